This is an optimization exercise on Yosys and OpenROAD, whose aim is small area and a short achievable clock period, not a production implementation. Function was checked by simulation only, so behaviour that the tests miss may differ from the original. Order is by start time. A run may have started before the one above it ended, and the first run may already hold edits. Not every run is shown, and edits may drop behaviour that the tests do not exercise. Power and IR drop assume default switching activity.

$ cat config.mk
export PLATFORM = sky130hd
export DESIGN_NAME = systolic_array_with_skew
export DESIGN_NICKNAME = systolic_array_with_skew
export VERILOG_FILES = /design/flow/design.v
export SDC_FILE = /design/flow/constraint.sdc
export NUM_CORES = 4
export LEC_CHECK = 0
export CAP_MARGIN = 20
export CORE_MARGIN = 2
export CORE_UTILIZATION = 40
export SLEW_MARGIN = 20
$ cat constraint.sdc
create_clock -name core_clock -period 10.0 [get_ports {clk}]
set_input_delay 2.0000 -clock core_clock [delete_from_list [all_inputs] [get_ports {clk}]]
set_output_delay 2.0000 -clock core_clock [all_outputs]
set_load 0.01 [all_outputs]
$ cat design.v
module multiplier
#(
  parameter A_WIDTH = 16,
  parameter B_WIDTH = 16,
  parameter P_WIDTH = 32
)(
  input signed [A_WIDTH-1:0] a,
  input signed [B_WIDTH-1:0] b,
  output signed [P_WIDTH-1:0] p
);
  assign p = a * b;
endmodule
module adder
#(
  parameter A_WIDTH = 32,
  parameter B_WIDTH = 32,
  parameter S_WIDTH = 32
)(
  input signed [A_WIDTH-1:0] a,
  input signed [B_WIDTH-1:0] b,
  output signed [S_WIDTH-1:0] s
);
  assign s = a + b;
endmodule
module mac
#(
  parameter IFMAP_WIDTH = 16,
  parameter WEIGHT_WIDTH = 16,
  parameter OFMAP_WIDTH = 32
)(
  input clk,
  input rst_n,
  input en,
  input weight_wen,
  input signed [IFMAP_WIDTH - 1 : 0] ifmap_in,
  input signed [WEIGHT_WIDTH - 1 : 0] weight_in,
  input signed [OFMAP_WIDTH - 1 : 0] ofmap_in,
  output signed [IFMAP_WIDTH - 1 : 0] ifmap_out,
  output signed [OFMAP_WIDTH - 1 : 0] ofmap_out
);
  reg signed [WEIGHT_WIDTH - 1 : 0] weight_r;
  reg signed [IFMAP_WIDTH - 1 : 0] ifmap_r;
  reg signed [OFMAP_WIDTH - 1 : 0] ofmap_r;
  wire signed [OFMAP_WIDTH-1:0] prd;
  wire signed [OFMAP_WIDTH-1:0] accum;
  multiplier #(IFMAP_WIDTH, WEIGHT_WIDTH, OFMAP_WIDTH) mul
  (
    .a (ifmap_in),
    .b (weight_r),
    .p (prd)
  );
  adder #(OFMAP_WIDTH, OFMAP_WIDTH, OFMAP_WIDTH) add
  (
    .a (prd),
    .b (ofmap_in),
    .s (accum)
  );
  assign ifmap_out = ifmap_r;
  assign ofmap_out = ofmap_r;
  always_ff @(posedge clk) begin
    if (!rst_n) begin
      weight_r <= 0;
      ifmap_r <= 0;
      ofmap_r <= 0;
    end else begin
      if (en) begin
        ifmap_r <= ifmap_in;
        ofmap_r <= accum;
      end
      if (weight_wen) begin
        weight_r <= weight_in;
      end
    end
  end   
endmodule
module en_reg #(parameter DATA_WIDTH = 1) (
  input clk,
  input rst_n,
  input en,
  input [DATA_WIDTH - 1 : 0] din,
  output [DATA_WIDTH - 1 : 0] dout
);
  reg [DATA_WIDTH - 1 : 0] r;
  always @ (posedge clk) begin
    if (rst_n) begin
      if (en) begin
        r <= din;
      end
    end else begin
      r <= 0;
    end
  end
  assign dout = r;
endmodule
module skew_registers
#(
  parameter DATA_WIDTH = 16,
  parameter N = 4
)(
  input clk,
  input rst_n,
  input en,
  input [N * DATA_WIDTH - 1 : 0] din,
  output [N * DATA_WIDTH - 1 : 0] dout
);
  genvar y, x;
  generate
    for (y = 0; y < N; y = y + 1) begin: row
      wire [DATA_WIDTH - 1 : 0] d_w [y : 0];
      assign d_w[0] = din[y * DATA_WIDTH +: DATA_WIDTH];
      for (x = 0; x < y; x = x + 1) begin: col
        en_reg #(.DATA_WIDTH(DATA_WIDTH)) skew_r (
          .clk(clk),
          .rst_n(rst_n),
          .en(en),
          .din(d_w[x]),
          .dout(d_w[x + 1])
        );
      end
      assign dout[y * DATA_WIDTH +: DATA_WIDTH] = d_w[y];
    end
  endgenerate
endmodule
module systolic_array
#( 
  parameter IFMAP_WIDTH = 16,
  parameter WEIGHT_WIDTH = 16,
  parameter OFMAP_WIDTH = 32,
  parameter ARRAY_HEIGHT = 4,
  parameter ARRAY_WIDTH = 4
)(
  input clk,
  input rst_n,
  input en,
  input weight_en,
  input [ARRAY_HEIGHT - 1 : 0] weight_wen,
  input [ARRAY_HEIGHT * IFMAP_WIDTH - 1 : 0] ifmap_in,
  input [ARRAY_WIDTH * WEIGHT_WIDTH - 1 : 0] weight_in,
  input [ARRAY_WIDTH * OFMAP_WIDTH - 1 : 0] ofmap_in,
  output [ARRAY_WIDTH * OFMAP_WIDTH - 1 : 0] ofmap_out
);
  wire [ARRAY_WIDTH * WEIGHT_WIDTH - 1 : 0] weight_in_skewed;
  skew_registers
  #(
    .DATA_WIDTH(WEIGHT_WIDTH),
    .N(ARRAY_WIDTH)
  ) weight_in_skew_registers_inst (
    .clk(clk),
    .rst_n(rst_n),
    .en(weight_en),
    .din(weight_in),
    .dout(weight_in_skewed)
  );
  genvar x, y; 
  generate
    for (x = 0; x < ARRAY_WIDTH; x = x + 1) begin: row_reg
      wire [ARRAY_HEIGHT - 1 : 0] wen_col;
      for (y = 0; y < ARRAY_HEIGHT; y = y + 1) begin: col_reg
        if (x == 0) begin
          assign wen_col[y] = weight_wen[y];
        end else begin
          en_reg #(.DATA_WIDTH(1)) skew_r (
            .clk(clk),
            .rst_n(rst_n),
            .en(weight_en),
            .din(row_reg[x - 1].wen_col[y]),
            .dout(wen_col[y])
          );
        end
      end
    end
  endgenerate
  generate
    for (x = 0; x < ARRAY_WIDTH; x = x + 1) begin : arr_row
      wire [ARRAY_HEIGHT * IFMAP_WIDTH - 1 : 0] ifmap_o;
      wire [(ARRAY_HEIGHT + 1) * OFMAP_WIDTH - 1 : 0] ofmap_c;
      assign ofmap_c[0 +: OFMAP_WIDTH] = ofmap_in[x * OFMAP_WIDTH +: OFMAP_WIDTH];
      for (y = 0; y < ARRAY_HEIGHT; y = y + 1) begin : arr_col
        wire [IFMAP_WIDTH-1:0] ifmap_i;
        if (x == 0) begin
          assign ifmap_i = ifmap_in[y * IFMAP_WIDTH +: IFMAP_WIDTH];
        end else begin
          assign ifmap_i = arr_row[x-1].ifmap_o[y * IFMAP_WIDTH +: IFMAP_WIDTH];
        end
        mac #(IFMAP_WIDTH, WEIGHT_WIDTH, OFMAP_WIDTH) pe 
        (
          .clk (clk),
          .rst_n (rst_n),
          .en (en),
          .weight_wen (row_reg[x].wen_col[y]),
          .ifmap_in (ifmap_i),
          .weight_in (weight_in_skewed[x * WEIGHT_WIDTH +: WEIGHT_WIDTH]),
          .ofmap_in (ofmap_c[y * OFMAP_WIDTH +: OFMAP_WIDTH]),
          .ifmap_out (ifmap_o[y * IFMAP_WIDTH +: IFMAP_WIDTH]),
          .ofmap_out (ofmap_c[(y + 1) * OFMAP_WIDTH +: OFMAP_WIDTH])
        );
      end
      assign ofmap_out[x * OFMAP_WIDTH +: OFMAP_WIDTH] = ofmap_c[ARRAY_HEIGHT * OFMAP_WIDTH +: OFMAP_WIDTH];
    end
  endgenerate
endmodule
module systolic_array_with_skew
#( 
  parameter IFMAP_WIDTH = 16,
  parameter WEIGHT_WIDTH = 16,
  parameter OFMAP_WIDTH = 32,
  parameter ARRAY_HEIGHT = 4,
  parameter ARRAY_WIDTH = 4
)(
  input clk,
  input rst_n,
  input en,
  input weight_en,
  input [ARRAY_HEIGHT - 1 : 0] weight_wen,
  input [ARRAY_HEIGHT * IFMAP_WIDTH - 1 : 0] ifmap_in,
  input [ARRAY_WIDTH * WEIGHT_WIDTH - 1 : 0] weight_in,
  input [ARRAY_WIDTH * OFMAP_WIDTH - 1 : 0] ofmap_in,
  output [ARRAY_WIDTH * OFMAP_WIDTH - 1 : 0] ofmap_out
);
  wire [ARRAY_HEIGHT * IFMAP_WIDTH - 1 : 0] ifmap;
  wire [ARRAY_WIDTH * OFMAP_WIDTH - 1 : 0] ofmap;
  wire [ARRAY_WIDTH * OFMAP_WIDTH - 1 : 0] ofmap_reversed;
  wire [ARRAY_WIDTH * OFMAP_WIDTH - 1 : 0] ofmap_out_reversed;
  skew_registers
  #(
    .DATA_WIDTH(IFMAP_WIDTH),
    .N(ARRAY_HEIGHT)
  ) ifmap_skew_registers (
    .clk(clk),
    .rst_n(rst_n),
    .en(en),
    .din(ifmap_in),
    .dout(ifmap)
  );
  systolic_array
  #( 
    .IFMAP_WIDTH(IFMAP_WIDTH),
    .WEIGHT_WIDTH(WEIGHT_WIDTH),
    .OFMAP_WIDTH(OFMAP_WIDTH),
    .ARRAY_HEIGHT(ARRAY_HEIGHT),
    .ARRAY_WIDTH(ARRAY_WIDTH)
  ) systolic_array_inst (
    .clk(clk),
    .rst_n(rst_n),
    .en(en),
    .weight_en(weight_en),
    .weight_wen(weight_wen),
    .ifmap_in(ifmap),
    .weight_in(weight_in),
    .ofmap_in(ofmap_in),
    .ofmap_out(ofmap)
  );
  skew_registers
  #(
    .DATA_WIDTH(OFMAP_WIDTH),
    .N(ARRAY_WIDTH)
  ) ofmap_skew_registers (
    .clk(clk),
    .rst_n(rst_n),
    .en(en),
    .din(ofmap_reversed),
    .dout(ofmap_out_reversed)
  );
  genvar x;
  generate
    for (x = 0; x < ARRAY_WIDTH; x++) begin: reverse 
      assign ofmap_reversed[x * OFMAP_WIDTH +: OFMAP_WIDTH] = ofmap[(ARRAY_WIDTH - 1 - x) * OFMAP_WIDTH +: OFMAP_WIDTH];
      assign ofmap_out[x * OFMAP_WIDTH +: OFMAP_WIDTH] = ofmap_out_reversed[(ARRAY_WIDTH - 1 - x) * OFMAP_WIDTH +: OFMAP_WIDTH];
    end
  endgenerate
endmodule
$ cat run.sh
#!/bin/bash
# synth_recipe.tcl (not shown) runs the flow's synth.tcl, then flattens the netlist and writes it again
# the make line also repeats each setting of config.mk as NAME=value (left out here)
make -C /OpenROAD-flow-scripts/flow DESIGN_CONFIG=/design/flow/config.mk WORK_HOME=/design/flow/orfs CLKGATE_MAP_FILE= SYNTH_SCRIPT=/design/flow/synth_recipe.tcl finish
==> results of run 1 <==
## state kept, by name, indices dropped and copies added, names as in the netlist, named ones only
name and flops:
systolic_array_inst.arr_row.arr_col.pe.ofmap_r 512, systolic_array_inst.arr_row.arr_col.pe.ifmap_r 192, ifmap_skew_registers.row.col.skew_r.r 96, systolic_array_inst.row.col.genblk1.skew_r.r 12, ofmap_skew_registers.row.col.skew_r.r 192, systolic_array_inst.arr_row.arr_col.pe.weight_r 256
## per-stage QoR
stage / setup WS [ns] / hold WS [ns]
2_1_floorplan: 2.22 / 0.425
3_3_place_gp: 0.626 / 0.441
3_5_place_dp: 0.838 / 0.445
4_1_cts: 1.88 / 0.458
5_1_grt: 1.49 / 0.479
6_report: 1.83 / 0.451
## placed cells by master (no fill, tap or decap), drive strengths merged, types with 69 or more instances in the layout
cell type / instances
nor3: 89
nand2: 2187
nand2b: 124
fa: 4672
nor2: 1554
o21a: 78
and2: 1956
buf: 163
mux2i: 1104
inv: 5404
a21o: 201
o21ai: 322
nor2b: 69
a21oi: 380
a211oi: 83
clkbuf: 242
clkdlybuf4s50: 386
xnor2: 430
dfxtp: 1356
xor2: 164
ha: 1568
nand3: 74
## worst reg2reg max path, delay by kind of cell (launching register included)
kind | cells | cell delay, ns
muxes | 1 | 0.14
DFF | 1 | 0.89
buffers and inverters | 3 | 0.14
xor gates and xnor gates | 1 | 0.46
and+or+nand+nor | 2 | 0.33
adders and majority gates | 7 | 3.41
AOI/OAI and AO/OA | 7 | 2.02
## worst paths after layout
path	from	to	depth (start not counted)
min	register	register	2
max reg2reg	ifmap_skew_registers.row[3].col[2].skew_r.r[9]	register	21
min reg2reg	register	register	2
max	ifmap_in[15]	register	23
## cell type report
| cell class | instances | area share, % |
|---|---|---|
| multi-input combinational | 15535 | 71.1 |
| sequential | 1356 | 11.5 |
| inverter | 5388 | 8.59 |
| tap | 7234 | 3.84 |
| timing repair buffer | 550 | 2.22 |
| clock buffer | 241 | 2.17 |
| clock inverter | 95 | 0.511 |
| antenna | 14 | 0.0149 |
## where the power goes
group / internal, W / total [W] / switching, W / leakage, nW
Sequential: 0.00570 / 0.00620 / 0.000500 / 11.0
Clock: 0.00412 / 0.00701 / 0.00289 / 3.08
Combinational: 0.00289 / 0.00681 / 0.00391 / 108
## synth_stat cells, types with 196 or more instances
master    count
xnor2_1     430
and2_1     1956
o21ai_0     289
nand2_1    2186
a21oi_1     380
clkbuf_1    868
a21o_1      196
nor2_1     1554
ha_1       1568
fa_1       4672
dfxtp_1    1356
mux2i_1    1104
inv_1      5387
## cells by family (layout without fill, tap and decap cells)
group           Yosys count  after routing  share of synthesized area, %
other cells               0             14                             0
buf+inv                6329           6274                          10.9
simple gates           6218           6218                          13.4
compound gates         1376           1376                          4.02
xor+xnor                594            594                          2.38
mux                    1107           1107                          5.07
fa+ha+maj              6240           6240                          51.7
flops                  1356           1356                          12.4
## routing by layer
layer	wire, µm	vias to the layer above	global-route usage [%]
li1	-	68472	-
met1	277000	76484	31.5
met2	258000	3636	34.1
met3	36200	590	3.32
met4	12400	16	4.35
met5	107	-	0
==> qor.txt, run 1 <==
Worst Setup Path Type - in -> reg
first-pass GRT wire length - 937 mm
share of layout cells above drive strength 1 - 2.24%
max-cap violations - 0
First DRT Iteration DRCs - 8966
Core Region - 545000 µm²
total CTS buffers - 182
Max VDD drop - 0.140 mV
multi-input logic area - 168000 µm²
pin count of the biggest net entering global routing - 169
Die Area - 553000 µm²
port bufs - 391
Final Skew - 0.0771 ns
Worst EP arrival - 8.95 ns
Synth cell types - 90
Skew-Pair Late Insertion Delay - 0.95 ns
LEAKAGE - 122 nW
RSZ-0062 raised after global routing - false
# DRC - 0
postcts setup bufs - 0
Warnings, synthesis - 6
Critical Path Max Stage Delay - 0.75 ns
CP startpoint kind - input port
routed via count - 149k
H-Tree Depth - 4
CTS tree - built
fin area - 236000 µm²
Final HPWL DP - 476 mm
Avg Inst Size Synth - 9.42 µm²
Die Y - 743 µm
Inst Count DP - 30.1k
Top Family by Delay on Critical Path - adder cells
Filler Cell Count - 53.1k
total power - 0.0200 W
FF+latch count, synth - 1356
Bufs on Longest Clock Path - 4
Tmin final - 8.17 ns
Starting Density - 40.2%
total grt overflow - 0
cell mode on critical path - fa_1
WP buf/inv - 6
GP Congestion - 0.886
FF+latch area - 27100 µm²
area of the mapped netlist - 219000 µm²
most area-hungry cell type in the Yosys netlist - fa_1
flop-to-flop setup slack - 2.51 ns
Post-synth ARST share - 0%
vias in the first global route - 160k
Rows - 271
final period utilization - 81.7%
routed vias/inst - 4.91
setup tns final - 0 ns
outcome - no timing/DRC/antenna violations
fmax - 122 MHz
Mapped Cells - 23.2k
IO Pins - 392
GRT Total Usage - 21.6%
Max-slew headroom - 26.1%
fin cells - 30.4k
Worst Tran Pin Value - 1.11 ns
Slowest cell on crit path - clkdlybuf4s50_1
drt pass-1 iters - 6
top post-synthesis cells by area - fa_1, dfxtp_1, inv_1
placed cell area - 229000 µm²
Synth top area share - 42.8%
Nets - 29.5k
Num Clock Sinks - 1356
Layout area overhead - 7.77%
CP Capture Type - register
worst-path cell chain - clkdlybuf4s50_1 -> nand2_1 -> inv_1 -> fa_1 -> inv_1 -> fa_1 -> inv_1 -> fa_1 -> fa_1 -> fa_1 -> inv_1 -> fa_1 -> inv_1 -> ha_1 -> a21o_1 -> a21oi_1 -> and3b_1 -> a21o_1 -> a21oi_1 -> a21oi_1 -> a21oi_1 -> mux2i_1 -> a211oi_1
Slew Limit Fails - 0
Post-CTS Hold Fix Bufs - 0
Post-synth EDFFs - 0
CP required - 10.78 ns
Root Driver - clkbuf_16
Finished Core Util - 43.3%
die width - 743 µm
WL/cell - 19.2 µm
Resized Gates After CTS - 0
# setup viols final - 0
register area share after synthesis - 12.4%
Hold Crit Class - reg -> reg
initial antenna violation count - 42
WL final - 584 mm
clock slew at reported path FFs - 0.06 ns
ANT nets after route - 0
Main synth FF type - dfxtp_1
crit path max fanout - 17
final hold violations - 0
pwr dens - 85.0 nW/µm²
==> run 2: too many edits to list; what changed since run 1 <==
design.v: 271 -> 1937 lines; modules unchanged: 0
  mac_cs: new, 483 lines, not shown
  mac_port: new, 450 lines, not shown
  mac_dbl: new, 890 lines, shown in part
  dffre: new, 14 lines
  systolic_array_with_skew: edited, 70 -> 100 lines
  removed: multiplier, adder, mac, en_reg, skew_registers, systolic_array
==> module mac_dbl as of run 2, first 37 of 890 lines <==
module mac_dbl (
  input [15:0] a,
  input [15:0] w,
  input [15:0] a2,
  input [15:0] w2,
  input [31:0] c,
  output [31:0] s,
  output [31:0] co
);
  wire p_one0 = w[0] ^ 1'b0;
  wire p_two0 = (w[1] & ~w[0] & ~1'b0) | (~w[1] & w[0] & 1'b0);
  wire p_e0_0 = (p_one0 & a[0]) ^ w[1];
  wire p_e0_1 = ((p_one0 & a[1]) | (p_two0 & a[0])) ^ w[1];
  wire p_e0_2 = ((p_one0 & a[2]) | (p_two0 & a[1])) ^ w[1];
  wire p_e0_3 = ((p_one0 & a[3]) | (p_two0 & a[2])) ^ w[1];
  wire p_e0_4 = ((p_one0 & a[4]) | (p_two0 & a[3])) ^ w[1];
  wire p_e0_5 = ((p_one0 & a[5]) | (p_two0 & a[4])) ^ w[1];
  wire p_e0_6 = ((p_one0 & a[6]) | (p_two0 & a[5])) ^ w[1];
  wire p_e0_7 = ((p_one0 & a[7]) | (p_two0 & a[6])) ^ w[1];
  wire p_e0_8 = ((p_one0 & a[8]) | (p_two0 & a[7])) ^ w[1];
  wire p_e0_9 = ((p_one0 & a[9]) | (p_two0 & a[8])) ^ w[1];
  wire p_e0_10 = ((p_one0 & a[10]) | (p_two0 & a[9])) ^ w[1];
  wire p_e0_11 = ((p_one0 & a[11]) | (p_two0 & a[10])) ^ w[1];
  wire p_e0_12 = ((p_one0 & a[12]) | (p_two0 & a[11])) ^ w[1];
  wire p_e0_13 = ((p_one0 & a[13]) | (p_two0 & a[12])) ^ w[1];
  wire p_e0_14 = ((p_one0 & a[14]) | (p_two0 & a[13])) ^ w[1];
  wire p_e0_15 = ((p_one0 & a[15]) | (p_two0 & a[14])) ^ w[1];
  wire p_e0_16 = ~(((p_one0 & a[15]) | (p_two0 & a[15])) ^ w[1]);
  wire p_one1 = w[2] ^ w[1];
  wire p_two1 = (w[3] & ~w[2] & ~w[1]) | (~w[3] & w[2] & w[1]);
  wire p_e1_0 = (p_one1 & a[0]) ^ w[3];
  wire p_e1_1 = ((p_one1 & a[1]) | (p_two1 & a[0])) ^ w[3];
  wire p_e1_2 = ((p_one1 & a[2]) | (p_two1 & a[1])) ^ w[3];
  wire p_e1_3 = ((p_one1 & a[3]) | (p_two1 & a[2])) ^ w[3];
  wire p_e1_4 = ((p_one1 & a[4]) | (p_two1 & a[3])) ^ w[3];
  wire p_e1_5 = ((p_one1 & a[5]) | (p_two1 & a[4])) ^ w[3];
  wire p_e1_6 = ((p_one1 & a[6]) | (p_two1 & a[5])) ^ w[3];
==> module dffre as of run 2 <==
module dffre #(parameter N = 1) (
  input clk,
  input rst_n,
  input en,
  input [N-1:0] d,
  output [N-1:0] q
);
  reg [N-1:0] r;
  always @(posedge clk) begin
    if (!rst_n) r <= {N{1'b0}};
    else if (en) r <= d;
  end
  assign q = r;
endmodule
==> module systolic_array_with_skew as of run 2 <==
module systolic_array_with_skew
#(
  parameter IFMAP_WIDTH = 16,
  parameter WEIGHT_WIDTH = 16,
  parameter OFMAP_WIDTH = 32,
  parameter ARRAY_HEIGHT = 4,
  parameter ARRAY_WIDTH = 4
)(
  input clk,
  input rst_n,
  input en,
  input weight_en,
  input [3:0] weight_wen,
  input [63:0] ifmap_in,
  input [63:0] weight_in,
  input [127:0] ofmap_in,
  output [127:0] ofmap_out
);
  genvar x, y, j;
  wire [15:0] pix [0:3];
  assign pix[0] = ifmap_in[15:0];
  generate
    for (y = 1; y < 4; y = y + 1) begin : isk
      wire [15:0] st [0:y];
      assign st[0] = ifmap_in[y*16 +: 16];
      for (j = 0; j < y; j = j + 1) begin : s
        dffre #(16) r (.clk(clk), .rst_n(rst_n), .en(en), .d(st[j]), .q(st[j+1]));
      end
      assign pix[y] = st[y];
    end
  endgenerate
  wire [15:0] wsk [0:3];
  assign wsk[0] = weight_in[15:0];
  generate
    for (x = 1; x < 4; x = x + 1) begin : wskw
      wire [15:0] st [0:x];
      assign st[0] = weight_in[x*16 +: 16];
      for (j = 0; j < x; j = j + 1) begin : s
        dffre #(16) r (.clk(clk), .rst_n(rst_n), .en(weight_en), .d(st[j]), .q(st[j+1]));
      end
      assign wsk[x] = st[x];
    end
  endgenerate
  wire [3:0] wen [0:3];
  assign wen[0] = weight_wen;
  generate
    for (x = 1; x < 4; x = x + 1) begin : wenr
      dffre #(4) r (.clk(clk), .rst_n(rst_n), .en(weight_en), .d(wen[x-1]), .q(wen[x]));
    end
  endgenerate
  wire [15:0] wr [0:3][0:3];
  wire [15:0] ir [0:3][0:3];
  generate
    for (x = 0; x < 4; x = x + 1) begin : col
      for (y = 0; y < 4; y = y + 1) begin : row
        dffre #(16) wreg (.clk(clk), .rst_n(rst_n), .en(wen[x][y]), .d(wsk[x]), .q(wr[x][y]));
        if (x < 3) begin : ip
          dffre #(16) ireg (.clk(clk), .rst_n(rst_n), .en(en),
                            .d(x == 0 ? pix[y] : ir[x == 0 ? 0 : x-1][y]), .q(ir[x][y]));
        end
      end
    end
  endgenerate
  wire [15:0] w00s;
  wire [31:0] c00;
  dffre #(16) w00snap (.clk(clk), .rst_n(rst_n), .en(en), .d(wr[0][0]), .q(w00s));
  dffre #(32) c00reg (.clk(clk), .rst_n(rst_n), .en(en), .d(ofmap_in[31:0]), .q(c00));
  wire [31:0] ps [0:3][0:3];
  wire [31:0] pc [0:3][0:3];
  generate
    for (x = 0; x < 4; x = x + 1) begin : mc
      for (y = 0; y < 4; y = y + 1) begin : mr
        if (!(x == 0 && y == 0)) begin : m
          wire [31:0] ns, nc;
          if (x == 0 && y == 1) begin : d
            mac_dbl u (.a(pix[1]), .w(wr[0][1]), .a2(ir[0][0]), .w2(w00s), .c(c00), .s(ns), .co(nc));
          end else if (y == 0) begin : p
            mac_port u (.a(ir[x == 0 ? 0 : x-1][0]), .w(wr[x][0]), .c(ofmap_in[x*32 +: 32]), .s(ns), .co(nc));
          end else begin : c
            mac_cs u (.a(x == 0 ? pix[y] : ir[x == 0 ? 0 : x-1][y]), .w(wr[x][y]),
                      .cs(ps[x][y == 0 ? 0 : y-1]), .cc(pc[x][y == 0 ? 0 : y-1]), .s(ns), .co(nc));
          end
          dffre #(32) sreg (.clk(clk), .rst_n(rst_n), .en(en), .d(ns), .q(ps[x][y]));
          dffre #(32) creg (.clk(clk), .rst_n(rst_n), .en(en), .d(nc), .q(pc[x][y]));
        end
      end
    end
  endgenerate
  generate
    for (x = 0; x < 3; x = x + 1) begin : dsk
      wire [31:0] st [0:3-x];
      assign st[0] = ps[x][3] + pc[x][3];
      for (j = 0; j < 3 - x; j = j + 1) begin : s
        dffre #(32) r (.clk(clk), .rst_n(rst_n), .en(en), .d(st[j]), .q(st[j+1]));
      end
      assign ofmap_out[x*32 +: 32] = st[3-x];
    end
  endgenerate
  assign ofmap_out[127:96] = ps[3][3] + pc[3][3];
endmodule
==> run 2 against run 1 <==
Against the previous run:
- sequential cell count is 466 higher
- non-clock buffer count is 394 higher
- combinational power is 54% higher
- area after synthesis is 9.6% lower
- die area is 9.5% lower
- worst setup slack better by 1.6 ns
- sequential power is about 40% higher
- total power is 41% higher
- fmax is 24% higher
- register-to-register slack better by 1.6 ns
- largest power group is now combinational cells
==> qor.txt, run 2 <==
pre-CTS setup slack - 4.15 ns (+3.32 ns)
Nets - 27.6k (-6.5%)
synth cell count leaders - nand2_1, nor2_1, inv_1, fa_1, clkbuf_1
RSZ-0062 raised after global routing - false
drt pass-1 iters - 9 (+3)
most area-hungry cell type in the Yosys netlist - fa_1
share of layout cells above drive strength 1 - 4.71% (+2.5 points)
Warnings, synthesis - 4 (-2)
Final WS setup - 3.39 ns (+1.56 ns)
Reg power frac - 30.7% (-0.3 points)
Synth top area share - 21.9% (-21 points)
setup tns final - 0 ns (unchanged)
GP Congestion - 0.932 (+5.3%)
Max VDD drop - 0.174 mV (+25%)
fmax - 151 MHz (+24%)
vias in the first global route - 162k (+0.87%)
Num Clock Sinks - 1822 (+34%)
Slew Limit Fails - 0 (unchanged)
Die Y - 707 µm (-4.9%)
# DRC - 0 (unchanged)
Main synth FF type - dfxtp_1
Final HPWL DP - 483 mm (+1.5%)
Worst EP arrival - 4.61 ns (-4.34 ns)
port bufs - 391 (unchanged)
WP buf/inv - 2 (-4)
pin count of the biggest net entering global routing - 223 (+32%)
final hold violations - 0 (unchanged)
commonest cells after routing, fill and taps aside - nand2_1, nor2_1, inv_1
top post-synthesis cells by area - fa_1, dfxtp_1, mux2i_1
clock power share - 32.1% (-2.9 points)
Starting Density - 40.1% (-0.040 points)
total CTS buffers - 230 (+26%)
routed vias/inst - 5.56 (+13%)
die width - 707 µm (-4.9%)
worst-path cell chain - ha_1 -> inv_1 -> fa_1 -> nor2b_1 -> o21ai_1 -> a211oi_2 -> o211ai_2 -> a2111oi_2 -> nor3_1 -> o21ai_0 -> o21ai_0 -> xnor2_1 -> clkdlybuf4s50_1
Mapped Cells - 26.2k (+13%)
biggest regs - mc.mr.m.sreg.r x480, mc.mr.m.creg.r x450, col.row.wreg.r x256
Top Family by Delay on Critical Path - compound AO/OA/AOI/OAI gates
Max-slew headroom - 24.9% (-1.2 points)
Finished Core Util - 43.1% (-0.14 points)
sw frac - 37.4% (+0.94 points)
IO Pins - 392 (unchanged)
fin area - 213000 µm² (-9.8%)
Root Driver - clkbuf_16
most common cell after layout, fill and taps aside - nand2_1
Filler Cell Count - 49.1k (-7.4%)
CP Capture Type - output port
Comb pwr share - 37.3% (+3.3 points)
H-Tree Depth - 4 (unchanged)
Core Region - 493000 µm² (-9.5%)
WL final - 659 mm (+13%)
final period utilization - 66.1% (-16 points)
Post-synth EDFFs - 0 (unchanged)
clock slew at reported path FFs - 0.06 ns (about the same)
max reg flops - 480 (-6.3%)
placed cell area - 204000 µm² (-11%)
Worst Setup Path Type - reg -> out
Slowest cell on crit path - a2111oi_2
LEAKAGE - 82.1 nW (-33%)
Hold Crit Class - reg -> reg
routed via count - 175k (+17%)
Tmin final - 6.61 ns (-1.56 ns)
Most flops, register - mc.mr.m.sreg.r
crit path max fanout - 3 (-14)
max-cap violations - 0 (unchanged)
Die Area - 500000 µm² (-9.5%)
register area share after synthesis - 18.4% (+6.0 points)
initial antenna violation count - 28 (-33%)
Final Skew - 0.0628 ns (-0.0143 ns)
Synth cell types - 87 (-3.3%)
Int Pwr - 0.0177 W (+39%)
Resized Gates After CTS - 0 (unchanged)
Post-CTS Hold Fix Bufs - 0 (unchanged)
outcome - no timing/DRC/antenna violations
Avg Inst Size Synth - 7.54 µm² (-20%)
GRT Total Usage - 25.5% (+3.9 points)
cell mode on critical path - o21ai_0
# setup viols final - 0 (unchanged)
CP required - 8.00 ns (-2.78 ns)
area of the mapped netlist - 198000 µm² (-9.6%)
total grt overflow - 0 (unchanged)
CP startpoint kind - register
FF+latch count, synth - 1822 (+34%)
count leader, synth - nand2_1
Bufs on Longest Clock Path - 4 (unchanged)
Post-synth ARST share - 0% (unchanged)
First DRT Iteration DRCs - 17.9k (+100%)
Rows - 258 (-4.8%)
WL/cell - 20.9 µm (+9.1%)
Critical Path Max Stage Delay - 0.71 ns (-0.04 ns)
Layout area overhead - 7.52%
first-pass GRT wire length - 1010 mm (+7.4%)
Skew-Pair Late Insertion Delay - 1.01 ns (+0.06 ns)
Worst Tran Pin Value - 1.12 ns (+0.0120 ns)
pwr dens - 133 nW/µm² (+56%)
CTS tree - built
postcts setup bufs - 0 (unchanged)
sw power - 0.0106 W (+45%)
ANT nets after route - 0 (unchanged)
## run 2: cell count changes after synthesis, sizes merged, moves of 1534 or more
cell,previous run,this run
inv,5387,2527
fa,4672,2164
nor2,1554,3356
and2,1956,174
nand2,2187,3964
a21oi,380,2089
o21ai,322,1856
## run 2: metrics by stage
| step | power (W) | hold WS [ns] | instances |
|---|---|---|---|
| 6_report | 0.0283 | 0.452 | 31470 |
| 2_1_floorplan | 0.0154 | 0.425 | 26212 |
| 4_1_cts | 0.0285 | 0.452 | 31463 |
| 5_1_grt | 0.0301 | 0.471 | 31464 |
| 3_3_place_gp | 0.0191 | 0.437 | 31042 |
| 3_5_place_dp | 0.0193 | 0.443 | 31043 |
## run 2: metal layers
metal	wire [µm]	part of all wire, %	vias to the layer above	GRT usage (%)
li1	-	-	82926	-
met1	285000	43	84533	35.0
met2	303000	46	6534	41.3
met3	43400	6.6	947	2.88
met4	27700	4.2	4	9.43
met5	27	0.0041	-	0
## run 2: cell type report
cell class              instances  area, µm²  share of cell area [%]
clock buffers                 291       6360                    2.99
diodes                          7       17.5                 0.00824
multi-input cells           19245     142000                    66.8
flip-flops and latches       1822      36600                    17.2
well taps                    6500       8130                    3.82
inverters                    2532       9510                    4.47
repair buffers                944       8270                    3.89
clock inverters               129       1790                   0.841
## run 2: worst min-delay path, delay by kind of cell, from the launching register on
family           cells  cell delay (ns)
AO/OA/AOI/OAI        1             0.05
flip-flops           1             0.31
AND/OR/NAND/NOR      1             0.05
## run 2: final timing paths
check	depth (start not counted)	end	slack [ns]	from
max	13	ofmap_out[120]	3.39	mc[3].mr[3].m.sreg.r[0]
min reg2reg	2	dsk[2].s[0].r.r[30]	0.45	dsk[2].s[0].r.r[30]
max reg2reg	14	mc[0].mr[1].m.sreg.r[14]	4.11	col[0].row[1].wreg.r[9]
min	2	dsk[2].s[0].r.r[30]	0.45	dsk[2].s[0].r.r[30]
## run 2: cells by family after synthesis
group / share of synthesized area [%]
and+or+nand+nor: 15.8
AOI/OAI and AO/OA: 18.4
buffers and inverters: 9.77
adders and majority gates: 26.2
DFF: 18.4
muxes: 8.72
xor gates and xnor gates: 2.67
## run 2: power groups by stage
stage,Clock (W),Combinational [W],Sequential [W]
4_1_cts,0.00929,0.0105,0.00865
3_5_place_dp,0,0.0105,0.00881
6_report,0.00907,0.0105,0.00866
2_1_floorplan,0,0.00695,0.00847
3_3_place_gp,0,0.0103,0.00879
5_1_grt,0.00955,0.0118,0.00874
==> run 3: too many edits to list; what changed since run 2 <==
design.v: 1937 -> 2931 lines; modules unchanged: 1
  mac_port: edited, 450 -> 434 lines, not shown
  mac_port0: new, 434 lines, not shown
  mac_prod: new, 369 lines, not shown
  mac_cs0: new, 465 lines, not shown
  mac_cs1: new, 463 lines, not shown
  mac_cs2: new, 467 lines, shown in part
  add4: new, 129 lines
  fa: new, 4 lines
  ha: new, 4 lines
  benc: new, 13 lines
  systolic_array_with_skew: edited, 100 -> 135 lines
  removed: mac_cs, mac_dbl
==> module mac_cs2 as of run 3, first 37 of 467 lines <==
module mac_cs2 (
  input [15:0] a,
  input [23:0] w,
  input [31:0] cs,
  input [31:0] cc,
  output [31:0] s,
  output [31:0] co
);
  wire p_e0_0 = (w[0] & a[0]) ^ w[16];
  wire p_e0_1 = ((w[0] & a[1]) | (w[8] & a[0])) ^ w[16];
  wire p_e0_2 = ((w[0] & a[2]) | (w[8] & a[1])) ^ w[16];
  wire p_e0_3 = ((w[0] & a[3]) | (w[8] & a[2])) ^ w[16];
  wire p_e0_4 = ((w[0] & a[4]) | (w[8] & a[3])) ^ w[16];
  wire p_e0_5 = ((w[0] & a[5]) | (w[8] & a[4])) ^ w[16];
  wire p_e0_6 = ((w[0] & a[6]) | (w[8] & a[5])) ^ w[16];
  wire p_e0_7 = ((w[0] & a[7]) | (w[8] & a[6])) ^ w[16];
  wire p_e0_8 = ((w[0] & a[8]) | (w[8] & a[7])) ^ w[16];
  wire p_e0_9 = ((w[0] & a[9]) | (w[8] & a[8])) ^ w[16];
  wire p_e0_10 = ((w[0] & a[10]) | (w[8] & a[9])) ^ w[16];
  wire p_e0_11 = ((w[0] & a[11]) | (w[8] & a[10])) ^ w[16];
  wire p_e0_12 = ((w[0] & a[12]) | (w[8] & a[11])) ^ w[16];
  wire p_e0_13 = ((w[0] & a[13]) | (w[8] & a[12])) ^ w[16];
  wire p_e0_14 = ((w[0] & a[14]) | (w[8] & a[13])) ^ w[16];
  wire p_e0_15 = ((w[0] & a[15]) | (w[8] & a[14])) ^ w[16];
  wire p_e0_16 = ~(((w[0] & a[15]) | (w[8] & a[15])) ^ w[16]);
  wire p_e1_0 = (w[1] & a[0]) ^ w[17];
  wire p_e1_1 = ((w[1] & a[1]) | (w[9] & a[0])) ^ w[17];
  wire p_e1_2 = ((w[1] & a[2]) | (w[9] & a[1])) ^ w[17];
  wire p_e1_3 = ((w[1] & a[3]) | (w[9] & a[2])) ^ w[17];
  wire p_e1_4 = ((w[1] & a[4]) | (w[9] & a[3])) ^ w[17];
  wire p_e1_5 = ((w[1] & a[5]) | (w[9] & a[4])) ^ w[17];
  wire p_e1_6 = ((w[1] & a[6]) | (w[9] & a[5])) ^ w[17];
  wire p_e1_7 = ((w[1] & a[7]) | (w[9] & a[6])) ^ w[17];
  wire p_e1_8 = ((w[1] & a[8]) | (w[9] & a[7])) ^ w[17];
  wire p_e1_9 = ((w[1] & a[9]) | (w[9] & a[8])) ^ w[17];
  wire p_e1_10 = ((w[1] & a[10]) | (w[9] & a[9])) ^ w[17];
  wire p_e1_11 = ((w[1] & a[11]) | (w[9] & a[10])) ^ w[17];
==> module add4 as of run 3 <==
module add4 (
  input [31:0] xs,
  input [31:0] xc,
  input [31:0] ys,
  input [31:0] yc,
  output [31:0] s,
  output [31:0] co
);
  wire t1, t2;
  fa t1_fa (.a(xs[0]), .b(xc[0]), .c(ys[0]), .s(t1), .co(t2));
  wire t3, t4;
  fa t3_fa (.a(xs[1]), .b(xc[1]), .c(ys[1]), .s(t3), .co(t4));
  wire t5, t6;
  fa t5_fa (.a(xs[2]), .b(xc[2]), .c(ys[2]), .s(t5), .co(t6));
  wire t7, t8;
  fa t7_fa (.a(xs[3]), .b(xc[3]), .c(ys[3]), .s(t7), .co(t8));
  wire t9, t10;
  fa t9_fa (.a(xs[4]), .b(xc[4]), .c(ys[4]), .s(t9), .co(t10));
  wire t11, t12;
  fa t11_fa (.a(xs[5]), .b(xc[5]), .c(ys[5]), .s(t11), .co(t12));
  wire t13, t14;
  fa t13_fa (.a(yc[5]), .b(t10), .c(t11), .s(t13), .co(t14));
  wire t15, t16;
  fa t15_fa (.a(xs[6]), .b(xc[6]), .c(ys[6]), .s(t15), .co(t16));
  wire t17, t18;
  fa t17_fa (.a(yc[6]), .b(t12), .c(t15), .s(t17), .co(t18));
  wire t19, t20;
  fa t19_fa (.a(xs[7]), .b(xc[7]), .c(ys[7]), .s(t19), .co(t20));
  wire t21, t22;
  fa t21_fa (.a(yc[7]), .b(t16), .c(t19), .s(t21), .co(t22));
  wire t23, t24;
  fa t23_fa (.a(xs[8]), .b(xc[8]), .c(ys[8]), .s(t23), .co(t24));
  wire t25, t26;
  ha t25_ha (.a(t20), .b(t23), .s(t25), .co(t26));
  wire t27, t28;
  fa t27_fa (.a(xs[9]), .b(xc[9]), .c(ys[9]), .s(t27), .co(t28));
  wire t29, t30;
  fa t29_fa (.a(yc[9]), .b(t24), .c(t27), .s(t29), .co(t30));
  wire t31, t32;
  fa t31_fa (.a(xs[10]), .b(xc[10]), .c(ys[10]), .s(t31), .co(t32));
  wire t33, t34;
  fa t33_fa (.a(yc[10]), .b(t28), .c(t31), .s(t33), .co(t34));
  wire t35, t36;
  fa t35_fa (.a(xs[11]), .b(xc[11]), .c(ys[11]), .s(t35), .co(t36));
  wire t37, t38;
  fa t37_fa (.a(yc[11]), .b(t32), .c(t35), .s(t37), .co(t38));
  wire t39, t40;
  fa t39_fa (.a(xs[12]), .b(xc[12]), .c(ys[12]), .s(t39), .co(t40));
  wire t41, t42;
  fa t41_fa (.a(yc[12]), .b(t36), .c(t39), .s(t41), .co(t42));
  wire t43, t44;
  fa t43_fa (.a(xs[13]), .b(xc[13]), .c(ys[13]), .s(t43), .co(t44));
  wire t45, t46;
  fa t45_fa (.a(yc[13]), .b(t40), .c(t43), .s(t45), .co(t46));
  wire t47, t48;
  fa t47_fa (.a(xs[14]), .b(xc[14]), .c(ys[14]), .s(t47), .co(t48));
  wire t49, t50;
  fa t49_fa (.a(yc[14]), .b(t44), .c(t47), .s(t49), .co(t50));
  wire t51, t52;
  fa t51_fa (.a(xs[15]), .b(xc[15]), .c(ys[15]), .s(t51), .co(t52));
  wire t53, t54;
  fa t53_fa (.a(yc[15]), .b(t48), .c(t51), .s(t53), .co(t54));
  wire t55, t56;
  fa t55_fa (.a(xs[16]), .b(xc[16]), .c(ys[16]), .s(t55), .co(t56));
  wire t57, t58;
  fa t57_fa (.a(yc[16]), .b(t52), .c(t55), .s(t57), .co(t58));
  wire t59, t60;
  fa t59_fa (.a(xs[17]), .b(xc[17]), .c(ys[17]), .s(t59), .co(t60));
  wire t61, t62;
  fa t61_fa (.a(yc[17]), .b(t56), .c(t59), .s(t61), .co(t62));
  wire t63, t64;
  fa t63_fa (.a(xs[18]), .b(xc[18]), .c(ys[18]), .s(t63), .co(t64));
  wire t65, t66;
  fa t65_fa (.a(yc[18]), .b(t60), .c(t63), .s(t65), .co(t66));
  wire t67, t68;
  fa t67_fa (.a(xs[19]), .b(xc[19]), .c(ys[19]), .s(t67), .co(t68));
  wire t69, t70;
  fa t69_fa (.a(yc[19]), .b(t64), .c(t67), .s(t69), .co(t70));
  wire t71, t72;
  fa t71_fa (.a(xs[20]), .b(xc[20]), .c(ys[20]), .s(t71), .co(t72));
  wire t73, t74;
  fa t73_fa (.a(yc[20]), .b(t68), .c(t71), .s(t73), .co(t74));
  wire t75, t76;
  fa t75_fa (.a(xs[21]), .b(xc[21]), .c(ys[21]), .s(t75), .co(t76));
  wire t77, t78;
  fa t77_fa (.a(yc[21]), .b(t72), .c(t75), .s(t77), .co(t78));
  wire t79, t80;
  fa t79_fa (.a(xs[22]), .b(xc[22]), .c(ys[22]), .s(t79), .co(t80));
  wire t81, t82;
  fa t81_fa (.a(yc[22]), .b(t76), .c(t79), .s(t81), .co(t82));
  wire t83, t84;
  fa t83_fa (.a(xs[23]), .b(xc[23]), .c(ys[23]), .s(t83), .co(t84));
  wire t85, t86;
  fa t85_fa (.a(yc[23]), .b(t80), .c(t83), .s(t85), .co(t86));
  wire t87, t88;
  fa t87_fa (.a(xs[24]), .b(xc[24]), .c(ys[24]), .s(t87), .co(t88));
  wire t89, t90;
  fa t89_fa (.a(yc[24]), .b(t84), .c(t87), .s(t89), .co(t90));
  wire t91, t92;
  fa t91_fa (.a(xs[25]), .b(xc[25]), .c(ys[25]), .s(t91), .co(t92));
  wire t93, t94;
  fa t93_fa (.a(yc[25]), .b(t88), .c(t91), .s(t93), .co(t94));
  wire t95, t96;
  fa t95_fa (.a(xs[26]), .b(xc[26]), .c(ys[26]), .s(t95), .co(t96));
  wire t97, t98;
  fa t97_fa (.a(yc[26]), .b(t92), .c(t95), .s(t97), .co(t98));
  wire t99, t100;
  fa t99_fa (.a(xs[27]), .b(xc[27]), .c(ys[27]), .s(t99), .co(t100));
  wire t101, t102;
  fa t101_fa (.a(yc[27]), .b(t96), .c(t99), .s(t101), .co(t102));
  wire t103, t104;
  fa t103_fa (.a(xs[28]), .b(xc[28]), .c(ys[28]), .s(t103), .co(t104));
  wire t105, t106;
  fa t105_fa (.a(yc[28]), .b(t100), .c(t103), .s(t105), .co(t106));
  wire t107, t108;
  fa t107_fa (.a(xs[29]), .b(xc[29]), .c(ys[29]), .s(t107), .co(t108));
  wire t109, t110;
  fa t109_fa (.a(yc[29]), .b(t104), .c(t107), .s(t109), .co(t110));
  wire t111, t112;
  fa t111_fa (.a(xs[30]), .b(xc[30]), .c(ys[30]), .s(t111), .co(t112));
  wire t113, t114;
  fa t113_fa (.a(yc[30]), .b(t108), .c(t111), .s(t113), .co(t114));
  wire t115, t116;
  fa t115_fa (.a(xs[31]), .b(xc[31]), .c(ys[31]), .s(t115), .co(t116));
  wire t117, t118;
  fa t117_fa (.a(yc[31]), .b(t112), .c(t115), .s(t117), .co(t118));
  assign s = {t114, t110, t106, t102, t98, t94, t90, t86, t82, t78, t74, t70, t66, t62, t58, t54, t50, t46, t42, t38, t34, t30, t26, t22, t18, t14, t13, t8, t6, t4, t2, t1};
  assign co = {t117, t113, t109, t105, t101, t97, t93, t89, t85, t81, t77, t73, t69, t65, t61, t57, t53, t49, t45, t41, t37, t33, t29, t25, t21, t17, 1'b0, t9, t7, t5, t3, 1'b0};
endmodule
==> module fa as of run 3 <==
module fa (input a, input b, input c, output s, output co);
  assign s = a ^ b ^ c;
  assign co = (a & b) | (a & c) | (b & c);
endmodule
==> module ha as of run 3 <==
module ha (input a, input b, output s, output co);
  assign s = a ^ b;
  assign co = a & b;
endmodule
==> module benc as of run 3 <==
module benc (input [15:0] b, output [23:0] e);
  genvar i;
  generate
    for (i = 0; i < 8; i = i + 1) begin : d
      wire b2 = b[2*i+1];
      wire b1 = b[2*i];
      wire b0 = (i == 0) ? 1'b0 : b[(i == 0 ? 0 : 2*i-1)];
      assign e[i] = b1 ^ b0;
      assign e[8+i] = (b2 & ~b1 & ~b0) | (~b2 & b1 & b0);
      assign e[16+i] = b2 & ~(b1 & b0);
    end
  endgenerate
endmodule
==> module systolic_array_with_skew as of run 3 <==
module systolic_array_with_skew
#(
  parameter IFMAP_WIDTH = 16,
  parameter WEIGHT_WIDTH = 16,
  parameter OFMAP_WIDTH = 32,
  parameter ARRAY_HEIGHT = 4,
  parameter ARRAY_WIDTH = 4
)(
  input clk,
  input rst_n,
  input en,
  input weight_en,
  input [3:0] weight_wen,
  input [63:0] ifmap_in,
  input [63:0] weight_in,
  input [127:0] ofmap_in,
  output [127:0] ofmap_out
);
  genvar x, y, j;
  wire [15:0] pix [0:3];
  assign pix[0] = ifmap_in[15:0];
  generate
    for (y = 1; y < 4; y = y + 1) begin : isk
      wire [15:0] st [0:y];
      assign st[0] = ifmap_in[y*16 +: 16];
      for (j = 0; j < y; j = j + 1) begin : s
        dffre #(16) r (.clk(clk), .rst_n(rst_n), .en(en), .d(st[j]), .q(st[j+1]));
      end
      assign pix[y] = st[y];
    end
  endgenerate
  wire [23:0] wenc [0:3];
  generate
    for (x = 0; x < 4; x = x + 1) begin : wskw
      wire [15:0] st [0:x];
      assign st[0] = weight_in[x*16 +: 16];
      for (j = 0; j < x; j = j + 1) begin : s
        dffre #(16) r (.clk(clk), .rst_n(rst_n), .en(weight_en), .d(st[j]), .q(st[j+1]));
      end
      benc e (.b(st[x]), .e(wenc[x]));
    end
  endgenerate
  wire [3:0] wen [0:3];
  assign wen[0] = weight_wen;
  generate
    for (x = 1; x < 4; x = x + 1) begin : wenr
      dffre #(4) r (.clk(clk), .rst_n(rst_n), .en(weight_en), .d(wen[x-1]), .q(wen[x]));
    end
  endgenerate
  wire [23:0] wr [0:3][0:3];
  wire [15:0] ir [0:3][0:3];
  generate
    for (x = 0; x < 4; x = x + 1) begin : col
      for (y = 0; y < 4; y = y + 1) begin : row
        dffre #(24) wreg (.clk(clk), .rst_n(rst_n), .en(wen[x][y]), .d(wenc[x]), .q(wr[x][y]));
        if (x < 3) begin : ip
          dffre #(16) ireg (.clk(clk), .rst_n(rst_n), .en(en),
                            .d(x == 0 ? pix[y] : ir[x == 0 ? 0 : x-1][y]), .q(ir[x][y]));
        end
      end
    end
  endgenerate
  wire [31:0] ps [0:3][0:3];
  wire [31:0] pc [0:3][0:3];
  generate
    for (x = 0; x < 4; x = x + 1) begin : mc
      for (y = 0; y < 4; y = y + 1) begin : mr
        if (!(x == 3 && y == 3)) begin : m
          wire [31:0] ns, nc;
          if (x == 0 && y == 0) begin : p0
            mac_port0 u (.a(pix[0]), .w(wr[0][0]), .c(ofmap_in[31:0]), .s(ns), .co(nc));
          end else if (y == 0) begin : p
            mac_port u (.a(ir[x == 0 ? 0 : x-1][0]), .w(wr[x][0]), .c(ofmap_in[x*32 +: 32]), .s(ns), .co(nc));
          end else if (x == 0 && y == 1) begin : c01
            mac_cs0 u (.a(x == 0 ? pix[y] : ir[x == 0 ? 0 : x-1][y]), .w(wr[x][y]),
                      .cs(ps[x][y == 0 ? 0 : y-1]), .cc(pc[x][y == 0 ? 0 : y-1]), .s(ns), .co(nc));
          end else if (x == 0 && y == 2) begin : c02
            mac_cs1 u (.a(x == 0 ? pix[y] : ir[x == 0 ? 0 : x-1][y]), .w(wr[x][y]),
                      .cs(ps[x][y == 0 ? 0 : y-1]), .cc(pc[x][y == 0 ? 0 : y-1]), .s(ns), .co(nc));
          end else if (x == 0 && y == 3) begin : c03
            mac_cs2 u (.a(x == 0 ? pix[y] : ir[x == 0 ? 0 : x-1][y]), .w(wr[x][y]),
                      .cs(ps[x][y == 0 ? 0 : y-1]), .cc(pc[x][y == 0 ? 0 : y-1]), .s(ns), .co(nc));
          end else if (x == 1 && y == 1) begin : c11
            mac_cs0 u (.a(x == 0 ? pix[y] : ir[x == 0 ? 0 : x-1][y]), .w(wr[x][y]),
                      .cs(ps[x][y == 0 ? 0 : y-1]), .cc(pc[x][y == 0 ? 0 : y-1]), .s(ns), .co(nc));
          end else if (x == 1 && y == 2) begin : c12
            mac_cs1 u (.a(x == 0 ? pix[y] : ir[x == 0 ? 0 : x-1][y]), .w(wr[x][y]),
                      .cs(ps[x][y == 0 ? 0 : y-1]), .cc(pc[x][y == 0 ? 0 : y-1]), .s(ns), .co(nc));
          end else if (x == 1 && y == 3) begin : c13
            mac_cs2 u (.a(x == 0 ? pix[y] : ir[x == 0 ? 0 : x-1][y]), .w(wr[x][y]),
                      .cs(ps[x][y == 0 ? 0 : y-1]), .cc(pc[x][y == 0 ? 0 : y-1]), .s(ns), .co(nc));
          end else if (x == 2 && y == 1) begin : c21
            mac_cs0 u (.a(x == 0 ? pix[y] : ir[x == 0 ? 0 : x-1][y]), .w(wr[x][y]),
                      .cs(ps[x][y == 0 ? 0 : y-1]), .cc(pc[x][y == 0 ? 0 : y-1]), .s(ns), .co(nc));
          end else if (x == 2 && y == 2) begin : c22
            mac_cs1 u (.a(x == 0 ? pix[y] : ir[x == 0 ? 0 : x-1][y]), .w(wr[x][y]),
                      .cs(ps[x][y == 0 ? 0 : y-1]), .cc(pc[x][y == 0 ? 0 : y-1]), .s(ns), .co(nc));
          end else if (x == 2 && y == 3) begin : c23
            mac_cs2 u (.a(x == 0 ? pix[y] : ir[x == 0 ? 0 : x-1][y]), .w(wr[x][y]),
                      .cs(ps[x][y == 0 ? 0 : y-1]), .cc(pc[x][y == 0 ? 0 : y-1]), .s(ns), .co(nc));
          end else if (x == 3 && y == 1) begin : c31
            mac_cs0 u (.a(x == 0 ? pix[y] : ir[x == 0 ? 0 : x-1][y]), .w(wr[x][y]),
                      .cs(ps[x][y == 0 ? 0 : y-1]), .cc(pc[x][y == 0 ? 0 : y-1]), .s(ns), .co(nc));
          end else if (x == 3 && y == 2) begin : c32
            mac_cs1 u (.a(x == 0 ? pix[y] : ir[x == 0 ? 0 : x-1][y]), .w(wr[x][y]),
                      .cs(ps[x][y == 0 ? 0 : y-1]), .cc(pc[x][y == 0 ? 0 : y-1]), .s(ns), .co(nc));
          end else begin : none
          end
          dffre #(32) sreg (.clk(clk), .rst_n(rst_n), .en(en), .d(ns), .q(ps[x][y]));
          dffre #(32) creg (.clk(clk), .rst_n(rst_n), .en(en), .d(nc), .q(pc[x][y]));
        end
      end
    end
  endgenerate
  wire [23:0] w33n = wen[3][3] ? wenc[3] : wr[3][3];
  wire [31:0] m1s, m1c, m2s, m2c, xs, xc, ys, yc;
  mac_prod m1 (.a(ir[1][3]), .w(w33n), .s(m1s), .co(m1c));
  mac_prod m2 (.a(ir[2][3]), .w(wenc[3]), .s(m2s), .co(m2c));
  dffre #(64) xreg (.clk(clk), .rst_n(rst_n), .en(en | wen[3][3]),
                    .d(en ? {m1s, m1c} : {m2s, m2c}), .q({xs, xc}));
  add4 a33 (.xs(xs), .xc(xc), .ys(ps[3][2]), .yc(pc[3][2]), .s(ys), .co(yc));
  wire [31:0] o33;
  dffre #(32) o33reg (.clk(clk), .rst_n(rst_n), .en(en), .d(ys + yc), .q(o33));
  assign ofmap_out[127:96] = o33;
  generate
    for (x = 0; x < 3; x = x + 1) begin : dsk
      wire [31:0] st [0:3-x];
      assign st[0] = ps[x][3] + pc[x][3];
      for (j = 0; j < 3 - x; j = j + 1) begin : s
        dffre #(32) r (.clk(clk), .rst_n(rst_n), .en(en), .d(st[j]), .q(st[j+1]));
      end
      assign ofmap_out[x*32 +: 32] = st[3-x];
    end
  endgenerate
endmodule
removed: run.sh
==> flow/run.sh (new file) <==
#!/bin/bash
set -euo pipefail
WORK=$(pwd)
SETUP_MARGIN=6.0
FLOWDIR=$WORK/flow

# synthesis script: synth_recipe.tcl with the adder mapping in front of the
# first synth call
{
  echo 'proc synth {args} {'
  echo '  if {![info exists ::adders_mapped]} {'
  echo '    set ::adders_mapped 1'
  echo "    yosys techmap -map $FLOWDIR/fa_map.v"
  echo '  }'
  echo '  yosys synth -nofsm -noshare {*}$args'
  echo '}'
  tail -n +2 "$WORK/synth_recipe.tcl"
} > "$WORK/own_synth.tcl"
grep -q '^proc synth {args} { yosys synth -nofsm -noshare {\*}\$args }$' "$WORK/synth_recipe.tcl"

sed "s#SYNTH_SCRIPT=[^ ]*#SYNTH_SCRIPT=$WORK/own_synth.tcl SETUP_SLACK_MARGIN=$SETUP_MARGIN#" "$WORK/standard.sh" > "$WORK/own_standard.sh"
grep -q "SYNTH_SCRIPT=$WORK/own_synth.tcl" "$WORK/own_standard.sh"

bash "$WORK/own_standard.sh" "$@" > "$WORK/orfs_make.log" 2>&1
==> flow/fa_map.v (new file) <==
// Maps the design's full and half adder modules straight onto the
// library's adder cells, so the compressor trees keep their structure.
(* techmap_celltype = "fa" *)
module _map_fa (input a, input b, input c, output s, output co);
  sky130_fd_sc_hd__fa_1 _TECHMAP_REPLACE_ (.A(a), .B(b), .CIN(c), .SUM(s), .COUT(co));
endmodule

(* techmap_celltype = "ha" *)
module _map_ha (input a, input b, output s, output co);
  sky130_fd_sc_hd__ha_1 _TECHMAP_REPLACE_ (.A(a), .B(b), .SUM(s), .COUT(co));
endmodule
==> standard.sh (new file) <==
#!/bin/bash
# synth_recipe.tcl (not shown) runs the flow's synth.tcl, then flattens the netlist and writes it again
# the make line also repeats each setting of config.mk as NAME=value (left out here)
make -C /OpenROAD-flow-scripts/flow DESIGN_CONFIG=/design/flow/config.mk WORK_HOME=/design/flow/orfs CLKGATE_MAP_FILE= SYNTH_SCRIPT=/design/flow/synth_recipe.tcl "${@:-finish}"
--- a/config.mk
+++ b/config.mk
@@ -7,2 +7,3 @@
 export LEC_CHECK = 0
+export ABC_AREA = 1
 export CAP_MARGIN = 20
==> run 3 against run 2 <==
Against the previous run:
- first-iteration DRC count is 19% lower
- worst hold slack improved by 0.0020 ns
- critical endpoint is now mc[0].mr[0].m.creg.r[16]
- sequential power up 18%
==> qor.txt, run 3 <==
Die Y - 645 µm (-8.9%)
LEAKAGE - 86.5 nW (+5.3%)
Core Region - 409000 µm² (-17%)
Synth cell types - 41 (-53%)
Post-Synth Adder-Cell Area - 31.2% (+5.0 points)
max reg flops - 480 (unchanged)
commonest cells after routing, fill and taps aside - xor2_1, nor2_1, fa_1
Warnings, synthesis - 6 (+2)
pwr dens - 262 nW/µm² (+97%)
die width - 645 µm (-8.9%)
final hold violations - 0 (unchanged)
H-Tree Depth - 4 (unchanged)
Post-synth EDFFs - 0 (unchanged)
clock slew at reported path FFs - 0.07 ns (about the same)
Final HPWL DP - 412 mm (-15%)
CP required - 10.83 ns (+2.83 ns)
ANT nets after route - 0 (unchanged)
hold wc startpoint - dsk[0].s[0].r.r[29]
Slew Limit Fails - 0 (unchanged)
Main synth FF type - dfxtp_1
share of layout cells above drive strength 1 - 10.6% (+5.9 points)
top post-synthesis cells by area - fa_1, dfxtp_1, xor2_1
routed via count - 136k (-22%)
mux contribution to synthesized area - 0% (-8.7 points)
routed vias/inst - 5.64 (+1.5%)
port bufs - 391 (unchanged)
Mapped Cells - 18.6k (-29%)
total grt overflow - 0 (unchanged)
CP Capture Type - register
Die Area - 415000 µm² (-17%)
Post-CTS Hold Fix Bufs - 0 (unchanged)
Tmin final - 4.08 ns (-2.53 ns)
Num Clock Sinks - 1915 (+5.1%)
Avg Inst Size Synth - 8.82 µm² (+17%)
crit path max fanout - 7 (+4)
Post-Synth XOR/XNOR Area - 12.6% (+10 points)
Synth Area in Simple Gates - 8.23% (-7.5 points)
RR Startpoint - wskw[3].s[2].r.r[7]
total CTS buffers - 226 (-1.7%)
placed cell area - 172000 µm² (-16%)
Layout area overhead - 13.9%
reg2reg path depth - 17 (+3)
fin area - 187000 µm² (-12%)
Final Skew - 0.104 ns (+0.0416 ns)
GRT Total Usage - 27.0% (+1.5 points)
FF+latch count, synth - 1915 (+5.1%)
GP Congestion - 0.943 (+1.1%)
most area-hungry cell type in the Yosys netlist - fa_1
Bufs on Longest Clock Path - 4 (unchanged)
Starting Density - 40.1% (about the same)
synth cell count leaders - fa_1, xor2_1, nor2_1, o22ai_1, o21ai_0
CP startpoint kind - input port
# setup viols final - 0 (unchanged)
Post-synth ARST share - 0% (unchanged)
register area share after synthesis - 23.4% (+4.9 points)
cell mode on critical path - fa_2
# DRC - 0 (unchanged)
Min-Delay Path Depth - 2 (unchanged)
outcome - no timing/DRC/antenna violations
WL final - 579 mm (-12%)
max-cap violations - 0 (unchanged)
main combinational cell family by area after synthesis - adder cells
first-pass GRT wire length - 866 mm (-14%)
drt pass-1 iters - 8 (-1)
Critical Path Max Stage Delay - 0.51 ns (-0.20 ns)
Skew-Pair Late Insertion Delay - 1.00 ns (about the same)
Most flops, register - mc.mr.m.sreg.r
Max VDD drop - 0.177 mV (+1.6%)
Reg-to-Reg End - xreg.r[45]
initial antenna violation count - 36 (+29%)
RSZ-0062 raised after global routing - true
Rows - 235 (-8.9%)
Max-slew headroom - 21.7% (-3.2 points)
Worst Setup Path Type - in -> reg
First DRT Iteration DRCs - 14.5k (-19%)
Worst Hold End - dsk[0].s[1].r.r[29]
Synth Area in Compound Gates - 17.1% (-1.3 points)
Nets - 21.5k (-22%)
Worst EP arrival - 4.91 ns (+0.30 ns)
pin count of the biggest net entering global routing - 228 (+2.2%)
biggest regs - mc.mr.m.sreg.r x480, col.row.wreg.r x384, mc.mr.m.creg.r x375
setup tns final - 0 ns (unchanged)
CTS tree - built
Root Driver - clkbuf_16
fmax - 245 MHz (+62%)
worst-path cell chain - buf_8 -> clkinv_8 -> o22ai_4 -> xor2_1 -> fa_2 -> fa_2 -> fa_2 -> fa_1 -> fa_2 -> o21ai_2 -> a21oi_1
Slowest cell on crit path - fa_1
flop-to-flop setup slack - 5.93 ns (+1.82 ns)
vias in the first global route - 134k (-17%)
IO Pins - 392 (unchanged)
Worst Tran Pin Value - 1.17 ns (+0.0555 ns)
most common cell after layout, fill and taps aside - xor2_1
Synth top area share - 27.8% (+5.9 points)
Hold Crit Class - reg -> reg
area of the mapped netlist - 164000 µm² (-17%)
final period utilization - 40.8% (-25 points)
count leader, synth - fa_1
WL/cell - 24.0 µm (+15%)
run 3: worst max-delay path by stage:
stage	end	cells past startpoint	slack [ns]	startpoint
finish	mc[0].mr[0].m.creg.r[16]	11	5.92	ifmap_in[13]
global route	xreg.r[45]	17	5.77	wskw[3].s[2].r.r[7]
CTS	mc[0].mr[0].m.sreg.r[19]	11	5.86	ifmap_in[0]
detailed placement	mc[0].mr[0].m.sreg.r[19]	11	3.87	ifmap_in[15]
global placement	mc[0].mr[0].m.sreg.r[19]	11	3.92	ifmap_in[15]
floorplan	mc[0].mr[0].m.creg.r[16]	11	5.11	ifmap_in[13]
run 3: kinds of logic (layout without fill, tap and decap cells):
kind of cell               Yosys count  after routing
and+or+nand+nor                   3441           3441
DFF                               1915           1915
xor gates and xnor gates          2368           2368
buffers and inverters             3118           3184
adders and majority gates         2725           2725
other                                1             19
AOI/OAI and AO/OA                 5044           5046
run 3: area by class of cell:
class	instances	area (µm²)
repair buffers	1110	10500
fillers	39400	222000
diodes	11	27.5
well taps	5451	6820
clock inverters	98	1290
clock buffers	317	6460
inverters	1655	7360
repair inverters	4	36.3
flip-flops and latches	1915	38500
multi-input cells	13588	116000
run 3: through the flow:
step,hold WS [ns],power (W),cells,util (%),worst slack [ns]
4_1_cts,0.452,0.0484,23846,44.7,5.86
5_1_grt,0.478,0.0532,24142,45.7,5.77
6_report,0.454,0.0490,24149,45.7,5.92
3_3_place_gp,0.447,0.0388,23235,42.1,3.92
2_1_floorplan,0.434,0.0294,18619,-,5.11
3_5_place_dp,0.447,0.0391,23235,42.1,3.87
run 3: layer usage:
layer	vias up	track usage (%)	share of wire [%]	wire length, µm
li1	61044	-	-	-
met1	67263	37.5	43	247000
met2	6764	41.0	43	252000
met3	1231	5.91	9.6	55400
met4	16	10.5	4.3	25100
met5	-	0	0.023	136
run 3: what timing repair did:
| item | in CTS | in global routing |
|---|---|---|
| cloned | 16 | 1 |
| setup buffers | 180 | 291 |
| pin swaps | 86 | 132 |
| gates resized for setup | 560 | 402 |
| setup endpoints to repair | 257 | 253 |
run 3: where the power goes:
part / internal [W] / total, W / leakage, nW / switching (W)
registers: 0.00914 / 0.0102 / 15.9 / 0.00110
clock network: 0.00510 / 0.00879 / 3.77 / 0.00368
logic: 0.0127 / 0.0300 / 66.8 / 0.0173
run 3: critical path, delay by kind of cell:
family,cells,cell delay [ns]
AO/OA/AOI/OAI,3,0.31
XOR/XNOR,1,0.21
adder cells (fa/ha/maj),5,2.21
buffers and inverters,2,0.17
==> run 4: too many edits to list; what changed since run 3 <==
design.v: 2931 -> 2499 lines; modules unchanged: 2
  mac_port: edited, 434 -> 423 lines, not shown
  mac_port0: edited, 434 -> 423 lines, not shown
  mac_prod: edited, 369 -> 368 lines, not shown
  mac_cs0: edited, 465 -> 496 lines, shown in part
  mac_cs1: edited, 463 -> 464 lines, not shown
  add4: edited, 129 -> 135 lines
  benc: edited, 13 -> 13 lines
  dffre: edited, 14 -> 14 lines
  systolic_array_with_skew: edited, 135 -> 155 lines
  removed: mac_cs2
==> module mac_cs0 as of run 4, first 37 of 496 lines <==
module mac_cs0 (
  input [15:0] a,
  input [23:0] w,
  input [31:0] cs,
  input [31:0] cc,
  input ns,
  output [31:0] s,
  output [31:0] co
);
  wire p_e0_0 = (~w[0] & ~a[0]) ^ w[16];
  wire p_e0_1 = ((~w[0] & ~a[1]) | (~w[8] & ~a[0])) ^ w[16];
  wire p_e0_2 = ((~w[0] & ~a[2]) | (~w[8] & ~a[1])) ^ w[16];
  wire p_e0_3 = ((~w[0] & ~a[3]) | (~w[8] & ~a[2])) ^ w[16];
  wire p_e0_4 = ((~w[0] & ~a[4]) | (~w[8] & ~a[3])) ^ w[16];
  wire p_e0_5 = ((~w[0] & ~a[5]) | (~w[8] & ~a[4])) ^ w[16];
  wire p_e0_6 = ((~w[0] & ~a[6]) | (~w[8] & ~a[5])) ^ w[16];
  wire p_e0_7 = ((~w[0] & ~a[7]) | (~w[8] & ~a[6])) ^ w[16];
  wire p_e0_8 = ((~w[0] & ~a[8]) | (~w[8] & ~a[7])) ^ w[16];
  wire p_e0_9 = ((~w[0] & ~a[9]) | (~w[8] & ~a[8])) ^ w[16];
  wire p_e0_10 = ((~w[0] & ~a[10]) | (~w[8] & ~a[9])) ^ w[16];
  wire p_e0_11 = ((~w[0] & ~a[11]) | (~w[8] & ~a[10])) ^ w[16];
  wire p_e0_12 = ((~w[0] & ~a[12]) | (~w[8] & ~a[11])) ^ w[16];
  wire p_e0_13 = ((~w[0] & ~a[13]) | (~w[8] & ~a[12])) ^ w[16];
  wire p_e0_14 = ((~w[0] & ~a[14]) | (~w[8] & ~a[13])) ^ w[16];
  wire p_e0_15 = ((~w[0] & ~a[15]) | (~w[8] & ~a[14])) ^ w[16];
  wire p_e0_16 = ((~w[0] & ~a[15]) | (~w[8] & ~a[15])) ^ w[16];
  wire p_e0_16n = ~p_e0_16;
  wire p_e1_0 = (~w[1] & ~a[0]) ^ w[17];
  wire p_e1_1 = ((~w[1] & ~a[1]) | (~w[9] & ~a[0])) ^ w[17];
  wire p_e1_2 = ((~w[1] & ~a[2]) | (~w[9] & ~a[1])) ^ w[17];
  wire p_e1_3 = ((~w[1] & ~a[3]) | (~w[9] & ~a[2])) ^ w[17];
  wire p_e1_4 = ((~w[1] & ~a[4]) | (~w[9] & ~a[3])) ^ w[17];
  wire p_e1_5 = ((~w[1] & ~a[5]) | (~w[9] & ~a[4])) ^ w[17];
  wire p_e1_6 = ((~w[1] & ~a[6]) | (~w[9] & ~a[5])) ^ w[17];
  wire p_e1_7 = ((~w[1] & ~a[7]) | (~w[9] & ~a[6])) ^ w[17];
  wire p_e1_8 = ((~w[1] & ~a[8]) | (~w[9] & ~a[7])) ^ w[17];
  wire p_e1_9 = ((~w[1] & ~a[9]) | (~w[9] & ~a[8])) ^ w[17];
==> module add4 as of run 4 <==
module add4 (
  input [31:0] xs,
  input [31:0] xc,
  input [31:0] ys,
  input [31:0] yc,
  output [31:0] s,
  output [31:0] co
);
  wire t1, t2;
  fa t1_fa (.a(xs[0]), .b(xc[0]), .c(ys[0]), .s(t1), .co(t2));
  wire t3, t4;
  fa t3_fa (.a(xs[1]), .b(xc[1]), .c(ys[1]), .s(t3), .co(t4));
  wire t5, t6;
  fa t5_fa (.a(xs[2]), .b(xc[2]), .c(ys[2]), .s(t5), .co(t6));
  wire t7, t8;
  fa t7_fa (.a(yc[2]), .b(t4), .c(t5), .s(t7), .co(t8));
  wire t9, t10;
  fa t9_fa (.a(xs[3]), .b(xc[3]), .c(ys[3]), .s(t9), .co(t10));
  wire t11, t12;
  fa t11_fa (.a(yc[3]), .b(t6), .c(t9), .s(t11), .co(t12));
  wire t13, t14;
  fa t13_fa (.a(xs[4]), .b(xc[4]), .c(ys[4]), .s(t13), .co(t14));
  wire t15, t16;
  fa t15_fa (.a(yc[4]), .b(t10), .c(t13), .s(t15), .co(t16));
  wire t17, t18;
  fa t17_fa (.a(xs[5]), .b(xc[5]), .c(ys[5]), .s(t17), .co(t18));
  wire t19, t20;
  fa t19_fa (.a(yc[5]), .b(t14), .c(t17), .s(t19), .co(t20));
  wire t21, t22;
  fa t21_fa (.a(xs[6]), .b(xc[6]), .c(ys[6]), .s(t21), .co(t22));
  wire t23, t24;
  fa t23_fa (.a(yc[6]), .b(t18), .c(t21), .s(t23), .co(t24));
  wire t25, t26;
  fa t25_fa (.a(xs[7]), .b(xc[7]), .c(ys[7]), .s(t25), .co(t26));
  wire t27, t28;
  fa t27_fa (.a(yc[7]), .b(t22), .c(t25), .s(t27), .co(t28));
  wire t29, t30;
  fa t29_fa (.a(xs[8]), .b(xc[8]), .c(ys[8]), .s(t29), .co(t30));
  wire t31, t32;
  fa t31_fa (.a(yc[8]), .b(t26), .c(t29), .s(t31), .co(t32));
  wire t33, t34;
  fa t33_fa (.a(xs[9]), .b(xc[9]), .c(ys[9]), .s(t33), .co(t34));
  wire t35, t36;
  fa t35_fa (.a(yc[9]), .b(t30), .c(t33), .s(t35), .co(t36));
  wire t37, t38;
  fa t37_fa (.a(xs[10]), .b(xc[10]), .c(ys[10]), .s(t37), .co(t38));
  wire t39, t40;
  fa t39_fa (.a(yc[10]), .b(t34), .c(t37), .s(t39), .co(t40));
  wire t41, t42;
  fa t41_fa (.a(xs[11]), .b(xc[11]), .c(ys[11]), .s(t41), .co(t42));
  wire t43, t44;
  fa t43_fa (.a(yc[11]), .b(t38), .c(t41), .s(t43), .co(t44));
  wire t45, t46;
  fa t45_fa (.a(xs[12]), .b(xc[12]), .c(ys[12]), .s(t45), .co(t46));
  wire t47, t48;
  fa t47_fa (.a(yc[12]), .b(t42), .c(t45), .s(t47), .co(t48));
  wire t49, t50;
  fa t49_fa (.a(xs[13]), .b(xc[13]), .c(ys[13]), .s(t49), .co(t50));
  wire t51, t52;
  fa t51_fa (.a(yc[13]), .b(t46), .c(t49), .s(t51), .co(t52));
  wire t53, t54;
  fa t53_fa (.a(xs[14]), .b(xc[14]), .c(ys[14]), .s(t53), .co(t54));
  wire t55, t56;
  fa t55_fa (.a(yc[14]), .b(t50), .c(t53), .s(t55), .co(t56));
  wire t57, t58;
  fa t57_fa (.a(xs[15]), .b(xc[15]), .c(ys[15]), .s(t57), .co(t58));
  wire t59, t60;
  fa t59_fa (.a(yc[15]), .b(t54), .c(t57), .s(t59), .co(t60));
  wire t61, t62;
  fa t61_fa (.a(xs[16]), .b(xc[16]), .c(ys[16]), .s(t61), .co(t62));
  wire t63, t64;
  fa t63_fa (.a(yc[16]), .b(t58), .c(t61), .s(t63), .co(t64));
  wire t65, t66;
  fa t65_fa (.a(xs[17]), .b(xc[17]), .c(ys[17]), .s(t65), .co(t66));
  wire t67, t68;
  fa t67_fa (.a(yc[17]), .b(t62), .c(t65), .s(t67), .co(t68));
  wire t69, t70;
  fa t69_fa (.a(xs[18]), .b(xc[18]), .c(ys[18]), .s(t69), .co(t70));
  wire t71, t72;
  fa t71_fa (.a(yc[18]), .b(t66), .c(t69), .s(t71), .co(t72));
  wire t73, t74;
  fa t73_fa (.a(xs[19]), .b(xc[19]), .c(ys[19]), .s(t73), .co(t74));
  wire t75, t76;
  fa t75_fa (.a(yc[19]), .b(t70), .c(t73), .s(t75), .co(t76));
  wire t77, t78;
  fa t77_fa (.a(xs[20]), .b(xc[20]), .c(ys[20]), .s(t77), .co(t78));
  wire t79, t80;
  fa t79_fa (.a(yc[20]), .b(t74), .c(t77), .s(t79), .co(t80));
  wire t81, t82;
  fa t81_fa (.a(xs[21]), .b(xc[21]), .c(ys[21]), .s(t81), .co(t82));
  wire t83, t84;
  fa t83_fa (.a(yc[21]), .b(t78), .c(t81), .s(t83), .co(t84));
  wire t85, t86;
  fa t85_fa (.a(xs[22]), .b(xc[22]), .c(ys[22]), .s(t85), .co(t86));
  wire t87, t88;
  fa t87_fa (.a(yc[22]), .b(t82), .c(t85), .s(t87), .co(t88));
  wire t89, t90;
  fa t89_fa (.a(xs[23]), .b(xc[23]), .c(ys[23]), .s(t89), .co(t90));
  wire t91, t92;
  fa t91_fa (.a(yc[23]), .b(t86), .c(t89), .s(t91), .co(t92));
  wire t93, t94;
  fa t93_fa (.a(xs[24]), .b(xc[24]), .c(ys[24]), .s(t93), .co(t94));
  wire t95, t96;
  fa t95_fa (.a(yc[24]), .b(t90), .c(t93), .s(t95), .co(t96));
  wire t97, t98;
  fa t97_fa (.a(xs[25]), .b(xc[25]), .c(ys[25]), .s(t97), .co(t98));
  wire t99, t100;
  fa t99_fa (.a(yc[25]), .b(t94), .c(t97), .s(t99), .co(t100));
  wire t101, t102;
  fa t101_fa (.a(xs[26]), .b(xc[26]), .c(ys[26]), .s(t101), .co(t102));
  wire t103, t104;
  fa t103_fa (.a(yc[26]), .b(t98), .c(t101), .s(t103), .co(t104));
  wire t105, t106;
  fa t105_fa (.a(xs[27]), .b(xc[27]), .c(ys[27]), .s(t105), .co(t106));
  wire t107, t108;
  fa t107_fa (.a(yc[27]), .b(t102), .c(t105), .s(t107), .co(t108));
  wire t109, t110;
  fa t109_fa (.a(xs[28]), .b(xc[28]), .c(ys[28]), .s(t109), .co(t110));
  wire t111, t112;
  fa t111_fa (.a(yc[28]), .b(t106), .c(t109), .s(t111), .co(t112));
  wire t113, t114;
  fa t113_fa (.a(xs[29]), .b(xc[29]), .c(ys[29]), .s(t113), .co(t114));
  wire t115, t116;
  fa t115_fa (.a(yc[29]), .b(t110), .c(t113), .s(t115), .co(t116));
  wire t117, t118;
  fa t117_fa (.a(xs[30]), .b(xc[30]), .c(ys[30]), .s(t117), .co(t118));
  wire t119, t120;
  fa t119_fa (.a(yc[30]), .b(t114), .c(t117), .s(t119), .co(t120));
  wire t121, t122;
  fa t121_fa (.a(xs[31]), .b(xc[31]), .c(ys[31]), .s(t121), .co(t122));
  wire t123, t124;
  fa t123_fa (.a(yc[31]), .b(t118), .c(t121), .s(t123), .co(t124));
  assign s = {t120, t116, t112, t108, t104, t100, t96, t92, t88, t84, t80, t76, t72, t68, t64, t60, t56, t52, t48, t44, t40, t36, t32, t28, t24, t20, t16, t12, t8, t7, t2, t1};
  assign co = {t123, t119, t115, t111, t107, t103, t99, t95, t91, t87, t83, t79, t75, t71, t67, t63, t59, t55, t51, t47, t43, t39, t35, t31, t27, t23, t19, t15, t11, 1'b0, t3, 1'b0};
endmodule
==> module benc as of run 4 <==
module benc #(parameter INV = 1) (input [15:0] b, output [23:0] e);
  genvar i;
  generate
    for (i = 0; i < 8; i = i + 1) begin : d
      wire b2 = b[2*i+1];
      wire b1 = b[2*i];
      wire b0 = (i == 0) ? 1'b0 : b[(i == 0 ? 0 : 2*i-1)];
      assign e[i] = INV[0] ^ b1 ^ b0;
      assign e[8+i] = INV[0] ^ ((b2 & ~b1 & ~b0) | (~b2 & b1 & b0));
      assign e[16+i] = b2 & ~(b1 & b0);
    end
  endgenerate
endmodule
==> module dffre as of run 4 <==
module dffre #(parameter N = 1, parameter [N-1:0] INIT = {N{1'b0}}) (
  input clk,
  input rst_n,
  input en,
  input [N-1:0] d,
  output [N-1:0] q
);
  reg [N-1:0] r;
  always @(posedge clk) begin
    if (!rst_n) r <= INIT;
    else if (en) r <= d;
  end
  assign q = r;
endmodule
==> module systolic_array_with_skew as of run 4 <==
module systolic_array_with_skew
#(
  parameter IFMAP_WIDTH = 16,
  parameter WEIGHT_WIDTH = 16,
  parameter OFMAP_WIDTH = 32,
  parameter ARRAY_HEIGHT = 4,
  parameter ARRAY_WIDTH = 4
)(
  input clk,
  input rst_n,
  input en,
  input weight_en,
  input [3:0] weight_wen,
  input [63:0] ifmap_in,
  input [63:0] weight_in,
  input [127:0] ofmap_in,
  output [127:0] ofmap_out
);
  genvar x, y, j;
  wire [15:0] pix [0:3];
  assign pix[0] = ~ifmap_in[15:0];      
  generate
    for (y = 1; y < 4; y = y + 1) begin : isk
      wire [15:0] st [0:y];
      assign st[0] = ~ifmap_in[y*16 +: 16];
      for (j = 0; j < y; j = j + 1) begin : s
        dffre #(16, 16'hffff) r (.clk(clk), .rst_n(rst_n), .en(en), .d(st[j]), .q(st[j+1]));
      end
      assign pix[y] = st[y];
    end
  endgenerate
  wire [23:0] wenc [0:3];
  generate
    for (x = 0; x < 4; x = x + 1) begin : wskw
      wire [15:0] st [0:x];
      assign st[0] = weight_in[x*16 +: 16];
      for (j = 0; j < x; j = j + 1) begin : s
        if (x < 3 || j < x - 1) begin : raw
          dffre #(16) r (.clk(clk), .rst_n(rst_n), .en(weight_en), .d(st[j]), .q(st[j+1]));
        end
      end
      if (x < 3) begin : e
        benc e (.b(st[x]), .e(wenc[x]));
      end else begin : e3
        wire [23:0] enc;
        benc e (.b(st[x-1]), .e(enc));
        dffre #(24, 24'h00ffff) r (.clk(clk), .rst_n(rst_n), .en(weight_en), .d(enc), .q(wenc[x]));
      end
    end
  endgenerate
  wire [3:0] wen [0:3];
  assign wen[0] = weight_wen;
  generate
    for (x = 1; x < 4; x = x + 1) begin : wenr
      dffre #(4) r (.clk(clk), .rst_n(rst_n), .en(weight_en), .d(wen[x-1]), .q(wen[x]));
    end
  endgenerate
  wire [23:0] wr [0:3][0:3];
  wire [15:0] ir [0:3][0:3];
  generate
    for (x = 0; x < 4; x = x + 1) begin : col
      for (y = 0; y < 4; y = y + 1) begin : row
        if (x == 0 && y == 0) begin : w00
          wire [23:0] enct;
          benc #(0) e (.b(weight_in[15:0]), .e(enct));
          dffre #(24) wreg (.clk(clk), .rst_n(rst_n), .en(wen[x][y]), .d(enct), .q(wr[x][y]));
        end else begin : wn
          dffre #(24, 24'h00ffff) wreg (.clk(clk), .rst_n(rst_n), .en(wen[x][y]), .d(wenc[x]), .q(wr[x][y]));
        end
        if (x < 3) begin : ip
          dffre #(16, 16'hffff) ireg (.clk(clk), .rst_n(rst_n), .en(en),
                            .d(x == 0 ? pix[y] : ir[x == 0 ? 0 : x-1][y]), .q(ir[x][y]));
        end
      end
    end
  endgenerate
  wire negs [0:3];
  generate
    for (x = 0; x < 4; x = x + 1) begin : ngs
      dffre #(1) r (.clk(clk), .rst_n(rst_n), .en(en), .d(wr[x][0][23]), .q(negs[x]));
    end
  endgenerate
  wire [31:0] ps [0:3][0:3];
  wire [31:0] pc [0:3][0:3];
  generate
    for (x = 0; x < 4; x = x + 1) begin : mc
      for (y = 0; y < 4; y = y + 1) begin : mr
        if (!(x == 3 && y == 3)) begin : m
          wire [31:0] ns, nc;
          if (x == 0 && y == 0) begin : p0
            mac_port0 u (.a(ifmap_in[15:0]), .w(wr[0][0]), .c(ofmap_in[31:0]), .s(ns), .co(nc));
          end else if (y == 0) begin : p
            mac_port u (.a(ir[x == 0 ? 0 : x-1][0]), .w(wr[x][0]), .c(ofmap_in[x*32 +: 32]), .s(ns), .co(nc));
          end else if (x == 0 && y == 1) begin : c01
            mac_cs0 u (.a(x == 0 ? pix[y] : ir[x == 0 ? 0 : x-1][y]), .w(wr[x][y]),
                      .cs(ps[x][y == 0 ? 0 : y-1]), .cc(pc[x][y == 0 ? 0 : y-1]), .ns(negs[x]), .s(ns), .co(nc));
          end else if (x == 0 && y == 2) begin : c02
            mac_cs1 u (.a(x == 0 ? pix[y] : ir[x == 0 ? 0 : x-1][y]), .w(wr[x][y]),
                      .cs(ps[x][y == 0 ? 0 : y-1]), .cc(pc[x][y == 0 ? 0 : y-1]), .s(ns), .co(nc));
          end else if (x == 0 && y == 3) begin : c03
            mac_cs1 u (.a(x == 0 ? pix[y] : ir[x == 0 ? 0 : x-1][y]), .w(wr[x][y]),
                      .cs(ps[x][y == 0 ? 0 : y-1]), .cc(pc[x][y == 0 ? 0 : y-1]), .s(ns), .co(nc));
          end else if (x == 1 && y == 1) begin : c11
            mac_cs0 u (.a(x == 0 ? pix[y] : ir[x == 0 ? 0 : x-1][y]), .w(wr[x][y]),
                      .cs(ps[x][y == 0 ? 0 : y-1]), .cc(pc[x][y == 0 ? 0 : y-1]), .ns(negs[x]), .s(ns), .co(nc));
          end else if (x == 1 && y == 2) begin : c12
            mac_cs1 u (.a(x == 0 ? pix[y] : ir[x == 0 ? 0 : x-1][y]), .w(wr[x][y]),
                      .cs(ps[x][y == 0 ? 0 : y-1]), .cc(pc[x][y == 0 ? 0 : y-1]), .s(ns), .co(nc));
          end else if (x == 1 && y == 3) begin : c13
            mac_cs1 u (.a(x == 0 ? pix[y] : ir[x == 0 ? 0 : x-1][y]), .w(wr[x][y]),
                      .cs(ps[x][y == 0 ? 0 : y-1]), .cc(pc[x][y == 0 ? 0 : y-1]), .s(ns), .co(nc));
          end else if (x == 2 && y == 1) begin : c21
            mac_cs0 u (.a(x == 0 ? pix[y] : ir[x == 0 ? 0 : x-1][y]), .w(wr[x][y]),
                      .cs(ps[x][y == 0 ? 0 : y-1]), .cc(pc[x][y == 0 ? 0 : y-1]), .ns(negs[x]), .s(ns), .co(nc));
          end else if (x == 2 && y == 2) begin : c22
            mac_cs1 u (.a(x == 0 ? pix[y] : ir[x == 0 ? 0 : x-1][y]), .w(wr[x][y]),
                      .cs(ps[x][y == 0 ? 0 : y-1]), .cc(pc[x][y == 0 ? 0 : y-1]), .s(ns), .co(nc));
          end else if (x == 2 && y == 3) begin : c23
            mac_cs1 u (.a(x == 0 ? pix[y] : ir[x == 0 ? 0 : x-1][y]), .w(wr[x][y]),
                      .cs(ps[x][y == 0 ? 0 : y-1]), .cc(pc[x][y == 0 ? 0 : y-1]), .s(ns), .co(nc));
          end else if (x == 3 && y == 1) begin : c31
            mac_cs0 u (.a(x == 0 ? pix[y] : ir[x == 0 ? 0 : x-1][y]), .w(wr[x][y]),
                      .cs(ps[x][y == 0 ? 0 : y-1]), .cc(pc[x][y == 0 ? 0 : y-1]), .ns(negs[x]), .s(ns), .co(nc));
          end else if (x == 3 && y == 2) begin : c32
            mac_cs1 u (.a(x == 0 ? pix[y] : ir[x == 0 ? 0 : x-1][y]), .w(wr[x][y]),
                      .cs(ps[x][y == 0 ? 0 : y-1]), .cc(pc[x][y == 0 ? 0 : y-1]), .s(ns), .co(nc));
          end else begin : none
          end
          dffre #(32) sreg (.clk(clk), .rst_n(rst_n), .en(en), .d(ns), .q(ps[x][y]));
          dffre #(32) creg (.clk(clk), .rst_n(rst_n), .en(en), .d(nc), .q(pc[x][y]));
        end
      end
    end
  endgenerate
  wire [23:0] w33n = wen[3][3] ? wenc[3] : wr[3][3];
  wire [31:0] m1s, m1c, m2s, m2c, xs, xc, ys, yc;
  mac_prod m1 (.a(ir[1][3]), .w(w33n), .s(m1s), .co(m1c));
  mac_prod m2 (.a(ir[2][3]), .w(wenc[3]), .s(m2s), .co(m2c));
  dffre #(64) xreg (.clk(clk), .rst_n(rst_n), .en(en | wen[3][3]),
                    .d(en ? {m1s, m1c} : {m2s, m2c}), .q({xs, xc}));
  add4 a33 (.xs(xs), .xc(xc), .ys(ps[3][2]), .yc(pc[3][2]), .s(ys), .co(yc));
  wire [31:0] o33;
  dffre #(32) o33reg (.clk(clk), .rst_n(rst_n), .en(en), .d(ys + yc), .q(o33));
  assign ofmap_out[127:96] = o33;
  generate
    for (x = 0; x < 3; x = x + 1) begin : dsk
      wire [31:0] st [0:3-x];
      assign st[0] = ps[x][3] + pc[x][3];
      for (j = 0; j < 3 - x; j = j + 1) begin : s
        dffre #(32) r (.clk(clk), .rst_n(rst_n), .en(en), .d(st[j]), .q(st[j+1]));
      end
      assign ofmap_out[x*32 +: 32] = st[3-x];
    end
  endgenerate
endmodule
--- a/flow/run.sh
+++ b/flow/run.sh
@@ -3,3 +3,5 @@
 WORK=$(pwd)
-SETUP_MARGIN=6.0
+SETUP_MARGIN=6.3
+# extra ORFS settings: no dummy clock-tree loads, small port buffers
+EXTRA="'CTS_ARGS=-sink_clustering_enable -repair_clock_nets -dont_use_dummy_load' BUFFER_PORTS_ARGS='-buffer_cell sky130_fd_sc_hd__buf_2'"
 FLOWDIR=$WORK/flow
@@ -20,3 +22,3 @@
 
-sed "s#SYNTH_SCRIPT=[^ ]*#SYNTH_SCRIPT=$WORK/own_synth.tcl SETUP_SLACK_MARGIN=$SETUP_MARGIN#" "$WORK/standard.sh" > "$WORK/own_standard.sh"
+sed "s#SYNTH_SCRIPT=[^ ]*#SYNTH_SCRIPT=$WORK/own_synth.tcl SETUP_SLACK_MARGIN=$SETUP_MARGIN $EXTRA#" "$WORK/standard.sh" > "$WORK/own_standard.sh"
 grep -q "SYNTH_SCRIPT=$WORK/own_synth.tcl" "$WORK/own_standard.sh"
==> run 4 against run 3 <==
Against the previous run:
- still clean
- final area fell by 0.61%
- non-clock buffer count decreased by 115
- sequential cell count is 93 higher
- critical path depth increased by 1
- worst hold slack worse by 0.024 ns
- critical endpoint unchanged
- highest routed layer unchanged
==> qor.txt, run 4 <==
Avg Inst Size Synth - 8.71 µm² (-1.2%)
outcome - no timing/DRC/antenna violations
Worst EP arrival - 4.81 ns (-0.10 ns)
Tmin final - 4.02 ns (-0.0612 ns)
Max VDD drop - 0.190 mV (+7.6%)
pwr dens - 245 nW/µm² (-6.4%)
H-Tree Depth - 4 (unchanged)
count leader, synth - nor2_1
Root Driver - clkbuf_16
fmax - 249 MHz (+1.5%)
placed cell area - 174000 µm² (+1.1%)
ANT nets after route - 0 (unchanged)
mux contribution to synthesized area - 0% (unchanged)
Layout area overhead - 9.61%
max reg flops - 480 (unchanged)
setup tns final - 0 ns (unchanged)
synth cell count leaders - nor2_1, fa_1, xor2_1, o22ai_1, dfxtp_1
top post-synthesis cells by area - fa_1, dfxtp_1, xor2_1
# setup viols final - 0 (unchanged)
Synth Area in Simple Gates - 11.0% (+2.8 points)
GRT Total Usage - 27.0% (-0.049 points)
Core Region - 423000 µm² (+3.4%)
vias in the first global route - 137k (+2.5%)
Skew-Pair Late Insertion Delay - 0.98 ns (-0.02 ns)
Post-CTS Hold Fix Bufs - 0 (unchanged)
fin area - 186000 µm² (-0.61%)
most area-hungry cell type in the Yosys netlist - fa_1
routed vias/inst - 5.70 (+0.92%)
Die Area - 429000 µm² (+3.3%)
final period utilization - 40.2% (-0.61 points)
# DRC - 0 (unchanged)
final hold violations - 0 (unchanged)
initial antenna violation count - 35 (-2.8%)
Rows - 239 (+1.7%)
max-cap violations - 0 (unchanged)
GP Congestion - 0.912 (-3.3%)
Synth cell types - 47 (+15%)
Nets - 21.7k (+1.2%)
Synth Area in Compound Gates - 15.2% (-1.9 points)
IO Pins - 392 (unchanged)
Max-slew headroom - 20.1% (-1.7 points)
commonest cells after routing, fill and taps aside - nor2_1, xor2_1, fa_1
Worst Setup Path Type - in -> reg
Post-Synth XOR/XNOR Area - 12.2% (-0.42 points)
CP required - 10.79 ns (-0.04 ns)
Worst Tran Pin Value - 1.19 ns (+0.0126 ns)
Warnings, synthesis - 9 (+3)
share of layout cells above drive strength 1 - 12.1% (+1.5 points)
total power - 0.0456 W (-7.0%)
Finished Core Util - 43.9% (-1.8 points)
Post-synth EDFFs - 0 (unchanged)
Final HPWL DP - 420 mm (+1.9%)
clock slew at reported path FFs - 0.06 ns (about the same)
CP Capture Type - register
Main synth FF type - dfxtp_1
First DRT Iteration DRCs - 14.6k (+0.13%)
Synth top area share - 27.3% (-0.43 points)
routed via count - 139k (+1.9%)
CP startpoint kind - input port
first-pass GRT wire length - 888 mm (+2.5%)
pin count of the biggest net entering global routing - 235 (+3.1%)
biggest regs - mc.mr.m.sreg.r x480, mc.mr.m.creg.r x450, col.row.wn.wreg.r x360
main combinational cell family by area after synthesis - adder cells
WL final - 598 mm (+3.2%)
Final Skew - 0.127 ns (+0.0225 ns)
total grt overflow - 0 (unchanged)
Starting Density - 40.1% (-0.042 points)
CTS tree - built
Num Clock Sinks - 2008 (+4.9%)
Bufs on Longest Clock Path - 4 (unchanged)
Filler Cell Count - 41.4k (+5.1%)
Slew Limit Fails - 0 (unchanged)
FF+latch count, synth - 2008 (+4.9%)
register area share after synthesis - 23.7% (+0.36 points)
Mapped Cells - 19.5k (+4.5%)
RSZ-0062 raised after global routing - true
crit path max fanout - 5 (-2)
Post-synth ARST share - 0% (unchanged)
Final WS setup - 5.98 ns (+0.0612 ns)
drt pass-1 iters - 7 (-1)
area of the mapped netlist - 169000 µm² (+3.3%)
pre-CTS setup slack - 4.73 ns (+0.863 ns)
WL/cell - 24.5 µm (+2.2%)
Hold Crit Class - reg -> reg
die width - 655 µm (+1.6%)
most common cell after layout, fill and taps aside - nor2_1
total CTS buffers - 237 (+4.9%)
Die Y - 655 µm (+1.6%)
Post-Synth Adder-Cell Area - 30.6% (-0.57 points)
Most flops, register - mc.mr.m.sreg.r
LEAKAGE - 88.4 nW (+2.2%)
port bufs - 391 (unchanged)
## run 4: changes by cell type after synthesis, sizes merged, moves of 177 or more
| cell | previous run | this run |
|---|---|---|
| nand2 | 1044 | 1790 |
| nor2 | 2100 | 2326 |
| nand3 | 222 | 547 |
| clkinv | 178 | 1 |
| inv | 1477 | 1080 |
| clkbuf | 961 | 1293 |
| o21ai | 1975 | 1591 |
| buf | 502 | 681 |
## run 4: final timing paths
kind,endpoint,depth (start not counted),from,slack (ns)
setup / recovery,mc[0].mr[0].m.creg.r[16],12,ifmap_in[13],5.98
hold / removal,dsk[0].s[1].r.r[7],2,dsk[0].s[0].r.r[7],0.43
setup reg to reg,mc[0].mr[0].m.creg.r[21],9,col[0].row[0].w00.wreg.r[11],6.19
hold reg to reg,dsk[0].s[1].r.r[7],2,dsk[0].s[0].r.r[7],0.43
## run 4: routing by layer
layer | up-vias | part of all wire (%) | GRT usage [%] | wire length (µm)
li1 | 62058 | - | - | -
met1 | 68525 | 42 | 37.1 | 249000
met2 | 7009 | 44 | 40.9 | 261000
met3 | 1354 | 8.9 | 4.87 | 53100
met4 | 14 | 5.7 | 13.1 | 34300
met5 | - | 0.019 | 0 | 112
## run 4: critical path, stage by stage
cell,delay (ns)
buf_8,0.08
clkinvlp_4,0.12
buf_6,0.17
buf_6,0.12
o22ai_4,0.14
xor2_1,0.21
fa_2,0.48
fa_2,0.36
fa_2,0.54
fa_2,0.42
nor2_1,0.11
nor2_1,0.05
## run 4: layout make-up
| cell class | instances | area, µm² | area share (%) |
|---|---|---|---|
| antenna | 13 | 32.5 | 0.0175 |
| tap | 5663 | 7090 | 3.81 |
| clock buffer | 237 | 5930 | 3.19 |
| inverter | 1081 | 4270 | 2.30 |
| multi-input combinational | 14396 | 120000 | 64.4 |
| timing repair buffer | 995 | 7860 | 4.23 |
| sequential | 2008 | 40900 | 22.0 |
## run 4: cell families (layout without fill, tap and decap cells)
logic type | after synthesis | count (layout)
xor+xnor | 2364 | 2364
fa+ha+maj | 2759 | 2759
buf+inv | 3055 | 2313
simple gates | 4720 | 4725
other cells | 1 | 15
flops | 2008 | 2008
compound gates | 4546 | 4546
## run 4: repair_timing
item / CTS / global route
pin swaps: 105 / 172
buffers inserted: 104 / 173
setup endpoints to repair: 347 / 437
cloned: 2 / 11
gates resized for setup: 503 / 576
## run 4: metrics by stage
stage | hold slack [ns] | instances
floorplan | 0.429 | 19454
global placement | 0.439 | 23852
detailed placement | 0.443 | 23852
CTS | 0.430 | 24195
global route | 0.443 | 24388
finish | 0.430 | 24393
## run 4: power breakdown
group | leakage [nW] | switching [W] | internal, W
logic | 68.9 | 0.0154 | 0.0115
clock network | 2.92 | 0.00338 | 0.00410
registers | 16.6 | 0.00169 | 0.00952
--- run 5: outline of the changes from run 4 ---
design.v: 2499 -> 3437 lines; modules unchanged: 7
  mac_port0: edited, 423 -> 235 lines, not shown
  mac_cs0: edited, 496 -> 656 lines, shown in part
  mac_cs1: edited, 464 -> 464 lines
  mac_cs2: new, 496 lines, not shown
  mac_cs3: new, 464 lines, not shown
  systolic_array_with_skew: edited, 155 -> 161 lines
==> module mac_cs0, changes in run 5, first 33 of 791 lines <==
@@ -5,3 +5,5 @@
   input [31:0] cc,
-  input ns,
+  input [15:0] a2,
+  input [23:0] w2,
+  input [7:0] ns,
   output [31:0] s,
@@ -146,351 +148,509 @@
   wire p_e7_16 = ~(((~w[7] & ~a[15]) | (~w[15] & ~a[15])) ^ w[23]);
+  wire q_e5_0 = (w2[5] & ~a2[0]) ^ w2[21];
+  wire q_e5_1 = ((w2[5] & ~a2[1]) | (w2[13] & ~a2[0])) ^ w2[21];
+  wire q_e5_2 = ((w2[5] & ~a2[2]) | (w2[13] & ~a2[1])) ^ w2[21];
+  wire q_e5_3 = ((w2[5] & ~a2[3]) | (w2[13] & ~a2[2])) ^ w2[21];
+  wire q_e5_4 = ((w2[5] & ~a2[4]) | (w2[13] & ~a2[3])) ^ w2[21];
+  wire q_e5_5 = ((w2[5] & ~a2[5]) | (w2[13] & ~a2[4])) ^ w2[21];
+  wire q_e5_6 = ((w2[5] & ~a2[6]) | (w2[13] & ~a2[5])) ^ w2[21];
+  wire q_e5_7 = ((w2[5] & ~a2[7]) | (w2[13] & ~a2[6])) ^ w2[21];
+  wire q_e5_8 = ((w2[5] & ~a2[8]) | (w2[13] & ~a2[7])) ^ w2[21];
+  wire q_e5_9 = ((w2[5] & ~a2[9]) | (w2[13] & ~a2[8])) ^ w2[21];
+  wire q_e5_10 = ((w2[5] & ~a2[10]) | (w2[13] & ~a2[9])) ^ w2[21];
+  wire q_e5_11 = ((w2[5] & ~a2[11]) | (w2[13] & ~a2[10])) ^ w2[21];
+  wire q_e5_12 = ((w2[5] & ~a2[12]) | (w2[13] & ~a2[11])) ^ w2[21];
+  wire q_e5_13 = ((w2[5] & ~a2[13]) | (w2[13] & ~a2[12])) ^ w2[21];
+  wire q_e5_14 = ((w2[5] & ~a2[14]) | (w2[13] & ~a2[13])) ^ w2[21];
+  wire q_e5_15 = ((w2[5] & ~a2[15]) | (w2[13] & ~a2[14])) ^ w2[21];
+  wire q_e5_16 = ~(((w2[5] & ~a2[15]) | (w2[13] & ~a2[15])) ^ w2[21]);
+  wire q_e6_0 = (w2[6] & ~a2[0]) ^ w2[22];
+  wire q_e6_1 = ((w2[6] & ~a2[1]) | (w2[14] & ~a2[0])) ^ w2[22];
+  wire q_e6_2 = ((w2[6] & ~a2[2]) | (w2[14] & ~a2[1])) ^ w2[22];
+  wire q_e6_3 = ((w2[6] & ~a2[3]) | (w2[14] & ~a2[2])) ^ w2[22];
+  wire q_e6_4 = ((w2[6] & ~a2[4]) | (w2[14] & ~a2[3])) ^ w2[22];
+  wire q_e6_5 = ((w2[6] & ~a2[5]) | (w2[14] & ~a2[4])) ^ w2[22];
+  wire q_e6_6 = ((w2[6] & ~a2[6]) | (w2[14] & ~a2[5])) ^ w2[22];
==> module mac_cs1, changes in run 5 <==
@@ -148,3 +148,3 @@
   wire t3, t4;
-  fa t3_fa (.a(cs[1]), .b(p_e0_1), .c(t2), .s(t3), .co(t4));
+  fa t3_fa (.a(cs[1]), .b(cc[1]), .c(p_e0_1), .s(t3), .co(t4));
   wire t5, t6;
@@ -461,4 +461,4 @@
   ha t315_ha (.a(t313), .b(t310), .s(t315), .co(t316));
-  assign s = {t312, t308, t302, t296, t288, t280, t270, t260, t248, t236, t222, t208, t192, t176, t160, t144, t128, t112, t98, t84, t72, t60, t50, t40, t37, t24, t18, t15, t8, t4, t3, t1};
-  assign co = {t315, t311, t307, t301, t295, t287, t279, t269, t259, t247, t235, t221, t207, t191, t175, t159, t143, t127, t111, t97, t83, t71, t59, t49, t39, t31, t23, t17, t11, t7, 1'b0, 1'b0};
+  assign s = {t312, t308, t302, t296, t288, t280, t270, t260, t248, t236, t222, t208, t192, t176, t160, t144, t128, t112, t98, t84, t72, t60, t50, t40, t37, t24, t18, t15, t8, t4, t2, t1};
+  assign co = {t315, t311, t307, t301, t295, t287, t279, t269, t259, t247, t235, t221, t207, t191, t175, t159, t143, t127, t111, t97, t83, t71, t59, t49, t39, t31, t23, t17, t11, t7, t3, 1'b0};
 endmodule
==> module systolic_array_with_skew, changes in run 5 <==
@@ -78,3 +78,3 @@
   generate
-    for (x = 0; x < 4; x = x + 1) begin : ngs
+    for (x = 1; x < 4; x = x + 1) begin : ngs
       dffre #(1) r (.clk(clk), .rst_n(rst_n), .en(en), .d(wr[x][0][23]), .q(negs[x]));
@@ -82,2 +82,8 @@
   endgenerate
+  wire [8:0] w00q;
+  wire [7:0] n00d;
+  dffre #(9) w00snap (.clk(clk), .rst_n(rst_n), .en(en),
+                      .d({wr[0][0][23:21], wr[0][0][15:13], wr[0][0][7:5]}), .q(w00q));
+  dffre #(8) n00snap (.clk(clk), .rst_n(rst_n), .en(en), .d(wr[0][0][23:16]), .q(n00d));
+  wire [23:0] w00d = {w00q[8:6], 5'd0, w00q[5:3], 5'd0, w00q[2:0], 5'd0};
   wire [31:0] ps [0:3][0:3];
@@ -95,3 +101,3 @@
             mac_cs0 u (.a(x == 0 ? pix[y] : ir[x == 0 ? 0 : x-1][y]), .w(wr[x][y]),
-                      .cs(ps[x][y == 0 ? 0 : y-1]), .cc(pc[x][y == 0 ? 0 : y-1]), .ns(negs[x]), .s(ns), .co(nc));
+                      .cs(ps[x][y == 0 ? 0 : y-1]), .cc(pc[x][y == 0 ? 0 : y-1]), .a2(ir[0][0]), .w2(w00d), .ns(n00d), .s(ns), .co(nc));
           end else if (x == 0 && y == 2) begin : c02
@@ -103,24 +109,24 @@
           end else if (x == 1 && y == 1) begin : c11
-            mac_cs0 u (.a(x == 0 ? pix[y] : ir[x == 0 ? 0 : x-1][y]), .w(wr[x][y]),
+            mac_cs2 u (.a(x == 0 ? pix[y] : ir[x == 0 ? 0 : x-1][y]), .w(wr[x][y]),
                       .cs(ps[x][y == 0 ? 0 : y-1]), .cc(pc[x][y == 0 ? 0 : y-1]), .ns(negs[x]), .s(ns), .co(nc));
           end else if (x == 1 && y == 2) begin : c12
-            mac_cs1 u (.a(x == 0 ? pix[y] : ir[x == 0 ? 0 : x-1][y]), .w(wr[x][y]),
+            mac_cs3 u (.a(x == 0 ? pix[y] : ir[x == 0 ? 0 : x-1][y]), .w(wr[x][y]),
                       .cs(ps[x][y == 0 ? 0 : y-1]), .cc(pc[x][y == 0 ? 0 : y-1]), .s(ns), .co(nc));
           end else if (x == 1 && y == 3) begin : c13
-            mac_cs1 u (.a(x == 0 ? pix[y] : ir[x == 0 ? 0 : x-1][y]), .w(wr[x][y]),
+            mac_cs3 u (.a(x == 0 ? pix[y] : ir[x == 0 ? 0 : x-1][y]), .w(wr[x][y]),
                       .cs(ps[x][y == 0 ? 0 : y-1]), .cc(pc[x][y == 0 ? 0 : y-1]), .s(ns), .co(nc));
           end else if (x == 2 && y == 1) begin : c21
-            mac_cs0 u (.a(x == 0 ? pix[y] : ir[x == 0 ? 0 : x-1][y]), .w(wr[x][y]),
+            mac_cs2 u (.a(x == 0 ? pix[y] : ir[x == 0 ? 0 : x-1][y]), .w(wr[x][y]),
                       .cs(ps[x][y == 0 ? 0 : y-1]), .cc(pc[x][y == 0 ? 0 : y-1]), .ns(negs[x]), .s(ns), .co(nc));
           end else if (x == 2 && y == 2) begin : c22
-            mac_cs1 u (.a(x == 0 ? pix[y] : ir[x == 0 ? 0 : x-1][y]), .w(wr[x][y]),
+            mac_cs3 u (.a(x == 0 ? pix[y] : ir[x == 0 ? 0 : x-1][y]), .w(wr[x][y]),
                       .cs(ps[x][y == 0 ? 0 : y-1]), .cc(pc[x][y == 0 ? 0 : y-1]), .s(ns), .co(nc));
           end else if (x == 2 && y == 3) begin : c23
-            mac_cs1 u (.a(x == 0 ? pix[y] : ir[x == 0 ? 0 : x-1][y]), .w(wr[x][y]),
+            mac_cs3 u (.a(x == 0 ? pix[y] : ir[x == 0 ? 0 : x-1][y]), .w(wr[x][y]),
                       .cs(ps[x][y == 0 ? 0 : y-1]), .cc(pc[x][y == 0 ? 0 : y-1]), .s(ns), .co(nc));
           end else if (x == 3 && y == 1) begin : c31
-            mac_cs0 u (.a(x == 0 ? pix[y] : ir[x == 0 ? 0 : x-1][y]), .w(wr[x][y]),
+            mac_cs2 u (.a(x == 0 ? pix[y] : ir[x == 0 ? 0 : x-1][y]), .w(wr[x][y]),
                       .cs(ps[x][y == 0 ? 0 : y-1]), .cc(pc[x][y == 0 ? 0 : y-1]), .ns(negs[x]), .s(ns), .co(nc));
           end else if (x == 3 && y == 2) begin : c32
-            mac_cs1 u (.a(x == 0 ? pix[y] : ir[x == 0 ? 0 : x-1][y]), .w(wr[x][y]),
+            mac_cs3 u (.a(x == 0 ? pix[y] : ir[x == 0 ? 0 : x-1][y]), .w(wr[x][y]),
                       .cs(ps[x][y == 0 ? 0 : y-1]), .cc(pc[x][y == 0 ? 0 : y-1]), .s(ns), .co(nc));
@@ -128,3 +134,3 @@
           end
-          dffre #(32) sreg (.clk(clk), .rst_n(rst_n), .en(en), .d(ns), .q(ps[x][y]));
+          dffre #(32, (x == 0 && y == 0) ? 32'h01550000 : 32'h0) sreg (.clk(clk), .rst_n(rst_n), .en(en), .d(ns), .q(ps[x][y]));
           dffre #(32) creg (.clk(clk), .rst_n(rst_n), .en(en), .d(nc), .q(pc[x][y]));
==> run 5 against run 4 <==
Against the previous run:
- synthesized cell count about the same
- highest routed layer unchanged
- non-clock buffer count down 13
- clock power barely moved
- worst hold slack gained 0.017 ns
==> qor.txt, run 5 <==
total CTS buffers - 236 (-0.42%)
max-cap violations - 0 (unchanged)
Final Skew - 0.128 ns (+0.000816 ns)
Avg Inst Size Synth - 8.71 µm² (about the same)
Slowest cell on crit path - fa_2
pwr dens - 250 nW/µm² (+1.8%)
most area-hungry cell type in the Yosys netlist - fa_1
Synth top area share - 27.3% (-0.076 points)
Post-synth EDFFs - 0 (unchanged)
worst-path cell chain - clkinvlp_4 -> buf_12 -> buf_6 -> buf_6 -> o22ai_4 -> xor2_2 -> fa_2 -> fa_2 -> fa_2 -> fa_2 -> fa_2 -> nor2_1 -> nor2_1
ANT nets after route - 0 (unchanged)
Main synth FF type - dfxtp_1
clock slew at reported path FFs - 0.06 ns (about the same)
fmax - 260 MHz (+4.4%)
Critical Path Max Stage Delay - 0.59 ns (+0.05 ns)
Filler Cell Count - 41.5k (+0.33%)
FF+latch count, synth - 2018 (+0.50%)
Slew Limit Fails - 0 (unchanged)
Worst Tran Pin Value - 1.14 ns (-0.0496 ns)
RSZ-0062 raised after global routing - true
# setup viols final - 0 (unchanged)
fin cells - 24.4k (+0.078%)
# DRC - 0 (unchanged)
area of the mapped netlist - 170000 µm² (about the same)
Rows - 239 (unchanged)
CP Capture Type - register
final hold violations - 0 (unchanged)
FF+latch area - 41200 µm² (+0.74%)
Final HPWL DP - 415 mm (-1.2%)
Inst Count DP - 23.9k (+0.0084%)
port bufs - 391 (unchanged)
Mapped Cells - 19.5k (+0.072%)
Worst Setup Path Type - reg -> reg
Layout area overhead - 9.38%
Post-synth ARST share - 0% (unchanged)
commonest cells after routing, fill and taps aside - nor2_1, xor2_1, fa_1
Nets - 21.7k (+0.0046%)
max reg flops - 480 (unchanged)
Most flops, register - mc.mr.m.sreg.r
Max VDD drop - 0.215 mV (+13%)
GRT Total Usage - 26.4% (-0.61 points)
Root Driver - clkbuf_16
LEAKAGE - 88.5 nW (+0.11%)
H-Tree Depth - 4 (unchanged)
CP required - 10.92 ns (+0.13 ns)
Bufs on Longest Clock Path - 4 (unchanged)
Core Region - 423000 µm² (unchanged)
register area share after synthesis - 23.8% (+0.11 points)
initial antenna violation count - 32 (-8.6%)
Die Y - 655 µm (about the same)
vias in the first global route - 135k (-2.0%)
First DRT Iteration DRCs - 15.4k (+5.7%)
first-pass GRT wire length - 874 mm (-1.6%)
count leader, synth - fa_1
WL/cell - 24.1 µm (-1.7%)
share of layout cells above drive strength 1 - 11.4% (-0.74 points)
IO Pins - 392 (unchanged)
routed vias/inst - 5.69 (about the same)
Starting Density - 40.1% (about the same)
Worst EP arrival - 4.77 ns (-0.04 ns)
Synth cell types - 42 (-11%)
top post-synthesis cells by area - fa_1, dfxtp_1, xor2_1
CP startpoint kind - register
Tmin final - 3.85 ns (-0.170 ns)
routed via count - 139k (+0.044%)
Warnings, synthesis - 13 (+4)
Num Clock Sinks - 2018 (+0.50%)
outcome - no timing/DRC/antenna violations
Hold Crit Class - reg -> reg
most common cell after layout, fill and taps aside - nor2_1
biggest regs - mc.mr.m.sreg.r x480, mc.mr.m.creg.r x447, col.row.wn.wreg.r x360
synth cell count leaders - fa_1, nor2_1, xor2_1, o22ai_1, dfxtp_1
setup tns final - 0 ns (unchanged)
pin count of the biggest net entering global routing - 218 (-7.2%)
GP Congestion - 0.928 (+1.8%)
Post-CTS Hold Fix Bufs - 0 (unchanged)
total grt overflow - 0 (unchanged)
die width - 655 µm (about the same)
WL final - 588 mm (-1.6%)
CTS tree - built
cell mode on critical path - fa_2
multi-input logic area - 119000 µm² (-0.73%)
Max-slew headroom - 24.2% (+4.1 points)
crit path max fanout - 4 (-1)
final period utilization - 38.5% (-1.7 points)
drt pass-1 iters - 9 (+2)
Skew-Pair Late Insertion Delay - 0.98 ns (about the same)
Die Area - 429000 µm² (about the same)
run 5: cell types whose count changed after synthesis, sizes merged, moves of 10 or more:
cell    before   now
clkbuf    1293  1304
dfxtp     2008  2018
a21oi      859   889
nand2     1790  1806
clkinv       1    16
buf        681   659
nor2      2326  2272
run 5: metal layers:
layer  vias up  wire, µm  global-route usage, %
met4        12     25000                   9.86
met5         -        82                      0
met2      7176    249000                   38.6
met3      1304     61500                   6.53
met1     68319    252000                   37.4
li1      62210         -                      -
run 5: kinds of logic (layout without fill, tap and decap cells):
group                    after synthesis  in the layout  synth area share (%)
buffers and inverters               3063           2318                  7.37
XOR/XNOR                            2367           2367                  12.2
AND/OR/NAND/NOR                     4690           4696                  10.9
adder cells (fa/ha/maj)             2748           2748                  30.5
other                                  1             22               0.00221
AO/OA/AOI/OAI                       4580           4580                  15.2
flip-flops                          2018           2018                  23.8
run 5: cell type report:
type / instances / share of cell area (%)
antenna: 20 / 0.0270
clock buffer: 236 / 3.19
inverter: 1100 / 2.42
multi-input combinational: 14393 / 64.1
sequential: 2018 / 22.2
tap: 5663 / 3.82
timing repair buffer: 982 / 4.24
run 5: worst paths after layout:
check,startpoint,to,slack [ns],cells past startpoint
max,w00snap.r[0],mc[0].mr[1].m.creg.r[18],6.15,13
min reg2reg,col[0].row[0].w00.wreg.r[15],w00snap.r[5],0.45,2
min,col[0].row[0].w00.wreg.r[15],w00snap.r[5],0.45,2
max reg2reg,w00snap.r[0],mc[0].mr[1].m.creg.r[18],6.15,13
run 5: metrics by stage:
stage | util [%] | worst slack, ns | total power, W | instance area, µm² | hold slack [ns]
2_1_floorplan | - | 5.96 | 0.0280 | 170000 | 0.429
3_3_place_gp | 41.1 | 5.34 | 0.0374 | 174000 | 0.440
3_5_place_dp | 41.1 | 5.31 | 0.0376 | 174000 | 0.443
4_1_cts | 43.0 | 6.18 | 0.0456 | 182000 | 0.429
5_1_grt | 43.8 | 6.11 | 0.0498 | 185000 | 0.465
6_report | 43.8 | 6.15 | 0.0463 | 185000 | 0.447
run 5: what timing repair did:
action                     4_1_cts  5_1_grt
cloned                           4       11
pin swaps                       97      150
resized for setup              608      485
setup endpoints to repair      215      693
buffers inserted               111      174
run 5: power breakdown:
part | total, W | internal (W) | switching, W
Combinational | 0.0277 | 0.0117 | 0.0159
Sequential | 0.0112 | 0.00954 | 0.00162
Clock | 0.00747 | 0.00408 | 0.00339
Total | 0.0463 | 0.0254 | 0.0209
run 5: critical path: cells and delay by family (launching register included):
family	cells	cell delay, ns
AOI/OAI and AO/OA	1	0.14
buffers and inverters	4	0.47
adders and majority gates	5	2.43
and+or+nand+nor	2	0.18
DFF	1	0.37
xor gates and xnor gates	1	0.19
==> inputs of run 6 (changes only) <==
--- a/config.mk
+++ b/config.mk
@@ -10,3 +10,3 @@
 export CORE_MARGIN = 2
-export CORE_UTILIZATION = 40
+export CORE_UTILIZATION = 65
 export SLEW_MARGIN = 20
==> run 6 against run 5 <==
Against the previous run:
- non-clock buffer count down 85
- largest power group unchanged
- fmax grew 0.48%
- area after synthesis is the same
- register-to-register slack improved by 0.02 ns
- count of clock-buffer cells in the layout down 8
- utilization is 26 points higher
==> qor.txt, run 6 <==
fin cells - 22.1k (-9.7%)
count leader, synth - fa_1
port bufs - 391 (unchanged)
Final HPWL DP - 386 mm (-7.0%)
Rows - 187 (-22%)
Layout area overhead - 6.84%
most area-hungry cell type in the Yosys netlist - fa_1
Worst EP arrival - 4.66 ns (-0.11 ns)
Final Skew - 0.0820 ns (-0.0457 ns)
sw frac - 44.8% (-0.45 points)
Max VDD drop - 0.169 mV (-22%)
Slew Limit Fails - 0 (unchanged)
crit path max fanout - 6 (+2)
Reg power frac - 25.2% (+1.1 points)
pre-CTS setup slack - 4.99 ns (-0.324 ns)
CP required - 10.83 ns (-0.09 ns)
pin count of the biggest net entering global routing - 212 (-2.8%)
Die Area - 265000 µm² (-38%)
first-pass GRT wire length - 823 mm (-5.9%)
IO Pins - 392 (unchanged)
Num Clock Sinks - 2018 (unchanged)
outcome - no timing/DRC/antenna violations
# DRC - 0 (unchanged)
Synth top area share - 27.3% (unchanged)
fmax - 261 MHz (+0.48%)
Bufs on Longest Clock Path - 4 (unchanged)
CP Capture Type - register
ANT nets after route - 0 (unchanged)
setup tns final - 0 ns (unchanged)
WL final - 551 mm (-6.4%)
total CTS buffers - 228 (-3.4%)
final hold violations - 0 (unchanged)
commonest cells after routing, fill and taps aside - nor2_1, xor2_1, fa_1
Die Y - 515 µm (-21%)
Int Pwr - 0.0248 W (-2.3%)
total grt overflow - 0 (unchanged)
top post-synthesis cells by area - fa_1, dfxtp_1, xor2_1
Tmin final - 3.83 ns (-0.0185 ns)
CP startpoint kind - register
most common cell after layout, fill and taps aside - nor2_1
routed via count - 140k (+0.83%)
final period utilization - 38.3% (-0.19 points)
Nets - 21.7k (-0.42%)
Avg Inst Size Synth - 8.71 µm² (unchanged)
Most flops, register - mc.mr.m.sreg.r
area of the mapped netlist - 170000 µm² (unchanged)
pwr dens - 248 nW/µm² (-0.79%)
Final WS setup - 6.17 ns (+0.0185 ns)
Worst Setup Path Type - reg -> reg
FF+latch count, synth - 2018 (unchanged)
Skew-Pair Late Insertion Delay - 0.94 ns (-0.04 ns)
sw power - 0.0201 W (-4.1%)
Mapped Cells - 19.5k (unchanged)
die width - 515 µm (-21%)
First DRT Iteration DRCs - 18.9k (+23%)
Main synth FF type - dfxtp_1
H-Tree Depth - 4 (unchanged)
Starting Density - 65.3% (+25 points)
Hold Crit Class - reg -> reg
initial antenna violation count - 24 (-25%)
register area share after synthesis - 23.8% (unchanged)
clock power share - 16.0% (about the same)
GRT Total Usage - 40.2% (+14 points)
# setup viols final - 0 (unchanged)
clock slew at reported path FFs - 0.06 ns (about the same)
synth cell count leaders - fa_1, nor2_1, xor2_1, o22ai_1, dfxtp_1
vias in the first global route - 132k (-1.9%)
Synth cell types - 42 (unchanged)
Post-synth EDFFs - 0 (unchanged)
RSZ-0062 raised after global routing - true
Warnings, synthesis - 13 (unchanged)
routed vias/inst - 6.36 (+12%)
Post-synth ARST share - 0% (unchanged)
Comb pwr share - 58.7% (-1.1 points)
LEAKAGE - 87.9 nW (-0.64%)
Max-slew headroom - 26.6% (+2.4 points)
Worst Tran Pin Value - 1.10 ns (-0.0369 ns)
biggest regs - mc.mr.m.sreg.r x480, mc.mr.m.creg.r x447, col.row.wn.wreg.r x360
CTS tree - built
Root Driver - clkbuf_16
max reg flops - 480 (unchanged)
Core Region - 259000 µm² (-39%)
drt pass-1 iters - 9 (unchanged)
total power - 0.0449 W (-3.1%)
Inst Count DP - 21.6k (-9.6%)
WL/cell - 25.0 µm (+3.6%)
GP Congestion - 0.984 (+6.0%)
share of layout cells above drive strength 1 - 10.6% (-0.79 points)
max-cap violations - 0 (unchanged)
run 6: cell counts after synthesis:
No cell type changed its count.
run 6: power by group through the flow:
stage	registers [W]	logic, W	clock network, W
floorplan	0.0104	0.0176	0
global placement	0.0114	0.0247	0
detailed placement	0.0114	0.0250	0
CTS	0.0113	0.0254	0.00727
global route	0.0115	0.0291	0.00755
finish	0.0113	0.0264	0.00720
run 6: metrics by stage:
stage,hold slack [ns],util (%),cell area [µm²]
final,0.420,69.8,181000
after global routing,0.442,69.8,181000
after CTS,0.413,68.7,178000
after detailed placement,0.443,65.7,171000
after global placement,0.438,65.7,171000
after floorplan,0.429,-,170000
run 6: layer usage:
layer  vias to the layer above  GRT usage, %  routed length (µm)
met5                         -         0.384                 477
met4                        16          12.7               20500
met3                      1293          13.2               77600
met2                      8721          55.4              223000
met1                     68147          59.3              229000
li1                      62003             -                   -
run 6: cell type report:
class	count	area, µm²
timing repair buffer	897	6940
tap	3402	4260
clock buffer	228	5710
antenna	15	37.5
sequential	2018	41200
fill	21153	78400
inverter	1100	4510
multi-input combinational	14394	119000
run 6: kinds of logic (layout without fill, tap and decap cells):
kind of cell	count (synthesis)	count (layout)	share of synthesized area [%]
fa+ha+maj	2748	2748	30.5
other cells	1	17	0.00221
buf+inv	3063	2225	7.37
compound gates	4580	4580	15.2
flops	2018	2018	23.8
xor+xnor	2367	2367	12.2
simple gates	4690	4697	10.9
run 6: worst paths after layout:
check	startpoint	to	slack (ns)	cells past startpoint
setup / recovery	w00snap.r[1]	mc[0].mr[1].m.creg.r[16]	6.17	11
hold / removal	dsk[0].s[0].r.r[6]	dsk[0].s[1].r.r[6]	0.42	2
setup reg to reg	w00snap.r[1]	mc[0].mr[1].m.creg.r[16]	6.17	11
hold reg to reg	dsk[0].s[0].r.r[6]	dsk[0].s[1].r.r[6]	0.42	2
run 6: timing repair:
item,4_1_cts,5_1_grt
cloned,5,12
setup buffers,86,140
pin swaps,48,117
resized for setup,505,468
hold buffers,0,0
setup endpoints to repair,662,997
run 6: worst max-delay path, stage by stage, from the launching register on:
cell and delay (ns):
dfxtp_2 0.37, clkinvlp_4 0.25, buf_4 0.23, o22ai_4 0.12, xor2_2 0.26, fa_2 0.52, fa_2 0.35, fa_2 0.54
fa_1 0.44, fa_2 0.53, nor2_1 0.04, nor2_1 0.10
## Run 7: large edit since run 6, in outline
design.v: 3437 -> 3936 lines; modules unchanged: 6
  mac_port: edited, 423 -> 423 lines, not shown
  mac_prod: edited, 368 -> 368 lines
  mac_cs0: edited, 656 -> 607 lines, shown in part
  mac_cs1: edited, 464 -> 539 lines, not shown
  mac_cs2: edited, 496 -> 464 lines, not shown
  mac_cs3: edited, 464 -> 496 lines, not shown
  mac_cs4: new, 464 lines, not shown
  systolic_array_with_skew: edited, 161 -> 170 lines
==> module mac_prod, changes in run 7 <==
@@ -237,5 +237,5 @@
   wire t94, t95;
-  fa t94_fa (.a(t36), .b(t41), .c(t32), .s(t94), .co(t95));
+  fa t94_fa (.a(t36), .b(t32), .c(t34), .s(t94), .co(t95));
   wire t96, t97;
-  fa t96_fa (.a(t34), .b(t37), .c(t39), .s(t96), .co(t97));
+  fa t96_fa (.a(t41), .b(t37), .c(t39), .s(t96), .co(t97));
   wire t98, t99;
@@ -294,3 +294,3 @@
   wire t151, t152;
-  fa t151_fa (.a(t98), .b(t95), .c(t97), .s(t151), .co(t152));
+  fa t151_fa (.a(t95), .b(t98), .c(t97), .s(t151), .co(t152));
   wire t153, t154;
==> module mac_cs0, changes in run 7, first 34 of 782 lines <==
@@ -182,475 +182,426 @@
   wire q_e6_16 = ~(((w2[6] & ~a2[15]) | (w2[14] & ~a2[15])) ^ w2[22]);
-  wire q_e7_0 = (w2[7] & ~a2[0]) ^ w2[23];
-  wire q_e7_1 = ((w2[7] & ~a2[1]) | (w2[15] & ~a2[0])) ^ w2[23];
-  wire q_e7_2 = ((w2[7] & ~a2[2]) | (w2[15] & ~a2[1])) ^ w2[23];
-  wire q_e7_3 = ((w2[7] & ~a2[3]) | (w2[15] & ~a2[2])) ^ w2[23];
-  wire q_e7_4 = ((w2[7] & ~a2[4]) | (w2[15] & ~a2[3])) ^ w2[23];
-  wire q_e7_5 = ((w2[7] & ~a2[5]) | (w2[15] & ~a2[4])) ^ w2[23];
-  wire q_e7_6 = ((w2[7] & ~a2[6]) | (w2[15] & ~a2[5])) ^ w2[23];
-  wire q_e7_7 = ((w2[7] & ~a2[7]) | (w2[15] & ~a2[6])) ^ w2[23];
-  wire q_e7_8 = ((w2[7] & ~a2[8]) | (w2[15] & ~a2[7])) ^ w2[23];
-  wire q_e7_9 = ((w2[7] & ~a2[9]) | (w2[15] & ~a2[8])) ^ w2[23];
-  wire q_e7_10 = ((w2[7] & ~a2[10]) | (w2[15] & ~a2[9])) ^ w2[23];
-  wire q_e7_11 = ((w2[7] & ~a2[11]) | (w2[15] & ~a2[10])) ^ w2[23];
-  wire q_e7_12 = ((w2[7] & ~a2[12]) | (w2[15] & ~a2[11])) ^ w2[23];
-  wire q_e7_13 = ((w2[7] & ~a2[13]) | (w2[15] & ~a2[12])) ^ w2[23];
-  wire q_e7_14 = ((w2[7] & ~a2[14]) | (w2[15] & ~a2[13])) ^ w2[23];
-  wire q_e7_15 = ((w2[7] & ~a2[15]) | (w2[15] & ~a2[14])) ^ w2[23];
-  wire q_e7_16 = ~(((w2[7] & ~a2[15]) | (w2[15] & ~a2[15])) ^ w2[23]);
   wire t1, t2;
-  fa t1_fa (.a(cs[14]), .b(cc[14]), .c(ns[7]), .s(t1), .co(t2));
+  ha t1_ha (.a(cs[14]), .b(cc[14]), .s(t1), .co(t2));
   wire t3, t4;
-  ha t3_ha (.a(cs[15]), .b(cc[15]), .s(t3), .co(t4));
-  wire t5 = ~(cs[16] ^ cc[16]);
-  wire t6 = cs[16] | cc[16];
-  wire t7 = ~(cs[17] ^ cc[17]);
-  wire t8 = cs[17] | cc[17];
+  fa t3_fa (.a(cs[10]), .b(cc[10]), .c(ns[5]), .s(t3), .co(t4));
+  wire t5, t6;
+  ha t5_ha (.a(cs[11]), .b(cc[11]), .s(t5), .co(t6));
+  wire t7, t8;
+  fa t7_fa (.a(cs[12]), .b(cc[12]), .c(ns[6]), .s(t7), .co(t8));
   wire t9, t10;
==> module systolic_array_with_skew, changes in run 7 <==
@@ -32,2 +32,3 @@
   wire [23:0] wenc [0:3];
+  wire [23:0] enc3;      
   generate
@@ -46,2 +47,3 @@
         benc e (.b(st[x-1]), .e(enc));
+        assign enc3 = enc;
         dffre #(24, 24'h00ffff) r (.clk(clk), .rst_n(rst_n), .en(weight_en), .d(enc), .q(wenc[x]));
@@ -66,3 +68,3 @@
           dffre #(24) wreg (.clk(clk), .rst_n(rst_n), .en(wen[x][y]), .d(enct), .q(wr[x][y]));
-        end else begin : wn
+        end else if (!(x == 3 && y == 3)) begin : wn
           dffre #(24, 24'h00ffff) wreg (.clk(clk), .rst_n(rst_n), .en(wen[x][y]), .d(wenc[x]), .q(wr[x][y]));
@@ -88,2 +90,5 @@
   wire [23:0] w00d = {w00q[8:6], 5'd0, w00q[5:3], 5'd0, w00q[2:0], 5'd0};
+  wire [2:0] w00q2;
+  dffre #(3) w00snap2 (.clk(clk), .rst_n(rst_n), .en(en), .d({w00q[8], w00q[5], w00q[2]}), .q(w00q2));
+  wire [23:0] w00d2 = {w00q2[2], 7'd0, w00q2[1], 7'd0, w00q2[0], 7'd0};
   wire [31:0] ps [0:3][0:3];
@@ -104,29 +109,29 @@
             mac_cs1 u (.a(x == 0 ? pix[y] : ir[x == 0 ? 0 : x-1][y]), .w(wr[x][y]),
-                      .cs(ps[x][y == 0 ? 0 : y-1]), .cc(pc[x][y == 0 ? 0 : y-1]), .s(ns), .co(nc));
+                      .cs(ps[x][y == 0 ? 0 : y-1]), .cc(pc[x][y == 0 ? 0 : y-1]), .a2(ir[1][0]), .w2(w00d2), .s(ns), .co(nc));
           end else if (x == 0 && y == 3) begin : c03
-            mac_cs1 u (.a(x == 0 ? pix[y] : ir[x == 0 ? 0 : x-1][y]), .w(wr[x][y]),
+            mac_cs2 u (.a(x == 0 ? pix[y] : ir[x == 0 ? 0 : x-1][y]), .w(wr[x][y]),
                       .cs(ps[x][y == 0 ? 0 : y-1]), .cc(pc[x][y == 0 ? 0 : y-1]), .s(ns), .co(nc));
           end else if (x == 1 && y == 1) begin : c11
-            mac_cs2 u (.a(x == 0 ? pix[y] : ir[x == 0 ? 0 : x-1][y]), .w(wr[x][y]),
+            mac_cs3 u (.a(x == 0 ? pix[y] : ir[x == 0 ? 0 : x-1][y]), .w(wr[x][y]),
                       .cs(ps[x][y == 0 ? 0 : y-1]), .cc(pc[x][y == 0 ? 0 : y-1]), .ns(negs[x]), .s(ns), .co(nc));
           end else if (x == 1 && y == 2) begin : c12
-            mac_cs3 u (.a(x == 0 ? pix[y] : ir[x == 0 ? 0 : x-1][y]), .w(wr[x][y]),
+            mac_cs4 u (.a(x == 0 ? pix[y] : ir[x == 0 ? 0 : x-1][y]), .w(wr[x][y]),
                       .cs(ps[x][y == 0 ? 0 : y-1]), .cc(pc[x][y == 0 ? 0 : y-1]), .s(ns), .co(nc));
           end else if (x == 1 && y == 3) begin : c13
-            mac_cs3 u (.a(x == 0 ? pix[y] : ir[x == 0 ? 0 : x-1][y]), .w(wr[x][y]),
+            mac_cs4 u (.a(x == 0 ? pix[y] : ir[x == 0 ? 0 : x-1][y]), .w(wr[x][y]),
                       .cs(ps[x][y == 0 ? 0 : y-1]), .cc(pc[x][y == 0 ? 0 : y-1]), .s(ns), .co(nc));
           end else if (x == 2 && y == 1) begin : c21
-            mac_cs2 u (.a(x == 0 ? pix[y] : ir[x == 0 ? 0 : x-1][y]), .w(wr[x][y]),
+            mac_cs3 u (.a(x == 0 ? pix[y] : ir[x == 0 ? 0 : x-1][y]), .w(wr[x][y]),
                       .cs(ps[x][y == 0 ? 0 : y-1]), .cc(pc[x][y == 0 ? 0 : y-1]), .ns(negs[x]), .s(ns), .co(nc));
           end else if (x == 2 && y == 2) begin : c22
-            mac_cs3 u (.a(x == 0 ? pix[y] : ir[x == 0 ? 0 : x-1][y]), .w(wr[x][y]),
+            mac_cs4 u (.a(x == 0 ? pix[y] : ir[x == 0 ? 0 : x-1][y]), .w(wr[x][y]),
                       .cs(ps[x][y == 0 ? 0 : y-1]), .cc(pc[x][y == 0 ? 0 : y-1]), .s(ns), .co(nc));
           end else if (x == 2 && y == 3) begin : c23
-            mac_cs3 u (.a(x == 0 ? pix[y] : ir[x == 0 ? 0 : x-1][y]), .w(wr[x][y]),
+            mac_cs4 u (.a(x == 0 ? pix[y] : ir[x == 0 ? 0 : x-1][y]), .w(wr[x][y]),
                       .cs(ps[x][y == 0 ? 0 : y-1]), .cc(pc[x][y == 0 ? 0 : y-1]), .s(ns), .co(nc));
           end else if (x == 3 && y == 1) begin : c31
-            mac_cs2 u (.a(x == 0 ? pix[y] : ir[x == 0 ? 0 : x-1][y]), .w(wr[x][y]),
+            mac_cs3 u (.a(x == 0 ? pix[y] : ir[x == 0 ? 0 : x-1][y]), .w(wr[x][y]),
                       .cs(ps[x][y == 0 ? 0 : y-1]), .cc(pc[x][y == 0 ? 0 : y-1]), .ns(negs[x]), .s(ns), .co(nc));
           end else if (x == 3 && y == 2) begin : c32
-            mac_cs3 u (.a(x == 0 ? pix[y] : ir[x == 0 ? 0 : x-1][y]), .w(wr[x][y]),
+            mac_cs4 u (.a(x == 0 ? pix[y] : ir[x == 0 ? 0 : x-1][y]), .w(wr[x][y]),
                       .cs(ps[x][y == 0 ? 0 : y-1]), .cc(pc[x][y == 0 ? 0 : y-1]), .s(ns), .co(nc));
@@ -134,3 +139,3 @@
           end
-          dffre #(32, (x == 0 && y == 0) ? 32'h01550000 : 32'h0) sreg (.clk(clk), .rst_n(rst_n), .en(en), .d(ns), .q(ps[x][y]));
+          dffre #(32, (x == 0 && y == 0) ? 32'h01550000 : (x == 0 && y == 1) ? 32'hc0000000 : 32'h0) sreg (.clk(clk), .rst_n(rst_n), .en(en), .d(ns), .q(ps[x][y]));
           dffre #(32) creg (.clk(clk), .rst_n(rst_n), .en(en), .d(nc), .q(pc[x][y]));
@@ -140,5 +145,9 @@
   endgenerate
-  wire [23:0] w33n = wen[3][3] ? wenc[3] : wr[3][3];
+  wire wen33_n = weight_en ? wen[2][3] : wen[3][3];
+  wire [23:0] wenc3_n = weight_en ? enc3 : wenc[3];
+  wire [23:0] w33a;
+  dffre #(24, 24'h00ffff) w33reg (.clk(clk), .rst_n(rst_n), .en(1'b1),
+                                  .d(wen33_n ? wenc3_n : w33a), .q(w33a));
   wire [31:0] m1s, m1c, m2s, m2c, xs, xc, ys, yc;
-  mac_prod m1 (.a(ir[1][3]), .w(w33n), .s(m1s), .co(m1c));
+  mac_prod m1 (.a(ir[1][3]), .w(w33a), .s(m1s), .co(m1c));
   mac_prod m2 (.a(ir[2][3]), .w(wenc[3]), .s(m2s), .co(m2c));
==> run 7 against run 6 <==
Against the previous run:
- still clean on timing, DRC and antenna
- non-clock buffer count down 141
- largest cell class unchanged
- sequential cell count grew 3
- clock skew decreased by 0.00070 ns
- critical path type is now in -> reg
==> qor.txt, run 7 <==
final hold violations - 0 (unchanged)
Post-synth EDFFs - 0 (unchanged)
placed cell area - 170000 µm² (-0.31%)
Die Y - 515 µm (+0.12%)
Avg Inst Size Synth - 8.73 µm² (+0.25%)
routed vias/inst - 6.37 (+0.29%)
Final Skew - 0.0813 ns (-0.000696 ns)
CP Capture Type - register
initial antenna violation count - 25 (+4.2%)
Filler Cell Count - 21.5k (+1.8%)
area of the mapped netlist - 170000 µm² (+0.24%)
routed via count - 140k (-0.45%)
most common cell after layout, fill and taps aside - xor2_1
port bufs - 391 (unchanged)
Rows - 187 (unchanged)
pre-CTS setup slack - 4.90 ns (-0.0873 ns)
# setup viols final - 0 (unchanged)
Starting Density - 65.4% (+0.097 points)
max-cap violations - 0 (unchanged)
Max-slew headroom - 25.4% (-1.2 points)
first-pass GRT wire length - 828 mm (+0.60%)
Layout area overhead - 4.98%
Core Region - 260000 µm² (about the same)
Min-Delay Path Depth - 2 (unchanged)
synth cell count leaders - fa_1, xor2_1, nor2_1, o22ai_1, dfxtp_1
outcome - no timing/DRC/antenna violations
commonest cells after routing, fill and taps aside - xor2_1, nor2_1, fa_1
WL/cell - 25.2 µm (+0.84%)
Worst Hold End - dsk[0].s[1].r.r[6]
Hold Crit Class - reg -> reg
Synth top area share - 27.2% (-0.041 points)
CP startpoint kind - input port
drt pass-1 iters - 8 (-1)
Most flops, register - mc.mr.m.sreg.r
setup tns final - 0 ns (unchanged)
reg2reg path depth - 11 (unchanged)
Inst Count DP - 21.5k (-0.17%)
pwr dens - 239 nW/µm² (-3.8%)
most area-hungry cell type in the Yosys netlist - fa_1
First DRT Iteration DRCs - 17.9k (-5.7%)
Root Driver - clkbuf_16
vias in the first global route - 133k (+0.93%)
final period utilization - 37.3% (-1.0 points)
crit path max fanout - 162 (+156)
Synth cell types - 41 (-2.4%)
IO Pins - 392 (unchanged)
Warnings, synthesis - 15 (+2)
total CTS buffers - 226 (-0.88%)
clock slew at reported path FFs - 0.06 ns (about the same)
Mapped Cells - 19.5k (-0.010%)
Nets - 21.5k (-0.71%)
Worst Setup Path Type - in -> reg
fin cells - 21.9k (-0.74%)
register area share after synthesis - 23.8% (about the same)
Post-synth ARST share - 0% (unchanged)
hold wc startpoint - dsk[0].s[0].r.r[6]
Final HPWL DP - 391 mm (+1.3%)
CP required - 10.75 ns (-0.08 ns)
FF+latch count, synth - 2021 (+0.15%)
Post-CTS Hold Fix Bufs - 0 (unchanged)
# DRC - 0 (unchanged)
WL final - 551 mm (about the same)
GP Congestion - 0.989 (+0.47%)
fmax - 268 MHz (+2.7%)
RSZ-0062 raised after global routing - true
Tmin final - 3.73 ns (-0.102 ns)
biggest regs - mc.mr.m.sreg.r x480, mc.mr.m.creg.r x447, col.row.genblk1.wn.wreg.r x336
Slew Limit Fails - 0 (unchanged)
GRT Total Usage - 40.5% (+0.29 points)
Bufs on Longest Clock Path - 4 (unchanged)
total grt overflow - 0 (unchanged)
Worst EP arrival - 4.48 ns (-0.18 ns)
RR Startpoint - w00snap.r[3]
Worst Tran Pin Value - 1.12 ns (+0.0174 ns)
fin area - 178000 µm² (-1.5%)
H-Tree Depth - 4 (unchanged)
flop-to-flop setup slack - 6.29 ns (+0.12 ns)
pin count of the biggest net entering global routing - 242 (+14%)
Reg-to-Reg End - mc[0].mr[1].m.creg.r[18]
Main synth FF type - dfxtp_1
share of layout cells above drive strength 1 - 8.60% (-2.0 points)
Final WS setup - 6.27 ns (+0.102 ns)
max reg flops - 480 (unchanged)
LEAKAGE - 87.7 nW (-0.26%)
count leader, synth - fa_1
ANT nets after route - 0 (unchanged)
top post-synthesis cells by area - fa_1, dfxtp_1, xor2_1
die width - 515 µm (+0.12%)
Skew-Pair Late Insertion Delay - 0.95 ns (about the same)
Num Clock Sinks - 2021 (+0.15%)
Max VDD drop - 0.220 mV (+31%)
Finished Core Util - 68.7% (-1.1 points)
Die Area - 266000 µm² (+0.24%)
CTS tree - built
[run 7: power by group]
group | total, W | switching, W | internal (W)
clock network | 0.00717 | 0.00325 | 0.00392
registers | 0.0114 | 0.00184 | 0.00953
logic | 0.0240 | 0.0138 | 0.0102
total | 0.0425 | 0.0189 | 0.0237
[run 7: cells by family after synthesis]
group	Yosys count	share of synthesized area, %
xor+xnor	2367	12.2
simple gates	4608	10.6
fa+ha+maj	2759	30.5
flops	2021	23.8
compound gates	4627	15.2
buf+inv	3082	7.57
other cells	1	0.00221
[run 7: repair_timing]
action,4_1_cts,5_1_grt
gates cloned,3,3
buffers inserted,48,61
pin swaps,2,27
hold endpoints to repair,0,0
gates resized for setup,396,337
endpoints found under the setup margin,491,640
[run 7: worst max path at each step]
stage	slack, ns	depth (start not counted)	startpoint	end
5_1_grt	6.20	11	w00snap.r[3]	mc[0].mr[1].m.creg.r[18]
3_3_place_gp	4.93	6	en	w00snap.r[5]
4_1_cts	6.23	9	isk[2].s[1].r.r[11]	mc[0].mr[2].m.creg.r[19]
6_report	6.27	6	en	mc[0].mr[3].m.creg.r[17]
3_5_place_dp	4.90	6	en	w00snap.r[5]
2_1_floorplan	5.98	8	ifmap_in[12]	mc[0].mr[0].m.creg.r[12]
[run 7: per-layer routing]
| layer | part of all wire [%] | routed length [µm] | global-route usage [%] | vias up |
|---|---|---|---|---|
| li1 | - | - | - | 61624 |
| met3 | 13 | 71900 | 11.2 | 1373 |
| met5 | 0.0038 | 21 | 0 | - |
| met1 | 41 | 229000 | 59.3 | 67928 |
| met2 | 41 | 227000 | 56.8 | 8622 |
| met4 | 4.3 | 23600 | 15.2 | 4 |
[run 7: metrics by stage]
step           total power, W  hold slack [ns]
3_3_place_gp           0.0343            0.438
5_1_grt                0.0455            0.468
6_report               0.0425            0.435
2_1_floorplan          0.0267            0.429
4_1_cts                0.0419            0.415
3_5_place_dp           0.0346            0.445
[run 7: critical path: stages]
cell	delay [ns]
buf_8	0.41
clkinv_16	0.31
buf_16	0.40
buf_6	0.47
nor2_1	0.19
nor2_1	0.06
[run 7: final cells by class]
type | instances | area, µm² | area share, %
Clock buffer | 226 | 5660 | 3.17
Timing Repair inverter | 1 | 11.3 | 0.00631
Multi-Input combinational cell | 14363 | 117000 | 65.7
Antenna cell | 17 | 42.5 | 0.0239
Tap cell | 3402 | 4260 | 2.39
Sequential cell | 2021 | 41400 | 23.2
Timing Repair Buffer | 756 | 5450 | 3.05
Inverter | 1105 | 4380 | 2.45
==> inputs of run 8 (changes only) <==
--- a/flow/run.sh
+++ b/flow/run.sh
@@ -3,3 +3,3 @@
 WORK=$(pwd)
-SETUP_MARGIN=6.3
+SETUP_MARGIN=6.5
 # extra ORFS settings: no dummy clock-tree loads, small port buffers
==> run 8 against run 7 <==
Against the previous run:
- largest power group unchanged
- sequential share of layout area is 0.62 points lower
- largest cell class unchanged
- highest routed layer unchanged
- still clean
- total power is 1.7% higher
- critical endpoint is now mc[0].mr[1].m.creg.r[17]
- synthesized cell count stayed put
==> qor.txt, run 8 <==
drt pass-1 iters - 8 (unchanged)
FF+latch count, synth - 2021 (unchanged)
first-pass GRT wire length - 842 mm (+1.7%)
total CTS buffers - 226 (unchanged)
share of layout cells above drive strength 1 - 13.1% (+4.5 points)
clock slew at reported path FFs - 0.07 ns (about the same)
CP Capture Type - register
Worst EP arrival - 4.45 ns (-0.03 ns)
Worst Setup Path Type - reg -> reg
Die Y - 515 µm (unchanged)
Final WS setup - 6.36 ns (+0.0926 ns)
Max VDD drop - 0.241 mV (+9.3%)
Critical Path Max Stage Delay - 0.54 ns (+0.07 ns)
register area share after synthesis - 23.8% (unchanged)
Main synth FF type - dfxtp_1
max-cap violations - 0 (unchanged)
max reg flops - 480 (unchanged)
RSZ-0062 raised after global routing - true
Final HPWL DP - 390 mm (about the same)
Core Region - 260000 µm² (unchanged)
Layout area overhead - 8.74%
Worst Tran Pin Value - 0.997 ns (-0.121 ns)
setup tns final - 0 ns (unchanged)
Num Clock Sinks - 2021 (unchanged)
Bufs on Longest Clock Path - 4 (unchanged)
Skew-Pair Late Insertion Delay - 0.95 ns (about the same)
Mapped Cells - 19.5k (unchanged)
Tmin final - 3.64 ns (-0.0926 ns)
Post-synth ARST share - 0% (unchanged)
Slowest cell on crit path - fa_1
CP required - 10.81 ns (+0.06 ns)
area of the mapped netlist - 170000 µm² (unchanged)
Post-Synth XOR/XNOR Area - 12.2% (unchanged)
routed vias/inst - 6.40 (+0.39%)
Min-Delay Path Depth - 2 (unchanged)
ANT nets after route - 0 (unchanged)
routed via count - 143k (+2.2%)
Root Driver - clkbuf_16
pre-CTS setup slack - 5.06 ns (+0.159 ns)
H-Tree Depth - 4 (unchanged)
Hold Crit Class - reg -> reg
Post-Synth Adder-Cell Area - 30.5% (unchanged)
# setup viols final - 0 (unchanged)
IO Pins - 392 (unchanged)
Avg Inst Size Synth - 8.73 µm² (unchanged)
First DRT Iteration DRCs - 19.0k (+6.4%)
WL final - 568 mm (+3.0%)
main combinational cell family by area after synthesis - adder cells
outcome - no timing/DRC/antenna violations
final hold violations - 0 (unchanged)
commonest cells after routing, fill and taps aside - nor2_1, xor2_1, fa_1
pin count of the biggest net entering global routing - 224 (-7.4%)
Synth cell types - 41 (unchanged)
synth cell count leaders - fa_1, xor2_1, nor2_1, o22ai_1, dfxtp_1
Synth Area in Simple Gates - 10.6% (unchanged)
Post-CTS Hold Fix Bufs - 0 (unchanged)
die width - 515 µm (unchanged)
Synth top area share - 27.2% (unchanged)
LEAKAGE - 89.8 nW (+2.4%)
crit path max fanout - 7 (-96%)
initial antenna violation count - 30 (+20%)
# DRC - 0 (unchanged)
Rows - 187 (unchanged)
port bufs - 391 (unchanged)
Final Skew - 0.0987 ns (+0.0174 ns)
GRT Total Usage - 41.2% (+0.76 points)
total grt overflow - 0 (unchanged)
Max-slew headroom - 33.5% (+8.2 points)
Most flops, register - mc.mr.m.sreg.r
Post-synth EDFFs - 0 (unchanged)
most area-hungry cell type in the Yosys netlist - fa_1
total power - 0.0433 W (+1.7%)
fin cells - 22.3k (+1.8%)
most common cell after layout, fill and taps aside - nor2_1
GP Congestion - 1.01 (+1.7%)
vias in the first global route - 136k (+1.8%)
fmax - 275 MHz (+2.5%)
Nets - 21.9k (+1.8%)
WL/cell - 25.5 µm (+1.2%)
worst-path cell chain - buf_2 -> o22ai_1 -> xor2_1 -> fa_1 -> fa_2 -> fa_1 -> fa_1 -> fa_2 -> nor2_1 -> nor2_1
reg2reg path depth - 10 (-1)
final hold slack - 0.418 ns (-0.0173 ns)
Synth Area in Compound Gates - 15.2% (unchanged)
Warnings, synthesis - 15 (unchanged)
CTS tree - built
mux contribution to synthesized area - 0% (unchanged)
count leader, synth - fa_1
pwr dens - 234 nW/µm² (-1.8%)
CP startpoint kind - register
Starting Density - 65.4% (unchanged)
Slew Limit Fails - 0 (unchanged)
final period utilization - 36.4% (-0.93 points)
cell mode on critical path - fa_1
biggest regs - mc.mr.m.sreg.r x480, mc.mr.m.creg.r x447, col.row.genblk1.wn.wreg.r x336
Inst Count DP - 21.6k (+0.14%)
top post-synthesis cells by area - fa_1, dfxtp_1, xor2_1
Die Area - 266000 µm² (unchanged)
## run 8: area by class of cell
| class | count | area (µm²) |
|---|---|---|
| well taps | 3402 | 4260 |
| multi-input cells | 14365 | 119000 |
| diodes | 21 | 52.6 |
| flip-flops and latches | 2021 | 41700 |
| fillers | 20662 | 75000 |
| inverters | 1105 | 4490 |
| repair inverters | 1 | 8.76 |
| repair buffers | 1137 | 9570 |
| clock buffers | 226 | 5660 |
## run 8: cells by family after synthesis
logic type	Yosys count
AO/OA/AOI/OAI	4627
other	1
AND/OR/NAND/NOR	4608
buffers and inverters	3082
XOR/XNOR	2367
flip-flops	2021
adder cells (fa/ha/maj)	2759
## run 8: final timing paths
path	slack, ns	from	endpoint
worst min-delay path	0.42	dsk[0].s[0].r.r[7]	dsk[0].s[1].r.r[7]
worst max-delay path	6.36	isk[1].s[0].r.r[12]	mc[0].mr[1].m.creg.r[17]
worst min register to register	0.42	dsk[0].s[0].r.r[7]	dsk[0].s[1].r.r[7]
worst max register to register	6.36	isk[1].s[0].r.r[12]	mc[0].mr[1].m.creg.r[17]
## run 8: per-stage QoR
| step | utilization, % | area, µm² |
|---|---|---|
| 2_1_floorplan | - | 171000 |
| 3_3_place_gp | 65.7 | 171000 |
| 3_5_place_dp | 65.7 | 171000 |
| 4_1_cts | 69.5 | 181000 |
| 5_1_grt | 71.1 | 185000 |
| 6_report | 71.1 | 185000 |
## run 8: layer usage
metal | GRT usage [%] | up-vias | share of wire, %
li1 | - | 62383 | -
met4 | 16.8 | 12 | 5.0
met5 | 0 | - | 0.015
met2 | 58.1 | 9250 | 42
met3 | 11.4 | 1741 | 13
met1 | 59.6 | 69191 | 40
## run 8: critical path: cells and delay by family (launching register included)
family | cells | cell delay, ns
flops | 1 | 0.38
xor+xnor | 1 | 0.23
compound gates | 1 | 0.23
fa+ha+maj | 5 | 2.36
buf+inv | 1 | 0.19
simple gates | 2 | 0.18
## run 8: power breakdown
group	switching, W	internal [W]
combinational	0.0142	0.0107
sequential	0.00173	0.00953
clock	0.00325	0.00392
total	0.0191	0.0241
## run 8: what timing repair did
action | CTS | global route
setup buffers | 247 | 198
pin swaps | 91 | 210
endpoints found under the setup margin | 1142 | 729
gates cloned | 9 | 15
resized for setup | 893 | 638
==> inputs of run 9 (changes only) <==
--- a/flow/run.sh
+++ b/flow/run.sh
@@ -3,5 +3,6 @@
 WORK=$(pwd)
-SETUP_MARGIN=6.5
-# extra ORFS settings: no dummy clock-tree loads, small port buffers
-EXTRA="'CTS_ARGS=-sink_clustering_enable -repair_clock_nets -dont_use_dummy_load' BUFFER_PORTS_ARGS='-buffer_cell sky130_fd_sc_hd__buf_2'"
+SETUP_MARGIN=6.4
+# extra ORFS settings: no dummy clock-tree loads, clkbuf_8 clock buffers,
+# small port buffers
+EXTRA="'CTS_ARGS=-sink_clustering_enable -repair_clock_nets -dont_use_dummy_load -buf_list sky130_fd_sc_hd__clkbuf_8' BUFFER_PORTS_ARGS='-buffer_cell sky130_fd_sc_hd__buf_2'"
 FLOWDIR=$WORK/flow
--- a/config.mk
+++ b/config.mk
@@ -10,3 +10,4 @@
 export CORE_MARGIN = 2
-export CORE_UTILIZATION = 65
+export CORE_UTILIZATION = 70
+export PLACE_DENSITY = 0.78
 export SLEW_MARGIN = 20
==> run 9 against run 8 <==
Against the previous run:
- non-clock buffer count shrank 213
- total power shrank 2.8%
- critical path depth decreased by 1
- first-iteration DRC count is 6.2% higher
- highest routed layer unchanged
- combinational power down 2%
- cell count down 1.3%
- via count increased by 1.5%
- register-to-register slack worse by 0.20 ns
- area after synthesis is the same
- sequential power barely moved
- fmax fell by 5.2%
==> qor.txt, run 9 <==
area of the mapped netlist - 170000 µm² (unchanged)
main combinational cell family by area after synthesis - adder cells
worst-path cell chain - o22ai_1 -> xor2_1 -> fa_1 -> fa_2 -> fa_2 -> fa_2 -> fa_2 -> o21ai_2 -> a21oi_1
Most flops, register - mc.mr.m.sreg.r
Mapped Cells - 19.5k (unchanged)
drt pass-1 iters - 8 (unchanged)
first-pass GRT wire length - 826 mm (-1.8%)
CTS tree - built
max-cap violations - 0 (unchanged)
Synth Area in Compound Gates - 15.2% (unchanged)
die width - 497 µm (-3.6%)
most common cell after layout, fill and taps aside - nor2_1
Worst Tran Pin Value - 1.08 ns (+0.0881 ns)
fin cells - 22.0k (-1.3%)
Bufs on Longest Clock Path - 4 (unchanged)
Slew Limit Fails - 0 (unchanged)
Top Family by Delay on Critical Path - adder cells
Synth Area in Simple Gates - 10.6% (unchanged)
Max VDD drop - 0.215 mV (-11%)
Final HPWL DP - 383 mm (-1.8%)
final hold violations - 0 (unchanged)
outcome - no timing/DRC/antenna violations
clock slew at reported path FFs - 0.06 ns (about the same)
mux contribution to synthesized area - 0% (unchanged)
crit path max fanout - 17 (+10)
Synth cell types - 41 (unchanged)
First DRT Iteration DRCs - 20.2k (+6.2%)
port bufs - 391 (unchanged)
ANT nets after route - 0 (unchanged)
pre-CTS setup slack - 4.95 ns (-0.108 ns)
Inst Count DP - 21.3k (-1.1%)
fmax - 261 MHz (-5.2%)
routed via count - 145k (+1.5%)
Post-CTS Hold Fix Bufs - 0 (unchanged)
pin count of the biggest net entering global routing - 230 (+2.7%)
WL final - 549 mm (-3.4%)
synth cell count leaders - fa_1, xor2_1, nor2_1, o22ai_1, dfxtp_1
LEAKAGE - 88.4 nW (-1.6%)
register area share after synthesis - 23.8% (unchanged)
FF+latch count, synth - 2021 (unchanged)
IO Pins - 392 (unchanged)
WP buf/inv - 0 (-1)
Worst Setup Path Type - reg -> reg
Num Clock Sinks - 2021 (unchanged)
Warnings, synthesis - 15 (unchanged)
final period utilization - 38.4% (+2.0 points)
biggest regs - mc.mr.m.sreg.r x480, mc.mr.m.creg.r x447, col.row.genblk1.wn.wreg.r x336
CP Capture Type - register
commonest cells after routing, fill and taps aside - nor2_1, xor2_1, fa_1
Slowest cell on crit path - fa_2
GP Congestion - 1.01 (+0.43%)
Nets - 21.8k (-0.38%)
Finished Core Util - 75.0% (+3.8 points)
total CTS buffers - 358 (+58%)
top post-synthesis cells by area - fa_1, dfxtp_1, xor2_1
Rows - 180 (-3.7%)
cell mode on critical path - fa_2
count leader, synth - fa_1
Post-synth EDFFs - 0 (unchanged)
routed vias/inst - 6.58 (+2.8%)
Avg Inst Size Synth - 8.73 µm² (unchanged)
Post-Synth XOR/XNOR Area - 12.2% (unchanged)
Hold Crit Class - reg -> reg
Layout area overhead - 6.31%
# setup viols final - 0 (unchanged)
pwr dens - 233 nW/µm² (-0.58%)
RSZ-0062 raised after global routing - true
Final WS setup - 6.16 ns (-0.201 ns)
Skew-Pair Late Insertion Delay - 1.12 ns (+0.17 ns)
share of layout cells above drive strength 1 - 11.9% (-1.2 points)
Tmin final - 3.84 ns (+0.201 ns)
Post-Synth Adder-Cell Area - 30.5% (unchanged)
GRT Total Usage - 43.2% (+2.0 points)
Max-slew headroom - 27.6% (-6.0 points)
Post-synth ARST share - 0% (unchanged)
Die Y - 497 µm (-3.6%)
WL/cell - 25.0 µm (-2.1%)
vias in the first global route - 139k (+2.6%)
initial antenna violation count - 26 (-13%)
Starting Density - 70.5% (+5.1 points)
CP startpoint kind - register
Worst EP arrival - 4.71 ns (+0.26 ns)
total power - 0.0421 W (-2.8%)
most area-hungry cell type in the Yosys netlist - fa_1
setup tns final - 0 ns (unchanged)
Core Region - 241000 µm² (-7.2%)
Final Skew - 0.129 ns (+0.0304 ns)
Die Area - 247000 µm² (-7.1%)
Main synth FF type - dfxtp_1
Root Driver - clkbuf_8
H-Tree Depth - 5 (+1)
Synth top area share - 27.2% (unchanged)
max reg flops - 480 (unchanged)
CP required - 10.88 ns (+0.07 ns)
total grt overflow - 0 (unchanged)
Critical Path Max Stage Delay - 0.65 ns (+0.11 ns)
# DRC - 0 (unchanged)
[run 9: cell counts after synthesis]
Identical to the previous run, type by type.
[run 9: routing by layer]
| layer | share of wire [%] | vias to the layer above | wire length [µm] | GRT usage, % |
|---|---|---|---|---|
| met2 | 41 | 10891 | 227000 | 60.6 |
| met5 | 0.018 | - | 100 | 0 |
| li1 | - | 62198 | - | - |
| met3 | 15 | 2139 | 85000 | 16.0 |
| met4 | 5.3 | 10 | 28800 | 18.9 |
| met1 | 38 | 69454 | 208000 | 59.9 |
[run 9: final timing paths]
path | slack, ns | end | cells past startpoint | start
setup / recovery | 6.16 | mc[0].mr[1].m.creg.r[19] | 9 | col[0].row[1].genblk1.wn.wreg.r[12]
hold / removal | 0.39 | dsk[0].s[1].r.r[5] | 2 | dsk[0].s[0].r.r[5]
setup reg to reg | 6.16 | mc[0].mr[1].m.creg.r[19] | 9 | col[0].row[1].genblk1.wn.wreg.r[12]
hold reg to reg | 0.39 | dsk[0].s[1].r.r[5] | 2 | dsk[0].s[0].r.r[5]
[run 9: logic make-up (layout without fill, tap and decap cells)]
family | Yosys count | count (layout)
DFF | 2021 | 2021
buffers and inverters | 3082 | 2388
AOI/OAI and AO/OA | 4627 | 4627
and+or+nand+nor | 4608 | 4608
adders and majority gates | 2759 | 2759
xor gates and xnor gates | 2367 | 2367
other | 1 | 29
[run 9: per-stage QoR]
stage,hold WS [ns],area (µm²)
3_3_place_gp,0.437,170000
3_5_place_dp,0.444,170000
6_report,0.391,181000
5_1_grt,0.408,181000
2_1_floorplan,0.429,171000
4_1_cts,0.369,177000
[run 9: area by class of cell]
cell class                      count  area (µm²)
Sequential cell                  2021       41600
Fill cell                       17938       60400
Antenna cell                       27        67.6
Timing Repair Buffer              924        7340
Timing Repair inverter              1        11.3
Clock buffer                      358        4930
Multi-Input combinational cell  14363      118000
Inverter                         1105        4450
Tap cell                         3185        3990
[run 9: tightest hold or removal path, cell delays in order, from the launching register on]
cell	delay, ns
dfxtp_1	0.29
inv_1	0.06
a21oi_1	0.06
[run 9: timing repair]
action,in CTS,in global routing
hold endpoints to repair,0,0
endpoints found under the setup margin,933,1005
gates resized for setup,704,573
setup buffers,108,163
pin swaps,46,103
gates cloned,3,1
[run 9: power breakdown]
group	internal [W]	switching, W	total [W]
Combinational	0.0105	0.0139	0.0244
Clock	0.00314	0.00319	0.00633
Sequential	0.00954	0.00177	0.0113

[re-timing with driven ports]
Ports are ideal in the flow. The routed layouts listed here were re-timed in OpenROAD.
Step 1, drivers: a clkbuf_16 drives clk and a buf_2 each remaining input, both assumed.
Step 2 moves the port delays by t, midway between the first and last clock arrival at a register: inputs arrive t later, outputs are due t later. That takes back most of the time a late clock gives input paths.
Slacks: ideal ports / drivers / drivers and shift; pairs: ideal ports / drivers.
run | shift t [ns] | setup slack, ns | worst register clock-pin slew, ns
run 1 | 1.043 | 1.831 / 1.945 / 0.901 | 0.07 / 0.07
run 2 | 1.083 | 3.392 / 3.271 / 4.113 | 0.07 / 0.07
run 3 | 1.056 | 5.919 / 5.929 / 4.916 | 0.07 / 0.07
run 4 | 1.034 | 5.980 / 5.984 / 4.950 | 0.07 / 0.07
run 5 | 1.041 | 6.150 / 6.150 / 5.417 | 0.06 / 0.06
run 6 | 0.998 | 6.169 / 6.169 / 5.452 | 0.06 / 0.06
run 7 | 1.014 | 6.270 / 6.290 / 5.321 | 0.07 / 0.07
run 8 | 1.006 | 6.363 / 6.363 / 5.460 | 0.07 / 0.07
run 9 | 1.165 | 6.162 / 6.162 / 5.382 | 0.07 / 0.07
After both steps setup and hold are still met in every run listed. The setup slack of run 4, which loses most, moves by +0.004 ns with the drivers and by -1.030 ns with both steps.
